This design comes from an exercise in tuning for small area, a short achievable clock period and few clock cycles per item on the open sky130 flow, not from production work.
RTL that was checked went through simulation tests only; none was proved equivalent to the original.
Runs are listed by start time; runs that overlapped did not see each other's results, and the first one shown may already differ from the original design.
Some runs may be left out. An edit can pass the tests and still lose a function that they never use.
Function not checked in runs 1 to 4, 8 and 9: the RTL went through the layout flow alone.

--- design/flow/run.sh ---
#!/bin/bash
# synth_recipe.tcl (not shown) runs the flow's synth.tcl, then flattens the netlist and writes it again
# the make line also repeats each setting of config.mk as NAME=value (left out here)
make -C /OpenROAD-flow-scripts/flow DESIGN_CONFIG=/design/flow/config.mk WORK_HOME=/design/flow/orfs CLKGATE_MAP_FILE= SYNTH_SCRIPT=/design/flow/synth_recipe.tcl finish
--- design/flow/config.mk ---
export PLATFORM = sky130hd
export DESIGN_NAME = btc_sha256d
export DESIGN_NICKNAME = btc_sha256d
export VERILOG_FILES = /design/flow/design.v
export SDC_FILE = /design/flow/constraint.sdc
export NUM_CORES = 8
export LEC_CHECK = 0
export CAP_MARGIN = 20
export CORE_MARGIN = 2
export CORE_UTILIZATION = 40
export SLEW_MARGIN = 20
--- design/flow/constraint.sdc ---
create_clock -name core_clock -period 12.0 [get_ports {clk}]
set_input_delay 2.4000 -clock core_clock [delete_from_list [all_inputs] [get_ports {clk}]]
set_output_delay 2.4000 -clock core_clock [all_outputs]
set_load 0.01 [all_outputs]
--- design/flow/design.v ---
`timescale 1ns / 1ps
module btc_sha256d(
    input clk,
    input rst_n,
    input start,
    input [639:0] header,
    output done,
    output [255:0] hash
    );
    localparam [31:0] IV0 = 32'h6a09e667, IV1 = 32'hbb67ae85,
                      IV2 = 32'h3c6ef372, IV3 = 32'ha54ff53a,
                      IV4 = 32'h510e527f, IV5 = 32'h9b05688c,
                      IV6 = 32'h1f83d9ab, IV7 = 32'h5be0cd19;
    function [31:0] kc;
        input [5:0] i;
        begin
            case (i)
                6'd0: kc = 32'h428a2f98; 6'd1: kc = 32'h71374491; 6'd2: kc = 32'hb5c0fbcf; 6'd3: kc = 32'he9b5dba5;
                6'd4: kc = 32'h3956c25b; 6'd5: kc = 32'h59f111f1; 6'd6: kc = 32'h923f82a4; 6'd7: kc = 32'hab1c5ed5;
                6'd8: kc = 32'hd807aa98; 6'd9: kc = 32'h12835b01; 6'd10: kc = 32'h243185be; 6'd11: kc = 32'h550c7dc3;
                6'd12: kc = 32'h72be5d74; 6'd13: kc = 32'h80deb1fe; 6'd14: kc = 32'h9bdc06a7; 6'd15: kc = 32'hc19bf174;
                6'd16: kc = 32'he49b69c1; 6'd17: kc = 32'hefbe4786; 6'd18: kc = 32'h0fc19dc6; 6'd19: kc = 32'h240ca1cc;
                6'd20: kc = 32'h2de92c6f; 6'd21: kc = 32'h4a7484aa; 6'd22: kc = 32'h5cb0a9dc; 6'd23: kc = 32'h76f988da;
                6'd24: kc = 32'h983e5152; 6'd25: kc = 32'ha831c66d; 6'd26: kc = 32'hb00327c8; 6'd27: kc = 32'hbf597fc7;
                6'd28: kc = 32'hc6e00bf3; 6'd29: kc = 32'hd5a79147; 6'd30: kc = 32'h06ca6351; 6'd31: kc = 32'h14292967;
                6'd32: kc = 32'h27b70a85; 6'd33: kc = 32'h2e1b2138; 6'd34: kc = 32'h4d2c6dfc; 6'd35: kc = 32'h53380d13;
                6'd36: kc = 32'h650a7354; 6'd37: kc = 32'h766a0abb; 6'd38: kc = 32'h81c2c92e; 6'd39: kc = 32'h92722c85;
                6'd40: kc = 32'ha2bfe8a1; 6'd41: kc = 32'ha81a664b; 6'd42: kc = 32'hc24b8b70; 6'd43: kc = 32'hc76c51a3;
                6'd44: kc = 32'hd192e819; 6'd45: kc = 32'hd6990624; 6'd46: kc = 32'hf40e3585; 6'd47: kc = 32'h106aa070;
                6'd48: kc = 32'h19a4c116; 6'd49: kc = 32'h1e376c08; 6'd50: kc = 32'h2748774c; 6'd51: kc = 32'h34b0bcb5;
                6'd52: kc = 32'h391c0cb3; 6'd53: kc = 32'h4ed8aa4a; 6'd54: kc = 32'h5b9cca4f; 6'd55: kc = 32'h682e6ff3;
                6'd56: kc = 32'h748f82ee; 6'd57: kc = 32'h78a5636f; 6'd58: kc = 32'h84c87814; 6'd59: kc = 32'h8cc70208;
                6'd60: kc = 32'h90befffa; 6'd61: kc = 32'ha4506ceb; 6'd62: kc = 32'hbef9a3f7; default: kc = 32'hc67178f2;
            endcase
        end
    endfunction
    reg run, done_r;
    reg [1:0] blk;           
    reg [6:0] t;             
    wire acc   = start & ~run;
    wire b1 = blk == 2'd1, b2 = blk == 2'd2, b3 = blk == 2'd3;
    wire rnd   = run & ~t[6];                          
    wire ff    = run & (t[6:2] == 5'b10000);           
    wire t63 = t == 7'd63, t64 = t == 7'd64, t65 = t == 7'd65, t66 = t == 7'd66,
         t67 = t == 7'd67, t68 = t == 7'd68, t127 = t == 7'd127;
    wire shift_e = rnd | ff | t68 | t127;              
    wire shift_a = rnd | ff;                           
    always @(posedge clk) begin
        if (!rst_n) begin
            run <= 1'b0;
            done_r <= 1'b0;
        end else if (acc) begin
            run <= 1'b1;
            done_r <= 1'b0;
            blk <= 2'd1;
            t <= 7'd127;
        end else if (run) begin
            if ((b1 & t67) | (b2 & t68)) begin
                t <= 7'd0;
                blk <= blk + 2'd1;
            end else if (b3 & t67) begin
                run <= 1'b0;
                done_r <= 1'b1;
            end else
                t <= t + 7'd1;
        end
    end
    assign done = done_r;
    reg [31:0] a, b, c, d, e, f, g, p;
    reg [511:0] wv;                          
    reg [31:0] xr0, xr1, xr2, xr3, yr0, yr1, yr2, yr3;
    wire [31:0] w0 = wv[31:0], w1 = wv[63:32], w9 = wv[319:288],
                w14 = wv[479:448], w15 = wv[511:480];
    wire [31:0] S0 = {a[1:0], a[31:2]} ^ {a[12:0], a[31:13]} ^ {a[21:0], a[31:22]};
    wire [31:0] S1 = {e[5:0], e[31:6]} ^ {e[10:0], e[31:11]} ^ {e[24:0], e[31:25]};
    wire [31:0] ch = (e & f) ^ (~e & g);
    wire [31:0] mj = (a & b) ^ (a & c) ^ (b & c);
    wire [31:0] T1 = p + S1 + ch;
    wire [31:0] a_new = T1 + S0 + mj;
    wire [31:0] e_new = T1 + d;
    wire [31:0] s0 = {w1[6:0], w1[31:7]} ^ {w1[17:0], w1[31:18]} ^ {3'b0, w1[31:3]};
    wire [31:0] s1 = {w14[16:0], w14[31:17]} ^ {w14[18:0], w14[31:19]} ^ {10'b0, w14[31:10]};
    wire [31:0] sched = s1 + w9 + s0 + w0;
    reg [31:0] ky;
    always @* begin
        if (t127 | t68 | (t67 & b1)) ky = kc(6'd0);
        else if (~t[6] & ~t63) ky = kc(t[5:0] + 6'd1);
        else if (b2 | t67) ky = 32'd0;
        else if (t63) ky = IV7;
        else if (t64) ky = IV6;
        else if (t65) ky = IV5;
        else ky = IV4;
    end
    wire use_w = t127 | t68 | (t67 & b1) | (~t[6] & ~t63);
    wire use_y = b2 & (t63 | t64 | t65 | t66);
    wire [31:0] wy = ({32{use_w}} & w15) | ({32{use_y}} & yr3);
    wire [31:0] pre = g + ky + wy;
    reg [31:0] ivx;
    always @* begin
        case (t[1:0])
            2'd0: ivx = IV3;
            2'd1: ivx = IV2;
            2'd2: ivx = IV1;
            default: ivx = IV0;
        endcase
    end
    wire [31:0] ffa = d + (b2 ? xr3 : ivx);
    reg [31:0] ive;
    always @* begin
        if (t65) ive = IV7;
        else if (t66) ive = IV6;
        else if (t67) ive = IV5;
        else ive = IV4;
    end
    wire [31:0] hw [0:19];
    genvar gi;
    generate
        for (gi = 0; gi < 20; gi = gi + 1) begin : hwords
            assign hw[gi] = header[639 - 32*gi -: 32];
        end
    endgenerate
    wire [19:0] hsel;
    assign hsel[0] = ~run;
    assign hsel[1] = run & t127;
    generate
        for (gi = 2; gi < 16; gi = gi + 1) begin : hs
            assign hsel[gi] = run & b1 & (t == gi - 2);
        end
    endgenerate
    assign hsel[16] = run & b1 & t66;
    assign hsel[17] = run & b1 & t67;
    assign hsel[18] = run & b2 & (t == 7'd0);
    assign hsel[19] = run & b2 & (t == 7'd1);
    wire sel_sched = run & ~t[6] & (t[5:4] != 2'b00 | t[3:1] == 3'b111);   
    wire sel_80  = run & ((b2 & t == 7'd2) | (b3 & t == 7'd6));
    wire sel_280 = run & b2 & t == 7'd13;
    wire sel_100 = run & b3 & t == 7'd13;
    wire sel_ffa = run & b2 & t67;
    wire sel_x1  = run & ((b2 & t68) | (b3 & t == 7'd1));
    wire sel_x3  = run & b3 & t == 7'd0;
    wire sel_y0  = run & b3 & (t == 7'd2 | t == 7'd4);
    wire sel_y2  = run & b3 & (t == 7'd3 | t == 7'd5);
    reg [31:0] wnext;
    integer k;
    always @* begin
        wnext = ({32{sel_sched}} & sched) | ({32{sel_ffa}} & ffa) |
                ({32{sel_x1}} & xr1) | ({32{sel_x3}} & xr3) |
                ({32{sel_y0}} & yr0) | ({32{sel_y2}} & yr2);
        wnext[31] = wnext[31] | sel_80;
        wnext[9] = wnext[9] | sel_280;
        wnext[7] = wnext[7] | sel_280;
        wnext[8] = wnext[8] | sel_100;
        for (k = 0; k < 20; k = k + 1)
            wnext = wnext | ({32{hsel[k]}} & hw[k]);
    end
    always @(posedge clk) begin
        wv <= {wnext, wv[511:32]};
        xr0 <= (run & ff) ? ffa : xr3;
        xr1 <= xr0; xr2 <= xr1; xr3 <= xr2;
        yr0 <= (run & (t63 | t64 | t65 | t66)) ? pre : yr3;
        yr1 <= yr0; yr2 <= yr1; yr3 <= yr2;
        if (acc) begin
            a <= IV0; b <= IV1; c <= IV2; d <= IV3;
        end else if (shift_a) begin
            a <= rnd ? a_new : (b2 ? ivx : ffa);
            b <= a; c <= b; d <= c;
        end
        if (acc) begin
            e <= IV5; f <= IV6; g <= IV7;
        end else if (shift_e) begin
            e <= rnd ? e_new : ((ff & ~b2) ? p : ive);
            f <= e; g <= f;
        end
        if (run) p <= pre;
    end
    assign hash = {p[7:0], p[15:8], p[23:16], p[31:24], g[7:0], g[15:8], g[23:16], g[31:24],
                   f[7:0], f[15:8], f[23:16], f[31:24], e[7:0], e[15:8], e[23:16], e[31:24],
                   d[7:0], d[15:8], d[23:16], d[31:24], c[7:0], c[15:8], c[23:16], c[31:24],
                   b[7:0], b[15:8], b[23:16], b[31:24], a[7:0], a[15:8], a[23:16], a[31:24]};
endmodule
==> results of run 1 <==
==> cell type report <==
cell class,instances,area (um^2)
inverter,389,1460
multi-input combinational,3714,27000
clock buffer,141,2940
sequential,1035,21100
tap,1650,2060
antenna,27,67.6
fill,11600,60400
clock inverter,49,707
timing repair buffer,1005,9810
==> worst paths after layout <==
check / start / end / slack (ns) / depth (start not counted)
min reg2reg: wv[415]$_DFF_P_ / wv[383]$_DFF_P_ / 0.27 / 0
max: t[1]$_SDFFCE_PP1P_ / yr0[15]$_DFF_P_ / 4.33 / 24
min: wv[415]$_DFF_P_ / wv[383]$_DFF_P_ / 0.27 / 0
max reg2reg: t[1]$_SDFFCE_PP1P_ / yr0[15]$_DFF_P_ / 4.33 / 24
==> logic make-up after synthesis <==
logic type               count (synthesis)  synth area share
multiplexers                            74            0.0162
XOR/XNOR                               420            0.0729
AND/OR/NAND/NOR                       1341             0.116
buffers and inverters                  729            0.0545
AO/OA/AOI/OAI                         1512             0.208
adder cells (fa/ha/maj)                367             0.115
flip-flops                            1035             0.418
==> stage by stage <==
stage | instance area [um^2] | std cells | setup slack [ns]
2_1_floorplan | 50600 | 5478 | 5.50
3_3_place_gp | 61400 | 7790 | 4.71
3_5_place_dp | 61400 | 7791 | 4.73
4_1_cts | 65100 | 7981 | 4.68
5_1_grt | 65200 | 8000 | 4.10
6_report | 65200 | 8010 | 4.33
==> placed cells by master, fill, tap and decap left out, types with 102 or more instances in the layout <==
cell type	count
a21o_1	122
a21oi_1	326
a22oi_1	151
buf_4	102
clkbuf_16	106
clkdlybuf4s50_1	899
dfxtp_1	993
fa_1	161
ha_1	202
inv_1	384
nand2_1	641
nand3_1	182
nor2_1	243
o21ai_0	243
xnor2_1	239
xor2_1	175
==> per-layer routing <==
metal  vias up  wire, um
met5         -       134
met4        24     27800
met3       866     39500
met2      3990    127000
met1     25000    124000
li1      20900         -
==> impl_results.md, run 1 <==
- Status: complete, no violations
- Minimum clock period after layout: 7.67 ns
- Layout Area Growth over Synthesis: 28.9%
- Syn Nets: about 6,500
- Number of DRC markers in iteration 0: 8,413
- Layout cells sized above 1: 0.0610
- Gr ovfl total: 0
- Hold WS: around 0.27 ns
- Routability Congestion: between 1 and 1.5
- Critical path, cell by cell: buf_4 > inv_1 > ha_1 > buf_4 > inv_1 > nand2_1 > nor2_1 > nor2_1 > a211oi_1 > a311o_1 > a31oi_1 > fa_1 > ha_1 > inv_1 > fa_1 > nor2b_1 > o31a_1 > o41ai_4 > a211oi_1 > o21a_1 > o21a_1 > o21a_1 > nor3_1 > o31ai_1
- Final setup viols: 0
- Gate Count Post-Synth: around 5,500
- Largest net degree at the start of global routing: between 100 and 150
- CTS tree: yes
- Slew margin rel.: 0.0600
- First-pass iteration count of the detailed router: 7
- CTS Buffer Depth: 3
- Port bufs: 899
- Vias per cell: ~6.3
- Starting Density: 0.403
- Post-synth EDFFs: a little over 40
- Top reg by flops: wv
- Met1 global-route usage: 0.630
- Die area: roughly 130,000 um^2
- Most Crowded Layer GR: met2
- Slowest stage delay, CP: approximately 0.87 ns
- Setup TNS Final: 0 ns
- Num rows: 130
- Syn Std Cell Area: around 51,000 um^2
- Core footprint: 126,000 um^2
- Critical Path Start Type: flip-flop
- Antenna Nets Post-Route: 0
- Util after Layout: 0.519
- M3 GR Usage: 0.138
- Width of the die: roughly 360 um
- Buffers and inverters on the worst path: 5
- Top area cells in the synthesized netlist: dfxtp_1 39%, fa_1 6.4%, ha_1 5.0%
- Worst clock skew: 0.0645 ns
- Main synth FF type: dfxtp_1
- Worst-Margin Slew: around 1.4 ns
- Max-Cap Viols: 0
- CP top delay family: compound AO/OA/AOI/OAI gates
- Final Max Tran Viols: 0
- Critical Path End Type: flip-flop
- Hpwl dp: 256,000 um
- Asr flop ratio synth: 0
- Setup repair after global routing missed its margin: false
- FMAX: between 0.1 and 0.15 GHz
- Worst EP required: between 10 and 15 ns
- Die H: about 360 um
- Post-synth top area cell: dfxtp_1
- Hold Crit Class: flip-flop to flip-flop
- Initial antenna violation count: 54
- Wire per inst: about 40 um
- Final hold vios: 0
- H-tree depth: 3
- CP Max Fanout: 23
- Clock sink total: 1,035
- Cell variety after synth: 86
- Most common cell in the synthesized netlist: dfxtp_1
- Met2 Use GR: 0.659
- Vias: 50,700
- Synthesis Warnings: 1
- Hold_buf cts: 0
- CTS buffer count: roughly 100
- Crit Path Class: flip-flop to flip-flop
- Sequential area share after synthesis: 0.418
- Clock tree root buffer cell: clkbuf_16
- Crit path DAT: 8.19 ns
- Drt drc: 0
- Synth top area share: 0.393
- Synth Area per Inst: between 9 and 10 um^2
- Top cells by count, synth: 994 x dfxtp_1, 645 x nand2_1, 384 x inv_1
- Setup Buffers After CTS: 0
- I/O pin count: 900
- Total GRT Usage: 0.475
- Nets: a little over 7,000
- First-pass GRT wire length: approximately 420,000 um
- Tcrit/Tclk final: 0.639
- Cts repair resizes: 0
- Latest clock arrival within the worst-skew pair: about 0.77 ns
- Vias in the first global route: between 40,000 and 50,000
- Crit-path slowest cell: o31ai_1
- WL final: approximately 320,000 um
- Reg clk slew, reported paths: 0.07 ns
- Max reg flops: roughly 510
- Seq cells post-synth: slightly above 1,000
Power of run 1 is not shown: default switching activity piles up to over one toggle a cycle in this logic, so the estimate is an artifact.
==> inputs of run 2 (changes only) <==
==> design/flow/design.v (replaced) <==
`timescale 1ns / 1ps
module btc_sha256d(
    input clk,
    input rst_n,
    input start,
    input [639:0] header,
    output done,
    output [255:0] hash
    );
    localparam [31:0] IV0 = 32'h6a09e667, IV1 = 32'hbb67ae85,
                      IV2 = 32'h3c6ef372, IV3 = 32'ha54ff53a,
                      IV4 = 32'h510e527f, IV5 = 32'h9b05688c,
                      IV6 = 32'h1f83d9ab, IV7 = 32'h5be0cd19;
    function [31:0] kn;
        input [5:0] i;
        begin
            case (i)
                6'd0: kn = 32'h71374491; 6'd1: kn = 32'hb5c0fbcf; 6'd2: kn = 32'he9b5dba5; 6'd3: kn = 32'h3956c25b;
                6'd4: kn = 32'h59f111f1; 6'd5: kn = 32'h923f82a4; 6'd6: kn = 32'hab1c5ed5; 6'd7: kn = 32'hd807aa98;
                6'd8: kn = 32'h12835b01; 6'd9: kn = 32'h243185be; 6'd10: kn = 32'h550c7dc3; 6'd11: kn = 32'h72be5d74;
                6'd12: kn = 32'h80deb1fe; 6'd13: kn = 32'h9bdc06a7; 6'd14: kn = 32'hc19bf174; 6'd15: kn = 32'he49b69c1;
                6'd16: kn = 32'hefbe4786; 6'd17: kn = 32'h0fc19dc6; 6'd18: kn = 32'h240ca1cc; 6'd19: kn = 32'h2de92c6f;
                6'd20: kn = 32'h4a7484aa; 6'd21: kn = 32'h5cb0a9dc; 6'd22: kn = 32'h76f988da; 6'd23: kn = 32'h983e5152;
                6'd24: kn = 32'ha831c66d; 6'd25: kn = 32'hb00327c8; 6'd26: kn = 32'hbf597fc7; 6'd27: kn = 32'hc6e00bf3;
                6'd28: kn = 32'hd5a79147; 6'd29: kn = 32'h06ca6351; 6'd30: kn = 32'h14292967; 6'd31: kn = 32'h27b70a85;
                6'd32: kn = 32'h2e1b2138; 6'd33: kn = 32'h4d2c6dfc; 6'd34: kn = 32'h53380d13; 6'd35: kn = 32'h650a7354;
                6'd36: kn = 32'h766a0abb; 6'd37: kn = 32'h81c2c92e; 6'd38: kn = 32'h92722c85; 6'd39: kn = 32'ha2bfe8a1;
                6'd40: kn = 32'ha81a664b; 6'd41: kn = 32'hc24b8b70; 6'd42: kn = 32'hc76c51a3; 6'd43: kn = 32'hd192e819;
                6'd44: kn = 32'hd6990624; 6'd45: kn = 32'hf40e3585; 6'd46: kn = 32'h106aa070; 6'd47: kn = 32'h19a4c116;
                6'd48: kn = 32'h1e376c08; 6'd49: kn = 32'h2748774c; 6'd50: kn = 32'h34b0bcb5; 6'd51: kn = 32'h391c0cb3;
                6'd52: kn = 32'h4ed8aa4a; 6'd53: kn = 32'h5b9cca4f; 6'd54: kn = 32'h682e6ff3; 6'd55: kn = 32'h748f82ee;
                6'd56: kn = 32'h78a5636f; 6'd57: kn = 32'h84c87814; 6'd58: kn = 32'h8cc70208; 6'd59: kn = 32'h90befffa;
                6'd60: kn = 32'ha4506ceb; 6'd61: kn = 32'hbef9a3f7; 6'd62: kn = 32'hc67178f2; default: kn = 32'h428a2f98;
            endcase
        end
    endfunction
    reg run, done_r;
    reg [1:0] blk;           
    reg [6:0] t;             
    wire acc = start & ~run;
    wire b1 = blk == 2'd1, b2 = blk == 2'd2, b3 = blk == 2'd3;
    wire t63 = t == 7'd63, t64 = t == 7'd64, t65 = t == 7'd65, t66 = t == 7'd66,
         t67 = t == 7'd67, t68 = t == 7'd68, t127 = t == 7'd127;
    reg n_run, n_done;
    reg [1:0] n_blk;
    reg [6:0] n_t;
    always @* begin
        n_run = run; n_done = done_r; n_blk = blk; n_t = t;
        if (acc) begin
            n_run = 1'b1; n_done = 1'b0; n_blk = 2'd1; n_t = 7'd127;
        end else if (run) begin
            if ((b1 & t67) | (b2 & t68)) begin
                n_t = 7'd0; n_blk = blk + 2'd1;
            end else if (b3 & t67) begin
                n_run = 1'b0; n_done = 1'b1;
            end else
                n_t = t + 7'd1;
        end
        if (!rst_n) begin
            n_run = 1'b0; n_done = 1'b0;
        end
    end
    wire nb1 = n_blk == 2'd1, nb2 = n_blk == 2'd2;
    wire nrnd = n_run & ~n_t[6];
    wire nff = n_run & (n_t[6:2] == 5'b10000);
    wire nt63 = n_t == 7'd63, nt67 = n_t == 7'd67, nt68 = n_t == 7'd68, nt127 = n_t == 7'd127;
    reg f_rnd, f_shift_a, f_shift_e, f_ff, f_ffiv, f_e_p, f_use_w, f_use_y;
    reg [31:0] kyr;
    always @(posedge clk) begin
        run <= n_run; done_r <= n_done; blk <= n_blk; t <= n_t;
        f_rnd <= nrnd;
        f_ff <= nff;
        f_shift_a <= nrnd | nff;
        f_shift_e <= nrnd | nff | (n_run & (nt68 | nt127));
        f_ffiv <= nff & nb2;                       
        f_e_p <= nff & ~nb2;                       
        f_use_w <= n_run & (nt127 | nt68 | (nt67 & nb1) | (~n_t[6] & ~nt63));
        f_use_y <= n_run & nb2 & (nt63 | (n_t[6:2] == 5'b10000 & ~nt67));
        if (nt127 | nt68 | (nt67 & nb1)) kyr <= kn(6'd63);
        else if (~n_t[6] & ~nt63) kyr <= kn(n_t[5:0]);
        else if (nb2 | nt67) kyr <= 32'd0;
        else if (nt63) kyr <= IV7;
        else if (n_t == 7'd64) kyr <= IV6;
        else if (n_t == 7'd65) kyr <= IV5;
        else kyr <= IV4;
    end
    assign done = done_r;
    reg [31:0] a, b, c, d, e, f, g, p;
    reg [511:0] wv;                          
    reg [31:0] xr0, xr1, xr2, xr3, yr0, yr1, yr2, yr3;
    wire [31:0] w0 = wv[31:0], w1 = wv[63:32], w9 = wv[319:288],
                w14 = wv[479:448], w15 = wv[511:480];
    reg [31:0] ivx;
    always @* begin
        case (t[1:0])
            2'd0: ivx = IV3;
            2'd1: ivx = IV2;
            2'd2: ivx = IV1;
            default: ivx = IV0;
        endcase
    end
    wire [31:0] xop = b2 ? xr3 : ivx;
    wire [31:0] S0 = {a[1:0], a[31:2]} ^ {a[12:0], a[31:13]} ^ {a[21:0], a[31:22]};
    wire [31:0] S1 = {e[5:0], e[31:6]} ^ {e[10:0], e[31:11]} ^ {e[24:0], e[31:25]};
    wire [31:0] ch = (e & f) ^ (~e & g);
    wire [31:0] mj = (a & b) ^ (a & c) ^ (b & c);
    wire [31:0] x1s = p ^ S1 ^ ch;
    wire [31:0] x1c = {(p[30:0] & S1[30:0]) | (p[30:0] & ch[30:0]) | (S1[30:0] & ch[30:0]), 1'b0};
    wire [31:0] ys = f_ff ? xop : x1s;
    wire [31:0] yc = f_ff ? 32'd0 : x1c;
    wire [31:0] xes = ys ^ yc ^ d;
    wire [31:0] xec = {(ys[30:0] & yc[30:0]) | (ys[30:0] & d[30:0]) | (yc[30:0] & d[30:0]), 1'b0};
    wire [31:0] x2s = x1s ^ x1c ^ S0;
    wire [31:0] x2c = {(x1s[30:0] & x1c[30:0]) | (x1s[30:0] & S0[30:0]) | (x1c[30:0] & S0[30:0]), 1'b0};
    wire [31:0] x3s = x2s ^ x2c ^ mj;
    wire [31:0] x3c = {(x2s[30:0] & x2c[30:0]) | (x2s[30:0] & mj[30:0]) | (x2c[30:0] & mj[30:0]), 1'b0};
    wire [31:0] a_new = x3s + x3c;
    wire [31:0] e_new = xes + xec;
    wire [31:0] s0 = {w1[6:0], w1[31:7]} ^ {w1[17:0], w1[31:18]} ^ {3'b0, w1[31:3]};
    wire [31:0] s1 = {w14[16:0], w14[31:17]} ^ {w14[18:0], w14[31:19]} ^ {10'b0, w14[31:10]};
    wire [31:0] sched = s1 + w9 + s0 + w0;
    wire [31:0] wy = ({32{f_use_w}} & w15) | ({32{f_use_y}} & yr3);
    wire [31:0] pre = g + kyr + wy;
    reg [31:0] ive;
    always @* begin
        if (t65) ive = IV7;
        else if (t66) ive = IV6;
        else if (t67) ive = IV5;
        else ive = IV4;
    end
    wire [31:0] hw [0:19];
    genvar gi;
    generate
        for (gi = 0; gi < 20; gi = gi + 1) begin : hwords
            assign hw[gi] = header[639 - 32*gi -: 32];
        end
    endgenerate
    wire [19:0] hsel;
    assign hsel[0] = ~run;
    assign hsel[1] = run & t127;
    generate
        for (gi = 2; gi < 16; gi = gi + 1) begin : hs
            assign hsel[gi] = run & b1 & (t == gi - 2);
        end
    endgenerate
    assign hsel[16] = run & b1 & t66;
    assign hsel[17] = run & b1 & t67;
    assign hsel[18] = run & b2 & (t == 7'd0);
    assign hsel[19] = run & b2 & (t == 7'd1);
    wire sel_sched = run & ~t[6] & (t[5:4] != 2'b00 | t[3:1] == 3'b111);   
    wire sel_80  = run & ((b2 & t == 7'd2) | (b3 & t == 7'd6));
    wire sel_280 = run & b2 & t == 7'd13;
    wire sel_100 = run & b3 & t == 7'd13;
    wire sel_ffa = run & b2 & t67;
    wire sel_x1  = run & ((b2 & t68) | (b3 & t == 7'd1));
    wire sel_x3  = run & b3 & t == 7'd0;
    wire sel_y0  = run & b3 & (t == 7'd2 | t == 7'd4);
    wire sel_y2  = run & b3 & (t == 7'd3 | t == 7'd5);
    reg [31:0] wnext;
    integer k;
    always @* begin
        wnext = ({32{sel_sched}} & sched) | ({32{sel_ffa}} & e_new) |
                ({32{sel_x1}} & xr1) | ({32{sel_x3}} & xr3) |
                ({32{sel_y0}} & yr0) | ({32{sel_y2}} & yr2);
        wnext[31] = wnext[31] | sel_80;
        wnext[9] = wnext[9] | sel_280;
        wnext[7] = wnext[7] | sel_280;
        wnext[8] = wnext[8] | sel_100;
        for (k = 0; k < 20; k = k + 1)
            wnext = wnext | ({32{hsel[k]}} & hw[k]);
    end
    always @(posedge clk) begin
        wv <= {wnext, wv[511:32]};
        xr0 <= f_ff ? e_new : xr3;
        xr1 <= xr0; xr2 <= xr1; xr3 <= xr2;
        yr0 <= (run & (t63 | t64 | t65 | t66)) ? pre : yr3;
        yr1 <= yr0; yr2 <= yr1; yr3 <= yr2;
        if (acc) begin
            a <= IV0; b <= IV1; c <= IV2; d <= IV3;
        end else if (f_shift_a) begin
            a <= f_rnd ? a_new : (f_ffiv ? ivx : e_new);
            b <= a; c <= b; d <= c;
        end
        if (acc) begin
            e <= IV5; f <= IV6; g <= IV7;
        end else if (f_shift_e) begin
            e <= f_rnd ? e_new : (f_e_p ? p : ive);
            f <= e; g <= f;
        end
        if (run) p <= pre;
    end
    assign hash = {p[7:0], p[15:8], p[23:16], p[31:24], g[7:0], g[15:8], g[23:16], g[31:24],
                   f[7:0], f[15:8], f[23:16], f[31:24], e[7:0], e[15:8], e[23:16], e[31:24],
                   d[7:0], d[15:8], d[23:16], d[31:24], c[7:0], c[15:8], c[23:16], c[31:24],
                   b[7:0], b[15:8], b[23:16], b[31:24], a[7:0], a[15:8], a[23:16], a[31:24]};
endmodule
--- a/design/flow/config.mk
+++ b/design/flow/config.mk
@@ -10,2 +10,3 @@
 export CORE_UTILIZATION = 40
+export SETUP_SLACK_MARGIN = 5
 export SLEW_MARGIN = 20
==> run 2 against run 1 <==
  * Critical path depth shrank 3
  * Synthesized cell count shrank 5.5%
  * Sequential share of layout area grew 0.75 points
  * Wire length grew 6.0%
  * Clock skew grew 0.0031 ns
  * Flip-flop and latch count grew 40
  * Largest cell class unchanged
  * Via count shrank 1.4%
  * Final cell count shrank 2.9%
==> impl_results.md, run 2 <==
- Top area cells in the synthesized netlist: dfxtp_1 41%, fa_1 8.5%, xnor2_1 4.5%
- Clock sink total: 1,075
- Nets: 6,982
- Hold_buf cts: 0
- Post-synth EDFFs: 32
- Syn Nets: between 6,000 and 7,000
- Latest clock arrival within the worst-skew pair: about 0.8 ns
- Mux cell area share after synthesis: 0.0511
- Top reg by flops: wv
- Drt drc: 0
- Setup repair after global routing missed its margin: false
- Critical Path Start Type: flip-flop
- Final setup viols: 0
- Starting Density: 0.402
- Most frequent cells in the layout: 1,038 x dfxtp_1, 899 x clkdlybuf4s50_1, 396 x inv_1
- Most common cell in the synthesized netlist: dfxtp_1
- Critical Path End Type: flip-flop
- Width of the die: ~360 um
- Worst clock skew: 0.0676 ns
- I/O pin count: 900
- Synthesis Warnings: 1
- Crit Path Class: flip-flop to flip-flop
- Port bufs: ~900
- Main combinational cell family by area after synthesis: compound AO/OA/AOI/OAI gates
- Seq cells post-synth: approximately 1,100
- Most common cell after layout, fill and taps aside: dfxtp_1
- Adder-cell share of the synthesized area: 0.129
- Slew margin rel.: 0.126
- Hold Crit Class: flip-flop to flip-flop
- Antenna Nets Post-Route: 0
- CTS Buffer Depth: 3
- First-pass GRT wire length: approximately 440,000 um
- FF-to-FF End: wv[503]$_DFF_P_
- Post-synth top area cell: dfxtp_1
- R2R cell count: 21
- Sequential area share after synthesis: 0.428
- Minimum clock period after layout: between 6 and 7 ns
- CTS buffer count: 112
- Worst EP required: around 13 ns
- Worst-Margin Slew: approximately 1.3 ns
- Main synth FF type: dfxtp_1
- Setup slack, reg-to-reg: 5.49 ns
- Setup TNS Final: 0 ns
- Hpwl dp: between 200,000 and 300,000 um
- Core footprint: ~130,000 um^2
- Max-Cap Viols: 0
- Vias in the first global route: ~46,000
- Final hold vios: 0
- Footprint of the multi-input gates: 26,600 um^2
- Simple-gate share of the synthesized area: 0.0944
- Number of DRC markers in iteration 0: about 8,700
- Routability Congestion: between 1 and 1.5
- Cts repair resizes: 0
- Die H: between 300 and 400 um
- Reg clk slew, reported paths: approximately 0.070 ns
- Clock tree root buffer cell: clkbuf_16
- Num rows: around 130
- Cell variety after synth: about 100
- Vias: 50,000
- Wire per inst: ~43 um
- Layout Area Growth over Synthesis: 29.1%
- Fillers: between 10,000 and 15,000
- CP Max Fanout: 11
- Syn Std Cell Area: just over 50,000 um^2
- Gate Count Post-Synth: between 5,000 and 6,000
- WL final: ~340,000 um
- Asr flop ratio synth: 0
- Total GRT Usage: 0.504
- Gr ovfl total: 0
- Max reg flops: approximately 510
- First-pass iteration count of the detailed router: 10
- Synth top area share: 0.409
- Post-Synth XOR/XNOR Area: 0.0613
- Worst Setup SP: t[0]$_DFF_P_
- Synth Area per Inst: 9.85 um^2
- CTS tree: yes
- Crit path DAT: between 7 and 8 ns
- Vias per cell: 6.43
- Post-synthesis compound-gate area fraction: 0.179
- Status: complete, no violations
- Setup Buffers After CTS: 0
- CP endpoint: wv[503]$_DFF_P_
- Final Max Tran Viols: 0
- Largest net degree at the start of global routing: 93
- Initial antenna violation count: 86
- Layout cells sized above 1: 0.0741
- Tcrit/Tclk final: 0.543
- Register area: about 22,000 um^2
- FF-to-FF Start: t[0]$_DFF_P_
- Die area: ~130,000 um^2
- H-tree depth: 3
- FMAX: ~0.15 GHz
- Top cells by count, synth: 1,043 x dfxtp_1, 398 x inv_1, 341 x nand2_1
==> run 2: layout make-up <==
type,count,share of cell area
tap,1662,0.0316
inverter,404,0.0232
antenna,53,0.00201
timing repair buffer,1014,0.150
clock inverter,44,0.00872
multi-input combinational,3363,0.404
clock buffer,159,0.0497
sequential,1075,0.332
==> run 2: per-stage QoR <==
step	worst slack, ns	cell area, um^2	utilization	hold WS, ns	cells
floorplan	7.22	51000	-	0.310	5179
global placement	5.31	61800	0.487	0.310	7510
detailed placement	5.26	61800	0.487	0.312	7514
CTS	5.83	65700	0.517	0.287	7717
global route	5.27	65800	0.518	0.294	7733
finish	5.49	65900	0.519	0.289	7774
==> run 2: how the worst min path moves through the flow <==
stage	startpoint	to	depth (start not counted)	slack (ns)
2_1_floorplan	wv[132]$_DFF_P_	wv[100]$_DFF_P_	0	0.31
3_3_place_gp	wv[227]$_DFF_P_	wv[195]$_DFF_P_	0	0.31
3_5_place_dp	wv[142]$_DFF_P_	wv[110]$_DFF_P_	0	0.31
4_1_cts	yr1[15]$_DFF_P_	yr2[15]$_DFF_P_	0	0.29
5_1_grt	yr1[15]$_DFF_P_	yr2[15]$_DFF_P_	0	0.29
6_report	xr2[18]$_DFF_P_	xr3[18]$_DFF_P_	0	0.29
==> run 2: critical path, stage by stage, from the launching register on <==
cell	delay [ns]
dfxtp_1	0.51
inv_1	0.20
ha_1	0.24
buf_4	0.20
nor2_1	0.50
inv_1	0.19
nor2_1	0.26
a21oi_1	0.08
nand2_1	0.10
o21ai_0	0.11
fa_1	0.56
inv_1	0.06
fa_1	0.41
nand2b_1	0.19
a21oi_1	0.32
o21bai_1	0.17
nand2_1	0.15
a311oi_1	0.15
o21ai_0	0.58
nor3_1	0.13
a311oi_2	0.92
o221ai_1	0.25
==> run 2: cells by family after synthesis <==
group                    after synthesis
multiplexers                         254
AND/OR/NAND/NOR                     1038
flip-flops                          1075
AO/OA/AOI/OAI                       1313
XOR/XNOR                             357
adder cells (fa/ha/maj)              401
buffers and inverters                741
==> run 2: per-layer routing <==
metal	track usage	vias to the layer above	routed length, um
met5	0.00666	-	262
met1	0.602	24700	122000
met4	0.364	38	29700
met2	0.700	4317	136000
met3	0.243	1052	49300
li1	-	19900	-
Power of run 2 is left out for the same reason.
==> inputs of run 3 (changes only) <==
--- a/design/flow/config.mk
+++ b/design/flow/config.mk
@@ -9,3 +9,3 @@
 export CORE_MARGIN = 2
-export CORE_UTILIZATION = 40
+export CORE_UTILIZATION = 65
 export SETUP_SLACK_MARGIN = 5
==> run 3 against run 2 <==
  * The run now fails in global routing
  * Synthesized area unchanged
  * Synthesized cell count unchanged
==> impl_results.md, run 3 <==
- H-tree depth: 3
- Cell variety after synth: 99
- Syn Std Cell Area: roughly 50,000 um^2
- Die H: 284 um
- Placed cell area: 60,700 um^2
- Hpwl dp: between 200,000 and 250,000 um
- Hold_buf cts: 0
- CTS buffer count: around 100
- Gate Count Post-Synth: approximately 5,200
- Sequential area share after synthesis: 0.428
- Status: did not finish
- First-pass GRT wire length: approximately 530,000 um
- Largest net degree at the start of global routing: 93
- Vias in the first global route: just over 60,000
- Main synth FF type: dfxtp_1
- Top cells by count, synth: 1,043 x dfxtp_1, 398 x inv_1, 341 x nand2_1
- Cts repair resizes: 0
- Total GRT Usage: 0.909
- Exit stage: global routing
- Setup Buffers After CTS: 0
- CTS Buffer Depth: 3
- Clock sink total: around 1,100
- Asr flop ratio synth: 0
- Starting Density: 0.658
- Syn Nets: slightly above 6,000
- Most common cell in the synthesized netlist: dfxtp_1
- Num rows: ~100
- Clock tree root buffer cell: clkbuf_16
- Seq cells post-synth: approximately 1,100
- Synth top area share: 0.409
- Top area cells in the synthesized netlist: dfxtp_1 41%, fa_1 8.5%, xnor2_1 4.5%
- Gr ovfl total: about 560
- I/O pin count: 900
- Halt Reason: [ERROR GRT-0116] Global routing finished with congestion. Check the congestion regions in the DRC Viewer.
- Width of the die: 284 um
- Post-synth top area cell: dfxtp_1
- Synthesis Warnings: 1
- Routability Congestion: about 1.3
- Placed Cells incl. Taps: roughly 6,900
- Synth Area per Inst: a little under 10 um^2
- Post-synth EDFFs: 32
- Port bufs: between 800 and 900
## run 3: cell counts after synthesis
No cell type changed its count.
## run 3: cells by family after synthesis
| logic type | Yosys count | synth area share |
|---|---|---|
| buf+inv | 741 | 0.0573 |
| mux | 254 | 0.0511 |
| flops | 1075 | 0.428 |
| xor+xnor | 357 | 0.0613 |
| compound gates | 1313 | 0.179 |
| simple gates | 1038 | 0.0944 |
| fa+ha+maj | 401 | 0.129 |
## run 3: worst max-delay path by stage
stage,to,slack [ns],depth (start not counted),from
floorplan,kyr[4]$_SDFF_PP1_,7.22,11,start
global placement,kyr[20]$_SDFF_PP0_,4.94,12,start
detailed placement,kyr[20]$_SDFF_PP0_,4.91,12,start
CTS,kyr[20]$_SDFF_PP0_,5.62,12,start
## run 3: metal layers
metal  overflow  track usage
met5          4        0.718
met4        190        0.880
met3         31        0.861
met2        287        0.985
met1         49        0.904
## run 3: metrics by stage
step	util	worst slack (ns)
after floorplan	-	7.22
after global placement	0.782	4.94
after detailed placement	0.782	4.91
after CTS	0.830	5.62
==> inputs of run 4 (changes only) <==
==> design/flow/flow/run.sh (new file) <==
#!/bin/bash
set -euo pipefail
MARGIN=${MARGIN:-7}
bash standard.sh \
  SETUP_SLACK_MARGIN=$MARGIN \
  "BUFFER_PORTS_ARGS=-buffer_cell sky130_fd_sc_hd__buf_1" \
  finish > flow_make.log 2>&1
==> design/flow/standard.sh (new file) <==
#!/bin/bash
# synth_recipe.tcl (not shown) runs the flow's synth.tcl, then flattens the netlist and writes it again
# the make line also repeats each setting of config.mk as NAME=value (left out here)
make -C /OpenROAD-flow-scripts/flow DESIGN_CONFIG=/design/flow/config.mk WORK_HOME=/design/flow/orfs CLKGATE_MAP_FILE= SYNTH_SCRIPT=/design/flow/synth_recipe.tcl "${@:-finish}"
--- a/design/flow/config.mk
+++ b/design/flow/config.mk
@@ -9,4 +9,3 @@
 export CORE_MARGIN = 2
-export CORE_UTILIZATION = 65
-export SETUP_SLACK_MARGIN = 5
+export CORE_UTILIZATION = 45
 export SLEW_MARGIN = 20
removed: design/flow/run.sh
==> run 4 against run 3 <==
  * The run now finishes clean
  * Synthesized cell count stayed put
  * Synthesized area is the same
==> impl_results.md, run 4 <==
- Post-Synth XOR/XNOR Area: 0.0613
- Most common cell in the synthesized netlist: dfxtp_1
- Synth Area per Inst: just under 10 um^2
- H-tree depth: 3
- I/O pin count: 900
- Die H: around 340 um
- Most frequent cells in the layout: 994 x dfxtp_1, 896 x buf_1, 394 x inv_1
- Minimum clock period after layout: 5.09 ns
- Main combinational cell family by area after synthesis: compound AO/OA/AOI/OAI gates
- Most common cell after layout, fill and taps aside: dfxtp_1
- Gate Count Post-Synth: about 5,200
- Post-synth EDFFs: 32
- Vias in the first global route: 45,800
- Hpwl dp: 260,000 um
- Top area cells in the synthesized netlist: dfxtp_1 41%, fa_1 8.5%, xnor2_1 4.5%
- Wire per inst: ~43 um
- Synth top area share: 0.409
- Num rows: 123
- Width of the die: 341 um
- Initial antenna violation count: approximately 100
- Max reg flops: just over 500
- Asr flop ratio synth: 0
- Setup repair after global routing missed its margin: true
- Post-synth top area cell: dfxtp_1
- Synthesis Warnings: 1
- Crit-path slowest cell: nor3_1
- CTS tree: yes
- Crit Path Class: input port to flip-flop
- Syn Nets: around 6,200
- Routability Congestion: 1.12
- Port bufs: 899
- Max-Cap Viols: 0
- First-pass GRT wire length: roughly 430,000 um
- Vias per cell: approximately 6.7
- Final Max Tran Viols: 0
- Status: complete, no violations
- Reg clk slew, reported paths: 0.07 ns
- Top reg by flops: wv
- Antenna Nets Post-Route: 0
- Worst-Margin Slew: 1.44 ns
- Hold_buf cts: 0
- CP top delay family: simple AND/OR/NAND/NOR gates
- Syn Std Cell Area: around 51,000 um^2
- Seq cells post-synth: ~1,100
- Slowest stage delay, CP: a little over 0.4 ns
- Drt drc: 0
- FMAX: a little under 0.2 GHz
- Crit path DAT: ~5.7 ns
- Met1 global-route usage: 0.646
- Vias: a little over 50,000
- Adder-cell share of the synthesized area: 0.129
- Simple-gate share of the synthesized area: 0.0944
- Slew margin rel.: 0.0410
- Top cells by count, synth: 1,043 x dfxtp_1, 398 x inv_1, 341 x nand2_1
- Critical Path End Type: flip-flop
- Most Crowded Layer GR: met2
- Gr ovfl total: 0
- Worst EP required: approximately 13 ns
- Number of DRC markers in iteration 0: 8,945
- Starting Density: 0.454
- Clock sink total: about 1,100
- Critical Path Start Type: input port
- Total GRT Usage: 0.557
- Final hold vios: 0
- Largest net degree at the start of global routing: between 90 and 100
- Core footprint: about 110,000 um^2
- Latest clock arrival within the worst-skew pair: 0.76 ns
- Nets: approximately 7,000
- Worst clock skew: around 0.043 ns
- Sequential area share after synthesis: 0.428
- Mux cell area share after synthesis: 0.0511
- Met2 Use GR: 0.726
- Hold Crit Class: flip-flop to flip-flop
- First-pass iteration count of the detailed router: 12
- Cell variety after synth: 99
- Post-synthesis compound-gate area fraction: 0.179
- Buffers and inverters on the worst path: 3
- Final setup viols: 0
- CTS Buffer Depth: 3
- Setup TNS Final: 0 ns
- M3 GR Usage: 0.319
- Util after Layout: 0.549
- Clock tree root buffer cell: clkbuf_16
- WL final: between 300,000 and 400,000 um
- CP Max Fanout: between 50 and 60
- Die area: approximately 120,000 um^2
- Tcrit/Tclk final: 0.424
- Layout Area Growth over Synthesis: 21.1%
- Main synth FF type: dfxtp_1
- CTS buffer count: 109
- Layout cells sized above 1: 0.114
- Critical path, cell by cell: buf_2 > nor2b_4 > a311o_1 > nand2_4 > inv_2 > buf_12 > nand2_2 > o32ai_1 > nor4_1 > nor3_1 > o221ai_1
## run 4: final timing paths
check / to / cells after the start / slack (ns) / from
setup / recovery: kyr[17]$_SDFF_PP1_ / 11 / 6.91 / start
hold / removal: wv[291]$_DFF_P_ / 0 / 0.31 / wv[323]$_DFF_P_
setup reg to reg: a[30]$_SDFFE_PP1P_ / 17 / 6.92 / e[24]$_SDFFE_PP1P_
hold reg to reg: wv[291]$_DFF_P_ / 0 / 0.31 / wv[323]$_DFF_P_
## run 4: metal layers
layer	wire, um	vias to the layer above
met3	55900	1250
met5	1370	-
met4	33900	42
met1	115000	24900
li1	-	20000
met2	127000	4798
## run 4: worst reg2reg max path, cell delays in order (launching register included)
cell	delay, ns
dfxtp_1	0.30
buf_4	0.19
xnor2_1	0.24
xnor2_1	0.14
fa_2	0.67
inv_1	0.12
fa_1	0.40
fa_1	0.53
ha_4	0.32
and2_1	0.16
nand3_1	0.09
or4_1	0.54
a211oi_2	0.30
nor3_2	0.09
o31ai_1	0.25
a21oi_1	0.14
xor2_2	0.31
o21ai_0	0.16
## run 4: layout make-up
type                       instances  area, um^2
multi-input combinational       3365       27700
antenna                           66         165
inverter                         404        1540
timing repair buffer            1049        4710
tap                             1500        1880
clock buffer                     143        3060
clock inverter                    61         821
sequential                      1075       22000
fill                           10400       50700
## run 4: stage by stage
stage,cells,hold slack [ns],instance area [um^2],setup WS [ns]
floorplan,5179,0.310,51000,7.22
global placement,7331,0.309,55900,5.74
detailed placement,7333,0.312,55900,5.73
CTS,7558,0.312,60500,6.95
global route,7628,0.318,61700,6.88
finish,7663,0.312,61800,6.91
## run 4: timing repair
item,4_1_cts,5_1_grt
pin swaps,18,41
resized for setup,154,147
gates cloned,2,0
endpoints found under the setup margin,120,75
setup buffers,19,30
## run 4: kinds of logic (layout without fill, tap and decap cells)
logic type / count (synthesis) / in the layout
compound gates: 1313 / 1313
flops: 1075 / 1075
xor+xnor: 357 / 357
buf+inv: 741 / 1657
simple gates: 1038 / 1040
other cells: 0 / 66
mux: 254 / 254
fa+ha+maj: 401 / 401
Power of run 4 is left out for the same reason.
==> inputs of run 5 (changes only) <==
--- a/design/flow/design.v
+++ b/design/flow/design.v
@@ -36,53 +36,111 @@
     endfunction
+    localparam NF = 39;
+    localparam F_RND = 0, F_FF = 1, F_SHA = 2, F_SHE = 3, F_LD = 4, F_FFIV = 5, F_EP = 6,
+               F_USEW = 7, F_USEY = 8, F_WRY = 9, F_SCHED = 10, F_80 = 11, F_280 = 12,
+               F_100 = 13, F_FFA = 14, F_X1 = 15, F_X3 = 16, F_Y0 = 17, F_Y2 = 18, F_H = 19;
+    function [NF-1:0] cflags;
+        input r;
+        input [1:0] bk;
+        input [6:0] tt;
+        reg q1, q2, q3, rnd, ff, t63_66;
+        integer i;
+        begin
+            q1 = bk == 2'd1; q2 = bk == 2'd2; q3 = bk == 2'd3;
+            rnd = r & ~tt[6];
+            ff = r & (tt[6:2] == 5'b10000);
+            t63_66 = tt == 7'd63 | tt == 7'd64 | tt == 7'd65 | tt == 7'd66;
+            cflags = {NF{1'b0}};
+            cflags[F_RND] = rnd;
+            cflags[F_FF] = ff;
+            cflags[F_SHA] = rnd | ff;
+            cflags[F_SHE] = rnd | ff | (r & tt == 7'd68);
+            cflags[F_LD] = r & tt == 7'd127;
+            cflags[F_FFIV] = ff & q2;
+            cflags[F_EP] = ff & ~q2;
+            cflags[F_USEW] = r & (tt == 7'd127 | tt == 7'd68 | (tt == 7'd67 & q1) | tt < 7'd63);
+            cflags[F_USEY] = r & q2 & t63_66;
+            cflags[F_WRY] = r & t63_66;
+            cflags[F_SCHED] = rnd & tt >= 7'd14;
+            cflags[F_80] = r & ((q2 & tt == 7'd2) | (q3 & tt == 7'd6));
+            cflags[F_280] = r & q2 & tt == 7'd13;
+            cflags[F_100] = r & q3 & tt == 7'd13;
+            cflags[F_FFA] = r & q2 & tt == 7'd67;
+            cflags[F_X1] = r & ((q2 & tt == 7'd68) | (q3 & tt == 7'd1));
+            cflags[F_X3] = r & q3 & tt == 7'd0;
+            cflags[F_Y0] = r & q3 & (tt == 7'd2 | tt == 7'd4);
+            cflags[F_Y2] = r & q3 & (tt == 7'd3 | tt == 7'd5);
+            cflags[F_H + 0] = ~r;
+            cflags[F_H + 1] = r & tt == 7'd127;
+            for (i = 2; i < 16; i = i + 1)
+                cflags[F_H + i] = r & q1 & (tt == i - 2);
+            cflags[F_H + 16] = r & q1 & tt == 7'd66;
+            cflags[F_H + 17] = r & q1 & tt == 7'd67;
+            cflags[F_H + 18] = r & q2 & tt == 7'd0;
+            cflags[F_H + 19] = r & q2 & tt == 7'd1;
+        end
+    endfunction
+    function [31:0] kyf;
+        input [1:0] bk;
+        input [6:0] tt;
+        begin
+            if (tt == 7'd127) kyf = 32'h9e6afcb1;                  
+            else if (tt < 7'd63) kyf = kn(tt[5:0]);
+            else if (tt == 7'd68 | (tt == 7'd67 & bk == 2'd1)) kyf = kn(6'd63);
+            else if (bk == 2'd2 | tt == 7'd67) kyf = 32'd0;
+            else if (tt == 7'd63) kyf = IV7;
+            else if (tt == 7'd64) kyf = IV6;
+            else if (tt == 7'd65) kyf = IV5;
+            else kyf = IV4;
+        end
+    endfunction
     reg run, done_r;
-    reg [1:0] blk;           
-    reg [6:0] t;             
+    reg [1:0] blk;
+    reg [6:0] t;
+    reg [NF-1:0] fl;
+    reg [31:0] kyr;
     wire acc = start & ~run;
-    wire b1 = blk == 2'd1, b2 = blk == 2'd2, b3 = blk == 2'd3;
-    wire t63 = t == 7'd63, t64 = t == 7'd64, t65 = t == 7'd65, t66 = t == 7'd66,
-         t67 = t == 7'd67, t68 = t == 7'd68, t127 = t == 7'd127;
-    reg n_run, n_done;
-    reg [1:0] n_blk;
-    reg [6:0] n_t;
-    always @* begin
-        n_run = run; n_done = done_r; n_blk = blk; n_t = t;
-        if (acc) begin
-            n_run = 1'b1; n_done = 1'b0; n_blk = 2'd1; n_t = 7'd127;
-        end else if (run) begin
-            if ((b1 & t67) | (b2 & t68)) begin
-                n_t = 7'd0; n_blk = blk + 2'd1;
-            end else if (b3 & t67) begin
-                n_run = 1'b0; n_done = 1'b1;
+    wire b2 = blk == 2'd2;
+    wire t67 = t == 7'd67;
+    reg r_run, r_done;
+    reg [1:0] r_blk;
+    reg [6:0] r_t;
+    always @* begin
+        r_run = run; r_done = done_r; r_blk = blk; r_t = t;
+        if (run) begin
+            if ((blk == 2'd1 & t67) | (b2 & t == 7'd68)) begin
+                r_t = 7'd0; r_blk = blk + 2'd1;
+            end else if (blk == 2'd3 & t67) begin
+                r_run = 1'b0; r_done = 1'b1;
             end else
-                n_t = t + 7'd1;
-        end
+                r_t = t + 7'd1;
+        end
+    end
+    always @(posedge clk) begin
         if (!rst_n) begin
-            n_run = 1'b0; n_done = 1'b0;
-        end
-    end
-    wire nb1 = n_blk == 2'd1, nb2 = n_blk == 2'd2;
-    wire nrnd = n_run & ~n_t[6];
-    wire nff = n_run & (n_t[6:2] == 5'b10000);
-    wire nt63 = n_t == 7'd63, nt67 = n_t == 7'd67, nt68 = n_t == 7'd68, nt127 = n_t == 7'd127;
-    reg f_rnd, f_shift_a, f_shift_e, f_ff, f_ffiv, f_e_p, f_use_w, f_use_y;
-    reg [31:0] kyr;
-    always @(posedge clk) begin
-        run <= n_run; done_r <= n_done; blk <= n_blk; t <= n_t;
-        f_rnd <= nrnd;
-        f_ff <= nff;
-        f_shift_a <= nrnd | nff;
-        f_shift_e <= nrnd | nff | (n_run & (nt68 | nt127));
-        f_ffiv <= nff & nb2;                       
-        f_e_p <= nff & ~nb2;                       
-        f_use_w <= n_run & (nt127 | nt68 | (nt67 & nb1) | (~n_t[6] & ~nt63));
-        f_use_y <= n_run & nb2 & (nt63 | (n_t[6:2] == 5'b10000 & ~nt67));
-        if (nt127 | nt68 | (nt67 & nb1)) kyr <= kn(6'd63);
-        else if (~n_t[6] & ~nt63) kyr <= kn(n_t[5:0]);
-        else if (nb2 | nt67) kyr <= 32'd0;
-        else if (nt63) kyr <= IV7;
-        else if (n_t == 7'd64) kyr <= IV6;
-        else if (n_t == 7'd65) kyr <= IV5;
-        else kyr <= IV4;
+            run <= 1'b0;
+            done_r <= 1'b0;
+            fl <= cflags(1'b0, 2'd0, 7'd0);
+        end else if (acc) begin
+            run <= 1'b1;
+            done_r <= 1'b0;
+            blk <= 2'd1;
+            t <= 7'd127;
+            fl <= cflags(1'b1, 2'd1, 7'd127);
+            kyr <= kyf(2'd1, 7'd127);
+        end else begin
+            run <= r_run;
+            done_r <= r_done;
+            blk <= r_blk;
+            t <= r_t;
+            fl <= cflags(r_run, r_blk, r_t);
+            kyr <= kyf(r_blk, r_t);
+        end
     end
     assign done = done_r;
+    wire f_rnd = fl[F_RND], f_ff = fl[F_FF], f_shift_a = fl[F_SHA], f_shift_e = fl[F_SHE],
+         f_ld = fl[F_LD], f_ffiv = fl[F_FFIV], f_e_p = fl[F_EP], f_use_w = fl[F_USEW],
+         f_use_y = fl[F_USEY], wr_y = fl[F_WRY], sel_sched = fl[F_SCHED], sel_80 = fl[F_80],
+         sel_280 = fl[F_280], sel_100 = fl[F_100], sel_ffa = fl[F_FFA], sel_x1 = fl[F_X1],
+         sel_x3 = fl[F_X3], sel_y0 = fl[F_Y0], sel_y2 = fl[F_Y2];
+    wire [19:0] hsel = fl[F_H +: 20];
     reg [31:0] a, b, c, d, e, f, g, p;
@@ -122,9 +180,11 @@
     wire [31:0] wy = ({32{f_use_w}} & w15) | ({32{f_use_y}} & yr3);
-    wire [31:0] pre = g + kyr + wy;
+    wire [31:0] pre = (g & {32{~f_ld}}) + kyr + wy;
     reg [31:0] ive;
     always @* begin
-        if (t65) ive = IV7;
-        else if (t66) ive = IV6;
-        else if (t67) ive = IV5;
-        else ive = IV4;
+        case (t[1:0])                        
+            2'd1: ive = IV7;
+            2'd2: ive = IV6;
+            2'd3: ive = IV5;
+            default: ive = IV4;
+        endcase
     end
@@ -137,23 +197,2 @@
     endgenerate
-    wire [19:0] hsel;
-    assign hsel[0] = ~run;
-    assign hsel[1] = run & t127;
-    generate
-        for (gi = 2; gi < 16; gi = gi + 1) begin : hs
-            assign hsel[gi] = run & b1 & (t == gi - 2);
-        end
-    endgenerate
-    assign hsel[16] = run & b1 & t66;
-    assign hsel[17] = run & b1 & t67;
-    assign hsel[18] = run & b2 & (t == 7'd0);
-    assign hsel[19] = run & b2 & (t == 7'd1);
-    wire sel_sched = run & ~t[6] & (t[5:4] != 2'b00 | t[3:1] == 3'b111);   
-    wire sel_80  = run & ((b2 & t == 7'd2) | (b3 & t == 7'd6));
-    wire sel_280 = run & b2 & t == 7'd13;
-    wire sel_100 = run & b3 & t == 7'd13;
-    wire sel_ffa = run & b2 & t67;
-    wire sel_x1  = run & ((b2 & t68) | (b3 & t == 7'd1));
-    wire sel_x3  = run & b3 & t == 7'd0;
-    wire sel_y0  = run & b3 & (t == 7'd2 | t == 7'd4);
-    wire sel_y2  = run & b3 & (t == 7'd3 | t == 7'd5);
     reg [31:0] wnext;
@@ -175,5 +214,5 @@
         xr1 <= xr0; xr2 <= xr1; xr3 <= xr2;
-        yr0 <= (run & (t63 | t64 | t65 | t66)) ? pre : yr3;
+        yr0 <= wr_y ? pre : yr3;
         yr1 <= yr0; yr2 <= yr1; yr3 <= yr2;
-        if (acc) begin
+        if (f_ld) begin
             a <= IV0; b <= IV1; c <= IV2; d <= IV3;
@@ -183,4 +222,4 @@
         end
-        if (acc) begin
-            e <= IV5; f <= IV6; g <= IV7;
+        if (f_ld) begin
+            e <= IV4; f <= IV5; g <= IV6;
         end else if (f_shift_e) begin
==> design/flow/run.sh (new file) <==
#!/bin/bash
# synth_recipe.tcl (not shown) runs the flow's synth.tcl, then flattens the netlist and writes it again
# the make line also repeats each setting of config.mk as NAME=value (left out here)
make -C /OpenROAD-flow-scripts/flow DESIGN_CONFIG=/design/flow/config.mk WORK_HOME=/design/flow/orfs CLKGATE_MAP_FILE= SYNTH_SCRIPT=/design/flow/synth_recipe.tcl finish
--- a/design/flow/config.mk
+++ b/design/flow/config.mk
@@ -9,3 +9,4 @@
 export CORE_MARGIN = 2
-export CORE_UTILIZATION = 45
+export CORE_UTILIZATION = 40
+export SETUP_SLACK_MARGIN = 5
 export SLEW_MARGIN = 20
removed: design/flow/flow/run.sh
removed: design/flow/standard.sh
==> run 5 against run 4 <==
  * Highest routed layer unchanged
  * Synthesized area is 3.1% higher
  * Maximum frequency is 17% lower
  * Sequential share of layout area is 1.5 points lower
  * Die area is 16% higher
  * Design area is 8.8% higher
  * Non-clock buffer count is 57 lower
  * Count of clock-buffer cells in the layout is 13 higher
  * Register-to-register slack worse by 1.0 ns
  * Clock skew is 0.0076 ns higher
  * Synthesized cell count is 2.8% higher
  * Flip-flop and latch count is 30 higher
==> impl_results.md, run 5 <==
- Status: complete, no violations
- CP Max Fanout: 44
- Nets: between 7,000 and 8,000
- Largest net degree at the start of global routing: 79
- CTS Buffer Depth: 3
- Wire per inst: approximately 38 um
- FMAX: ~0.16 GHz
- Hpwl dp: 241,000 um
- H-tree depth: 3
- Top reg by flops: wv
- Routability Congestion: between 1 and 1.5
- Number of DRC markers in iteration 0: 6,671
- Layout Area Growth over Synthesis: 27.8%
- Critical Path Start Type: flip-flop
- Final hold vios: 0
- Port bufs: 899
- Synth top area share: 0.393
- Antenna Nets Post-Route: 0
- Max reg flops: roughly 500
- Worst clock skew: between 0.05 and 0.06 ns
- Layout cells sized above 1: 0.0646
- Setup TNS Final: 0 ns
- Minimum clock period after layout: 6.12 ns
- Vias per cell: about 6
- Syn Std Cell Area: roughly 53,000 um^2
- Die area: between 100,000 and 150,000 um^2
- Top area cells in the synthesized netlist: dfxtp_1 39%, fa_1 8.3%, edfxtp_1 4.2%
- Starting Density: 0.402
- Crit-path slowest cell: a2111oi_1
- I/O pin count: 900
- Gate Count Post-Synth: approximately 5,300
- Most frequent cells in the layout: 1,002 x dfxtp_1, 898 x clkdlybuf4s50_1, 373 x inv_1
- Core footprint: between 100,000 and 150,000 um^2
- Final Max Tran Viols: 0
- Crit path DAT: roughly 6.7 ns
- CP top delay family: compound AO/OA/AOI/OAI gates
- Drt drc: 0
- Clock tree root buffer cell: clkbuf_16
- Critical Path End Type: flip-flop
- Buffers and inverters on the worst path: 2
- Sequential area share after synthesis: 0.434
- Worst EP required: 12.61 ns
- First-pass iteration count of the detailed router: 7
- Hold_buf cts: 0
- First-pass GRT wire length: approximately 400,000 um
- Asr flop ratio synth: 0
- Vias in the first global route: 46,000
- Top cells by count, synth: 1,032 x dfxtp_1, 374 x inv_1, 342 x nor2_1
- Slew margin rel.: 0.175
- Seq cells post-synth: 1,105
- Crit Path Class: flip-flop to flip-flop
- Most common cell in the synthesized netlist: dfxtp_1
- Gr ovfl total: 0
- Slowest stage delay, CP: slightly above 1 ns
- Top Registers: wv: 512 flops, fl: 38 flops
- WL final: roughly 300,000 um
- Clock sink total: between 1,000 and 1,500
- Synthesis Warnings: 1
- Cts repair resizes: 0
- Vias: just under 50,000
- Main synth FF type: dfxtp_1
- Post-synth EDFFs: between 70 and 80
- Setup Buffers After CTS: 0
- Die H: approximately 370 um
- Reg clk slew, reported paths: approximately 0.070 ns
- Syn Nets: between 6,000 and 7,000
- Cell variety after synth: 95
- Total GRT Usage: 0.432
- Synth Area per Inst: 9.88 um^2
- Tcrit/Tclk final: 0.510
- CTS buffer count: approximately 110
- Setup repair after global routing missed its margin: false
- Critical path, cell by cell: inv_1 > ha_2 > buf_4 > nor3_1 > a21oi_1 > nand2_1 > o21ai_0 > fa_1 > ha_1 > a21o_1 > a21oi_1 > o211ai_1 > nand4_1 > a211o_1 > a31oi_1 > xor2_1 > a2111oi_1 > o21ai_0
- Num rows: approximately 130
- Post-synth top area cell: dfxtp_1
- Width of the die: 367 um
- CTS tree: yes
- Most common cell after layout, fill and taps aside: dfxtp_1
- Initial antenna violation count: 34
- Max-Cap Viols: 0
- Latest clock arrival within the worst-skew pair: roughly 0.78 ns
- Hold Crit Class: flip-flop to flip-flop
- Final setup viols: 0
- Worst-Margin Slew: about 1.2 ns
## run 5: changes by cell type in the layout (fill, tap and decap cells not counted), moves of 45 or more
cell | previous run | this run
a211o_1 | 7 | 100
and2_1 | 10 | 79
diode_2 | 66 | 11
mux2i_1 | 187 | 142
clkdlybuf4s50_1 | 0 | 898
a22oi_1 | 206 | 291
nor2_1 | 276 | 342
buf_1 | 896 | 0
## run 5: layout make-up
type | instances | area, um^2
Tap cell | 1755 | 2200
Sequential cell | 1105 | 22900
Fill cell | 12000 | 63800
Clock inverter | 50 | 634
Clock buffer | 156 | 3230
Timing Repair Buffer | 992 | 9700
Inverter | 382 | 1440
Antenna cell | 11 | 27.5
Multi-Input combinational cell | 3494 | 27100
## run 5: cell families (layout without fill, tap and decap cells)
kind of cell	after synthesis	after routing	share of synthesized area
AOI/OAI and AO/OA	1444	1444	0.193
xor gates and xnor gates	342	342	0.0571
adders and majority gates	404	404	0.126
buffers and inverters	723	1580	0.0529
DFF	1105	1105	0.434
muxes	184	184	0.0360
other	0	11	0
and+or+nand+nor	1120	1120	0.101
## run 5: metal layers
metal / routed length (um) / part of all wire / vias to the layer above / GRT usage
met5: 202 / 0.00067 / - / 0
met4: 17000 / 0.057 / 28 / 0.205
met3: 34400 / 0.11 / 667 / 0.153
met2: 127000 / 0.42 / 3021 / 0.632
met1: 123000 / 0.41 / 24100 / 0.565
li1: - / - / 20400 / -
## run 5: final timing paths
kind / slack, ns / depth (start not counted) / from / end
max: 5.88 / 18 / blk[0]$_SDFFCE_PP1P_ / wv[504]$_DFF_P_
min: 0.29 / 0 / yr1[18]$_DFF_P_ / yr2[18]$_DFF_P_
max reg2reg: 5.88 / 18 / blk[0]$_SDFFCE_PP1P_ / wv[504]$_DFF_P_
min reg2reg: 0.29 / 0 / yr1[18]$_DFF_P_ / yr2[18]$_DFF_P_
## run 5: per-stage QoR
stage / hold WS [ns] / instance area, um^2 / setup slack [ns] / instances / util
2_1_floorplan: 0.310 / 52600 / 7.14 / 5322 / -
5_1_grt: 0.292 / 67200 / 5.72 / 7938 / 0.513
6_report: 0.286 / 67200 / 5.88 / 7945 / 0.513
3_3_place_gp: 0.310 / 63200 / 5.80 / 7723 / 0.483
3_5_place_dp: 0.312 / 63300 / 6.07 / 7725 / 0.483
4_1_cts: 0.285 / 67100 / 6.06 / 7931 / 0.513
Testbench counts for the RTL of run 5, summed over its fixed seeds: cycles 9,936, hashes 48.
Power of run 5 is left out for the same reason.
==> inputs of run 6 (changes only) <==
==> design/flow/flow/run.sh (new file) <==
#!/bin/bash
set -euo pipefail
MARGIN=${MARGIN:-8}
bash standard.sh \
  SETUP_SLACK_MARGIN=$MARGIN \
  "BUFFER_PORTS_ARGS=-buffer_cell sky130_fd_sc_hd__buf_1" \
  finish > flow_make.log 2>&1
==> design/flow/standard.sh (new file) <==
#!/bin/bash
# synth_recipe.tcl (not shown) runs the flow's synth.tcl, then flattens the netlist and writes it again
# the make line also repeats each setting of config.mk as NAME=value (left out here)
make -C /OpenROAD-flow-scripts/flow DESIGN_CONFIG=/design/flow/config.mk WORK_HOME=/design/flow/orfs CLKGATE_MAP_FILE= SYNTH_SCRIPT=/design/flow/synth_recipe.tcl "${@:-finish}"
--- a/design/flow/config.mk
+++ b/design/flow/config.mk
@@ -9,4 +9,3 @@
 export CORE_MARGIN = 2
-export CORE_UTILIZATION = 40
-export SETUP_SLACK_MARGIN = 5
+export CORE_UTILIZATION = 45
 export SLEW_MARGIN = 20
removed: design/flow/run.sh
==> run 6 against run 5 <==
  * Still clean
  * Die area is 11% lower
  * Synthesized cell count stayed put
  * Wire length is 1.5% higher
  * Sequential share of layout area is 0.63 points higher
  * Worst hold slack worse by 0.0021 ns
  * Global-route usage is 5.5 points higher
  * Setup slack better by 1.1 ns
  * Count of clock-buffer cells in the layout is 16 lower
  * Maximum frequency is 22% higher
  * First-iteration DRC count is 18% higher
  * Design area is 1.2% lower
  * Via count is 6.4% higher
==> impl_results.md, run 6 <==
- Status: complete, no violations
- Initial antenna violation count: 47
- Hold Crit Class: flip-flop to flip-flop
- WL final: about 300,000 um
- Clock tree root buffer cell: clkbuf_16
- Starting Density: 0.453
- Asr flop ratio synth: 0
- Worst-Margin Slew: ~1.2 ns
- Latest clock arrival within the worst-skew pair: 0.76 ns
- Most common cell after layout, fill and taps aside: dfxtp_1
- Top reg by flops: wv
- Drt drc: 0
- Main synth FF type: dfxtp_1
- Antenna Nets Post-Route: 0
- Max reg flops: between 500 and 600
- First-pass GRT wire length: between 400,000 and 500,000 um
- Most frequent cells in the layout: 934 x dfxtp_1, 893 x buf_1, 359 x inv_1
- CTS tree: yes
- Total GRT Usage: 0.487
- Layout cells sized above 1: 0.167
- FMAX: about 0.20 GHz
- Final setup viols: 0
- Number of DRC markers in iteration 0: just under 8,000
- Final hold vios: 0
- Crit-path most repeated cell: fa_1
- Crit-path slowest cell: fa_2
- Reg clk slew, reported paths: roughly 0.070 ns
- Vias: ~50,000
- Largest net degree at the start of global routing: 79
- Placed Cells incl. Taps: 7,483
- Num rows: around 130
- Hpwl dp: ~230,000 um
- Worst clock skew: around 0.062 ns
- Vias in the first global route: approximately 48,000
- Syn Std Cell Area: 52,600 um^2
- Non-Filler Instances: between 7,000 and 8,000
- CP Max Fanout: 5
- Port bufs: roughly 900
- Slew margin rel.: 0.188
- Post-synth top area cell: dfxtp_1
- Syn Nets: ~6,300
- Most common cell in the synthesized netlist: dfxtp_1
- Final Max Tran Viols: 0
- Critical Path Start Type: flip-flop
- CP top delay family: adder cells
- CTS Buffer Depth: 3
- Wire per inst: approximately 39 um
- Die H: 346 um
- Hold_buf cts: 0
- Clock sink total: between 1,000 and 1,500
- Worst EP required: ~13 ns
- Crit Path Class: flip-flop to flip-flop
- Die area: about 120,000 um^2
- Crit path DAT: around 5.6 ns
- Util after Layout: 0.572
- Gate Count Post-Synth: roughly 5,300
- Synth Area per Inst: just under 10 um^2
- Cell variety after synth: 95
- Layout Area Growth over Synthesis: 26.2%
- Synth top area share: 0.393
- Critical path, cell by cell: buf_6 > mux2i_4 > fa_2 > inv_2 > fa_1 > fa_1 > ha_4 > buf_4 > a21oi_2 > o21ai_2 > a21o_1 > o211a_1 > o41a_1 > and3b_1 > nor4b_2 > a211oi_1
- First-pass iteration count of the detailed router: 7
- Seq cells post-synth: about 1,100
- Top area cells in the synthesized netlist: dfxtp_1 39%, fa_1 8.3%, edfxtp_1 4.2%
- I/O pin count: 900
- Top cells by count, synth: 1,032 x dfxtp_1, 374 x inv_1, 342 x nor2_1
- Max-Cap Viols: 0
- Top Registers: wv: 512 flops, fl: 38 flops
- Critical Path End Type: flip-flop
- Sequential area share after synthesis: 0.434
- Nets: between 7,000 and 8,000
- Post-synth EDFFs: 73
- Slowest stage delay, CP: ~0.8 ns
- Vias per cell: around 6.5
- Gr ovfl total: 0
- Setup TNS Final: 0 ns
- H-tree depth: 3
- Synthesis Warnings: 1
- Routability Congestion: about 1.1
- Minimum clock period after layout: around 5.0 ns
- Width of the die: 346 um
- CTS buffer count: ~110
- Setup repair after global routing missed its margin: true
- Buffers and inverters on the worst path: 3
- Tcrit/Tclk final: 0.418
- Core footprint: roughly 120,000 um^2
-- run 6: cell counts after synthesis --
Identical to the previous run, type by type.
-- run 6: kinds of logic after synthesis --
logic type,after synthesis,synth area share
compound gates,1444,0.193
mux,184,0.0360
fa+ha+maj,404,0.126
simple gates,1120,0.101
flops,1105,0.434
xor+xnor,342,0.0571
buf+inv,723,0.0529
-- run 6: cell type report --
cell class	instances	area, um^2
Antenna cell	16	40.0
Inverter	382	1470
Clock buffer	140	3040
Fill cell	10000	49700
Multi-Input combinational cell	3495	30100
Sequential cell	1105	23000
Clock inverter	61	763
Tap cell	1524	1910
Timing Repair Buffer	1174	6070
-- run 6: worst reg2reg max path: cells and delay by family, from the launching register on --
family,cells,cell delay [ns]
fa+ha+maj,4,2.07
compound gates,6,1.34
simple gates,2,0.49
flops,1,0.38
buf+inv,3,0.37
mux,1,0.20
-- run 6: timing repair --
action	CTS	global route
resized for setup	493	299
gates cloned	1	1
buffers inserted	117	78
endpoints found under the setup margin	225	174
pin swaps	129	143
-- run 6: through the flow --
stage                     hold slack, ns  area [um^2]  worst slack (ns)
after global routing               0.288        66400              6.89
after floorplan                    0.310        53000              7.60
after CTS                          0.284        64400              7.05
after global placement             0.310        57500              5.09
final                              0.284        66400              6.98
after detailed placement           0.312        57600              6.58
-- run 6: worst paths after layout --
check                           cells past startpoint  slack [ns]                from            endpoint
worst max-delay path                               16        6.98  e[12]$_SDFFE_PP1P_  a[29]$_SDFFE_PP1P_
worst min-delay path                                0        0.28     yr1[28]$_DFF_P_     yr2[28]$_DFF_P_
worst max register to register                     16        6.98  e[12]$_SDFFE_PP1P_  a[29]$_SDFFE_PP1P_
worst min register to register                      0        0.28     yr1[28]$_DFF_P_     yr2[28]$_DFF_P_
-- run 6: per-layer routing --
| layer | vias to the layer above | GRT usage | part of all wire |
|---|---|---|---|
| li1 | 20700 | - | - |
| met1 | 25400 | 0.644 | 0.39 |
| met2 | 4158 | 0.672 | 0.40 |
| met3 | 954 | 0.183 | 0.14 |
| met4 | 38 | 0.287 | 0.073 |
| met5 | - | 0 | 0.0013 |
Power of run 6 is left out for the same reason.
==> inputs of run 7 (changes only) <==
--- a/design/flow/flow/run.sh
+++ b/design/flow/flow/run.sh
@@ -2,3 +2,3 @@
 set -euo pipefail
-MARGIN=${MARGIN:-8}
+MARGIN=${MARGIN:-7}
 bash standard.sh \
==> run 7 against run 6 <==
  * Setup slack lost 0.093 ns
  * Clock skew shrank 0.0095 ns
  * Maximum frequency shrank 1.8%
  * First-iteration DRC count shrank 10%
  * Synthesized area is the same
  * Highest routed layer unchanged
  * Largest cell class unchanged
  * Non-clock buffer count shrank 148
  * Wire length shrank 5.8%
  * Via count shrank 3.8%
  * Synthesized cell count is the same
==> impl_results.md, run 7 <==
- Vias per cell: roughly 6.4
- Critical Path Start Type: flip-flop
- Synth top area share: 0.393
- First-pass iteration count of the detailed router: 6
- Clock sink total: between 1,000 and 1,500
- Gr ovfl total: 0
- Latest clock arrival within the worst-skew pair: between 0.7 and 0.8 ns
- Hold_sp: xr0[10]$_DFF_P_
- CTS buffer count: 110
- Setup repair after global routing missed its margin: true
- Die H: 346 um
- Seq cells post-synth: 1,105
- Status: complete, no violations
- CP Max Fanout: 6
- Starting Density: 0.453
- CTS tree: yes
- Antenna Nets Post-Route: 0
- Port bufs: around 900
- Vias: slightly below 50,000
- Most frequent cells in the layout: 966 x dfxtp_1, 898 x buf_1, 369 x inv_1
- Nets: roughly 7,100
- Syn Std Cell Area: 52,600 um^2
- Wire per inst: ~37 um
- Met2 Use GR: 0.654
- Most common cell in the synthesized netlist: dfxtp_1
- Most common cell after layout, fill and taps aside: dfxtp_1
- Asr flop ratio synth: 0
- Setup TNS Final: 0 ns
- Critical Path End Type: flip-flop
- Crit path DAT: between 5 and 6 ns
- Slew margin rel.: 0.177
- Vias in the first global route: roughly 46,000
- M3 GR Usage: 0.185
- Post-synth EDFFs: 73
- Total GRT Usage: 0.461
- Syn Nets: roughly 6,300
- Top Registers: wv: 512 flops, fl: 38 flops
- Max-Cap Viols: 0
- Final Max Tran Viols: 0
- Width of the die: 346 um
- Drt drc: 0
- Worst clock skew: between 0.05 and 0.06 ns
- Reg clk slew, reported paths: roughly 0.07 ns
- Hold Crit Class: flip-flop to flip-flop
- Worst EP required: 12.63 ns
- Hold Path End: xr1[10]$_DFF_P_
- Synthesis Warnings: 1
- Setup slack, reg-to-reg: 6.89 ns
- Top reg by flops: wv
- Most Crowded Layer GR: met2
- Post-synth top area cell: dfxtp_1
- R2R cell count: 17
- Minimum clock period after layout: between 5 and 6 ns
- Core footprint: ~120,000 um^2
- Cell variety after synth: 95
- I/O pin count: 900
- First-pass GRT wire length: around 380,000 um
- Sequential area share after synthesis: 0.434
- Crit Path Class: flip-flop to flip-flop
- Tcrit/Tclk final: 0.426
- Final setup viols: 0
- Hold Path Cell Cnt: 0
- Clock tree root buffer cell: clkbuf_16
- Synth Area per Inst: 9.88 um^2
- Main synth FF type: dfxtp_1
- Slowest stage delay, CP: between 0.7 and 0.8 ns
- Initial antenna violation count: 37
- FF-to-FF Start: e[9]$_SDFFE_PP1P_
- H-tree depth: 3
- Top area cells in the synthesized netlist: dfxtp_1 39%, fa_1 8.3%, edfxtp_1 4.2%
- Layout cells sized above 1: 0.0977
- WL final: 288,000 um
- Top cells by count, synth: 1,032 x dfxtp_1, 374 x inv_1, 342 x nor2_1
- Worst-Margin Slew: ~1.2 ns
- Finished Cell Area: ~63,000 um^2
- Met1 global-route usage: 0.597
- Hpwl dp: 227,000 um
- Max reg flops: just over 500
- Num rows: about 130
- Routability Congestion: around 1.1
- Die area: approximately 120,000 um^2
- Placed cell area: about 57,000 um^2
- Crit-path slowest cell: fa_2
- Final hold vios: 0
- CTS Buffer Depth: 3
- Critical path, cell by cell: xor2_4 > xnor2_2 > fa_2 > inv_2 > fa_1 > fa_1 > ha_4 > nor2b_4 > o21a_1 > o21ai_4 > a211oi_2 > buf_4 > o211a_4 > o41a_1 > nor4b_2 > nor4b_2 > a211oi_1
- Largest net degree at the start of global routing: 84
- FF-to-FF End: a[29]$_SDFFE_PP1P_
- Gate Count Post-Synth: roughly 5,300
- Layout Area Growth over Synthesis: 19.2%
- FMAX: just under 0.2 GHz
- Number of DRC markers in iteration 0: 7,051
[run 7: metal layers]
metal / routed length [um] / part of all wire
met2: 118000 / 0.41
met1: 112000 / 0.39
met4: 19400 / 0.067
met5: 259 / 0.00090
met3: 38100 / 0.13
[run 7: layout make-up]
class	instances	area [um^2]
antenna	19	47.5
clock buffer	150	3120
clock inverter	59	852
fill	10600	53400
inverter	382	1440
multi-input combinational	3494	27900
sequential	1105	23000
tap	1524	1910
timing repair buffer	1026	4390
[run 7: worst max-delay path by stage]
stage                                     to            startpoint  slack (ns)
final                     a[29]$_SDFFE_PP1P_     e[9]$_SDFFE_PP1P_        6.89
after global routing      a[29]$_SDFFE_PP1P_     e[9]$_SDFFE_PP1P_        6.81
after CTS                    wv[499]$_DFF_P_     e[1]$_SDFFE_PP1P_        7.00
after detailed placement  e[25]$_SDFFE_PP0P_  blk[0]$_SDFFCE_PP1P_        6.09
after global placement       wv[495]$_DFF_P_  blk[0]$_SDFFCE_PP1P_        5.05
after floorplan              wv[505]$_DFF_P_  blk[0]$_SDFFCE_PP1P_        7.14
[run 7: timing repair]
item,CTS,global route
pin swaps,13,33
buffers inserted,13,30
setup endpoints to repair,111,81
endpoints found under the hold margin,0,0
gates resized for setup,117,127
hold buffers,0,0
[run 7: cell families (layout without fill, tap and decap cells)]
group | Yosys count | count (layout) | synth area share
compound gates | 1444 | 1444 | 0.193
simple gates | 1120 | 1120 | 0.101
flops | 1105 | 1105 | 0.434
buf+inv | 723 | 1617 | 0.0529
fa+ha+maj | 404 | 404 | 0.126
xor+xnor | 342 | 342 | 0.0571
mux | 184 | 184 | 0.0360
other cells | 0 | 19 | 0
[run 7: worst max-delay path: cells and delay by family (launching register included)]
| family | cells | cell delay [ns] |
|---|---|---|
| flip-flops | 1 | 0.39 |
| AND/OR/NAND/NOR | 3 | 0.50 |
| adder cells (fa/ha/maj) | 4 | 2.08 |
| AO/OA/AOI/OAI | 6 | 1.38 |
| XOR/XNOR | 2 | 0.37 |
| buffers and inverters | 2 | 0.26 |
[run 7: stage by stage]
stage	util	worst slack, ns	std cells	hold slack (ns)
global placement	0.494	5.05	7484	0.310
CTS	0.533	7.00	7708	0.294
finish	0.540	6.89	7759	0.300
global route	0.540	6.81	7743	0.297
floorplan	-	7.14	5322	0.310
detailed placement	0.494	6.09	7486	0.312
Power of run 7 is left out for the same reason.
==> inputs of run 8 (changes only) <==
--- a/design/flow/design.v
+++ b/design/flow/design.v
@@ -121,3 +121,6 @@
             done_r <= 1'b0;
+            blk <= r_blk;
+            t <= r_t;
             fl <= cflags(1'b0, 2'd0, 7'd0);
+            kyr <= kyf(r_blk, r_t);
         end else if (acc) begin
--- a/design/flow/config.mk
+++ b/design/flow/config.mk
@@ -10,2 +10,4 @@
 export CORE_UTILIZATION = 45
+export CTS_CLUSTER_DIAMETER = 120
+export CTS_CLUSTER_SIZE = 24
 export SLEW_MARGIN = 20
==> run 8 against run 7 <==
  * Critical path depth stayed put
  * Non-clock buffer count is 22 higher
  * Register-to-register slack worse by 0.18 ns
  * Setup slack worse by 0.18 ns
  * Count of clock-buffer cells in the layout is 86 lower
  * Wire length is 8.7% higher
  * Flip-flop and latch count stayed put
  * Worst hold slack better by 0.0069 ns
  * Global-route usage is 5.3 points higher
==> impl_results.md, run 8 <==
- Status: complete, no violations
- CTS Buffer Depth: 3
- Most frequent cells in the layout: 1,004 x dfxtp_1, 899 x buf_1, 358 x inv_1
- Worst clock skew: approximately 0.050 ns
- Clock tree root buffer cell: clkbuf_16
- Layout Area Growth over Synthesis: 16.4%
- Synthesis Warnings: 1
- Register area: between 20,000 and 25,000 um^2
- Syn Std Cell Area: a little over 50,000 um^2
- Syn Nets: 6,193
- Critical Path End Type: flip-flop
- Tcrit/Tclk final: 0.440
- First-pass GRT wire length: around 400,000 um
- Minimum clock period after layout: between 5 and 6 ns
- Sequential area share after synthesis: 0.438
- Initial antenna violation count: 70
- Core footprint: between 100,000 and 150,000 um^2
- First-pass iteration count of the detailed router: 8
- Layout cells sized above 1: 0.0905
- Vias: 49,600
- Worst EP required: around 13 ns
- Fillers: between 10,000 and 15,000
- Final hold vios: 0
- Reg clk slew, reported paths: ~0.11 ns
- Wire per inst: approximately 42 um
- Setup TNS Final: 0 ns
- Gate Count Post-Synth: 5,167
- Final Max Tran Viols: 0
- Synth top area share: 0.419
- WL final: roughly 310,000 um
- Top reg by flops: wv
- Post-synth top area cell: dfxtp_1
- Critical Path Start Type: flip-flop
- Seq cells post-synth: around 1,100
- Nets: around 7,000
- CTS buffer count: between 50 and 60
- Final setup viols: 0
- Most common cell in the synthesized netlist: dfxtp_1
- Largest net degree at the start of global routing: 121
- Max-Cap Viols: 0
- Vias in the first global route: around 46,000
- Latest clock arrival within the worst-skew pair: 0.73 ns
- Gr ovfl total: 0
- CTS tree: yes
- Slew margin rel.: 0.154
- Top area cells in the synthesized netlist: dfxtp_1 42%, fa_1 8.5%, mux2i_1 4.5%
- Drt drc: 0
- Footprint of the multi-input gates: 27,500 um^2
- Max reg flops: about 510
- Top cells by count, synth: 1,073 x dfxtp_1, 362 x inv_1, 348 x nor2_1
- Crit Path Class: flip-flop to flip-flop
- Hold WS: just over 0.3 ns
- FMAX: between 0.15 and 0.2 GHz
- Asr flop ratio synth: 0
- Hpwl dp: ~250,000 um
- Die area: 117,000 um^2
- Antenna Nets Post-Route: 0
- Width of the die: 342 um
- I/O pin count: 900
- Routability Congestion: 1.14
- Total GRT Usage: 0.514
- Synth Area per Inst: slightly below 10 um^2
- Num rows: between 100 and 150
- Top Registers: wv: 512 flops, fl: 38 flops
- Hold Crit Class: flip-flop to flip-flop
- Clock sink total: between 1,000 and 1,500
- Post-synth EDFFs: 32
- CP Max Fanout: 7
- Setup repair after global routing missed its margin: true
- Cell variety after synth: approximately 80
- Number of DRC markers in iteration 0: between 8,000 and 9,000
- Worst-Margin Slew: between 1 and 1.5 ns
- Starting Density: 0.455
- Hold_buf cts: 0
- Die H: 342 um
- Port bufs: about 900
- H-tree depth: 2
- Vias per cell: 6.60
- Most common cell after layout, fill and taps aside: dfxtp_1
- Crit path DAT: around 5.9 ns
- Main synth FF type: dfxtp_1
==> run 8: what timing repair did <==
| action | 4_1_cts | 5_1_grt |
|---|---|---|
| cloned | 0 | 0 |
| endpoints found under the setup margin | 125 | 101 |
| pin swaps | 22 | 59 |
| setup buffers | 19 | 34 |
| gates resized for setup | 156 | 160 |
==> run 8: kinds of logic after synthesis <==
logic type	share of synthesized area
AOI/OAI and AO/OA	0.170
xor gates and xnor gates	0.0615
adders and majority gates	0.132
buffers and inverters	0.0503
DFF	0.438
muxes	0.0571
and+or+nand+nor	0.0913
==> run 8: final timing paths <==
kind	slack, ns	cells past startpoint	to	start
max reg2reg	6.71	17	e[25]$_SDFFE_PP0P_	e[30]$_SDFFE_PP1P_
min	0.31	0	wv[149]$_DFF_P_	wv[181]$_DFF_P_
max	6.71	17	e[25]$_SDFFE_PP0P_	e[30]$_SDFFE_PP1P_
min reg2reg	0.31	0	wv[149]$_DFF_P_	wv[181]$_DFF_P_
==> run 8: cell type report <==
cell class | count | area share
Multi-Input combinational cell | 3377 | 0.461
Sequential cell | 1105 | 0.379
Timing Repair Buffer | 1048 | 0.0777
Tap cell | 1500 | 0.0315
Inverter | 365 | 0.0232
Clock buffer | 64 | 0.0231
Clock inverter | 8 | 0.00266
Antenna cell | 44 | 0.00185
==> run 8: per-layer routing <==
metal	track usage	part of all wire	wire length, um
met5	0.0392	0.0031	973
met4	0.313	0.075	23500
met3	0.241	0.16	48900
met2	0.692	0.39	122000
met1	0.657	0.37	117000
==> run 8: metrics by stage <==
stage	cells	setup slack [ns]	util	area, um^2
2_1_floorplan	5167	7.03	-	51300
3_3_place_gp	7339	5.07	0.498	56200
3_5_place_dp	7341	5.87	0.498	56200
4_1_cts	7432	6.77	0.519	58500
5_1_grt	7485	6.75	0.528	59600
6_report	7511	6.71	0.529	59700
==> run 8: critical path, stage by stage (launching register included) <==
cell,delay (ns)
dfxtp_4,0.41
xor2_2,0.17
xnor2_2,0.34
fa_1,0.50
mux2i_1,0.20
fa_2,0.52
ha_4,0.29
nand4_1,0.14
buf_4,0.16
a2111oi_2,0.05
a2111o_1,0.40
a211oi_4,0.18
buf_6,0.16
a21boi_2,0.08
xnor2_1,0.92
a211oi_1,0.38
a21oi_1,0.23
nor2_1,0.05
Power of run 8 is left out for the same reason.
==> inputs of run 9 (changes only) <==
--- a/design/flow/design.v
+++ b/design/flow/design.v
@@ -36,6 +36,6 @@
     endfunction
-    localparam NF = 39;
+    localparam NF = 40;
     localparam F_RND = 0, F_FF = 1, F_SHA = 2, F_SHE = 3, F_LD = 4, F_FFIV = 5, F_EP = 6,
                F_USEW = 7, F_USEY = 8, F_WRY = 9, F_SCHED = 10, F_80 = 11, F_280 = 12,
-               F_100 = 13, F_FFA = 14, F_X1 = 15, F_X3 = 16, F_Y0 = 17, F_Y2 = 18, F_H = 19;
+               F_100 = 13, F_FFA = 14, F_X1 = 15, F_X3 = 16, F_Y0 = 17, F_Y2 = 18, F_H = 19, F_XR = 39;
     function [NF-1:0] cflags;
@@ -67,2 +67,3 @@
             cflags[F_FFA] = r & q2 & tt == 7'd67;
+            cflags[F_XR] = q2;
             cflags[F_X1] = r & ((q2 & tt == 7'd68) | (q3 & tt == 7'd1));
@@ -162,3 +163,3 @@
     end
-    wire [31:0] xop = b2 ? xr3 : ivx;
+    wire [31:0] xop = fl[F_XR] ? xr3 : ivx;
     wire [31:0] S0 = {a[1:0], a[31:2]} ^ {a[12:0], a[31:13]} ^ {a[21:0], a[31:22]};
@@ -167,12 +168,16 @@
     wire [31:0] mj = (a & b) ^ (a & c) ^ (b & c);
-    wire [31:0] x1s = p ^ S1 ^ ch;
-    wire [31:0] x1c = {(p[30:0] & S1[30:0]) | (p[30:0] & ch[30:0]) | (S1[30:0] & ch[30:0]), 1'b0};
-    wire [31:0] ys = f_ff ? xop : x1s;
-    wire [31:0] yc = f_ff ? 32'd0 : x1c;
-    wire [31:0] xes = ys ^ yc ^ d;
-    wire [31:0] xec = {(ys[30:0] & yc[30:0]) | (ys[30:0] & d[30:0]) | (yc[30:0] & d[30:0]), 1'b0};
-    wire [31:0] x2s = x1s ^ x1c ^ S0;
-    wire [31:0] x2c = {(x1s[30:0] & x1c[30:0]) | (x1s[30:0] & S0[30:0]) | (x1c[30:0] & S0[30:0]), 1'b0};
-    wire [31:0] x3s = x2s ^ x2c ^ mj;
-    wire [31:0] x3c = {(x2s[30:0] & x2c[30:0]) | (x2s[30:0] & mj[30:0]) | (x2c[30:0] & mj[30:0]), 1'b0};
+    wire [31:0] q  = p ^ S1;
+    wire [31:0] co = (q & ch) | (~q & p);
+    wire [31:0] ci = {co[30:0], 1'b0};
+    wire [31:0] xa = q ^ (ch ^ S0);
+    wire [31:0] cs_a = xa ^ ci;
+    wire [31:0] cc_a = (xa & ci) | (~xa & S0);
+    wire [31:0] ca = {cc_a[30:0], 1'b0};
+    wire [31:0] x3s = cs_a ^ ca ^ mj;
+    wire [31:0] x3c = {(cs_a[30:0] & ca[30:0]) | (cs_a[30:0] & mj[30:0]) | (ca[30:0] & mj[30:0]), 1'b0};
+    wire [31:0] xe = f_ff ? (xop ^ d) : (q ^ (ch ^ d));
+    wire [31:0] cie = f_ff ? 32'd0 : ci;
+    wire [31:0] xes = xe ^ cie;
+    wire [31:0] cc_e = (xe & cie) | (~xe & d);
+    wire [31:0] xec = {cc_e[30:0], 1'b0};
     wire [31:0] a_new = x3s + x3c;
==> run 9 against run 8 <==
  * Count of clock-buffer cells in the layout rose by 1
  * Synthesized area is 1.8% higher
  * Sequential share of layout area is 0.41 points lower
  * Setup slack lost 0.053 ns
  * Register-to-register slack got worse by 0.05 ns
  * Final cell count grew 3.5%
  * Worst hold slack gained 0.016 ns
  * Utilization is 0.29 points lower
  * Synthesized cell count increased by 5.2%
  * Wire length is 4.4% lower
  * Critical path type unchanged
  * Critical endpoint is now kyr[13]$_DFF_P_
==> impl_results.md, run 9 <==
- Nets: slightly above 7,000
- Post-synthesis compound-gate area fraction: 0.187
- Post-Synth XOR/XNOR Area: 0.0849
- Die H: approximately 340 um
- Reg clk slew, reported paths: 0.11 ns
- Top area cells in the synthesized netlist: dfxtp_1 41%, xnor2_1 5.9%, fa_1 4.9%
- Top cells by count, synth: 1,074 x dfxtp_1, 359 x inv_1, 352 x xnor2_1
- Starting Density: 0.455
- Num rows: ~120
- Cell variety after synth: slightly below 90
- Placed cell area: ~57,000 um^2
- Synth Area per Inst: 9.61 um^2
- Largest net degree at the start of global routing: 93
- CP endpoint: kyr[13]$_DFF_P_
- First-pass GRT wire length: 388,000 um
- Most common cell in the synthesized netlist: dfxtp_1
- Worst-Margin Slew: roughly 1.3 ns
- Main synth FF type: dfxtp_1
- Max-Cap Viols: 0
- Max reg flops: just over 500
- Vias in the first global route: 44,600
- Setup ws final: roughly 6.7 ns
- Worst Setup SP: t[0]$_DFF_P_
- Vias per cell: roughly 6.5
- Tcrit/Tclk final: 0.445
- Layout cells sized above 1: 0.0793
- Buffers and inverters on the worst path: 5
- Crit-path slowest cell: o41ai_4
- Crit Path Class: flip-flop to flip-flop
- CTS tree: yes
- Worst EP required: ~13 ns
- Gate Count Post-Synth: about 5,400
- Total GRT Usage: 0.483
- Synth top area share: 0.412
- WL final: approximately 300,000 um
- Clock sink total: 1,106
- Hold Crit Class: flip-flop to flip-flop
- Setup TNS Final: 0 ns
- Most common cell after layout, fill and taps aside: dfxtp_1
- Width of the die: 345 um
- Crit path DAT: 5.93 ns
- CP top delay family: simple AND/OR/NAND/NOR gates
- Critical path, cell by cell: inv_1 > ha_1 > nand3_1 > a21oi_1 > o21ai_1 > nand2_1 > and2_1 > buf_4 > inv_2 > ha_1 > buf_4 > inv_1 > nor2_1 > nor3_2 > nor3_1 > o41ai_4 > nand3_1
- Hold WS: about 0.32 ns
- Synthesis Warnings: 1
- Die area: 119,000 um^2
- Critical Path Start Type: flip-flop
- Minimum clock period after layout: between 5 and 6 ns
- CTS buffer count: 54
- Critical Path End Type: flip-flop
- FMAX: 0.187 GHz
- Syn Nets: 6,369
- Hold_buf cts: 0
- Seq cells post-synth: 1,106
- First-pass iteration count of the detailed router: 8
- Post-synth top area cell: dfxtp_1
- Most frequent cells in the layout: 1,005 x dfxtp_1, 899 x buf_1, 358 x inv_1
- Finished Cell Area: 60,300 um^2
- Worst slack, placed: between 6 and 7 ns
- Final hold vios: 0
- Setup repair after global routing missed its margin: true
- Layout Area Growth over Synthesis: 15.5%
- Final Max Tran Viols: 0
- Post-synth EDFFs: 32
- Worst path depth: 17
- Setup slack, reg-to-reg: ~6.7 ns
- Worst clock skew: around 0.044 ns
- CP Max Fanout: 15
- FF-to-FF Start: t[0]$_DFF_P_
- Initial antenna violation count: 73
- Gr ovfl total: 0
- Slowest stage delay, CP: 0.68 ns
- Antenna Nets Post-Route: 0
- Syn Std Cell Area: roughly 52,000 um^2
- Drt drc: 0
- Core footprint: approximately 110,000 um^2
- Fillers: 10,700
- R2R cell count: 17
- Vias: 50,200
- H-tree depth: 2
- FF-to-FF End: kyr[13]$_DFF_P_
- Final setup viols: 0
- Port bufs: between 800 and 900
- Sequential area share after synthesis: 0.430
- Number of DRC markers in iteration 0: slightly above 8,000
- Top Registers: wv: 512 flops, fl: 39 flops
- Adder-cell share of the synthesized area: 0.0984
- Clock tree root buffer cell: clkbuf_16
- CTS Buffer Depth: 3
- Hpwl dp: ~240,000 um
- Latest clock arrival within the worst-skew pair: 0.74 ns
- Asr flop ratio synth: 0
- Main combinational cell family by area after synthesis: compound AO/OA/AOI/OAI gates
- I/O pin count: 900
- Top reg by flops: wv
- Status: complete, no violations
- Slew margin rel.: 0.143
- Simple-gate share of the synthesized area: 0.0971
- Wire per inst: 38.5 um
- Mux cell area share after synthesis: 0.0520
- Routability Congestion: around 1.1
[run 9: changes by cell type in the layout (fill, tap and decap cells not counted), sizes merged, moves of 11 or more]
cell    change
nor3       +27
o21ai      +31
mux2i      -25
fa         -91
or3        +11
maj3       +20
a21o       +39
nand2b     +12
xnor2      +88
o31ai      +12
xor2       +48
nand3      +15
nor2       -24
[run 9: kinds of logic (layout without fill, tap and decap cells)]
group                      count (synthesis)  count (layout)
AOI/OAI and AO/OA                       1417            1417
xor gates and xnor gates                 500             500
adders and majority gates                344             344
buffers and inverters                    693            1476
DFF                                     1106            1106
muxes                                    263             263
other                                      0              43
and+or+nand+nor                         1111            1111
[run 9: cell type report]
cell class | count | area, um^2 | area share
Multi-Input combinational cell | 3635 | 28200 | 0.468
Timing Repair Buffer | 1041 | 4560 | 0.0757
Antenna cell | 43 | 108 | 0.00178
Clock buffer | 65 | 1400 | 0.0233
Inverter | 362 | 1370 | 0.0227
Sequential cell | 1106 | 22600 | 0.375
Tap cell | 1512 | 1890 | 0.0314
Clock inverter | 8 | 163 | 0.00270
[run 9: worst min path at each step]
stage,startpoint,cells after the start,endpoint,slack (ns)
final,yr1[15]$_DFF_P_,0,yr2[15]$_DFF_P_,0.32
after global placement,xr2[20]$_DFF_P_,0,xr3[20]$_DFF_P_,0.31
after global routing,wv[335]$_DFF_P_,0,wv[303]$_DFF_P_,0.33
after floorplan,wv[132]$_DFF_P_,0,wv[100]$_DFF_P_,0.31
after detailed placement,wv[136]$_DFF_P_,0,wv[104]$_DFF_P_,0.31
after CTS,yr1[27]$_DFF_P_,0,yr2[27]$_DFF_P_,0.32
[run 9: through the flow]
step                 util  cells
CTS                 0.518   7705
detailed placement  0.499   7621
global placement    0.498   7615
finish              0.526   7772
floorplan               -   5434
global route        0.525   7748
[run 9: repair_timing]
item	CTS	global route
setup endpoints to repair	115	97
pin swaps	12	30
setup buffers	11	22
resized for setup	113	130
cloned	0	0
[run 9: routing by layer]
metal	vias up	wire [um]	GRT usage	part of all wire
met5	-	1110	0.0637	0.0037
li1	20700	-	-	-
met3	842	46000	0.237	0.15
met1	24700	115000	0.619	0.38
met2	3897	120000	0.667	0.40
met4	60	17900	0.229	0.060
Power of run 9 is left out for the same reason.
==> inputs of run 10 (changes only) <==
--- a/design/flow/design.v
+++ b/design/flow/design.v
@@ -98,3 +98,3 @@
     reg [1:0] blk;
-    reg [6:0] t;
+    reg [6:0] t, tn;         
     reg [NF-1:0] fl;
@@ -115,3 +115,3 @@
             end else
-                r_t = t + 7'd1;
+                r_t = tn;
         end
@@ -124,2 +124,3 @@
             t <= r_t;
+            tn <= r_t + 7'd1;
             fl <= cflags(1'b0, 2'd0, 7'd0);
@@ -131,2 +132,3 @@
             t <= 7'd127;
+            tn <= 7'd0;
             fl <= cflags(1'b1, 2'd1, 7'd127);
@@ -138,2 +140,3 @@
             t <= r_t;
+            tn <= r_t + 7'd1;
             fl <= cflags(r_run, r_blk, r_t);
==> run 10 against run 9 <==
  * Still clean
  * Largest cell class unchanged
  * First-iteration DRC count rose by 7.2%
  * Via count grew 2.8%
  * Count of clock-buffer cells in the layout grew 2
  * Utilization fell by 0.31 points
  * Worst hold slack worse by 0.0023 ns
  * Critical path type unchanged
  * Setup slack improved by 0.30 ns
==> impl_results.md, run 10 <==
- R2R cell count: 16
- Core footprint: 118,000 um^2
- Top Registers: wv: 512 flops, fl: 39 flops
- Adder-cell share of the synthesized area: 0.0964
- Syn Std Cell Area: around 53,000 um^2
- Worst clock skew: ~0.057 ns
- Post-synth EDFFs: 32
- Buffers and inverters on the worst path: 2
- Number of DRC markers in iteration 0: about 8,600
- Clock tree root buffer cell: clkbuf_16
- Vias in the first global route: 46,100
- Width of the die: around 350 um
- Total GRT Usage: 0.482
- Drt drc: 0
- Port bufs: between 800 and 900
- Top cells by count, synth: 1,081 x dfxtp_1, 372 x inv_1, 366 x nand2_1
- Critical path, cell by cell: inv_1 > maj3_1 > nand2_1 > inv_1 > nor2_1 > o21ai_0 > xnor2_1 > ha_1 > a21o_1 > a21oi_1 > o211ai_1 > a221o_1 > a211oi_1 > and2_2 > a22oi_1 > a211oi_1
- Tcrit/Tclk final: 0.420
- Gate Count Post-Synth: between 5,000 and 6,000
- Hold Path Cell Cnt: 0
- First-pass GRT wire length: ~400,000 um
- Slew margin rel.: 0.127
- Mux cell area share after synthesis: 0.0506
- Util after Layout: 0.523
- Crit-path slowest cell: edfxtp_1
- Setup slack, reg-to-reg: 6.96 ns
- Top reg by flops: wv
- Simple-gate share of the synthesized area: 0.100
- Critical Path End Type: flip-flop
- FF-to-FF Start: p[18]$_DFFE_PP_
- Non-Filler Instances: roughly 8,000
- Top area cells in the synthesized netlist: dfxtp_1 41%, xnor2_1 5.7%, fa_1 4.8%
- Routability Congestion: between 1 and 1.5
- Final setup viols: 0
- Asr flop ratio synth: 0
- CP top delay family: compound AO/OA/AOI/OAI gates
- Antenna Nets Post-Route: 0
- Synth top area share: 0.407
- Largest net degree at the start of global routing: 100
- Hold WS: around 0.32 ns
- Setup repair after global routing missed its margin: true
- Die H: between 300 and 400 um
- CTS buffer count: 54
- Crit Path Class: flip-flop to flip-flop
- Max reg flops: between 500 and 600
- Layout Area Growth over Synthesis: 15.7%
- Initial antenna violation count: 66
- WL final: approximately 310,000 um
- Synth Area per Inst: 9.58 um^2
- Hold_buf cts: 0
- Setup TNS Final: 0 ns
- Placed Cells incl. Taps: ~7,700
- Synthesis Warnings: 1
- Num rows: roughly 130
- Max-Cap Viols: 0
- Main combinational cell family by area after synthesis: compound AO/OA/AOI/OAI gates
- Status: complete, no violations
- Layout cells sized above 1: 0.0888
- Wire per inst: 38.6 um
- Vias: a little over 50,000
- Crit path DAT: 5.67 ns
- Starting Density: 0.452
- Syn Nets: between 6,000 and 7,000
- Hpwl dp: ~240,000 um
- Fillers: ~11,000
- Most frequent cells in the layout: 1,008 x dfxtp_1, 899 x buf_1, 369 x inv_1
- Most common cell in the synthesized netlist: dfxtp_1
- Hold_sp: wv[332]$_DFF_P_
- Worst EP required: approximately 13 ns
- Critical Path Start Type: flip-flop
- CTS Buffer Depth: 3
- Most common cell after layout, fill and taps aside: dfxtp_1
- Final hold vios: 0
- Worst-Margin Slew: around 1.3 ns
- Post-Synth XOR/XNOR Area: 0.0832
- Reg clk slew, reported paths: around 0.12 ns
- FF-to-FF End: a[26]$_SDFFE_PP0P_
- Sequential area share after synthesis: 0.425
- Final Max Tran Viols: 0
- CTS tree: yes
- Main synth FF type: dfxtp_1
- First-pass iteration count of the detailed router: 7
- Die area: roughly 120,000 um^2
- FMAX: about 0.20 GHz
- Post-synthesis compound-gate area fraction: 0.192
- Hold Crit Class: flip-flop to flip-flop
- CP Max Fanout: 8
- Gr ovfl total: 0
- Minimum clock period after layout: approximately 5.0 ns
- Clock sink total: ~1,100
- Nets: around 7,300
- Slowest stage delay, CP: roughly 0.66 ns
- I/O pin count: 900
- Latest clock arrival within the worst-skew pair: 0.75 ns
- Hold Path End: wv[300]$_DFF_P_
- H-tree depth: 2
- Cell variety after synth: approximately 110
- Post-synth top area cell: dfxtp_1
- Vias per cell: 6.52
- Seq cells post-synth: approximately 1,100
-- run 10: changes by cell type after synthesis, sizes merged, moves of 15 or more --
cell	change
o211ai	+18
buf	+33
inv	+15
nand2	+23
clkbuf	-22
nor2	+32
-- run 10: area by class of cell --
cell class                      instances  area, um^2  area share
Inverter                              379        1450      0.0235
Tap cell                             1536        1920      0.0312
Multi-Input combinational cell       3718       29000       0.472
Sequential cell                      1113       22700       0.370
Antenna cell                           44         110     0.00179
Clock inverter                          7         161     0.00262
Timing Repair Buffer                 1054        4690      0.0762
Clock buffer                           67        1400      0.0228
-- run 10: stage by stage --
step	area, um^2	worst slack, ns
6_report	61500	6.96
5_1_grt	61400	6.94
4_1_cts	60400	6.87
3_5_place_dp	58000	5.91
3_3_place_gp	58000	5.75
2_1_floorplan	53200	7.27
-- run 10: cells by family after synthesis --
kind of cell	after synthesis
buffers and inverters	721
DFF	1113
adders and majority gates	343
and+or+nand+nor	1159
xor gates and xnor gates	497
AOI/OAI and AO/OA	1455
muxes	263
-- run 10: worst max-delay path by stage --
stage	startpoint	endpoint	slack [ns]	cells after the start
floorplan	e[11]$_SDFFE_PP0P_	a[23]$_SDFFE_PP0P_	7.27	21
global placement	e[15]$_SDFFE_PP0P_	wv[498]$_DFF_P_	5.75	17
detailed placement	e[15]$_SDFFE_PP0P_	wv[498]$_DFF_P_	5.91	17
CTS	t[0]$_DFF_P_	kyr[13]$_DFF_P_	6.87	15
global route	e[29]$_SDFFE_PP0P_	a[26]$_SDFFE_PP0P_	6.94	20
finish	p[18]$_DFFE_PP_	a[26]$_SDFFE_PP0P_	6.96	16
-- run 10: repair_timing --
item,4_1_cts,5_1_grt
cloned,0,1
setup endpoints to repair,146,100
pin swaps,13,35
resized for setup,137,146
setup buffers,14,35
-- run 10: routing by layer --
layer / up-vias / track usage / routed length, um
li1: 21100 / - / -
met1: 25400 / 0.620 / 117000
met2: 4048 / 0.660 / 121000
met3: 965 / 0.220 / 46500
met4: 46 / 0.270 / 21100
met5: - / 0.0176 / 482
Testbench counts for the RTL of run 10, summed over its fixed seeds: cycles 9,936, hashes 48.
Power of run 10 is left out for the same reason.
==> inputs of run 11 (changes only) <==
--- a/design/flow/flow/run.sh
+++ b/design/flow/flow/run.sh
@@ -2,3 +2,3 @@
 set -euo pipefail
-MARGIN=${MARGIN:-7}
+MARGIN=${MARGIN:-8}
 bash standard.sh \
==> run 11 against run 10 <==
  * Via count is 3.2% higher
  * Synthesized cell count stayed put
  * Clock skew is 0.015 ns lower
  * Flip-flop and latch count stayed put
  * Count of clock-buffer cells in the layout stayed put
  * Die area stayed put
  * Synthesized area stayed put
  * Still clean on timing, DRC and antenna
  * Wire length is 4.4% higher
  * Maximum frequency is 5.0% higher
  * Non-clock buffer count is 198 higher
  * Setup slack better by 0.24 ns
==> impl_results.md, run 11 <==
- Critical Path Start Type: flip-flop
- Worst-Margin Slew: 1.26 ns
- Largest net degree at the start of global routing: 110
- Number of DRC markers in iteration 0: 8,447
- Sequential area share after synthesis: 0.425
- Status: complete, no violations
- Syn Nets: ~6,500
- I/O pin count: 900
- Vias in the first global route: between 40,000 and 50,000
- CTS tree: yes
- Most common cell after layout, fill and taps aside: dfxtp_1
- Reg clk slew, reported paths: between 0.1 and 0.15 ns
- Clock sink total: roughly 1,100
- Max-Cap Viols: 0
- Die H: approximately 350 um
- Starting Density: 0.452
- Total GRT Usage: 0.503
- Asr flop ratio synth: 0
- Setup TNS Final: 0 ns
- Worst EP required: around 13 ns
- Drt drc: 0
- Final setup viols: 0
- Wl on met1: around 120,000 um
- Gr ovfl total: 0
- Top reg by flops: wv
- CP Max Fanout: 5
- Highest Signal Layer: met5
- Vias per cell: between 6 and 7
- Tcrit/Tclk final: 0.400
- Hpwl dp: around 250,000 um
- Main synth FF type: dfxtp_1
- Met3 wire len: 49,800 um
- Antenna Nets Post-Route: 0
- Port bufs: between 800 and 900
- Layout Area Growth over Synthesis: 23.9%
- Top Registers: wv: 512 flops, fl: 39 flops
- Slew margin rel.: 0.156
- Syn Std Cell Area: 53,200 um^2
- Final hold vios: 0
- First-pass GRT wire length: slightly above 400,000 um
- Setup repair after global routing missed its margin: true
- Crit path DAT: between 5 and 6 ns
- WL final: about 320,000 um
- Hold Crit Class: flip-flop to flip-flop
- Post-synth top area cell: dfxtp_1
- Finished Cell Area: ~66,000 um^2
- Crit Path Class: flip-flop to flip-flop
- CTS buffer count: between 50 and 60
- Placed Cells incl. Taps: approximately 7,800
- Vias: 53,300
- Initial antenna violation count: 65
- Post-synth EDFFs: 32
- Clock tree root buffer cell: clkbuf_16
- Minimum clock period after layout: 4.80 ns
- Num rows: about 130
- Hold WS: approximately 0.32 ns
- Non-Filler Instances: 8,115
- CTS Buffer Depth: 3
- Most common cell in the synthesized netlist: dfxtp_1
- Core footprint: 118,000 um^2
- Synth top area share: 0.407
- Routability Congestion: 1.12
- FMAX: 0.208 GHz
- Top cells by count, synth: 1,081 x dfxtp_1, 372 x inv_1, 366 x nand2_1
- Gate Count Post-Synth: approximately 5,600
- Placed cell area: between 50,000 and 60,000 um^2
- Critical Path End Type: flip-flop
- Latest clock arrival within the worst-skew pair: 0.75 ns
- Die area: 121,000 um^2
- Nets: roughly 7,500
- Most frequent cells in the layout: 978 x dfxtp_1, 891 x buf_1, 363 x inv_1
- Wire per inst: between 30 and 40 um
- Synthesis Warnings: 1
- Top area cells in the synthesized netlist: dfxtp_1 41%, xnor2_1 5.7%, fa_1 4.8%
- Cell variety after synth: 113
- First-pass iteration count of the detailed router: 7
- Max reg flops: 512
- Width of the die: about 350 um
- Layout cells sized above 1: 0.165
- H-tree depth: 2
- Final Max Tran Viols: 0
- WL met2: approximately 120,000 um
- Synth Area per Inst: 9.58 um^2
- Seq cells post-synth: ~1,100
- Worst clock skew: between 0.04 and 0.05 ns
run 11: through the flow:
step            util  setup WS (ns)
3_5_place_dp   0.495           5.97
2_1_floorplan      -           7.72
6_report       0.560           7.20
5_1_grt        0.560           7.11
3_3_place_gp   0.495           5.26
4_1_cts        0.545           7.31
run 11: final timing paths:
check                     startpoint                  to  slack (ns)  depth (start not counted)
hold reg to reg       wv[99]$_DFF_P_      wv[67]$_DFF_P_        0.32                          0
setup reg to reg  e[11]$_SDFFE_PP0P_  e[24]$_SDFFE_PP1P_        7.20                         20
hold / removal        wv[99]$_DFF_P_      wv[67]$_DFF_P_        0.32                          0
setup / recovery  e[11]$_SDFFE_PP0P_  e[24]$_SDFFE_PP1P_        7.20                         20
run 11: kinds of logic (layout without fill, tap and decap cells):
kind of cell             count (synthesis)  after routing  synth area share
AO/OA/AOI/OAI                         1455           1455             0.192
AND/OR/NAND/NOR                       1159           1159             0.100
flip-flops                            1113           1113             0.425
buffers and inverters                  721           1709            0.0528
XOR/XNOR                               497            497            0.0832
adder cells (fa/ha/maj)                343            343            0.0964
multiplexers                           263            263            0.0506
other                                    0             40                 0
run 11: final cells by class:
cell class	count	area [um^2]
fill	10600	51700
clock buffer	67	1400
timing repair inverter	2	17.5
multi-input combinational	3717	31100
clock inverter	9	170
antenna	40	100
timing repair buffer	1252	6870
sequential	1113	22800
inverter	379	1470
tap	1536	1920
run 11: worst max-delay path, stage by stage, from the launching register on:
cell       delay, ns
dfxtp_4         0.41
xnor2_4         0.22
xnor2_4         0.10
ha_4            0.29
nor2b_4         0.16
nor2_4          0.07
buf_4           0.14
buf_6           0.10
maj3_2          0.33
o22ai_4         0.17
ha_1            0.25
a21o_1          0.19
a21oi_2         0.19
o21ai_2         0.12
a2111oi_4       0.31
buf_6           0.18
o21ai_4         0.12
a21o_1          0.22
a21oi_2         0.22
nand4_1         0.47
a221o_1         0.45
run 11: timing repair:
action | CTS | global route
setup buffers | 169 | 72
endpoints found under the setup margin | 244 | 171
resized for setup | 613 | 232
hold buffers | 0 | 0
pin swaps | 174 | 132
gates cloned | 4 | 0
run 11: routing by layer:
metal	vias to the layer above	track usage
met2	4310	0.680
met5	-	0.0492
met3	994	0.243
met4	62	0.283
met1	26400	0.642
li1	21500	-
Power of run 11 is left out for the same reason.
==> inputs of run 12 (changes only) <==
--- a/design/flow/flow/run.sh
+++ b/design/flow/flow/run.sh
@@ -2,3 +2,3 @@
 set -euo pipefail
-MARGIN=${MARGIN:-8}
+MARGIN=${MARGIN:-8.5}
 bash standard.sh \
==> run 12 against run 11 <==
  * Still clean on timing, DRC and antenna
  * Register-to-register slack worse by 0.10 ns
  * Synthesized cell count unchanged
  * Flip-flop and latch count unchanged
  * Final cell count grew 3.8%
  * Wire length grew 1.4%
  * Critical endpoint is now a[23]$_SDFFE_PP0P_
  * Largest cell class unchanged
==> impl_results.md, run 12 <==
- Reg clk slew, reported paths: 0.10 ns
- Synth Area per Inst: approximately 9.6 um^2
- WL final: approximately 320,000 um
- Main synth FF type: dfxtp_1
- Worst clock skew: around 0.047 ns
- Syn Std Cell Area: 53,200 um^2
- Starting Density: 0.452
- First-pass GRT wire length: around 420,000 um
- Tcrit/Tclk final: 0.409
- Clock sink total: approximately 1,100
- Final setup viols: 0
- Seq cells post-synth: approximately 1,100
- First-pass iteration count of the detailed router: 9
- Total GRT Usage: 0.502
- Number of DRC markers in iteration 0: 8,579
- Max-Cap Viols: 0
- Hold WS: about 0.31 ns
- Synth top area share: 0.407
- Sequential area share after synthesis: 0.425
- Num rows: ~130
- Clock tree root buffer cell: clkbuf_16
- Critical Path End Type: flip-flop
- FMAX: between 0.2 and 0.25 GHz
- Worst Setup SP: e[25]$_SDFFE_PP0P_
- CTS tree: yes
- Width of the die: roughly 350 um
- Vias per cell: roughly 6.6
- Top Registers: wv: 512 flops, fl: 39 flops
- CTS buffer count: 54
- CTS Buffer Depth: 3
- Slew margin rel.: 0.199
- Top reg by flops: wv
- Most common cell in the synthesized netlist: dfxtp_1
- Placed cell area: roughly 60,000 um^2
- Routability Congestion: around 1.1
- Synthesis Warnings: 1
- Antenna Nets Post-Route: 0
- Status: complete, no violations
- Hpwl dp: ~240,000 um
- Post-synth top area cell: dfxtp_1
- Largest net degree at the start of global routing: 110
- Top cells by count, synth: 1,081 x dfxtp_1, 372 x inv_1, 366 x nand2_1
- Die H: about 350 um
- Crit Path Class: flip-flop to flip-flop
- Vias: ~56,000
- Util after Layout: 0.621
- Asr flop ratio synth: 0
- Cell variety after synth: around 110
- CP Max Fanout: 5
- Nets: 7,769
- Setup TNS Final: 0 ns
- Wire per inst: 38.4 um
- Crit path DAT: between 5 and 6 ns
- Drt drc: 0
- Final hold vios: 0
- Latest clock arrival within the worst-skew pair: between 0.7 and 0.8 ns
- Top area cells in the synthesized netlist: dfxtp_1 41%, xnor2_1 5.7%, fa_1 4.8%
- Core footprint: between 100,000 and 150,000 um^2
- Vias in the first global route: 49,600
- Final Max Tran Viols: 0
- Most common cell after layout, fill and taps aside: dfxtp_1
- Finished Cell Area: between 70,000 and 80,000 um^2
- Port bufs: approximately 900
- Worst EP required: approximately 13 ns
- Max reg flops: 512
- Most frequent cells in the layout: 807 x dfxtp_1, 680 x buf_1, 435 x buf_4
- Critical Path Start Type: flip-flop
- Gr ovfl total: 0
- Post-synth EDFFs: 32
- Hold Crit Class: flip-flop to flip-flop
- Layout cells sized above 1: 0.299
- Hold_sp: wv[372]$_DFF_P_
- FF-to-FF Start: e[25]$_SDFFE_PP0P_
- Gate Count Post-Synth: roughly 5,600
- Setup repair after global routing missed its margin: true
- I/O pin count: 900
- Hold_buf cts: 0
- Initial antenna violation count: 55
- Syn Nets: between 6,000 and 7,000
- Worst-Margin Slew: approximately 1.2 ns
- Minimum clock period after layout: roughly 5 ns
- Die area: 121,000 um^2
- Layout Area Growth over Synthesis: 37.4%
- H-tree depth: 2
## run 12: final timing paths
path | endpoint | slack, ns | cells past startpoint
setup / recovery | a[23]$_SDFFE_PP0P_ | 7.09 | 21
setup reg to reg | a[23]$_SDFFE_PP0P_ | 7.09 | 21
hold / removal | wv[340]$_DFF_P_ | 0.31 | 0
hold reg to reg | wv[340]$_DFF_P_ | 0.31 | 0
## run 12: area by class of cell
type | instances | area (um^2)
flip-flops and latches | 1113 | 23400
multi-input cells | 3720 | 33300
diodes | 36 | 90.1
clock inverters | 11 | 191
repair buffers | 1564 | 11200
well taps | 1536 | 1920
clock buffers | 61 | 1390
inverters | 379 | 1510
repair inverters | 2 | 25.0
fillers | 9718 | 44500
## run 12: cells by family after synthesis
| group | after synthesis | synth area share |
|---|---|---|
| AND/OR/NAND/NOR | 1159 | 0.100 |
| AO/OA/AOI/OAI | 1455 | 0.192 |
| multiplexers | 263 | 0.0506 |
| adder cells (fa/ha/maj) | 343 | 0.0964 |
| flip-flops | 1113 | 0.425 |
| XOR/XNOR | 497 | 0.0832 |
| buffers and inverters | 721 | 0.0528 |
## run 12: metrics by stage
step	cells	setup slack, ns
floorplan	5551	7.72
global placement	7748	6.06
detailed placement	7748	6.11
CTS	8184	7.43
global route	8392	7.07
finish	8422	7.09
## run 12: repair_timing
item	CTS	global route
cloned	8	12
resized for setup	1569	477
setup endpoints to repair	482	462
endpoints found under the hold margin	0	0
pin swaps	249	275
setup buffers	356	189
## run 12: routing by layer
layer / GRT usage / part of all wire / up-vias
met5: 0.0144 / 0.0020 / -
met4: 0.297 / 0.081 / 46
met3: 0.233 / 0.16 / 1307
met2: 0.693 / 0.39 / 4891
met1: 0.633 / 0.36 / 27200
li1: - / - / 22200
## run 12: critical path, cell delays in order, from the launching register on
cell and delay [ns]:
dfxtp_4 0.39, xnor2_2 0.14, xnor2_1 0.21, ha_1 0.29, nor2b_4 0.14, nor2_4 0.22
xor2_2 0.20, xnor2_1 0.11, fa_1 0.51, ha_2 0.20, inv_2 0.04, fa_2 0.38
nor2b_4 0.16, o31ai_4 0.13, a2111oi_4 0.46, buf_4 0.19, o2111ai_2 0.14, a21boi_1 0.17
o21a_1 0.17, o32ai_2 0.09, mux2_4 0.31, a211oi_2 0.17
Power of run 12 is left out for the same reason.
==> inputs of run 13 (changes only) <==
--- a/design/flow/flow/run.sh
+++ b/design/flow/flow/run.sh
@@ -2,3 +2,3 @@
 set -euo pipefail
-MARGIN=${MARGIN:-8.5}
+MARGIN=${MARGIN:-7.5}
 bash standard.sh \
==> run 13 against run 12 <==
  * Die area unchanged
  * Maximum frequency is 3.1% higher
  * Final cell count is 5.0% lower
  * Clock skew rose by 0.025 ns
  * Register-to-register slack gained 0.15 ns
  * Non-clock buffer count decreased by 413
  * Sequential share of layout area is 3.7 points higher
  * Design area fell by 13%
  * First-iteration DRC count is 5.0% lower
  * Critical endpoint unchanged
==> impl_results.md, run 13 <==
- Final setup viols: 0
- Total GRT Usage: 0.489
- Vias per cell: 6.49
- Layout cells sized above 1: 0.131
- Clock sink total: about 1,100
- Buffers and inverters on the worst path: 2
- Critical path, cell by cell: xor2_2 > xnor2_2 > buf_4 > xnor2_2 > xnor2_1 > xnor2_1 > fa_1 > inv_1 > ha_1 > a21oi_1 > o21ai_1 > a221o_1 > o2111ai_2 > a21boi_1 > o21a_1 > o32ai_2 > mux2_2 > a211oi_1
- Mux cell area share after synthesis: 0.0506
- Post-synthesis compound-gate area fraction: 0.192
- Largest net degree at the start of global routing: roughly 100
- Status: complete, no violations
- Crit-path slowest cell: fa_1
- Seq cells post-synth: between 1,000 and 1,500
- Adder-cell share of the synthesized area: 0.0964
- Setup repair after global routing missed its margin: true
- Max-Cap Viols: 0
- CP Max Fanout: 7
- Layout Area Growth over Synthesis: 19.7%
- Met1 global-route usage: 0.632
- Latest clock arrival within the worst-skew pair: around 0.76 ns
- Worst EP required: between 10 and 15 ns
- Worst clock skew: ~0.072 ns
- Reg clk slew, reported paths: about 0.10 ns
- Width of the die: approximately 350 um
- M3 GR Usage: 0.209
- Critical Path End Type: flip-flop
- First-pass iteration count of the detailed router: 10
- Top cells by count, synth: 1,081 x dfxtp_1, 372 x inv_1, 366 x nand2_1
- Post-synth EDFFs: 32
- Critical Path Start Type: flip-flop
- Most common cell in the synthesized netlist: dfxtp_1
- Top reg by flops: wv
- Wire per inst: approximately 39 um
- Crit path DAT: around 5.4 ns
- Num rows: between 100 and 150
- Clock tree root buffer cell: clkbuf_16
- Cell variety after synth: ~110
- Simple-gate share of the synthesized area: 0.100
- CP top delay family: compound AO/OA/AOI/OAI gates
- Drt drc: 0
- Synth top area share: 0.407
- Vias in the first global route: between 40,000 and 50,000
- Final hold vios: 0
- Main combinational cell family by area after synthesis: compound AO/OA/AOI/OAI gates
- Syn Std Cell Area: between 50,000 and 60,000 um^2
- Syn Nets: approximately 6,500
- Asr flop ratio synth: 0
- Sequential area share after synthesis: 0.425
- Crit Path Class: flip-flop to flip-flop
- Gate Count Post-Synth: between 5,000 and 6,000
- Starting Density: 0.452
- Core footprint: roughly 120,000 um^2
- Fillers: 10,800
- Die area: between 100,000 and 150,000 um^2
- Antenna Nets Post-Route: 0
- Hold Crit Class: flip-flop to flip-flop
- Number of DRC markers in iteration 0: between 8,000 and 9,000
- Top area cells in the synthesized netlist: dfxtp_1 41%, xnor2_1 5.7%, fa_1 4.8%
- I/O pin count: 900
- Most frequent cells in the layout: 1,004 x dfxtp_1, 899 x buf_1, 369 x inv_1
- Die H: about 350 um
- WL final: about 310,000 um
- CTS Buffer Depth: 3
- Synth Area per Inst: 9.58 um^2
- Tcrit/Tclk final: 0.397
- Worst-Margin Slew: approximately 1.4 ns
- Top Registers: wv: 512 flops, fl: 39 flops
- Routability Congestion: 1.11
- Initial antenna violation count: 52
- Most Crowded Layer GR: met2
- Most common cell after layout, fill and taps aside: dfxtp_1
- Setup TNS Final: 0 ns
- Gr ovfl total: 0
- FMAX: roughly 0.21 GHz
- Slew margin rel.: 0.0893
- Met2 Use GR: 0.670
- Vias: 52,000
- Slowest stage delay, CP: between 0.4 and 0.5 ns
- CTS tree: yes
- Nets: about 7,400
- Port bufs: approximately 900
- Post-Synth XOR/XNOR Area: 0.0832
- Setup slack, reg-to-reg: 7.24 ns
- Final Max Tran Viols: 0
- H-tree depth: 2
- CTS buffer count: between 50 and 60
- Hpwl dp: between 200,000 and 250,000 um
- Minimum clock period after layout: 4.76 ns
- Main synth FF type: dfxtp_1
- First-pass GRT wire length: between 400,000 and 500,000 um
- Synthesis Warnings: 1
- Post-synth top area cell: dfxtp_1
- Max reg flops: about 500
[run 13: path summary, 6_finish.rpt]
path / from / to / cells past startpoint
min: xr2[10]$_DFF_P_ / xr3[10]$_DFF_P_ / 0
max: e[21]$_SDFFE_PP0P_ / a[23]$_SDFFE_PP0P_ / 18
max reg2reg: e[21]$_SDFFE_PP0P_ / a[23]$_SDFFE_PP0P_ / 18
min reg2reg: xr2[10]$_DFF_P_ / xr3[10]$_DFF_P_ / 0
[run 13: cells by family (layout without fill, tap and decap cells)]
kind of cell,Yosys count,count (layout)
xor gates and xnor gates,497,497
buffers and inverters,721,1602
other,0,36
adders and majority gates,343,343
AOI/OAI and AO/OA,1455,1456
muxes,263,263
DFF,1113,1113
and+or+nand+nor,1159,1159
[run 13: layer usage]
metal  share of wire  vias to the layer above  wire length [um]
met3            0.15                      985             45500
met4           0.072                       50             22500
met2            0.40                     4161            123000
met5          0.0026                        -               823
li1                -                    21300                 -
met1            0.38                    25500            119000
[run 13: final cells by class]
cell class | instances | area [um^2] | share of cell area
Antenna cell | 36 | 90.1 | 0.00141
Clock buffer | 65 | 1370 | 0.0215
Timing Repair Buffer | 1151 | 5660 | 0.0889
Sequential cell | 1113 | 22800 | 0.358
Inverter | 379 | 1460 | 0.0229
Clock inverter | 7 | 126 | 0.00198
Tap cell | 1536 | 1920 | 0.0302
Multi-Input combinational cell | 3718 | 30300 | 0.475
[run 13: stage by stage]
stage | worst slack (ns) | utilization | instances | hold WS (ns) | area [um^2]
3_5_place_dp | 6.05 | 0.494 | 7752 | 0.312 | 58000
5_1_grt | 7.14 | 0.541 | 7986 | 0.300 | 63600
2_1_floorplan | 7.52 | - | 5551 | 0.310 | 53200
4_1_cts | 7.38 | 0.528 | 7917 | 0.293 | 62100
6_report | 7.24 | 0.541 | 8005 | 0.302 | 63700
3_3_place_gp | 6.04 | 0.493 | 7752 | 0.310 | 58000
[run 13: worst register-to-register path, cell delays in order (launching register included)]
cell       delay (ns)
dfxtp_4          0.44
xor2_2           0.22
xnor2_2          0.10
buf_4            0.17
xnor2_2          0.38
xnor2_1          0.16
xnor2_1          0.33
fa_1             0.47
inv_1            0.07
ha_1             0.30
a21oi_1          0.24
o21ai_1          0.13
a221o_1          0.39
o2111ai_2        0.24
a21boi_1         0.10
o21a_1           0.19
o32ai_2          0.23
mux2_2           0.37
a211oi_1         0.19
[run 13: timing repair]
action / CTS / global route
setup endpoints to repair: 186 / 111
buffers inserted: 92 / 50
gates cloned: 1 / 1
resized for setup: 368 / 211
hold buffers: 0 / 0
pin swaps: 93 / 92
Power of run 13 is left out for the same reason.
==> inputs of run 14 (changes only) <==
--- a/design/flow/config.mk
+++ b/design/flow/config.mk
@@ -12,2 +12,3 @@
 export CTS_CLUSTER_SIZE = 24
+export PLACE_DENSITY = 0.75
 export SLEW_MARGIN = 20
==> run 14 against run 13 <==
  * Via count up 1.2%
  * Non-clock buffer count up 31
  * Synthesized cell count unchanged
  * Critical endpoint is now e[24]$_SDFFE_PP1P_
==> impl_results.md, run 14 <==
- Slowest stage delay, CP: ~0.53 ns
- Setup slack, reg-to-reg: between 7 and 8 ns
- Critical path, cell by cell: xor2_4 > xnor2_4 > buf_6 > nor2_4 > a21oi_4 > buf_6 > nor2_2 > maj3_1 > ha_2 > nand4_1 > nor2_2 > nand2_1 > o21ai_4 > buf_4 > a211oi_1 > a21oi_2 > nand4_1 > a221o_1
- Most common cell in the synthesized netlist: dfxtp_1
- Worst EP required: around 13 ns
- Initial antenna violation count: 103
- Buffers and inverters on the worst path: 3
- CP Max Fanout: 7
- Hold Path End: wv[254]$_DFF_P_
- Crit path DAT: about 5.5 ns
- Post-synth EDFFs: 32
- Footprint of the multi-input gates: between 30,000 and 40,000 um^2
- CTS Buffer Depth: 3
- WL final: ~320,000 um
- CTS tree: yes
- Minimum clock period after layout: 4.85 ns
- Layout Area Growth over Synthesis: 21.6%
- Setup TNS Final: 0 ns
- Latest clock arrival within the worst-skew pair: between 0.7 and 0.8 ns
- Hpwl dp: 251,000 um
- Width of the die: 348 um
- FMAX: ~0.21 GHz
- Setup repair after global routing missed its margin: true
- Worst path depth: 18
- FF-to-FF End: e[24]$_SDFFE_PP1P_
- Wire per inst: between 30 and 40 um
- Antenna Nets Post-Route: 0
- Synth Area per Inst: between 9 and 10 um^2
- I/O pin count: 900
- First-pass iteration count of the detailed router: 11
- Port bufs: 899
- Cell variety after synth: about 110
- Num rows: around 130
- Reg clk slew, reported paths: roughly 0.11 ns
- Tcrit/Tclk final: 0.404
- Worst slack, placed: between 5 and 6 ns
- R2R cell count: 18
- Layout cells sized above 1: 0.146
- Clock sink total: about 1,100
- Gr ovfl total: 0
- Hold_buf cts: 0
- Top area cells in the synthesized netlist: dfxtp_1 41%, xnor2_1 5.7%, fa_1 4.8%
- Largest net degree at the start of global routing: about 70
- Setup ws final: about 7 ns
- Final Max Tran Viols: 0
- Drt drc: 0
- First-pass GRT wire length: 410,000 um
- Max reg flops: approximately 510
- Seq cells post-synth: approximately 1,100
- Asr flop ratio synth: 0
- Die area: ~120,000 um^2
- Top reg by flops: wv
- Top Registers: wv: 512 flops, fl: 39 flops
- Wl on met1: between 100,000 and 150,000 um
- Total GRT Usage: 0.501
- CP top delay family: compound AO/OA/AOI/OAI gates
- Critical Path End Type: flip-flop
- Vias in the first global route: between 40,000 and 50,000
- Final setup viols: 0
- Gate Count Post-Synth: between 5,000 and 6,000
- Routability Congestion: roughly 1.1
- Crit Path Class: flip-flop to flip-flop
- Syn Std Cell Area: 53,200 um^2
- Synth top area share: 0.407
- Number of DRC markers in iteration 0: just under 9,000
- WL met2: around 130,000 um
- Highest Signal Layer: met5
- Max-Cap Viols: 0
- Hold Path Cell Cnt: 0
- Post-synth top area cell: dfxtp_1
- Clock tree root buffer cell: clkbuf_16
- Hold WS: roughly 0.29 ns
- H-tree depth: 2
- Nets: approximately 7,400
- Core footprint: 118,000 um^2
- Most common cell after layout, fill and taps aside: dfxtp_1
- Crit-path slowest cell: nand4_1
- Critical Path Start Type: flip-flop
- Hold Crit Class: flip-flop to flip-flop
- FF-to-FF Start: e[20]$_SDFFE_PP0P_
- Worst-Margin Slew: 1.44 ns
- Syn Nets: 6,486
- Final hold vios: 0
- Worst clock skew: 0.0650 ns
- Most frequent cells in the layout: 994 x dfxtp_1, 899 x buf_1, 368 x inv_1
- Sequential area share after synthesis: 0.425
- Status: complete, no violations
- Met3 wire len: roughly 48,000 um
- Synthesis Warnings: 1
- CTS buffer count: 56
- Slew margin rel.: 0.0433
- Die H: between 300 and 400 um
- Register area: between 20,000 and 25,000 um^2
- Main synth FF type: dfxtp_1
- Hold_sp: wv[286]$_DFF_P_
- Top cells by count, synth: 1,081 x dfxtp_1, 372 x inv_1, 366 x nand2_1
- Fillers: ~11,000
- Vias: 52,600
- Vias per cell: ~6.5
- Starting Density: 0.452
## run 14: metrics by stage
stage / utilization / cell area (um^2) / instances
6_report: 0.550 / 64700 / 8055
5_1_grt: 0.549 / 64600 / 8024
4_1_cts: 0.532 / 62500 / 7923
3_5_place_dp: 0.494 / 58100 / 7749
3_3_place_gp: 0.494 / 58100 / 7749
2_1_floorplan: - / 53200 / 5551
## run 14: layout make-up
class | count | area share
clock inverter | 12 | 0.00387
clock buffer | 64 | 0.0221
antenna | 52 | 0.00201
timing repair buffer | 1182 | 0.0924
inverter | 379 | 0.0225
multi-input combinational | 3717 | 0.475
sequential | 1113 | 0.353
tap | 1536 | 0.0297
## run 14: cells by family (layout without fill, tap and decap cells)
family | Yosys count | after routing | share of synthesized area
buf+inv | 721 | 1637 | 0.0528
simple gates | 1159 | 1159 | 0.100
other cells | 0 | 52 | 0
compound gates | 1455 | 1455 | 0.192
xor+xnor | 497 | 497 | 0.0832
mux | 263 | 263 | 0.0506
flops | 1113 | 1113 | 0.425
fa+ha+maj | 343 | 343 | 0.0964
## run 14: routing by layer
metal | up-vias | global-route usage
li1 | 21400 | -
met1 | 25800 | 0.640
met2 | 4346 | 0.693
met3 | 1039 | 0.222
met4 | 82 | 0.290
met5 | - | 0.00600
## run 14: worst max-delay path by stage
| stage | startpoint | to | slack, ns |
|---|---|---|---|
| global placement | e[14]$_SDFFE_PP1P_ | wv[500]$_DFF_P_ | 5.42 |
| finish | e[20]$_SDFFE_PP0P_ | e[24]$_SDFFE_PP1P_ | 7.15 |
| CTS | e[25]$_SDFFE_PP0P_ | a[31]$_SDFFE_PP0P_ | 7.35 |
| floorplan | e[12]$_SDFFE_PP1P_ | a[23]$_SDFFE_PP0P_ | 7.52 |
| global route | e[11]$_SDFFE_PP0P_ | a[17]$_SDFFE_PP0P_ | 7.09 |
| detailed placement | e[9]$_SDFFE_PP1P_ | wv[500]$_DFF_P_ | 5.69 |
## run 14: repair_timing
| item | in CTS | in global routing |
|---|---|---|
| buffers inserted | 95 | 78 |
| pin swaps | 97 | 143 |
| endpoints found under the setup margin | 182 | 98 |
| resized for setup | 412 | 257 |
| cloned | 3 | 0 |
Power of run 14 is left out for the same reason.
==> inputs of run 15 (changes only) <==
--- a/design/flow/config.mk
+++ b/design/flow/config.mk
@@ -9,6 +9,5 @@
 export CORE_MARGIN = 2
-export CORE_UTILIZATION = 45
+export CORE_UTILIZATION = 38
 export CTS_CLUSTER_DIAMETER = 120
 export CTS_CLUSTER_SIZE = 24
-export PLACE_DENSITY = 0.75
 export SLEW_MARGIN = 20
==> run 15 against run 14 <==
  * Design area shrank 0.12%
  * Final cell count up 3.8%
  * Die area increased by 18%
  * Via count shrank 1.3%
==> impl_results.md, run 15 <==
- Hpwl dp: between 200,000 and 300,000 um
- Post-Synth XOR/XNOR Area: 0.0832
- Worst-Margin Slew: 1.39 ns
- Critical path, cell by cell: xor2_2 > xnor2_2 > buf_4 > xnor2_2 > xor2_2 > xnor2_1 > fa_1 > ha_4 > inv_2 > fa_2 > nor2b_4 > o31ai_4 > a2111oi_4 > buf_4 > o2111ai_2 > a21boi_1 > o21a_1 > o32ai_2 > mux2_4 > a211oi_2
- Main combinational cell family by area after synthesis: compound AO/OA/AOI/OAI gates
- Top reg by flops: wv
- Worst Setup SP: e[12]$_SDFFE_PP1P_
- Gate Count Post-Synth: 5,551
- Sequential area share after synthesis: 0.425
- CP top delay family: compound AO/OA/AOI/OAI gates
- Vias: 51,900
- I/O pin count: 900
- Main synth FF type: dfxtp_1
- Tcrit/Tclk final: 0.391
- Slowest stage delay, CP: 0.48 ns
- First-pass iteration count of the detailed router: 6
- Reg clk slew, reported paths: 0.11 ns
- CTS buffer count: 55
- Most frequent cells in the layout: 1,009 x dfxtp_1, 899 x buf_1, 366 x inv_1
- Synthesis Warnings: 1
- Hold_buf cts: 0
- Cell variety after synth: 113
- Synth top area share: 0.407
- WL final: 328,000 um
- Setup slack, reg-to-reg: approximately 7.3 ns
- Placed Cells incl. Taps: 8,104
- Largest net degree at the start of global routing: around 120
- R2R cell count: 20
- Die H: between 300 and 400 um
- Mux cell area share after synthesis: 0.0506
- Post-synthesis compound-gate area fraction: 0.192
- Layout Area Growth over Synthesis: 21.5%
- Non-Filler Instances: approximately 8,400
- Width of the die: between 300 and 400 um
- Layout cells sized above 1: 0.141
- Top Registers: wv: 512 flops, fl: 39 flops
- Latest clock arrival within the worst-skew pair: approximately 0.75 ns
- Most common cell in the synthesized netlist: dfxtp_1
- Drt drc: 0
- Top cells by count, synth: 1,081 x dfxtp_1, 372 x inv_1, 366 x nand2_1
- Setup TNS Final: 0 ns
- Setup repair after global routing missed its margin: true
- CP Max Fanout: 7
- Status: complete, no violations
- Clock sink total: roughly 1,100
- Seq cells post-synth: approximately 1,100
- Critical Path Start Type: flip-flop
- Synth Area per Inst: between 9 and 10 um^2
- Crit-path slowest cell: fa_1
- Max reg flops: roughly 510
- Gr ovfl total: 0
- Vias per cell: 6.21
- Initial antenna violation count: 58
- Total GRT Usage: 0.439
- Hold Crit Class: flip-flop to flip-flop
- Top area cells in the synthesized netlist: dfxtp_1 41%, xnor2_1 5.7%, fa_1 4.8%
- CTS Buffer Depth: 3
- H-tree depth: 2
- Syn Nets: approximately 6,500
- Worst clock skew: roughly 0.061 ns
- Asr flop ratio synth: 0
- Slew margin rel.: 0.0764
- Port bufs: ~900
- Syn Std Cell Area: between 50,000 and 60,000 um^2
- Minimum clock period after layout: 4.69 ns
- Fillers: around 14,000
- FMAX: between 0.2 and 0.25 GHz
- Die area: ~140,000 um^2
- Critical Path End Type: flip-flop
- Routability Congestion: 1.07
- Antenna Nets Post-Route: 0
- Crit Path Class: flip-flop to flip-flop
- Post-synth top area cell: dfxtp_1
- Num rows: 137
- FF-to-FF Start: e[12]$_SDFFE_PP1P_
- Crit path DAT: between 5 and 6 ns
- Starting Density: 0.382
- Number of DRC markers in iteration 0: 7,601
- CP endpoint: a[23]$_SDFFE_PP0P_
- Post-synth EDFFs: 32
- Final setup viols: 0
- Vias in the first global route: 46,800
- First-pass GRT wire length: roughly 420,000 um
- Buffers and inverters on the worst path: 3
- Final Max Tran Viols: 0
- CTS tree: yes
- Final hold vios: 0
- FF-to-FF End: a[23]$_SDFFE_PP0P_
- Core footprint: between 100,000 and 150,000 um^2
- Nets: approximately 7,400
- Clock tree root buffer cell: clkbuf_16
- Max-Cap Viols: 0
- Adder-cell share of the synthesized area: 0.0964
- Wire per inst: between 30 and 40 um
- Most common cell after layout, fill and taps aside: dfxtp_1
- Worst path depth: 20
- Simple-gate share of the synthesized area: 0.100
- Worst EP required: 12.64 ns
run 15: cell counts after synthesis:
No cell type changed its count.
run 15: cell type report:
| class | count | area [um^2] | share of cell area |
|---|---|---|---|
| Sequential cell | 1113 | 22800 | 0.353 |
| Clock buffer | 63 | 1420 | 0.0219 |
| Antenna cell | 20 | 50.0 | 0.000775 |
| Tap cell | 1876 | 2350 | 0.0363 |
| Timing Repair Buffer | 1182 | 5850 | 0.0906 |
| Inverter | 379 | 1470 | 0.0227 |
| Clock inverter | 11 | 214 | 0.00331 |
| Multi-Input combinational cell | 3717 | 30500 | 0.472 |
run 15: kinds of logic after synthesis:
kind of cell | Yosys count
muxes | 263
buffers and inverters | 721
and+or+nand+nor | 1159
adders and majority gates | 343
AOI/OAI and AO/OA | 1455
DFF | 1113
xor gates and xnor gates | 497
run 15: worst reg2reg max path: cells and delay by family (launching register included):
family                   cells  cell delay, ns
AO/OA/AOI/OAI                7            1.38
XOR/XNOR                     5            1.12
adder cells (fa/ha/maj)      3            0.90
flip-flops                   1            0.42
buffers and inverters        3            0.39
multiplexers                 1            0.34
AND/OR/NAND/NOR              1            0.06
run 15: layer usage:
layer / track usage / vias up / part of all wire
li1: - / 21300 / -
met1: 0.575 / 25800 / 0.39
met2: 0.636 / 3849 / 0.41
met3: 0.145 / 891 / 0.13
met4: 0.236 / 56 / 0.068
met5: 0 / - / 0.0011
run 15: per-stage QoR:
step / worst slack [ns] / hold slack [ns] / instance area, um^2 / util
final: 7.31 / 0.300 / 64600 / 0.464
after global routing: 7.22 / 0.309 / 64600 / 0.464
after CTS: 7.38 / 0.289 / 63200 / 0.454
after detailed placement: 5.39 / 0.312 / 58600 / 0.421
after global placement: 4.57 / 0.310 / 58500 / 0.420
after floorplan: 7.52 / 0.310 / 53200 / -
run 15: how the worst min path moves through the flow:
stage / startpoint / end / slack, ns / cells past startpoint
floorplan: wv[132]$_DFF_P_ / wv[100]$_DFF_P_ / 0.31 / 0
global placement: wv[379]$_DFF_P_ / wv[347]$_DFF_P_ / 0.31 / 0
detailed placement: wv[140]$_DFF_P_ / wv[108]$_DFF_P_ / 0.31 / 0
CTS: yr1[19]$_DFF_P_ / yr2[19]$_DFF_P_ / 0.29 / 0
global route: yr1[19]$_DFF_P_ / yr2[19]$_DFF_P_ / 0.31 / 0
finish: yr1[19]$_DFF_P_ / yr2[19]$_DFF_P_ / 0.30 / 0
run 15: timing repair:
item                                    4_1_cts  5_1_grt
cloned                                        1        1
endpoints found under the setup margin      195      117
pin swaps                                   106       81
resized for setup                           415      181
setup buffers                               109       51
Power of run 15 is left out for the same reason.
==> inputs of run 16 (changes only) <==
--- a/design/flow/config.mk
+++ b/design/flow/config.mk
@@ -9,3 +9,3 @@
 export CORE_MARGIN = 2
-export CORE_UTILIZATION = 38
+export CORE_UTILIZATION = 55
 export CTS_CLUSTER_DIAMETER = 120
==> run 16 against run 15 <==
  * Via count grew 3.7%
  * Wire length down 10%
  * First-iteration DRC count rose by 31%
  * Synthesized area stayed put
  * Final cell count is 7.0% lower
  * Global-route usage rose by 13 points
  * Worst hold slack improved by 0.018 ns
  * Synthesized cell count is the same
  * Critical endpoint is now a[31]$_SDFFE_PP0P_
  * Design area is 1.1% lower
  * Largest cell class unchanged
==> impl_results.md, run 16 <==
- Crit-path slowest cell: fa_1
- Hold_buf cts: 0
- Sequential area share after synthesis: 0.425
- Layout Area Growth over Synthesis: 20.2%
- Drt drc: 0
- Syn Nets: around 6,500
- Number of DRC markers in iteration 0: approximately 10,000
- Crit path DAT: around 5.4 ns
- Hold Crit Class: flip-flop to flip-flop
- Slew margin rel.: 0.142
- Critical Path End Type: flip-flop
- Port bufs: around 900
- Max-Cap Viols: 0
- Routability Congestion: between 1 and 1.5
- Die area: ~99,000 um^2
- Clock sink total: about 1,100
- WL final: 295,000 um
- CP Max Fanout: 3
- Syn Std Cell Area: between 50,000 and 60,000 um^2
- Reg clk slew, reported paths: 0.11 ns
- Vias: roughly 54,000
- Worst EP required: around 13 ns
- H-tree depth: 2
- Hpwl dp: between 200,000 and 250,000 um
- Finished Cell Area: around 64,000 um^2
- Top cells by count, synth: 1,081 x dfxtp_1, 372 x inv_1, 366 x nand2_1
- Setup TNS Final: 0 ns
- Gate Count Post-Synth: ~5,600
- Seq cells post-synth: ~1,100
- Minimum clock period after layout: approximately 4.8 ns
- Main synth FF type: dfxtp_1
- Placed Cells incl. Taps: 7,466
- Die H: 315 um
- Critical path, cell by cell: xnor2_2 > xnor2_2 > ha_4 > nor2b_4 > nor2_4 > buf_4 > buf_6 > maj3_2 > inv_2 > fa_1 > inv_1 > fa_2 > nor2b_4 > o31ai_4 > a2111oi_4 > o211ai_1 > a21oi_2 > nor2_2 > o2111a_1 > a211oi_2 > a211oi_1
- Synth top area share: 0.407
- Largest net degree at the start of global routing: just over 80
- Most frequent cells in the layout: 996 x dfxtp_1, 899 x buf_1, 366 x inv_1
- Gr ovfl total: 0
- Top Registers: wv: 512 flops, fl: 39 flops
- Slowest stage delay, CP: 0.53 ns
- CTS Buffer Depth: 3
- Post-synth top area cell: dfxtp_1
- Crit Path Class: flip-flop to flip-flop
- Core footprint: about 96,000 um^2
- CTS tree: yes
- Most common cell after layout, fill and taps aside: dfxtp_1
- Total GRT Usage: 0.567
- Num rows: 114
- Most common cell in the synthesized netlist: dfxtp_1
- Synthesis Warnings: 1
- Top reg by flops: wv
- Setup repair after global routing missed its margin: true
- Top area cells in the synthesized netlist: dfxtp_1 41%, xnor2_1 5.7%, fa_1 4.8%
- First-pass iteration count of the detailed router: 10
- Util after Layout: 0.664
- First-pass GRT wire length: around 390,000 um
- Vias in the first global route: 48,600
- I/O pin count: 900
- Starting Density: 0.552
- CTS buffer count: 54
- Final setup viols: 0
- Final Max Tran Viols: 0
- Worst clock skew: roughly 0.055 ns
- Critical Path Start Type: flip-flop
- Vias per cell: around 6.9
- Nets: approximately 7,400
- Buffers and inverters on the worst path: 4
- Post-synth EDFFs: 32
- Tcrit/Tclk final: 0.397
- Worst-Margin Slew: around 1.3 ns
- FMAX: between 0.2 and 0.25 GHz
- Antenna Nets Post-Route: 0
- Status: complete, no violations
- Final hold vios: 0
- Non-Filler Instances: 7,778
- Placed cell area: roughly 57,000 um^2
- CP top delay family: compound AO/OA/AOI/OAI gates
- Latest clock arrival within the worst-skew pair: 0.74 ns
- Wire per inst: between 30 and 40 um
- Max reg flops: slightly above 500
- Asr flop ratio synth: 0
- Width of the die: roughly 310 um
- Initial antenna violation count: between 70 and 80
- Layout cells sized above 1: 0.142
- Cell variety after synth: 113
- Clock tree root buffer cell: clkbuf_16
- Synth Area per Inst: 9.58 um^2
run 16: cell types whose count changed in the layout (fill, tap and decap cells not counted), moves of 7 or more:
cell / change
diode_2: +26
xnor2_1: -14
dfxtp_1: -13
xnor2_2: +13
a21oi_1: +10
a21oi_2: -10
ha_2: -9
nor2_4: +9
o21ai_0: -9
dfxtp_4: +8
nor2_1: -8
o21ai_1: +8
nand2_1: -7
nand2_2: +7
run 16: logic make-up (layout without fill, tap and decap cells):
group,count (synthesis),in the layout,synth area share
xor gates and xnor gates,497,497,0.0832
AOI/OAI and AO/OA,1455,1456,0.192
other,0,46,0
and+or+nand+nor,1159,1159,0.100
DFF,1113,1113,0.425
adders and majority gates,343,343,0.0964
buffers and inverters,721,1625,0.0528
muxes,263,263,0.0506
run 16: layout make-up:
cell class	count	area [um^2]
well taps	1276	1600
inverters	379	1450
fillers	7606	32400
diodes	46	115
clock inverters	8	168
multi-input cells	3718	30600
repair buffers	1174	5730
flip-flops and latches	1113	22800
clock buffers	64	1410
run 16: per-stage QoR:
step           setup WS (ns)  hold WS, ns
2_1_floorplan           7.52        0.310
3_3_place_gp            5.91        0.309
3_5_place_dp            5.89        0.312
4_1_cts                 7.40        0.324
5_1_grt                 7.14        0.329
6_report                7.24        0.317
run 16: final timing paths:
kind | startpoint | end | slack [ns] | depth (start not counted)
worst max-delay path | e[25]$_SDFFE_PP0P_ | a[31]$_SDFFE_PP0P_ | 7.24 | 21
worst min-delay path | wv[83]$_DFF_P_ | wv[51]$_DFF_P_ | 0.32 | 0
worst max register to register | e[25]$_SDFFE_PP0P_ | a[31]$_SDFFE_PP0P_ | 7.24 | 21
worst min register to register | wv[83]$_DFF_P_ | wv[51]$_DFF_P_ | 0.32 | 0
run 16: what timing repair did:
item                                    CTS  global route
pin swaps                                89           131
buffers inserted                         87           104
gates cloned                              1             1
resized for setup                       383           271
endpoints found under the setup margin  181           118
run 16: worst reg2reg max path, cell delays in order, from the launching register on:
cell       delay, ns
dfxtp_4         0.39
xnor2_2         0.15
xnor2_2         0.25
ha_4            0.25
nor2b_4         0.13
nor2_4          0.16
buf_4           0.15
buf_6           0.08
maj3_2          0.18
inv_2           0.05
fa_1            0.53
inv_1           0.07
fa_2            0.39
nor2b_4         0.16
o31ai_4         0.10
a2111oi_4       0.43
o211ai_1        0.21
a21oi_2         0.24
nor2_2          0.08
o2111a_1        0.25
a211oi_2        0.27
a211oi_1        0.14
run 16: layer usage:
layer	vias up	routed length [um]	share of wire	global-route usage
li1	21300	-	-	-
met1	25500	99000	0.34	0.670
met2	5345	111000	0.38	0.751
met3	1619	53400	0.18	0.318
met4	58	30100	0.10	0.427
met5	-	1090	0.0037	0.0484
Power of run 16 is left out for the same reason.
==> inputs of run 17 (changes only) <==
--- a/design/flow/design.v
+++ b/design/flow/design.v
@@ -171,16 +171,18 @@
     wire [31:0] mj = (a & b) ^ (a & c) ^ (b & c);
-    wire [31:0] q  = p ^ S1;
-    wire [31:0] co = (q & ch) | (~q & p);
+    wire [31:0] f1s = p ^ ch ^ mj;
+    wire [31:0] f1c = {(p[30:0] & ch[30:0]) | (p[30:0] & mj[30:0]) | (ch[30:0] & mj[30:0]), 1'b0};
+    wire [31:0] q  = S1 ^ S0;
+    wire [31:0] co = (q & f1s) | (~q & S1);             
     wire [31:0] ci = {co[30:0], 1'b0};
-    wire [31:0] xa = q ^ (ch ^ S0);
-    wire [31:0] cs_a = xa ^ ci;
-    wire [31:0] cc_a = (xa & ci) | (~xa & S0);
-    wire [31:0] ca = {cc_a[30:0], 1'b0};
-    wire [31:0] x3s = cs_a ^ ca ^ mj;
-    wire [31:0] x3c = {(cs_a[30:0] & ca[30:0]) | (cs_a[30:0] & mj[30:0]) | (ca[30:0] & mj[30:0]), 1'b0};
-    wire [31:0] xe = f_ff ? (xop ^ d) : (q ^ (ch ^ d));
-    wire [31:0] cie = f_ff ? 32'd0 : ci;
-    wire [31:0] xes = xe ^ cie;
-    wire [31:0] cc_e = (xe & cie) | (~xe & d);
-    wire [31:0] xec = {cc_e[30:0], 1'b0};
+    wire [31:0] xa = q ^ (f1s ^ f1c);
+    wire [31:0] x3s = xa ^ ci;
+    wire [31:0] cc_a = (xa & ci) | (~xa & f1c);
+    wire [31:0] x3c = {cc_a[30:0], 1'b0};
+    wire [31:0] pe = f_ff ? xop : p;
+    wire [31:0] che = ch & {32{~f_ff}};
+    wire [31:0] s1e = S1 & {32{~f_ff}};
+    wire [31:0] g1s = pe ^ che ^ d;
+    wire [31:0] g1c = {(pe[30:0] & che[30:0]) | (pe[30:0] & d[30:0]) | (che[30:0] & d[30:0]), 1'b0};
+    wire [31:0] xes = g1s ^ g1c ^ s1e;
+    wire [31:0] xec = {(g1s[30:0] & g1c[30:0]) | (g1s[30:0] & s1e[30:0]) | (g1c[30:0] & s1e[30:0]), 1'b0};
     wire [31:0] a_new = x3s + x3c;
--- a/design/flow/config.mk
+++ b/design/flow/config.mk
@@ -9,3 +9,3 @@
 export CORE_MARGIN = 2
-export CORE_UTILIZATION = 55
+export CORE_UTILIZATION = 45
 export CTS_CLUSTER_DIAMETER = 120
==> run 17 against run 16 <==
  * Still clean on timing, DRC and antenna
  * Highest routed layer unchanged
  * Clock skew up 0.019 ns
  * Sequential share of layout area down 0.45 points
  * Non-clock buffer count down 17
  * Critical path depth down 1
  * Largest cell class unchanged
  * Die area up 23%
==> impl_results.md, run 17 <==
- Top cells by count, synth: 1,081 x dfxtp_1, 411 x inv_1, 382 x nor2_1
- Post-synth top area cell: dfxtp_1
- Latest clock arrival within the worst-skew pair: around 0.75 ns
- CTS Buffer Depth: 3
- Layout Area Growth over Synthesis: 20.1%
- Nets: roughly 7,500
- Most common cell after layout, fill and taps aside: dfxtp_1
- Most common cell in the synthesized netlist: dfxtp_1
- Final Max Tran Viols: 0
- Clock sink total: roughly 1,100
- CTS buffer count: between 50 and 60
- Main synth FF type: dfxtp_1
- Worst-Margin Slew: 1.28 ns
- I/O pin count: 900
- Die area: about 120,000 um^2
- Final setup viols: 0
- Slew margin rel.: 0.149
- Worst clock skew: about 0.073 ns
- H-tree depth: 2
- Vias per cell: between 6 and 7
- Max reg flops: between 500 and 600
- Most frequent cells in the layout: 988 x dfxtp_1, 899 x buf_1, 399 x inv_1
- Crit-path slowest cell: fa_1
- Minimum clock period after layout: a little under 5 ns
- Clock tree root buffer cell: clkbuf_16
- Asr flop ratio synth: 0
- FMAX: ~0.21 GHz
- Slowest stage delay, CP: around 0.46 ns
- Setup slack, reg-to-reg: between 7 and 8 ns
- Sequential area share after synthesis: 0.420
- Worst EP required: about 13 ns
- Largest net degree at the start of global routing: 112
- Num rows: approximately 130
- Routability Congestion: approximately 1.1
- WL final: approximately 310,000 um
- Antenna Nets Post-Route: 0
- Number of DRC markers in iteration 0: 8,209
- CTS tree: yes
- Port bufs: 899
- Final hold vios: 0
- Critical path, cell by cell: buf_12 > ha_4 > or3_1 > o21ai_2 > nor2_1 > a21oi_2 > fa_1 > inv_2 > fa_1 > ha_4 > buf_4 > o211ai_1 > nand2_1 > a41oi_4 > o31a_1 > a21o_4 > o31ai_4 > a311oi_4 > o221ai_1 > or3b_1
- Critical Path End Type: flip-flop
- Seq cells post-synth: 1,113
- Syn Std Cell Area: between 50,000 and 60,000 um^2
- Critical Path Start Type: flip-flop
- Top area cells in the synthesized netlist: dfxtp_1 40%, fa_1 7.1%, xnor2_1 5.4%
- Vias: approximately 52,000
- Width of the die: roughly 350 um
- Initial antenna violation count: 54
- Vias in the first global route: approximately 47,000
- Status: complete, no violations
- Top Registers: wv: 512 flops, fl: 39 flops
- Syn Nets: ~6,600
- Layout cells sized above 1: 0.138
- Core footprint: 118,000 um^2
- Total GRT Usage: 0.478
- Synth Area per Inst: 9.61 um^2
- Crit path DAT: 5.47 ns
- Crit Path Class: flip-flop to flip-flop
- Die H: between 300 and 400 um
- Wire per inst: about 38 um
- Tcrit/Tclk final: 0.403
- Gate Count Post-Synth: approximately 5,600
- Reg clk slew, reported paths: 0.11 ns
- Hold Crit Class: flip-flop to flip-flop
- Drt drc: 0
- Setup repair after global routing missed its margin: true
- Cell variety after synth: between 100 and 150
- First-pass iteration count of the detailed router: 12
- Post-synth EDFFs: 32
- First-pass GRT wire length: 398,000 um
- Synth top area share: 0.402
- CP Max Fanout: 5
- Starting Density: 0.455
- Top reg by flops: wv
- Hpwl dp: approximately 240,000 um
- Setup TNS Final: 0 ns
- Max-Cap Viols: 0
- Synthesis Warnings: 1
- Gr ovfl total: 0
[run 17: final timing paths]
kind,endpoint,cells past startpoint,startpoint
worst min register to register,yr2[0]$_DFF_P_,0,yr1[0]$_DFF_P_
worst max register to register,wv[511]$_DFF_P_,20,t[0]$_DFF_P_
worst min-delay path,yr2[0]$_DFF_P_,0,yr1[0]$_DFF_P_
worst max-delay path,wv[511]$_DFF_P_,20,t[0]$_DFF_P_
[run 17: final cells by class]
class,count,area [um^2]
diodes,31,77.6
clock buffers,65,1420
clock inverters,10,191
fillers,10900,53700
inverters,418,1590
multi-input cells,3738,30900
flip-flops and latches,1113,22800
well taps,1600,2000
repair buffers,1157,5740
[run 17: what timing repair did]
action                                  in CTS  in global routing
hold buffers                                 0                  0
gates resized for setup                    391                230
buffers inserted                            78                 56
pin swaps                                  120                112
endpoints found under the setup margin     173                115
cloned                                       1                  1
[run 17: metal layers]
metal | vias to the layer above | global-route usage | wire length (um)
met5 | - | 0.0326 | 498
li1 | 21400 | - | -
met2 | 3995 | 0.661 | 123000
met4 | 46 | 0.251 | 20500
met1 | 25700 | 0.621 | 118000
met3 | 899 | 0.210 | 45800
[run 17: critical path: cells and delay by family (launching register included)]
kind | cells | cell delay [ns]
compound gates | 9 | 1.70
fa+ha+maj | 4 | 1.29
simple gates | 4 | 1.01
flops | 1 | 0.41
buf+inv | 3 | 0.36
[run 17: logic make-up after synthesis]
family / share of synthesized area
XOR/XNOR: 0.0767
AND/OR/NAND/NOR: 0.103
buffers and inverters: 0.0531
flip-flops: 0.420
adder cells (fa/ha/maj): 0.114
multiplexers: 0.0493
AO/OA/AOI/OAI: 0.184
[run 17: stage by stage]
stage                     instances  utilization  worst slack, ns  hold WS (ns)  instance area (um^2)
after detailed placement       7887        0.499             5.73         0.312                 59000
final                          8132        0.546             7.16         0.293                 64700
after global placement         7884        0.498             5.37         0.310                 59000
after CTS                      8041        0.533             7.19         0.290                 63100
after global routing           8112        0.546             7.12         0.282                 64600
after floorplan                5602            -             7.42         0.310                 54000
Testbench counts for the RTL of run 17, summed over its fixed seeds: cycles 9,936, hashes 48.
Power of run 17 is left out for the same reason.
==> inputs of run 18 (changes only) <==
--- a/design/flow/design.v
+++ b/design/flow/design.v
@@ -171,18 +171,16 @@
     wire [31:0] mj = (a & b) ^ (a & c) ^ (b & c);
-    wire [31:0] f1s = p ^ ch ^ mj;
-    wire [31:0] f1c = {(p[30:0] & ch[30:0]) | (p[30:0] & mj[30:0]) | (ch[30:0] & mj[30:0]), 1'b0};
-    wire [31:0] q  = S1 ^ S0;
-    wire [31:0] co = (q & f1s) | (~q & S1);             
+    wire [31:0] q  = p ^ S1;
+    wire [31:0] co = (q & ch) | (~q & p);
     wire [31:0] ci = {co[30:0], 1'b0};
-    wire [31:0] xa = q ^ (f1s ^ f1c);
-    wire [31:0] x3s = xa ^ ci;
-    wire [31:0] cc_a = (xa & ci) | (~xa & f1c);
-    wire [31:0] x3c = {cc_a[30:0], 1'b0};
-    wire [31:0] pe = f_ff ? xop : p;
-    wire [31:0] che = ch & {32{~f_ff}};
-    wire [31:0] s1e = S1 & {32{~f_ff}};
-    wire [31:0] g1s = pe ^ che ^ d;
-    wire [31:0] g1c = {(pe[30:0] & che[30:0]) | (pe[30:0] & d[30:0]) | (che[30:0] & d[30:0]), 1'b0};
-    wire [31:0] xes = g1s ^ g1c ^ s1e;
-    wire [31:0] xec = {(g1s[30:0] & g1c[30:0]) | (g1s[30:0] & s1e[30:0]) | (g1c[30:0] & s1e[30:0]), 1'b0};
+    wire [31:0] xa = q ^ (ch ^ S0);
+    wire [31:0] cs_a = xa ^ ci;
+    wire [31:0] cc_a = (xa & ci) | (~xa & S0);
+    wire [31:0] ca = {cc_a[30:0], 1'b0};
+    wire [31:0] x3s = cs_a ^ ca ^ mj;
+    wire [31:0] x3c = {(cs_a[30:0] & ca[30:0]) | (cs_a[30:0] & mj[30:0]) | (ca[30:0] & mj[30:0]), 1'b0};
+    wire [31:0] xe = f_ff ? (xop ^ d) : (q ^ (ch ^ d));
+    wire [31:0] cie = f_ff ? 32'd0 : ci;
+    wire [31:0] xes = xe ^ cie;
+    wire [31:0] cc_e = (xe & cie) | (~xe & d);
+    wire [31:0] xec = {cc_e[30:0], 1'b0};
     wire [31:0] a_new = x3s + x3c;
--- a/design/flow/flow/run.sh
+++ b/design/flow/flow/run.sh
@@ -2,3 +2,3 @@
 set -euo pipefail
-MARGIN=${MARGIN:-7.5}
+MARGIN=${MARGIN:-8}
 bash standard.sh \
--- a/design/flow/config.mk
+++ b/design/flow/config.mk
@@ -7,2 +7,3 @@
 export LEC_CHECK = 0
+export ABC_AREA = 1
 export CAP_MARGIN = 20
==> run 18 against run 17 <==
  * Still clean
  * Final cell count grew 21%
  * Die area grew 2.7%
  * Setup slack gained 0.35 ns
  * Design area grew 9.4%
  * Clock skew shrank 0.0049 ns
  * Utilization grew 3.4 points
  * Global-route usage grew 2.6 points
  * Critical endpoint is now wv[505]$_DFF_P_
  * Largest cell class unchanged
  * Highest routed layer unchanged
==> impl_results.md, run 18 <==
- Max reg flops: around 500
- Setup TNS Final: 0 ns
- CP Max Fanout: 2
- Worst path depth: 8
- H-tree depth: 2
- Worst slack, placed: 5.55 ns
- Max-Cap Viols: 0
- CTS Buffer Depth: 3
- Most common cell in the synthesized netlist: nand2_1
- Gr ovfl total: 0
- WL final: between 300,000 and 400,000 um
- Total GRT Usage: 0.504
- Sequential area share after synthesis: 0.409
- Hold Crit Class: flip-flop to flip-flop
- First-pass GRT wire length: ~440,000 um
- Layout cells sized above 1: 0.176
- Setup ws final: about 7.5 ns
- Initial antenna violation count: 40
- Top cells by count, synth: 1,819 x nand2_1, 1,081 x dfxtp_1, 825 x inv_1
- Most common cell after layout, fill and taps aside: nand2_1
- Final Max Tran Viols: 0
- Syn Std Cell Area: 55,300 um^2
- Placed Cells incl. Taps: between 9,000 and 10,000
- Worst EP required: 12.57 ns
- Cell variety after synth: 64
- Slew margin rel.: 0.222
- Num rows: about 130
- Gate Count Post-Synth: ~7,200
- Layout Area Growth over Synthesis: 27.9%
- Width of the die: between 300 and 400 um
- Vias per cell: ~6
- Worst clock skew: roughly 0.07 ns
- Port bufs: about 900
- Die area: about 130,000 um^2
- Top Registers: wv: 512 flops, fl: 39 flops
- Top area cells in the synthesized netlist: dfxtp_1 39%, nand2_1 12%, inv_1 5.6%
- Vias in the first global route: ~55,000
- Starting Density: 0.454
- CTS tree: yes
- Antenna Nets Post-Route: 0
- Crit-path slowest cell: nor4_4
- Most frequent cells in the layout: 1,677 x nand2_1, 970 x dfxtp_1, 893 x buf_1
- Non-Filler Instances: 9,855
- Drt drc: 0
- Post-synth EDFFs: 32
- Crit-path most repeated cell: nand4_1
- Asr flop ratio synth: 0
- Post-synth top area cell: dfxtp_1
- Die H: between 300 and 400 um
- Wire per inst: roughly 34 um
- Slowest stage delay, CP: a little under 0.9 ns
- CP top delay family: simple AND/OR/NAND/NOR gates
- Vias: 60,700
- I/O pin count: 900
- Worst-Margin Slew: 1.16 ns
- Latest clock arrival within the worst-skew pair: 0.76 ns
- Reg clk slew, reported paths: 0.09 ns
- Largest net degree at the start of global routing: between 90 and 100
- Routability Congestion: about 1.1
- Critical path, cell by cell: buf_1 > a22o_1 > nor2_4 > nand4_1 > nor4_4 > nand4_1 > nor2_1 > nand3_1
- Hold Path Cell Cnt: 0
- Tcrit/Tclk final: 0.374
- R2R cell count: 25
- Critical Path End Type: flip-flop
- Final setup viols: 0
- Syn Nets: approximately 8,100
- Final hold vios: 0
- Top reg by flops: wv
- Synthesis Warnings: 1
- Nets: 9,130
- Main synth FF type: dfxtp_1
- Hpwl dp: 266,000 um
- First-pass iteration count of the detailed router: 13
- Fillers: around 11,000
- Crit Path Class: input port to flip-flop
- Clock tree root buffer cell: clkbuf_16
- Buffers and inverters on the worst path: 1
- Critical Path Start Type: input port
- Synth top area share: 0.391
- Minimum clock period after layout: roughly 4.5 ns
- Crit path DAT: 5.06 ns
- CTS buffer count: 55
- Hold_buf cts: 0
- Setup repair after global routing missed its margin: true
- Synth Area per Inst: between 7 and 8 um^2
- FMAX: around 0.22 GHz
- Core footprint: approximately 120,000 um^2
- Number of DRC markers in iteration 0: 10,700
- Status: complete, no violations
- Clock sink total: around 1,100
- Seq cells post-synth: approximately 1,100
==> run 18: per-stage QoR <==
stage / hold slack [ns] / instance area [um^2] / util
floorplan: 0.310 / 55300 / -
global placement: 0.310 / 60200 / 0.494
detailed placement: 0.312 / 60200 / 0.494
CTS: 0.289 / 67300 / 0.552
global route: 0.302 / 70700 / 0.580
finish: 0.296 / 70700 / 0.580
==> run 18: timing repair <==
action                                  in CTS  in global routing
endpoints found under the setup margin     241                169
cloned                                       4                  4
setup buffers                              168                110
gates resized for setup                    952                567
pin swaps                                  170                217
==> run 18: final cells by class <==
cell class	count	area, um^2	area share
Tap cell	1625	2030	0.0287
Timing Repair inverter	1	7.51	0.000106
Timing Repair Buffer	1255	6770	0.0957
Clock buffer	61	1410	0.0199
Sequential cell	1113	22900	0.324
Inverter	840	3210	0.0453
Antenna cell	21	52.6	0.000743
Multi-Input combinational cell	4929	34200	0.483
Clock inverter	10	191	0.00271
==> run 18: kinds of logic (layout without fill, tap and decap cells) <==
family | after synthesis | after routing | share of synthesized area
AO/OA/AOI/OAI | 1263 | 1264 | 0.134
XOR/XNOR | 445 | 445 | 0.0715
adder cells (fa/ha/maj) | 298 | 298 | 0.0845
buffers and inverters | 1131 | 2167 | 0.0784
flip-flops | 1113 | 1113 | 0.409
multiplexers | 13 | 13 | 0.00253
other | 0 | 21 | 0
AND/OR/NAND/NOR | 2908 | 2909 | 0.221
==> run 18: layer usage <==
layer  part of all wire  track usage
met1               0.39        0.691
met2               0.39        0.683
met3               0.17        0.227
met4              0.053        0.203
met5             0.0016            0
==> run 18: final timing paths <==
| check | startpoint | slack (ns) | to |
|---|---|---|---|
| max | header[441] | 7.51 | wv[505]$_DFF_P_ |
| min | wv[406]$_DFF_P_ | 0.30 | wv[374]$_DFF_P_ |
| max reg2reg | e[25]$_SDFFE_PP0P_ | 7.52 | e[19]$_SDFFE_PP1P_ |
| min reg2reg | wv[406]$_DFF_P_ | 0.30 | wv[374]$_DFF_P_ |
Testbench counts for the RTL of run 18, summed over its fixed seeds: cycles 9,936, hashes 48.
Power of run 18 is left out for the same reason.
==> inputs of run 19 (changes only) <==
--- a/design/flow/flow/run.sh
+++ b/design/flow/flow/run.sh
@@ -2,3 +2,3 @@
 set -euo pipefail
-MARGIN=${MARGIN:-8}
+MARGIN=${MARGIN:-7}
 bash standard.sh \
--- a/design/flow/config.mk
+++ b/design/flow/config.mk
@@ -12,3 +12,3 @@
 export CTS_CLUSTER_DIAMETER = 120
-export CTS_CLUSTER_SIZE = 24
+export CTS_CLUSTER_SIZE = 20
 export SLEW_MARGIN = 20
==> run 19 against run 18 <==
  * Synthesized cell count did not move
  * Still clean on timing, DRC and antenna
  * Via count fell by 4.0%
  * Clock skew fell by 0.021 ns
  * Design area fell by 11%
  * Non-clock buffer count fell by 274
==> impl_results.md, run 19 <==
- CP endpoint: wv[493]$_DFF_P_
- Most common cell in the synthesized netlist: nand2_1
- Num rows: between 100 and 150
- Max-Cap Viols: 0
- FMAX: about 0.19 GHz
- CTS Buffer Depth: 3
- Post-synth EDFFs: 32
- Most frequent cells in the layout: 1,811 x nand2_1, 1,023 x dfxtp_1, 899 x buf_1
- Top Registers: wv: 512 flops, fl: 39 flops
- Syn Nets: approximately 8,000
- Top reg by flops: wv
- First-pass GRT wire length: 426,000 um
- Final setup viols: 0
- Util after Layout: 0.516
- Minimum clock period after layout: approximately 5.3 ns
- Seq cells post-synth: ~1,100
- Clock sink total: roughly 1,100
- Crit-path slowest cell: nor4_2
- Layout cells sized above 1: 0.0497
- Critical path, cell by cell: buf_1 > nand2_1 > nand2_1 > a21oi_1 > nand4_1 > nor4_2 > nand4_1 > nor3_1 > o221ai_1
- Drt drc: 0
- Post-synth top area cell: dfxtp_1
- Max reg flops: between 500 and 600
- R2R cell count: 20
- Core footprint: between 100,000 and 150,000 um^2
- Most common cell after layout, fill and taps aside: nand2_1
- Critical Path Start Type: input port
- Synth top area share: 0.391
- FF-to-FF Start: e[30]$_SDFFE_PP1P_
- Port bufs: 899
- H-tree depth: 3
- Wire per inst: 33.5 um
- Number of DRC markers in iteration 0: about 11,000
- Setup slack, reg-to-reg: 6.98 ns
- Setup repair after global routing missed its margin: true
- CTS tree: yes
- Hpwl dp: ~260,000 um
- CTS buffer count: 67
- Clock tree root buffer cell: clkbuf_16
- Cell variety after synth: 64
- CP Max Fanout: 1
- Starting Density: 0.454
- Placed cell area: 60,100 um^2
- Finished Cell Area: 62,900 um^2
- Slowest stage delay, CP: ~0.8 ns
- Crit path DAT: between 5 and 6 ns
- Status: complete, no violations
- Total GRT Usage: 0.490
- Gate Count Post-Synth: 7,171
- WL final: about 320,000 um
- Worst EP required: around 13 ns
- Gr ovfl total: 0
- Die area: roughly 130,000 um^2
- Die H: 355 um
- CP top delay family: simple AND/OR/NAND/NOR gates
- Tcrit/Tclk final: 0.439
- Worst Setup SP: header[397]
- Top cells by count, synth: 1,819 x nand2_1, 1,081 x dfxtp_1, 825 x inv_1
- Vias: around 58,000
- Reg clk slew, reported paths: around 0.12 ns
- Initial antenna violation count: 39
- Synth Area per Inst: about 7.7 um^2
- Worst path depth: 9
- Hold_buf cts: 0
- Hold Crit Class: flip-flop to flip-flop
- Width of the die: 355 um
- Antenna Nets Post-Route: 0
- Final Max Tran Viols: 0
- Syn Std Cell Area: 55,300 um^2
- Setup TNS Final: 0 ns
- Setup ws final: slightly below 7 ns
- Worst slack, placed: around 6 ns
- Crit Path Class: input port to flip-flop
- Buffers and inverters on the worst path: 1
- Asr flop ratio synth: 0
- Top area cells in the synthesized netlist: dfxtp_1 39%, nand2_1 12%, inv_1 5.6%
- Layout Area Growth over Synthesis: 13.8%
- Vias in the first global route: 52,700
- FF-to-FF End: a[30]$_SDFFE_PP1P_
- Main synth FF type: dfxtp_1
- Sequential area share after synthesis: 0.409
- Slew margin rel.: 0.130
- Synthesis Warnings: 1
- Nets: 8,866
- First-pass iteration count of the detailed router: 8
- Worst clock skew: approximately 0.048 ns
- Fillers: roughly 12,000
- Critical Path End Type: flip-flop
- Worst-Margin Slew: roughly 1.3 ns
- I/O pin count: 900
- Largest net degree at the start of global routing: 92
- Latest clock arrival within the worst-skew pair: slightly above 0.7 ns
- Routability Congestion: 1.11
- Vias per cell: about 6.1
- Final hold vios: 0
[run 19: worst min path at each step]
stage | from | endpoint | cells after the start
final | xr2[30]$_DFF_P_ | xr3[30]$_DFF_P_ | 0
after global routing | yr1[3]$_DFF_P_ | yr2[3]$_DFF_P_ | 0
after CTS | xr0[25]$_DFF_P_ | xr1[25]$_DFF_P_ | 0
after detailed placement | xr2[26]$_DFF_P_ | xr3[26]$_DFF_P_ | 0
after global placement | wv[255]$_DFF_P_ | wv[223]$_DFF_P_ | 0
after floorplan | wv[132]$_DFF_P_ | wv[100]$_DFF_P_ | 0
[run 19: stage by stage]
stage,std cells,hold slack (ns)
3_5_place_dp,9468,0.312
5_1_grt,9573,0.310
3_3_place_gp,9468,0.310
6_report,9590,0.287
2_1_floorplan,7171,0.310
4_1_cts,9558,0.297
[run 19: per-layer routing]
| metal | wire (um) | up-vias | GRT usage |
|---|---|---|---|
| li1 | - | 24700 | - |
| met1 | 128000 | 28100 | 0.670 |
| met2 | 124000 | 4654 | 0.661 |
| met3 | 53200 | 792 | 0.225 |
| met4 | 16300 | 34 | 0.194 |
| met5 | 360 | - | 0.00491 |
[run 19: repair_timing]
item                                    4_1_cts  5_1_grt
cloned                                        0        1
endpoints found under the setup margin      134       92
buffers inserted                              4       14
gates resized for setup                      64      130
pin swaps                                     2        7
[run 19: cell type report]
class	count	area (um^2)	area share
Clock inverter	12	173	0.00274
Inverter	840	3170	0.0504
Multi-Input combinational cell	4927	29000	0.461
Tap cell	1625	2030	0.0323
Antenna cell	17	42.5	0.000676
Sequential cell	1113	22700	0.361
Timing Repair Buffer	981	4080	0.0648
Timing Repair inverter	1	5.00	0.0000795
Clock buffer	74	1700	0.0271
[run 19: cell families (layout without fill, tap and decap cells)]
family / after synthesis / after routing / synth area share
AOI/OAI and AO/OA: 1263 / 1263 / 0.134
and+or+nand+nor: 2908 / 2908 / 0.221
DFF: 1113 / 1113 / 0.409
muxes: 13 / 13 / 0.00253
other: 0 / 17 / 0
xor gates and xnor gates: 445 / 445 / 0.0715
adders and majority gates: 298 / 298 / 0.0845
buffers and inverters: 1131 / 1908 / 0.0784
[run 19: worst register-to-register path, delay by kind of cell (launching register included)]
family	cells	cell delay, ns
XOR/XNOR	4	0.99
AO/OA/AOI/OAI	5	1.35
flip-flops	1	0.52
adder cells (fa/ha/maj)	2	0.89
buffers and inverters	3	0.43
AND/OR/NAND/NOR	6	0.80
Power of run 19 is left out for the same reason.
==> inputs of run 20 (changes only) <==
--- a/design/flow/design.v
+++ b/design/flow/design.v
@@ -171,16 +171,18 @@
     wire [31:0] mj = (a & b) ^ (a & c) ^ (b & c);
-    wire [31:0] q  = p ^ S1;
-    wire [31:0] co = (q & ch) | (~q & p);
+    wire [31:0] f1s = p ^ ch ^ mj;
+    wire [31:0] f1c = {(p[30:0] & ch[30:0]) | (p[30:0] & mj[30:0]) | (ch[30:0] & mj[30:0]), 1'b0};
+    wire [31:0] q  = S1 ^ S0;
+    wire [31:0] co = (q & f1s) | (~q & S1);             
     wire [31:0] ci = {co[30:0], 1'b0};
-    wire [31:0] xa = q ^ (ch ^ S0);
-    wire [31:0] cs_a = xa ^ ci;
-    wire [31:0] cc_a = (xa & ci) | (~xa & S0);
-    wire [31:0] ca = {cc_a[30:0], 1'b0};
-    wire [31:0] x3s = cs_a ^ ca ^ mj;
-    wire [31:0] x3c = {(cs_a[30:0] & ca[30:0]) | (cs_a[30:0] & mj[30:0]) | (ca[30:0] & mj[30:0]), 1'b0};
-    wire [31:0] xe = f_ff ? (xop ^ d) : (q ^ (ch ^ d));
-    wire [31:0] cie = f_ff ? 32'd0 : ci;
-    wire [31:0] xes = xe ^ cie;
-    wire [31:0] cc_e = (xe & cie) | (~xe & d);
-    wire [31:0] xec = {cc_e[30:0], 1'b0};
+    wire [31:0] xa = q ^ (f1s ^ f1c);
+    wire [31:0] x3s = xa ^ ci;
+    wire [31:0] cc_a = (xa & ci) | (~xa & f1c);
+    wire [31:0] x3c = {cc_a[30:0], 1'b0};
+    wire [31:0] pe = f_ff ? xop : p;
+    wire [31:0] che = ch & {32{~f_ff}};
+    wire [31:0] s1e = S1 & {32{~f_ff}};
+    wire [31:0] g1s = pe ^ che ^ d;
+    wire [31:0] g1c = {(pe[30:0] & che[30:0]) | (pe[30:0] & d[30:0]) | (che[30:0] & d[30:0]), 1'b0};
+    wire [31:0] xes = g1s ^ g1c ^ s1e;
+    wire [31:0] xec = {(g1s[30:0] & g1c[30:0]) | (g1s[30:0] & s1e[30:0]) | (g1c[30:0] & s1e[30:0]), 1'b0};
     wire [31:0] a_new = x3s + x3c;
--- a/design/flow/flow/run.sh
+++ b/design/flow/flow/run.sh
@@ -2,3 +2,3 @@
 set -euo pipefail
-MARGIN=${MARGIN:-7}
+MARGIN=${MARGIN:-7.5}
 bash standard.sh \
==> run 20 against run 19 <==
  * Global-route usage up 1.7 points
  * Wire length up 4.1%
  * Critical endpoint is now a[31]$_SDFFE_PP0P_
  * Final cell count up 0.75%
  * Flip-flop and latch count unchanged
  * Count of clock-buffer cells in the layout up 1
  * Clock skew up 0.0061 ns
  * Worst hold slack better by 0.016 ns
==> impl_results.md, run 20 <==
- Status: complete, no violations
- Most common cell in the synthesized netlist: nand2_1
- Reg clk slew, reported paths: 0.10 ns
- Num rows: about 130
- Clock tree root buffer cell: clkbuf_16
- Post-synth EDFFs: 32
- Buffers and inverters on the worst path: 0
- CP Max Fanout: 8
- Number of DRC markers in iteration 0: ~9,200
- Most common cell after layout, fill and taps aside: nand2_1
- Crit-path slowest cell: dfxtp_2
- Hold_sp: wv[419]$_DFF_P_
- Wire per inst: 34.7 um
- Worst Setup SP: e[14]$_SDFFE_PP1P_
- Max-Cap Viols: 0
- Footprint of the multi-input gates: roughly 30,000 um^2
- CP top delay family: XOR/XNOR gates
- Synthesis Warnings: 1
- Slowest stage delay, CP: roughly 0.63 ns
- Asr flop ratio synth: 0
- Die H: 357 um
- Max reg flops: 512
- Synth Area per Inst: 7.82 um^2
- First-pass GRT wire length: about 440,000 um
- Setup repair after global routing missed its margin: true
- FF-to-FF Start: e[14]$_SDFFE_PP1P_
- CTS buffer count: 66
- CTS Buffer Depth: 3
- Register area: between 20,000 and 25,000 um^2
- Slew margin rel.: 0.202
- Seq cells post-synth: 1,113
- WL final: between 300,000 and 400,000 um
- Gr ovfl total: 0
- Mux cell area share after synthesis: 0.00235
- Worst EP required: approximately 13 ns
- Fillers: 12,200
- Clock sink total: 1,113
- Final setup viols: 0
- Critical Path End Type: flip-flop
- Vias per cell: slightly above 6
- Cell variety after synth: 64
- Port bufs: ~900
- Layout cells sized above 1: 0.0814
- Top area cells in the synthesized netlist: dfxtp_1 39%, nand2_1 12%, fa_1 6.8%
- Routability Congestion: roughly 1.1
- Starting Density: 0.453
- Top cells by count, synth: 1,790 x nand2_1, 1,081 x dfxtp_1, 899 x inv_1
- CTS tree: yes
- Crit Path Class: flip-flop to flip-flop
- Final Max Tran Viols: 0
- Initial antenna violation count: 43
- Hpwl dp: 273,000 um
- Top Registers: wv: 512 flops, fl: 39 flops
- Sequential area share after synthesis: 0.404
- Layout Area Growth over Synthesis: 16.3%
- Top reg by flops: wv
- Worst clock skew: 0.0542 ns
- Post-synthesis compound-gate area fraction: 0.125
- Final hold vios: 0
- Drt drc: 0
- Post-Synth XOR/XNOR Area: 0.0596
- I/O pin count: 900
- Setup TNS Final: 0 ns
- Minimum clock period after layout: about 4.6 ns
- Adder-cell share of the synthesized area: 0.105
- Antenna Nets Post-Route: 0
- FMAX: 0.218 GHz
- Latest clock arrival within the worst-skew pair: just over 0.7 ns
- Tcrit/Tclk final: 0.381
- Simple-gate share of the synthesized area: 0.222
- Syn Std Cell Area: ~56,000 um^2
- Width of the die: roughly 360 um
- Gate Count Post-Synth: roughly 7,200
- Die area: around 130,000 um^2
- Syn Nets: 8,147
- Synth top area share: 0.387
- Core footprint: 124,000 um^2
- Crit path DAT: 5.20 ns
- Vias in the first global route: around 54,000
- Worst-Margin Slew: 1.19 ns
- Hold Crit Class: flip-flop to flip-flop
- Largest net degree at the start of global routing: 108
- Main synth FF type: dfxtp_1
- Post-synth top area cell: dfxtp_1
- Critical path, cell by cell: xnor2_1 > xor2_1 > xnor2_1 > xor2_2 > xor2_1 > xor2_1 > ha_2 > a21oi_1 > o21bai_1 > a21oi_1 > nand2_1 > nand2_1 > nand2_4 > nand3_1 > nand3_1 > a21oi_1
- H-tree depth: 3
- Most frequent cells in the layout: 1,767 x nand2_1, 1,012 x dfxtp_1, 899 x buf_1
- Nets: about 9,000
- Main combinational cell family by area after synthesis: simple AND/OR/NAND/NOR gates
- Total GRT Usage: 0.506
- First-pass iteration count of the detailed router: 8
- Vias: 58,800
- Critical Path Start Type: flip-flop
run 20: cell types whose count changed in the layout (fill, tap and decap cells not counted), moves of 35 or more:
cell     before   now
o21ai_0     428   357
a21oi_1     424   366
xor2_1      239   181
nand3_1     430   395
nand2_1    1811  1767
fa_1        128   186
inv_1       820   879
buf_4        76   134
run 20: area by class of cell:
type | instances | share of cell area
diodes | 19 | 0.000730
clock buffers | 75 | 0.0265
clock inverters | 9 | 0.00265
inverters | 913 | 0.0533
multi-input cells | 4842 | 0.462
flip-flops and latches | 1113 | 0.349
well taps | 1637 | 0.0315
repair buffers | 1053 | 0.0735
repair inverters | 1 | 0.000115
run 20: layer usage:
layer | GRT usage | wire (um) | vias to the layer above
met2 | 0.682 | 129000 | 4646
met4 | 0.240 | 19600 | 32
met1 | 0.668 | 129000 | 28500
li1 | - | - | 24700
met3 | 0.250 | 56100 | 883
met5 | 0.0148 | 598 | -
run 20: timing repair:
action / 4_1_cts / 5_1_grt
buffers inserted: 17 / 40
cloned: 4 / 0
hold endpoints to repair: 0 / 0
pin swaps: 4 / 27
hold buffers: 0 / 0
gates resized for setup: 181 / 232
setup endpoints to repair: 185 / 111
run 20: cells by family (layout without fill, tap and decap cells):
family,after synthesis,in the layout
AND/OR/NAND/NOR,2917,2917
other,0,19
multiplexers,13,13
AO/OA/AOI/OAI,1175,1175
flip-flops,1113,1113
buffers and inverters,1198,2051
XOR/XNOR,381,381
adder cells (fa/ha/maj),356,356
run 20: metrics by stage:
step	hold WS [ns]	instance area [um^2]	util	setup WS [ns]	instances
final	0.303	65100	0.526	7.42	9662
after global routing	0.308	65000	0.526	7.38	9646
after CTS	0.307	63800	0.516	7.37	9602
after detailed placement	0.312	61000	0.493	5.74	9497
after global placement	0.310	60900	0.493	5.23	9495
after floorplan	0.310	56000	-	7.99	7153
run 20: worst paths after layout:
check | slack [ns] | to | cells after the start
setup / recovery | 7.42 | a[31]$_SDFFE_PP0P_ | 16
setup reg to reg | 7.42 | a[31]$_SDFFE_PP0P_ | 16
hold reg to reg | 0.30 | wv[387]$_DFF_P_ | 0
hold / removal | 0.30 | wv[387]$_DFF_P_ | 0
Testbench counts for the RTL of run 20, summed over its fixed seeds: cycles 9,936, hashes 48.
Power of run 20 is left out for the same reason.
==> inputs of run 21 (changes only) <==
--- a/design/flow/flow/run.sh
+++ b/design/flow/flow/run.sh
@@ -2,3 +2,3 @@
 set -euo pipefail
-MARGIN=${MARGIN:-7.5}
+MARGIN=${MARGIN:-8}
 bash standard.sh \
==> run 21 against run 20 <==
  * Utilization increased by 4.4 points
  * Worst hold slack got worse by 0.016 ns
  * Synthesized cell count unchanged
  * Wire length increased by 4.1%
  * Largest cell class unchanged
==> impl_results.md, run 21 <==
- Status: complete, no violations
- Nets: between 9,000 and 10,000
- Most common cell in the synthesized netlist: nand2_1
- CTS buffer count: 68
- Worst-Margin Slew: between 1 and 1.5 ns
- CP Max Fanout: 4
- FMAX: between 0.2 and 0.25 GHz
- Worst EP required: about 12 ns
- Synth Area per Inst: 7.82 um^2
- First-pass iteration count of the detailed router: 9
- Most frequent cells in the layout: 1,675 x nand2_1, 984 x dfxtp_1, 893 x buf_1
- Syn Nets: 8,147
- WL final: around 350,000 um
- CTS tree: yes
- Post-synthesis compound-gate area fraction: 0.125
- Final hold vios: 0
- FF-to-FF End: wv[482]$_DFF_P_
- Vias: roughly 60,000
- Mux cell area share after synthesis: 0.00235
- Crit-path most repeated cell: buf_4
- Slowest stage delay, CP: approximately 0.46 ns
- Gr ovfl total: 0
- Final Max Tran Viols: 0
- Layout Area Growth over Synthesis: 26.0%
- Util after Layout: 0.570
- Critical Path Start Type: flip-flop
- Final setup viols: 0
- Cell variety after synth: 64
- Hold Path End: yr2[25]$_DFF_P_
- Post-synth EDFFs: 32
- Layout cells sized above 1: 0.163
- Crit path DAT: around 4.8 ns
- Top Registers: wv: 512 flops, fl: 39 flops
- Port bufs: roughly 900
- Setup TNS Final: 0 ns
- Drt drc: 0
- Critical Path End Type: flip-flop
- Most common cell after layout, fill and taps aside: nand2_1
- Vias in the first global route: 55,100
- Hpwl dp: between 200,000 and 300,000 um
- Critical path, cell by cell: ha_4 > buf_4 > buf_6 > nor2_4 > inv_2 > nor2_4 > buf_4 > a221oi_4 > fa_2 > inv_1 > fa_1 > inv_2 > ha_4 > fa_2 > clkinvlp_4 > o2111ai_4 > a2111oi_4 > buf_4 > nand4_1
- Largest net degree at the start of global routing: 90
- Max-Cap Viols: 0
- Register area: 22,800 um^2
- Syn Std Cell Area: roughly 56,000 um^2
- Main synth FF type: dfxtp_1
- Tcrit/Tclk final: 0.366
- Buffers and inverters on the worst path: 8
- Fillers: between 10,000 and 15,000
- Clock sink total: 1,113
- Synth top area share: 0.387
- Antenna Nets Post-Route: 0
- Initial antenna violation count: 43
- Minimum clock period after layout: ~4.4 ns
- Post-Synth XOR/XNOR Area: 0.0596
- Synthesis Warnings: 1
- Reg clk slew, reported paths: approximately 0.08 ns
- Crit Path Class: flip-flop to flip-flop
- Die area: 127,000 um^2
- Top cells by count, synth: 1,790 x nand2_1, 1,081 x dfxtp_1, 899 x inv_1
- Clock tree root buffer cell: clkbuf_16
- Core footprint: about 120,000 um^2
- Hold_buf cts: 0
- Hold_sp: yr1[25]$_DFF_P_
- Top area cells in the synthesized netlist: dfxtp_1 39%, nand2_1 12%, fa_1 6.8%
- Hold Path Cell Cnt: 0
- Setup slack, reg-to-reg: around 7.6 ns
- FF-to-FF Start: t[0]$_DFF_P_
- Starting Density: 0.453
- Setup ws final: 7.61 ns
- Wire per inst: around 35 um
- Finished Cell Area: ~70,000 um^2
- CP top delay family: adder cells
- Width of the die: about 360 um
- Asr flop ratio synth: 0
- Num rows: roughly 130
- H-tree depth: 3
- Total GRT Usage: 0.525
- Hold Crit Class: flip-flop to flip-flop
- Simple-gate share of the synthesized area: 0.222
- Footprint of the multi-input gates: around 33,000 um^2
- CTS Buffer Depth: 3
- Sequential area share after synthesis: 0.404
- Vias per cell: slightly above 6
- Setup repair after global routing missed its margin: true
- Main combinational cell family by area after synthesis: simple AND/OR/NAND/NOR gates
- Worst slack, placed: around 6.4 ns
- Worst clock skew: roughly 0.080 ns
- Routability Congestion: roughly 1.2
- R2R cell count: 19
- Placed cell area: about 60,000 um^2
- Top reg by flops: wv
- Number of DRC markers in iteration 0: roughly 11,000
- Worst path depth: 19
- Adder-cell share of the synthesized area: 0.105
- Max reg flops: 512
- Gate Count Post-Synth: 7,153
- Post-synth top area cell: dfxtp_1
- I/O pin count: 900
- Slew margin rel.: 0.159
- Crit-path slowest cell: fa_2
- First-pass GRT wire length: between 400,000 and 500,000 um
- Seq cells post-synth: between 1,000 and 1,500
- Die H: around 360 um
- Latest clock arrival within the worst-skew pair: around 0.77 ns
==> run 21: logic make-up after synthesis <==
family                   count (synthesis)
adder cells (fa/ha/maj)                356
multiplexers                            13
flip-flops                            1113
AO/OA/AOI/OAI                         1175
AND/OR/NAND/NOR                       2917
XOR/XNOR                               381
buffers and inverters                 1198
==> run 21: worst max-delay path by stage <==
stage,start,endpoint,slack [ns]
floorplan,t[0]$_DFF_P_,wv[501]$_DFF_P_,8.06
global route,t[0]$_DFF_P_,a[31]$_SDFFE_PP0P_,7.59
finish,t[0]$_DFF_P_,wv[482]$_DFF_P_,7.61
global placement,fl[1]$_SDFF_PP0_,wv[482]$_DFF_P_,5.22
CTS,wv[40]$_DFF_P_,wv[482]$_DFF_P_,7.74
detailed placement,fl[1]$_SDFF_PP0_,wv[482]$_DFF_P_,6.40
==> run 21: layer usage <==
layer / routed length (um) / up-vias / global-route usage / share of wire
met5: 327 / - / 0 / 0.00094
met4: 23000 / 39 / 0.272 / 0.066
met1: 130000 / 29100 / 0.679 / 0.37
met3: 63300 / 1092 / 0.289 / 0.18
met2: 132000 / 5097 / 0.693 / 0.38
li1: - / 25100 / - / -
==> run 21: repair_timing <==
item | 4_1_cts | 5_1_grt
pin swaps | 134 | 198
setup endpoints to repair | 243 | 170
resized for setup | 777 | 493
endpoints found under the hold margin | 0 | 0
setup buffers | 138 | 111
cloned | 5 | 2
==> run 21: through the flow <==
stage               hold slack (ns)  std cells
detailed placement            0.312       9513
CTS                           0.288       9744
floorplan                     0.310       7153
global placement              0.310       9511
finish                        0.287       9877
global route                  0.300       9859
==> run 21: area by class of cell <==
class / instances / area share
multi-input combinational: 4844 / 0.471
sequential: 1113 / 0.323
timing repair buffer: 1261 / 0.0975
inverter: 913 / 0.0503
tap: 1637 / 0.0290
clock buffer: 75 / 0.0249
clock inverter: 13 / 0.00326
antenna: 20 / 0.000710
timing repair inverter: 1 / 0.000106
Power of run 21 is left out for the same reason.
==> inputs of run 22 (changes only) <==
--- a/design/flow/flow/run.sh
+++ b/design/flow/flow/run.sh
@@ -2,3 +2,3 @@
 set -euo pipefail
-MARGIN=${MARGIN:-8}
+MARGIN=${MARGIN:-7.25}
 bash standard.sh \
==> run 22 against run 21 <==
  * Critical path depth stayed put
  * Design area is 9.3% lower
  * Worst hold slack better by 0.015 ns
  * Register-to-register slack worse by 0.43 ns
  * Synthesized area stayed put
  * Via count is 3.0% lower
  * Die area stayed put
  * Largest cell class unchanged
==> impl_results.md, run 22 <==
- Status: complete, no violations
- Hpwl dp: between 200,000 and 300,000 um
- CTS buffer count: 66
- Seq cells post-synth: around 1,100
- Most common cell in the synthesized netlist: nand2_1
- Layout cells sized above 1: 0.0614
- Top Registers: wv: 512 flops, fl: 39 flops
- FF-to-FF Start: fl[1]$_SDFF_PP0_
- I/O pin count: 900
- Setup TNS Final: 0 ns
- Syn Nets: roughly 8,000
- Setup repair after global routing missed its margin: true
- Latest clock arrival within the worst-skew pair: 0.71 ns
- Critical Path Start Type: flip-flop
- Synthesis Warnings: 1
- Initial antenna violation count: 47
- R2R cell count: 19
- Number of DRC markers in iteration 0: around 9,000
- Setup slack, reg-to-reg: between 7 and 8 ns
- Final setup viols: 0
- Setup ws final: 7.17 ns
- Clock tree root buffer cell: clkbuf_16
- Critical Path End Type: flip-flop
- First-pass GRT wire length: between 400,000 and 500,000 um
- Top cells by count, synth: 1,790 x nand2_1, 1,081 x dfxtp_1, 899 x inv_1
- Worst clock skew: around 0.056 ns
- Worst slack, placed: about 5.7 ns
- Crit Path Class: flip-flop to flip-flop
- Num rows: between 100 and 150
- Drt drc: 0
- Tcrit/Tclk final: 0.402
- Hold_buf cts: 0
- Core footprint: 124,000 um^2
- Hold WS: 0.302 ns
- Vias: just under 60,000
- Worst-Margin Slew: between 1 and 1.5 ns
- FMAX: 0.207 GHz
- Hold Path End: wv[387]$_DFF_P_
- Gate Count Post-Synth: roughly 7,200
- Minimum clock period after layout: about 4.8 ns
- Clock sink total: about 1,100
- Reg clk slew, reported paths: about 0.10 ns
- FF-to-FF End: a[30]$_SDFFE_PP1P_
- CTS tree: yes
- Max-Cap Viols: 0
- Wire per inst: 34.7 um
- Hold_sp: wv[419]$_DFF_P_
- Worst Setup SP: fl[1]$_SDFF_PP0_
- Port bufs: 899
- First-pass iteration count of the detailed router: 7
- Main synth FF type: dfxtp_1
- Final hold vios: 0
- Gr ovfl total: 0
- Asr flop ratio synth: 0
- Hold Crit Class: flip-flop to flip-flop
- Most frequent cells in the layout: 1,782 x nand2_1, 1,022 x dfxtp_1, 899 x buf_1
- Syn Std Cell Area: between 50,000 and 60,000 um^2
- Starting Density: 0.453
- Synth Area per Inst: 7.82 um^2
- Post-synth top area cell: dfxtp_1
- Die H: roughly 360 um
- Routability Congestion: around 1.1
- Die area: between 100,000 and 150,000 um^2
- Synth top area share: 0.387
- CTS Buffer Depth: 3
- Width of the die: about 360 um
- Worst EP required: roughly 13 ns
- Total GRT Usage: 0.505
- WL final: roughly 330,000 um
- Largest net degree at the start of global routing: 108
- Layout Area Growth over Synthesis: 14.3%
- Vias in the first global route: between 50,000 and 60,000
- Sequential area share after synthesis: 0.404
- Post-synth EDFFs: 32
- Util after Layout: 0.518
- Antenna Nets Post-Route: 0
- Hold Path Cell Cnt: 0
- H-tree depth: 3
- Max reg flops: slightly above 500
- Vias per cell: just over 6
- Crit path DAT: 5.44 ns
- Top reg by flops: wv
- Cell variety after synth: between 60 and 70
- Top area cells in the synthesized netlist: dfxtp_1 39%, nand2_1 12%, fa_1 6.8%
- Nets: approximately 8,900
- Slew margin rel.: 0.258
- CP Max Fanout: 20
- Final Max Tran Viols: 0
- Most common cell after layout, fill and taps aside: nand2_1
==> run 22: cell counts after synthesis <==
Identical to the previous run, type by type.
==> run 22: cell families (layout without fill, tap and decap cells) <==
group / Yosys count / count (layout) / share of synthesized area
buffers and inverters: 1198 / 2015 / 0.0827
flip-flops: 1113 / 1113 / 0.404
multiplexers: 13 / 13 / 0.00235
AO/OA/AOI/OAI: 1175 / 1175 / 0.125
XOR/XNOR: 381 / 381 / 0.0596
AND/OR/NAND/NOR: 2917 / 2917 / 0.222
other: 0 / 21 / 0
adder cells (fa/ha/maj): 356 / 356 / 0.105
==> run 22: worst max-delay path by stage <==
| stage | to | cells after the start |
|---|---|---|
| after floorplan | wv[501]$_DFF_P_ | 21 |
| after global placement | wv[481]$_DFF_P_ | 14 |
| after detailed placement | a[11]$_SDFFE_PP0P_ | 21 |
| after CTS | a[23]$_SDFFE_PP0P_ | 26 |
| after global routing | a[30]$_SDFFE_PP1P_ | 19 |
| final | a[30]$_SDFFE_PP1P_ | 19 |
==> run 22: what timing repair did <==
action / in CTS / in global routing
pin swaps: 1 / 4
endpoints found under the setup margin: 154 / 108
cloned: 2 / 2
buffers inserted: 7 / 15
resized for setup: 99 / 118
==> run 22: layer usage <==
| metal | part of all wire | GRT usage |
|---|---|---|
| met2 | 0.38 | 0.679 |
| met4 | 0.061 | 0.241 |
| met5 | 0.0022 | 0.0148 |
| met1 | 0.39 | 0.667 |
| met3 | 0.16 | 0.247 |
==> run 22: layout make-up <==
| class | count | area [um^2] |
|---|---|---|
| Clock buffer | 75 | 1730 |
| Multi-Input combinational cell | 4842 | 29400 |
| Fill cell | 12300 | 59600 |
| Clock inverter | 9 | 173 |
| Antenna cell | 21 | 52.6 |
| Timing Repair inverter | 1 | 7.51 |
| Timing Repair Buffer | 1017 | 4450 |
| Inverter | 913 | 3450 |
| Sequential cell | 1113 | 22700 |
| Tap cell | 1637 | 2050 |
==> run 22: worst max-delay path, cell delays in order (launching register included) <==
cell and delay (ns):
dfxtp_4 0.40, buf_12 0.15, nand2_4 0.24, clkinvlp_4 0.33, a22oi_1 0.32, fa_1 0.51, fa_1 0.50, inv_1 0.05
ha_1 0.51, inv_1 0.14, o21ai_1 0.36, a31oi_1 0.23, o21ai_0 0.25, nor2_1 0.10, nand2_1 0.09, nand2_1 0.09
nand3_1 0.20, o211ai_1 0.14, nand2_1 0.08, nand2_1 0.06
==> run 22: stage by stage <==
stage / std cells / cell area (um^2)
6_report: 9628 / 64000
5_1_grt: 9611 / 64000
4_1_cts: 9590 / 63300
3_5_place_dp: 9497 / 61000
3_3_place_gp: 9495 / 60900
2_1_floorplan: 7153 / 56000
Power of run 22 is left out for the same reason.
==> inputs of run 23 (changes only) <==
--- a/design/flow/flow/run.sh
+++ b/design/flow/flow/run.sh
@@ -2,3 +2,3 @@
 set -euo pipefail
-MARGIN=${MARGIN:-7.25}
+MARGIN=${MARGIN:-7.75}
 bash standard.sh \
==> run 23 against run 22 <==
  * Worst hold slack better by 0.0049 ns
  * Design area up 5.0%
  * Register-to-register slack better by 0.45 ns
  * First-iteration DRC count up 7.7%
  * Sequential share of layout area down 1.6 points
  * Largest cell class unchanged
  * Via count up 1.1%
  * Highest routed layer unchanged
  * Still clean on timing, DRC and antenna
  * Final cell count up 1.0%
==> impl_results.md, run 23 <==
- Worst EP required: roughly 13 ns
- Crit-path slowest cell: fa_1
- Asr flop ratio synth: 0
- Routability Congestion: around 1.1
- Post-synth EDFFs: 32
- Layout Area Growth over Synthesis: 20.1%
- Synthesis Warnings: 1
- Worst clock skew: between 0.05 and 0.06 ns
- Minimum clock period after layout: 4.37 ns
- I/O pin count: 900
- Clock tree root buffer cell: clkbuf_16
- Hold Path End: wv[387]$_DFF_P_
- First-pass iteration count of the detailed router: 8
- Final setup viols: 0
- Final hold vios: 0
- Post-synth top area cell: dfxtp_1
- FMAX: ~0.23 GHz
- Die H: 357 um
- Width of the die: 357 um
- Top reg by flops: wv
- CP top delay family: simple AND/OR/NAND/NOR gates
- Status: complete, no violations
- Worst-Margin Slew: between 1 and 1.5 ns
- Sequential area share after synthesis: 0.404
- Critical Path Start Type: flip-flop
- Max-Cap Viols: 0
- Clock sink total: approximately 1,100
- Setup repair after global routing missed its margin: true
- Latest clock arrival within the worst-skew pair: 0.71 ns
- Most common cell in the synthesized netlist: nand2_1
- FF-to-FF Start: a[12]$_SDFFE_PP0P_
- Hold_sp: wv[419]$_DFF_P_
- Vias per cell: slightly above 6
- Gate Count Post-Synth: around 7,000
- Num rows: about 130
- Wire per inst: about 35 um
- Slew margin rel.: 0.190
- Top Registers: wv: 512 flops, fl: 39 flops
- Final Max Tran Viols: 0
- Nets: a little over 9,000
- Hpwl dp: 273,000 um
- Main synth FF type: dfxtp_1
- Top area cells in the synthesized netlist: dfxtp_1 39%, nand2_1 12%, fa_1 6.8%
- Crit-path most repeated cell: nand3_1
- Synth Area per Inst: between 7 and 8 um^2
- Vias in the first global route: around 54,000
- Crit path DAT: approximately 5.0 ns
- Number of DRC markers in iteration 0: 9,933
- First-pass GRT wire length: about 440,000 um
- Starting Density: 0.453
- Synth top area share: 0.387
- Largest net degree at the start of global routing: ~110
- Drt drc: 0
- Gr ovfl total: 0
- R2R cell count: 18
- Setup TNS Final: 0 ns
- Syn Std Cell Area: approximately 56,000 um^2
- Most common cell after layout, fill and taps aside: nand2_1
- FF-to-FF End: a[31]$_SDFFE_PP0P_
- Syn Nets: 8,147
- CTS buffer count: 66
- Cell variety after synth: 64
- H-tree depth: 3
- Initial antenna violation count: between 40 and 50
- Vias: just under 60,000
- Total GRT Usage: 0.508
- Port bufs: 899
- Die area: ~130,000 um^2
- Core footprint: 124,000 um^2
- Most frequent cells in the layout: 1,741 x nand2_1, 994 x dfxtp_1, 899 x buf_1
- CP Max Fanout: 6
- Seq cells post-synth: between 1,000 and 1,500
- Hold Crit Class: flip-flop to flip-flop
- WL final: roughly 340,000 um
- Max reg flops: between 500 and 600
- Tcrit/Tclk final: 0.364
- Layout cells sized above 1: 0.114
- Hold Path Cell Cnt: 0
- Reg clk slew, reported paths: 0.10 ns
- Top cells by count, synth: 1,790 x nand2_1, 1,081 x dfxtp_1, 899 x inv_1
- Setup slack, reg-to-reg: approximately 7.6 ns
- Critical path, cell by cell: clkinvlp_4 > nand2_1 > o21ai_1 > fa_1 > xor2_2 > xor2_1 > xor2_1 > ha_1 > a21o_1 > nand3_1 > nand3_1 > a21oi_1 > nand2_1 > nand2_1 > nand2_4 > nand3_1 > nand3_1 > a21oi_1
- Crit Path Class: flip-flop to flip-flop
- Antenna Nets Post-Route: 0
- Critical Path End Type: flip-flop
- CTS tree: yes
- Slowest stage delay, CP: between 0.6 and 0.7 ns
- Buffers and inverters on the worst path: 1
- CTS Buffer Depth: 3
run 23: final cells by class:
type / instances / area, um^2
timing repair buffer: 1116 / 5430
timing repair inverter: 1 / 7.51
sequential: 1113 / 22800
tap: 1637 / 2050
antenna: 16 / 40.0
fill: 12000 / 56400
clock buffer: 75 / 1730
inverter: 913 / 3500
clock inverter: 9 / 173
multi-input combinational: 4844 / 31500
run 23: metrics by stage:
step	setup slack, ns	std cells	utilization	hold slack (ns)	instance area (um^2)
2_1_floorplan	7.99	7153	-	0.310	56000
3_3_place_gp	5.23	9495	0.493	0.310	60900
3_5_place_dp	5.74	9497	0.493	0.312	61000
4_1_cts	7.68	9622	0.522	0.307	64500
5_1_grt	7.59	9712	0.543	0.309	67200
6_report	7.63	9724	0.544	0.306	67200
run 23: worst max path at each step:
stage	from	endpoint	slack (ns)	depth (start not counted)
floorplan	t[0]$_DFF_P_	wv[501]$_DFF_P_	7.99	21
detailed placement	fl[1]$_SDFF_PP0_	a[11]$_SDFFE_PP0P_	5.74	21
global placement	fl[1]$_SDFF_PP0_	wv[481]$_DFF_P_	5.23	14
finish	a[12]$_SDFFE_PP0P_	a[31]$_SDFFE_PP0P_	7.63	18
CTS	fl[1]$_SDFF_PP0_	a[31]$_SDFFE_PP0P_	7.68	19
global route	a[1]$_SDFFE_PP1P_	a[30]$_SDFFE_PP1P_	7.59	24
run 23: layer usage:
metal | part of all wire | vias to the layer above | GRT usage
met4 | 0.059 | 28 | 0.245
li1 | - | 24800 | -
met2 | 0.39 | 4862 | 0.684
met1 | 0.38 | 28700 | 0.674
met3 | 0.17 | 911 | 0.245
met5 | 0.0010 | - | 0
run 23: kinds of logic after synthesis:
logic type	Yosys count	synth area share
multiplexers	13	0.00235
adder cells (fa/ha/maj)	356	0.105
XOR/XNOR	381	0.0596
AO/OA/AOI/OAI	1175	0.125
AND/OR/NAND/NOR	2917	0.222
flip-flops	1113	0.404
buffers and inverters	1198	0.0827
run 23: what timing repair did:
item,in CTS,in global routing
endpoints found under the hold margin,0,0
endpoints found under the setup margin,207,153
resized for setup,334,427
pin swaps,14,103
gates cloned,5,2
setup buffers,36,83
hold buffers,0,0
Power of run 23 is left out for the same reason.
==> inputs of run 24 (changes only) <==
--- a/design/flow/config.mk
+++ b/design/flow/config.mk
@@ -10,3 +10,3 @@
 export CORE_MARGIN = 2
-export CORE_UTILIZATION = 45
+export CORE_UTILIZATION = 40
 export CTS_CLUSTER_DIAMETER = 120
==> run 24 against run 23 <==
  * Flip-flop and latch count unchanged
  * Die area increased by 12%
  * Count of clock-buffer cells in the layout increased by 1
  * Setup slack improved by 0.053 ns
  * Via count decreased by 1.7%
  * Non-clock buffer count increased by 8
  * Synthesized area unchanged
  * Worst hold slack got worse by 0.017 ns
==> impl_results.md, run 24 <==
- Status: complete, no violations
- Worst clock skew: roughly 0.056 ns
- Sequential area share after synthesis: 0.404
- Drt drc: 0
- Gr ovfl total: 0
- Num rows: 137
- Top cells by count, synth: 1,790 x nand2_1, 1,081 x dfxtp_1, 899 x inv_1
- Slew margin rel.: 0.0848
- Synthesis Warnings: 1
- Seq cells post-synth: around 1,100
- Die area: approximately 140,000 um^2
- Clock tree root buffer cell: clkbuf_16
- Hpwl dp: about 280,000 um
- First-pass GRT wire length: between 400,000 and 500,000 um
- R2R cell count: 21
- Clock sink total: ~1,100
- Routability Congestion: 1.09
- Number of DRC markers in iteration 0: 7,905
- Main synth FF type: dfxtp_1
- Max-Cap Viols: 0
- CTS buffer count: approximately 70
- Initial antenna violation count: 47
- WL final: 342,000 um
- Core footprint: 139,000 um^2
- Hold Path End: wv[63]$_DFF_P_
- Vias: 58,300
- Hold_sp: wv[95]$_DFF_P_
- Crit Path Class: flip-flop to flip-flop
- Setup repair after global routing missed its margin: true
- Final Max Tran Viols: 0
- Critical Path Start Type: flip-flop
- I/O pin count: 900
- Worst-Margin Slew: 1.36 ns
- Nets: ~9,000
- Worst EP required: 12.63 ns
- Antenna Nets Post-Route: 0
- Syn Std Cell Area: around 56,000 um^2
- FF-to-FF Start: e[20]$_SDFFE_PP0P_
- Hold WS: around 0.29 ns
- Port bufs: 899
- Synth Area per Inst: roughly 8 um^2
- Most frequent cells in the layout: 1,734 x nand2_1, 982 x dfxtp_1, 899 x buf_1
- Final setup viols: 0
- CTS tree: yes
- Hold_buf cts: 0
- Layout Area Growth over Synthesis: 20.8%
- Final hold vios: 0
- Hold Crit Class: flip-flop to flip-flop
- Top reg by flops: wv
- Reg clk slew, reported paths: 0.10 ns
- Setup slack, reg-to-reg: about 7.7 ns
- Latest clock arrival within the worst-skew pair: roughly 0.73 ns
- Gate Count Post-Synth: around 7,200
- FMAX: roughly 0.23 GHz
- H-tree depth: 3
- Crit path DAT: about 5 ns
- Post-synth top area cell: dfxtp_1
- First-pass iteration count of the detailed router: 9
- Starting Density: 0.402
- FF-to-FF End: a[31]$_SDFFE_PP0P_
- Syn Nets: roughly 8,000
- Largest net degree at the start of global routing: around 100
- Synth top area share: 0.387
- CP Max Fanout: 5
- Tcrit/Tclk final: 0.360
- Hold Path Cell Cnt: 0
- Vias per cell: roughly 5.8
- Post-synth EDFFs: 32
- Total GRT Usage: 0.461
- CTS Buffer Depth: 3
- Most common cell after layout, fill and taps aside: nand2_1
- Asr flop ratio synth: 0
- Minimum clock period after layout: between 4 and 5 ns
- Setup TNS Final: 0 ns
- Wire per inst: 34.3 um
- Max reg flops: slightly above 500
- Vias in the first global route: 53,000
- Die H: about 380 um
- Layout cells sized above 1: 0.118
- Most common cell in the synthesized netlist: nand2_1
- Top area cells in the synthesized netlist: dfxtp_1 39%, nand2_1 12%, fa_1 6.8%
- Width of the die: 378 um
- Cell variety after synth: 64
- Top Registers: wv: 512 flops, fl: 39 flops
- Critical Path End Type: flip-flop
run 24: changes by cell type in the layout (fill, tap and decap cells not counted), moves of 7 or more:
cell     before   now
buf_6        17    10
buf_4       173   189
dfxtp_2      56    63
dfxtp_1     994   982
nand2_1    1741  1734
diode_2      16    24
xor2_1      159   149
run 24: stage by stage:
| step | worst slack (ns) | std cells | instance area, um^2 | utilization |
|---|---|---|---|---|
| after floorplan | 7.99 | 7153 | 56000 | - |
| after global placement | 4.91 | 9737 | 61300 | 0.440 |
| after detailed placement | 5.22 | 9739 | 61300 | 0.440 |
| after CTS | 7.68 | 9876 | 65400 | 0.470 |
| after global routing | 7.55 | 9963 | 67600 | 0.485 |
| final | 7.68 | 9983 | 67600 | 0.486 |
run 24: critical path, cell delays in order, from the launching register on:
cell,delay [ns]
dfxtp_4,0.43
buf_4,0.18
xnor2_1,0.25
xor2_1,0.23
inv_1,0.09
nand2_1,0.08
nand2_1,0.09
xor2_2,0.28
xor2_2,0.30
xor2_4,0.30
inv_1,0.09
ha_2,0.41
nand2_2,0.14
nor4_4,0.32
nand2_1,0.10
nand2_2,0.14
nand2_1,0.11
nand2_4,0.21
inv_1,0.06
nand2_1,0.08
nand3_2,0.13
a21oi_1,0.16
run 24: cell families (layout without fill, tap and decap cells):
logic type,after synthesis,after routing,synth area share
flip-flops,1113,1113,0.404
XOR/XNOR,381,381,0.0596
buffers and inverters,1198,2127,0.0827
multiplexers,13,13,0.00235
adder cells (fa/ha/maj),356,356,0.105
AND/OR/NAND/NOR,2917,2918,0.222
other,0,24,0
AO/OA/AOI/OAI,1175,1175,0.125
run 24: worst max-delay path by stage:
stage	startpoint	to	slack, ns	cells past startpoint
floorplan	t[0]$_DFF_P_	wv[501]$_DFF_P_	7.99	21
global placement	fl[1]$_SDFF_PP0_	wv[483]$_DFF_P_	4.91	15
detailed placement	fl[1]$_SDFF_PP0_	wv[483]$_DFF_P_	5.22	15
CTS	wv[40]$_DFF_P_	wv[483]$_DFF_P_	7.68	12
global route	t[1]$_DFF_P_	a[31]$_SDFFE_PP0P_	7.55	23
finish	e[20]$_SDFFE_PP0P_	a[31]$_SDFFE_PP0P_	7.68	21
run 24: cell type report:
| class | count | area [um^2] |
|---|---|---|
| repair inverters | 2 | 16.3 |
| clock buffers | 76 | 1770 |
| multi-input cells | 4843 | 31500 |
| repair buffers | 1124 | 5450 |
| fillers | 14200 | 71600 |
| inverters | 913 | 3510 |
| well taps | 1876 | 2350 |
| flip-flops and latches | 1113 | 22800 |
| diodes | 24 | 60.1 |
| clock inverters | 12 | 166 |
run 24: what timing repair did:
action / CTS / global route
pin swaps: 30 / 73
setup buffers: 44 / 82
gates cloned: 5 / 1
gates resized for setup: 410 / 350
endpoints found under the setup margin: 221 / 137
run 24: routing by layer:
metal | wire length, um | part of all wire | track usage
met1 | 139000 | 0.41 | 0.623
met2 | 138000 | 0.40 | 0.653
met3 | 49000 | 0.14 | 0.193
met4 | 15500 | 0.045 | 0.164
met5 | 587 | 0.0017 | 0
Power of run 24 is left out for the same reason.
==> inputs of run 25 (changes only) <==
--- a/design/flow/config.mk
+++ b/design/flow/config.mk
@@ -10,5 +10,6 @@
 export CORE_MARGIN = 2
-export CORE_UTILIZATION = 40
+export CORE_UTILIZATION = 45
 export CTS_CLUSTER_DIAMETER = 120
 export CTS_CLUSTER_SIZE = 20
+export PLACE_DENSITY = 0.65
 export SLEW_MARGIN = 20
==> run 25 against run 24 <==
  * Setup slack lost 0.041 ns
  * First-iteration DRC count grew 14%
  * Non-clock buffer count shrank 29
  * Highest routed layer unchanged
  * Flip-flop and latch count is the same
  * Largest cell class unchanged
  * Synthesized cell count is the same
  * Maximum frequency shrank 0.93%
  * Utilization grew 5.3 points
  * Design area shrank 1.4%
  * Still clean
==> impl_results.md, run 25 <==
- First-pass iteration count of the detailed router: 8
- R2R cell count: 16
- Setup ws final: 7.64 ns
- Initial antenna violation count: 51
- Wire per inst: 34.3 um
- Main synth FF type: dfxtp_1
- Crit path DAT: roughly 4.8 ns
- Vias: between 50,000 and 60,000
- Most common cell after layout, fill and taps aside: nand2_1
- FF-to-FF End: wv[483]$_DFF_P_
- Final Max Tran Viols: 0
- Seq cells post-synth: approximately 1,100
- CTS tree: yes
- Asr flop ratio synth: 0
- Routability Congestion: 1.13
- Setup repair after global routing missed its margin: true
- Clock sink total: between 1,000 and 1,500
- CTS Buffer Depth: 3
- Crit Path Class: flip-flop to flip-flop
- Synth top area share: 0.387
- Num rows: 129
- Width of the die: about 360 um
- Worst-Margin Slew: between 1 and 1.5 ns
- Number of DRC markers in iteration 0: approximately 9,000
- I/O pin count: 900
- Worst clock skew: about 0.074 ns
- Worst EP required: roughly 12 ns
- Syn Std Cell Area: between 50,000 and 60,000 um^2
- Gate Count Post-Synth: approximately 7,000
- Latest clock arrival within the worst-skew pair: 0.76 ns
- Setup TNS Final: 0 ns
- CP endpoint: wv[483]$_DFF_P_
- Clock tree root buffer cell: clkbuf_16
- Cell variety after synth: 64
- Minimum clock period after layout: between 4 and 5 ns
- Gr ovfl total: 0
- Nets: around 9,000
- Critical Path End Type: flip-flop
- Max-Cap Viols: 0
- FMAX: about 0.23 GHz
- Total GRT Usage: 0.503
- Max reg flops: just over 500
- Top cells by count, synth: 1,790 x nand2_1, 1,081 x dfxtp_1, 899 x inv_1
- Worst Setup SP: t[0]$_DFF_P_
- Status: complete, no violations
- Layout Area Growth over Synthesis: 19.1%
- CP Max Fanout: 5
- Die area: between 100,000 and 150,000 um^2
- Most frequent cells in the layout: 1,739 x nand2_1, 992 x dfxtp_1, 899 x buf_1
- Hold Crit Class: flip-flop to flip-flop
- Layout cells sized above 1: 0.106
- Setup slack, reg-to-reg: around 7.6 ns
- Hold_buf cts: 0
- WL final: about 330,000 um
- Top Registers: wv: 512 flops, fl: 39 flops
- Fillers: around 12,000
- Reg clk slew, reported paths: about 0.10 ns
- Syn Nets: ~8,100
- Core footprint: 124,000 um^2
- Post-synth top area cell: dfxtp_1
- Drt drc: 0
- Final hold vios: 0
- Critical Path Start Type: flip-flop
- H-tree depth: 3
- First-pass GRT wire length: between 400,000 and 500,000 um
- Largest net degree at the start of global routing: 89
- Vias per cell: a little over 6
- Synthesis Warnings: 1
- Port bufs: roughly 900
- Antenna Nets Post-Route: 0
- Top area cells in the synthesized netlist: dfxtp_1 39%, nand2_1 12%, fa_1 6.8%
- Worst slack, placed: between 5 and 6 ns
- Final setup viols: 0
- Starting Density: 0.453
- Die H: 357 um
- Synth Area per Inst: between 7 and 8 um^2
- Post-synth EDFFs: 32
- CTS buffer count: 67
- Slew margin rel.: 0.0917
- Hpwl dp: ~270,000 um
- Sequential area share after synthesis: 0.404
- Vias in the first global route: about 53,000
- Tcrit/Tclk final: 0.363
- Most common cell in the synthesized netlist: nand2_1
- Top reg by flops: wv
- FF-to-FF Start: t[0]$_DFF_P_
-- run 25: layout make-up --
type | instances | area, um^2 | share of cell area
Multi-Input combinational cell | 4843 | 31100 | 0.467
Sequential cell | 1113 | 22800 | 0.342
Timing Repair Buffer | 1095 | 5180 | 0.0777
Inverter | 913 | 3490 | 0.0524
Tap cell | 1637 | 2050 | 0.0307
Clock buffer | 77 | 1730 | 0.0260
Clock inverter | 10 | 203 | 0.00304
Antenna cell | 19 | 47.5 | 0.000713
Timing Repair inverter | 1 | 7.51 | 0.000113
-- run 25: kinds of logic after synthesis --
group           count (synthesis)  share of synthesized area
simple gates                 2917                      0.222
fa+ha+maj                     356                      0.105
flops                        1113                      0.404
buf+inv                      1198                     0.0827
xor+xnor                      381                     0.0596
mux                            13                    0.00235
compound gates               1175                      0.125
-- run 25: layer usage --
metal / GRT usage / part of all wire / vias up / wire length, um
met5: 0.00889 / 0.0020 / - / 656
met2: 0.683 / 0.39 / 4684 / 129000
met1: 0.657 / 0.38 / 28500 / 127000
met4: 0.229 / 0.058 / 50 / 19500
li1: - / - / 24800 / -
met3: 0.257 / 0.17 / 884 / 57500
-- run 25: worst max-delay path, cell delays in order (launching register included) --
cell and delay (ns):
dfxtp_4 0.40, inv_4 0.10, ha_4 0.21, clkinvlp_4 0.16
a21oi_4 0.21, o21ai_2 0.09, o21ai_2 0.07, fa_1 0.46
fa_1 0.51, inv_2 0.05, ha_4 0.16, fa_2 0.41
xor2_1 0.21, inv_2 0.17, o22ai_4 0.13, a2111oi_4 0.37
nand4_1 0.40
-- run 25: how the worst min path moves through the flow --
| stage | start | to | slack (ns) | depth (start not counted) |
|---|---|---|---|---|
| floorplan | wv[132]$_DFF_P_ | wv[100]$_DFF_P_ | 0.31 | 0 |
| CTS | xr0[16]$_DFF_P_ | xr1[16]$_DFF_P_ | 0.29 | 0 |
| finish | wv[283]$_DFF_P_ | wv[251]$_DFF_P_ | 0.29 | 0 |
| detailed placement | wv[195]$_DFF_P_ | wv[163]$_DFF_P_ | 0.31 | 0 |
| global placement | wv[321]$_DFF_P_ | wv[289]$_DFF_P_ | 0.31 | 0 |
| global route | wv[283]$_DFF_P_ | wv[251]$_DFF_P_ | 0.30 | 0 |
-- run 25: metrics by stage --
step,util,area [um^2],std cells,hold WS [ns]
after floorplan,-,56000,7153,0.310
after global placement,0.493,61000,9495,0.310
after detailed placement,0.493,61000,9495,0.312
after CTS,0.521,64500,9614,0.294
after global routing,0.539,66600,9693,0.298
final,0.539,66600,9708,0.289
-- run 25: what timing repair did --
item	in CTS	in global routing
resized for setup	334	353
pin swaps	20	71
gates cloned	3	3
setup buffers	29	71
setup endpoints to repair	201	145
Power of run 25 is left out for the same reason.
==> inputs of run 26 (changes only) <==
--- a/design/flow/design.v
+++ b/design/flow/design.v
@@ -87,2 +87,3 @@
             if (tt == 7'd127) kyf = 32'h9e6afcb1;                  
+            else if (tt == 7'd62 & bk == 2'd3) kyf = 32'h307b5f59;    
             else if (tt < 7'd63) kyf = kn(tt[5:0]);
@@ -93,2 +94,3 @@
             else if (tt == 7'd65) kyf = IV5;
+            else if (bk == 2'd3) kyf = 32'he7046c18;               
             else kyf = IV4;
@@ -112,3 +114,3 @@
                 r_t = 7'd0; r_blk = blk + 2'd1;
-            end else if (blk == 2'd3 & t67) begin
+            end else if (blk == 2'd3 & t == 7'd66) begin
                 r_run = 1'b0; r_done = 1'b1;
@@ -243,6 +245,7 @@
     end
-    assign hash = {p[7:0], p[15:8], p[23:16], p[31:24], g[7:0], g[15:8], g[23:16], g[31:24],
-                   f[7:0], f[15:8], f[23:16], f[31:24], e[7:0], e[15:8], e[23:16], e[31:24],
-                   d[7:0], d[15:8], d[23:16], d[31:24], c[7:0], c[15:8], c[23:16], c[31:24],
-                   b[7:0], b[15:8], b[23:16], b[31:24], a[7:0], a[15:8], a[23:16], a[31:24]};
+    function [31:0] rb;
+        input [31:0] x;
+        rb = {x[7:0], x[15:8], x[23:16], x[31:24]};
+    endfunction
+    assign hash = {rb(g), rb(f), rb(e), rb(p), rb(c), rb(b), rb(a), rb(d)};
 endmodule
--- a/design/flow/config.mk
+++ b/design/flow/config.mk
@@ -13,3 +13,2 @@
 export CTS_CLUSTER_SIZE = 20
-export PLACE_DENSITY = 0.65
 export SLEW_MARGIN = 20
==> run 26 against run 25 <==
  * Clock skew up 0.0040 ns
  * Critical path depth down 9
  * Synthesized cell count down 2.4%
  * First-iteration DRC count up 3.1%
  * Via count down 1.8%
  * Final cell count down 1.5%
  * Die area down 1.0%
  * Register-to-register slack better by 0.04 ns
  * Utilization up 0.77 points
  * Global-route usage down 1.7 points
  * Wire length down 3.9%
  * Worst hold slack better by 0.012 ns
==> impl_results.md, run 26 <==
- Mux cell area share after synthesis: 0.00181
- Die area: roughly 130,000 um^2
- Finished Cell Area: roughly 67,000 um^2
- Antenna Nets Post-Route: 0
- CTS Buffer Depth: 3
- Synth top area share: 0.391
- Worst Setup SP: header[52]
- Layout cells sized above 1: 0.123
- Setup repair after global routing missed its margin: true
- Main combinational cell family by area after synthesis: simple AND/OR/NAND/NOR gates
- Total GRT Usage: 0.486
- FF-to-FF End: kyr[6]$_DFF_P_
- Hpwl dp: about 260,000 um
- Core footprint: 122,000 um^2
- Worst EP required: roughly 13 ns
- Final setup viols: 0
- Vias: between 50,000 and 60,000
- Status: complete, no violations
- CP Max Fanout: 1
- Most Crowded Layer GR: met2
- Slew margin rel.: 0.116
- FF-to-FF Start: t[0]$_DFF_P_
- First-pass iteration count of the detailed router: 9
- Port bufs: between 800 and 900
- Top cells by count, synth: 1,668 x nand2_1, 1,081 x dfxtp_1, 821 x inv_1
- Crit Path Class: input port to flip-flop
- Max-Cap Viols: 0
- Met2 Use GR: 0.661
- CP endpoint: wv[500]$_DFF_P_
- Die H: between 300 and 400 um
- Reg clk slew, reported paths: 0.09 ns
- Hold_sp: xr2[19]$_DFF_P_
- Met1 global-route usage: 0.640
- CTS buffer count: 66
- Vias per cell: between 6 and 7
- Layout Area Growth over Synthesis: 20.4%
- Post-synthesis compound-gate area fraction: 0.129
- Hold Crit Class: flip-flop to flip-flop
- Gr ovfl total: 0
- Post-synth top area cell: dfxtp_1
- Wire per inst: 33.5 um
- FMAX: approximately 0.23 GHz
- Clock sink total: between 1,000 and 1,500
- Starting Density: 0.454
- Num rows: 128
- M3 GR Usage: 0.253
- Placed cell area: between 60,000 and 70,000 um^2
- Syn Nets: ~8,000
- CTS tree: yes
- Util after Layout: 0.547
- Simple-gate share of the synthesized area: 0.214
- Final hold vios: 0
- Number of DRC markers in iteration 0: 9,277
- Seq cells post-synth: 1,113
- Minimum clock period after layout: approximately 4.3 ns
- Top area cells in the synthesized netlist: dfxtp_1 39%, nand2_1 11%, fa_1 6.8%
- Worst clock skew: around 0.078 ns
- Top reg by flops: wv
- Setup TNS Final: 0 ns
- Latest clock arrival within the worst-skew pair: approximately 0.76 ns
- Width of the die: around 350 um
- I/O pin count: 900
- WL final: between 300,000 and 400,000 um
- Syn Std Cell Area: roughly 55,000 um^2
- Post-synth EDFFs: 32
- Top Registers: wv: 512 flops, fl: 39 flops
- Max reg flops: about 510
- Hold_buf cts: 0
- Final Max Tran Viols: 0
- R2R cell count: 20
- Initial antenna violation count: a little over 40
- Most common cell in the synthesized netlist: nand2_1
- Gate Count Post-Synth: 6,980
- Critical Path End Type: flip-flop
- Vias in the first global route: 52,900
- Nets: between 8,000 and 9,000
- Synthesis Warnings: 1
- H-tree depth: 3
- Placed Cells incl. Taps: between 9,000 and 10,000
- Drt drc: 0
- Critical Path Start Type: input port
- Most frequent cells in the layout: 1,612 x nand2_1, 987 x dfxtp_1, 898 x buf_1
- Post-Synth XOR/XNOR Area: 0.0634
- Fillers: 11,800
- Adder-cell share of the synthesized area: 0.105
- Largest net degree at the start of global routing: 82
- Main synth FF type: dfxtp_1
- Crit path DAT: 4.93 ns
- First-pass GRT wire length: 423,000 um
- Routability Congestion: approximately 1.1
- Most common cell after layout, fill and taps aside: nand2_1
- Non-Filler Instances: approximately 9,600
- Asr flop ratio synth: 0
- Synth Area per Inst: 7.94 um^2
- Worst-Margin Slew: between 1 and 1.5 ns
- Tcrit/Tclk final: 0.360
- Cell variety after synth: 64
- Setup slack, reg-to-reg: 7.68 ns
- Sequential area share after synthesis: 0.408
- Clock tree root buffer cell: clkbuf_16
==> run 26: timing repair <==
item | CTS | global route
pin swaps | 24 | 120
endpoints found under the setup margin | 206 | 152
resized for setup | 342 | 441
gates cloned | 1 | 2
setup buffers | 38 | 103
==> run 26: logic make-up (layout without fill, tap and decap cells) <==
logic type	count (synthesis)	in the layout
AOI/OAI and AO/OA	1215	1215
buffers and inverters	1127	2062
other	0	20
xor gates and xnor gates	401	401
DFF	1113	1113
and+or+nand+nor	2758	2758
muxes	10	10
adders and majority gates	356	356
==> run 26: through the flow <==
step                      setup WS [ns]  hold WS (ns)
after floorplan                    7.77         0.310
after global placement             6.03         0.310
after detailed placement           5.99         0.312
after CTS                          7.60         0.305
after global routing               7.65         0.317
final                              7.68         0.301
==> run 26: how the worst min path moves through the flow <==
stage                            to  slack [ns]  depth (start not counted)
finish              xr3[19]$_DFF_P_        0.30                          0
global route        wv[386]$_DFF_P_        0.32                          0
CTS                 xr3[19]$_DFF_P_        0.31                          0
detailed placement  wv[112]$_DFF_P_        0.31                          0
global placement    wv[254]$_DFF_P_        0.31                          0
floorplan           wv[100]$_DFF_P_        0.31                          0
==> run 26: worst max-delay path, stage by stage <==
cell	delay, ns
buf_1	0.08
nand2_1	0.37
nand3_1	0.21
nor4_2	0.86
nand4_1	0.16
nor3_1	0.69
nand3_1	0.15
==> run 26: final cells by class <==
cell class | instances | area, um^2 | share of cell area
Timing Repair Buffer | 1137 | 5450 | 0.0817
Clock inverter | 12 | 198 | 0.00296
Inverter | 840 | 3210 | 0.0481
Clock buffer | 72 | 1670 | 0.0251
Timing Repair inverter | 1 | 7.51 | 0.000113
Sequential cell | 1113 | 22800 | 0.342
Tap cell | 1625 | 2030 | 0.0305
Antenna cell | 20 | 50.0 | 0.000750
Multi-Input combinational cell | 4740 | 31300 | 0.469
==> run 26: routing by layer <==
| metal | share of wire | up-vias |
|---|---|---|
| li1 | - | 24400 |
| met1 | 0.39 | 28000 |
| met2 | 0.39 | 4551 |
| met3 | 0.17 | 961 |
| met4 | 0.054 | 36 |
| met5 | 0.0010 | - |
Testbench counts for the RTL of run 26, summed over its fixed seeds: cycles 9,888, hashes 48.
Power of run 26 is left out for the same reason.
==> inputs of run 27 (changes only) <==
--- a/design/flow/flow/run.sh
+++ b/design/flow/flow/run.sh
@@ -2,3 +2,3 @@
 set -euo pipefail
-MARGIN=${MARGIN:-7.75}
+MARGIN=${MARGIN:-7.6}
 bash standard.sh \
==> run 27 against run 26 <==
  * Sequential share of layout area increased by 0.93 points
  * Register-to-register slack got worse by 0.39 ns
  * First-iteration DRC count decreased by 1.3%
  * Die area unchanged
  * Global-route usage decreased by 0.13 points
  * Maximum frequency decreased by 8.2%
==> impl_results.md, run 27 <==
- Status: complete, no violations
- Gr ovfl total: 0
- FF-to-FF End: a[21]$_SDFFE_PP0P_
- Starting Density: 0.454
- CTS tree: yes
- Worst EP required: roughly 13 ns
- CP Max Fanout: 7
- Footprint of the multi-input gates: approximately 30,000 um^2
- Top reg by flops: wv
- Routability Congestion: 1.12
- R2R cell count: 18
- FF-to-FF Start: e[8]$_SDFFE_PP0P_
- Simple-gate share of the synthesized area: 0.214
- Initial antenna violation count: 36
- Synth top area share: 0.391
- Crit Path Class: flip-flop to flip-flop
- Syn Std Cell Area: between 50,000 and 60,000 um^2
- Worst Setup SP: e[8]$_SDFFE_PP0P_
- Layout Area Growth over Synthesis: 17.0%
- CTS buffer count: 66
- Die H: 355 um
- Clock tree root buffer cell: clkbuf_16
- Seq cells post-synth: ~1,100
- I/O pin count: 900
- Post-synth top area cell: dfxtp_1
- Final setup viols: 0
- Most common cell in the synthesized netlist: nand2_1
- First-pass GRT wire length: ~420,000 um
- Vias: about 57,000
- Crit path DAT: 5.35 ns
- Final Max Tran Viols: 0
- Vias in the first global route: 52,700
- Most frequent cells in the layout: 1,645 x nand2_1, 999 x dfxtp_1, 899 x buf_1
- Sequential area share after synthesis: 0.408
- Port bufs: 899
- Width of the die: approximately 350 um
- Largest net degree at the start of global routing: 82
- H-tree depth: 3
- Worst clock skew: around 0.076 ns
- Mux cell area share after synthesis: 0.00181
- WL final: 317,000 um
- CTS Buffer Depth: 3
- Minimum clock period after layout: between 4 and 5 ns
- Syn Nets: 7,970
- Clock sink total: around 1,100
- Post-synthesis compound-gate area fraction: 0.129
- Synth Area per Inst: between 7 and 8 um^2
- Hold Crit Class: flip-flop to flip-flop
- Core footprint: 122,000 um^2
- Nets: between 8,000 and 9,000
- Vias per cell: just over 6
- Final hold vios: 0
- Register area: about 23,000 um^2
- Post-synth EDFFs: 32
- Top cells by count, synth: 1,668 x nand2_1, 1,081 x dfxtp_1, 821 x inv_1
- Critical Path End Type: flip-flop
- Latest clock arrival within the worst-skew pair: around 0.76 ns
- Synthesis Warnings: 1
- Util after Layout: 0.531
- Most common cell after layout, fill and taps aside: nand2_1
- Layout cells sized above 1: 0.0921
- Antenna Nets Post-Route: 0
- Main synth FF type: dfxtp_1
- Critical Path Start Type: flip-flop
- FMAX: ~0.21 GHz
- Max reg flops: between 500 and 600
- Top Registers: wv: 512 flops, fl: 39 flops
- Die area: ~130,000 um^2
- Setup TNS Final: 0 ns
- Main combinational cell family by area after synthesis: simple AND/OR/NAND/NOR gates
- Post-Synth XOR/XNOR Area: 0.0634
- Slew margin rel.: 0.149
- Hpwl dp: ~260,000 um
- Gate Count Post-Synth: between 6,000 and 7,000
- Num rows: roughly 130
- Reg clk slew, reported paths: ~0.1 ns
- Max-Cap Viols: 0
- Fillers: about 12,000
- Number of DRC markers in iteration 0: 9,155
- CP endpoint: a[21]$_SDFFE_PP0P_
- Wire per inst: between 30 and 40 um
- Top area cells in the synthesized netlist: dfxtp_1 39%, nand2_1 11%, fa_1 6.8%
- Asr flop ratio synth: 0
- Worst-Margin Slew: ~1.3 ns
- Tcrit/Tclk final: 0.393
- Setup slack, reg-to-reg: 7.29 ns
- Total GRT Usage: 0.485
- Setup repair after global routing missed its margin: true
- Drt drc: 0
- Cell variety after synth: 64
- First-pass iteration count of the detailed router: 7
- Adder-cell share of the synthesized area: 0.105
[run 27: cell count changes in the layout (fill, tap and decap cells not counted), moves of 21 or more]
cell / change
buf_4: -60
nand2_1: +33
o21ai_0: +24
ha_4: -24
a21oi_1: +21
nand2_2: -31
[run 27: cell type report]
type | instances | area share
antenna | 13 | 0.000502
clock buffer | 72 | 0.0258
clock inverter | 12 | 0.00305
inverter | 840 | 0.0494
multi-input combinational | 4740 | 0.465
sequential | 1113 | 0.351
tap | 1625 | 0.0314
timing repair buffer | 1062 | 0.0731
timing repair inverter | 1 | 0.000116
[run 27: worst min path at each step]
| stage | start | to | depth (start not counted) |
|---|---|---|---|
| 6_report | wv[152]$_DFF_P_ | wv[120]$_DFF_P_ | 0 |
| 5_1_grt | wv[418]$_DFF_P_ | wv[386]$_DFF_P_ | 0 |
| 4_1_cts | xr2[19]$_DFF_P_ | xr3[19]$_DFF_P_ | 0 |
| 3_5_place_dp | wv[144]$_DFF_P_ | wv[112]$_DFF_P_ | 0 |
| 3_3_place_gp | wv[286]$_DFF_P_ | wv[254]$_DFF_P_ | 0 |
| 2_1_floorplan | wv[132]$_DFF_P_ | wv[100]$_DFF_P_ | 0 |
[run 27: per-stage QoR]
stage / instance area [um^2] / worst slack (ns) / hold slack [ns] / instances
2_1_floorplan: 55400 / 7.77 / 0.310 / 6980
3_3_place_gp: 60400 / 6.03 / 0.310 / 9310
3_5_place_dp: 60400 / 5.99 / 0.312 / 9312
4_1_cts: 63300 / 7.45 / 0.305 / 9418
5_1_grt: 64800 / 7.43 / 0.317 / 9468
6_report: 64800 / 7.29 / 0.301 / 9478
[run 27: worst max-delay path: stages, from the launching register on]
cell	delay, ns
dfxtp_2	0.59
mux2i_2	0.54
fa_1	0.55
xor2_1	0.24
xor2_1	0.26
nor2_1	0.10
a21oi_2	0.38
ha_1	0.33
nand2_1	0.12
nor2_1	0.15
inv_1	0.22
nor3_1	0.23
nand3_2	0.22
nand3b_1	0.18
a21oi_1	0.07
o21ai_0	0.17
nand3_1	0.12
o211ai_1	0.11
inv_1	0.05
[run 27: what timing repair did]
action	4_1_cts	5_1_grt
hold endpoints to repair	0	0
hold buffers	0	0
cloned	1	0
pin swaps	8	35
buffers inserted	21	47
endpoints found under the setup margin	191	142
resized for setup	231	257
[run 27: cell families after synthesis]
family | after synthesis
xor gates and xnor gates | 401
muxes | 10
buffers and inverters | 1127
adders and majority gates | 356
AOI/OAI and AO/OA | 1215
and+or+nand+nor | 2758
DFF | 1113
[run 27: routing by layer]
layer	vias to the layer above	global-route usage	routed length [um]
li1	24200	-	-
met1	27800	0.645	124000
met2	4461	0.661	123000
met3	785	0.243	53400
met4	26	0.196	16300
met5	-	0	228
Power of run 27 is left out for the same reason.
==> inputs of run 28 (changes only) <==
--- a/design/flow/flow/run.sh
+++ b/design/flow/flow/run.sh
@@ -2,3 +2,3 @@
 set -euo pipefail
-MARGIN=${MARGIN:-7.6}
+MARGIN=${MARGIN:-7.9}
 bash standard.sh \
==> run 28 against run 27 <==
  * Still clean on timing, DRC and antenna
  * Critical path depth decreased by 10
  * Flip-flop and latch count did not move
  * Synthesized area is the same
  * Global-route usage increased by 1.7 points
  * Utilization is 3.5 points higher
  * Setup slack improved by 0.42 ns
  * Synthesized cell count unchanged
  * Critical path type is now input port to flip-flop
==> impl_results.md, run 28 <==
- WL final: about 330,000 um
- Tcrit/Tclk final: 0.358
- Top cells by count, synth: 1,668 x nand2_1, 1,081 x dfxtp_1, 821 x inv_1
- Hold Crit Class: flip-flop to flip-flop
- Syn Nets: between 7,000 and 8,000
- Max reg flops: 512
- Placed Cells incl. Taps: about 9,300
- Crit Path Class: input port to flip-flop
- Routability Congestion: between 1 and 1.5
- Main synth FF type: dfxtp_1
- Width of the die: approximately 350 um
- Wire per inst: 34.4 um
- Core footprint: 122,000 um^2
- Antenna Nets Post-Route: 0
- H-tree depth: 3
- Placed cell area: roughly 60,000 um^2
- Reg clk slew, reported paths: ~0.090 ns
- Top area cells in the synthesized netlist: dfxtp_1 39%, nand2_1 11%, fa_1 6.8%
- Crit-path most repeated cell: nand4_1
- Worst-Margin Slew: 1.29 ns
- Setup repair after global routing missed its margin: true
- Crit-path slowest cell: nor4_1
- Fillers: approximately 11,000
- Largest net degree at the start of global routing: approximately 90
- Footprint of the multi-input gates: between 30,000 and 40,000 um^2
- Critical Path Start Type: input port
- Post-synth EDFFs: 32
- Seq cells post-synth: between 1,000 and 1,500
- Final Max Tran Viols: 0
- Critical path, cell by cell: buf_1 > a21oi_1 > nand4_1 > nor4_1 > buf_4 > nand4_1 > nor3_1 > nand3_2
- Worst EP required: between 10 and 15 ns
- CTS Buffer Depth: 3
- Hpwl dp: around 270,000 um
- Top reg by flops: wv
- I/O pin count: 900
- Vias: 58,900
- Slowest stage delay, CP: around 0.71 ns
- Util after Layout: 0.566
- FF-to-FF Start: t[0]$_DFF_P_
- Setup slack, reg-to-reg: a little under 8 ns
- Slew margin rel.: 0.133
- Starting Density: 0.454
- Status: complete, no violations
- Synth top area share: 0.391
- Layout cells sized above 1: 0.164
- First-pass GRT wire length: between 400,000 and 500,000 um
- CTS tree: yes
- Critical Path End Type: flip-flop
- First-pass iteration count of the detailed router: 10
- CP Max Fanout: 1
- Port bufs: around 900
- Latest clock arrival within the worst-skew pair: around 0.71 ns
- Synth Area per Inst: around 8 um^2
- Initial antenna violation count: 52
- Final setup viols: 0
- Max-Cap Viols: 0
- Most common cell in the synthesized netlist: nand2_1
- Nets: between 8,000 and 9,000
- Die area: 126,000 um^2
- Top Registers: wv: 512 flops, fl: 39 flops
- Register area: roughly 23,000 um^2
- Drt drc: 0
- Vias in the first global route: 54,500
- Num rows: roughly 130
- Worst clock skew: 0.0561 ns
- Number of DRC markers in iteration 0: slightly above 9,000
- Clock sink total: 1,113
- Hold_sp: xr2[9]$_DFF_P_
- Setup TNS Final: 0 ns
- Minimum clock period after layout: around 4.3 ns
- FMAX: 0.233 GHz
- Final hold vios: 0
- Most frequent cells in the layout: 1,567 x nand2_1, 976 x dfxtp_1, 899 x buf_1
- Gr ovfl total: 0
- Die H: ~350 um
- Total GRT Usage: 0.502
- Hold_buf cts: 0
- Clock tree root buffer cell: clkbuf_16
- Gate Count Post-Synth: ~7,000
- Post-synth top area cell: dfxtp_1
- Layout Area Growth over Synthesis: 24.7%
- Finished Cell Area: 69,100 um^2
- CTS buffer count: 67
- Synthesis Warnings: 1
- Asr flop ratio synth: 0
- Cell variety after synth: 64
- Non-Filler Instances: 9,639
- Most common cell after layout, fill and taps aside: nand2_1
- Syn Std Cell Area: about 55,000 um^2
- Vias per cell: just over 6
- Sequential area share after synthesis: 0.408
- Crit path DAT: approximately 4.9 ns
- Worst Setup SP: header[596]
run 28: cell counts after synthesis:
Identical to the previous run, type by type.
run 28: metal layers:
layer / track usage / part of all wire / wire (um)
met5: 0 / 0.0014 / 474
met4: 0.246 / 0.066 / 21800
met3: 0.230 / 0.16 / 54500
met2: 0.688 / 0.39 / 129000
met1: 0.662 / 0.38 / 126000
run 28: what timing repair did:
action,4_1_cts,5_1_grt
setup buffers,90,131
pin swaps,62,212
resized for setup,563,622
cloned,3,3
endpoints found under the setup margin,218,163
run 28: worst paths after layout:
path | cells past startpoint | endpoint
hold reg to reg | 0 | xr3[9]$_DFF_P_
hold / removal | 0 | xr3[9]$_DFF_P_
setup reg to reg | 25 | a[23]$_SDFFE_PP0P_
setup / recovery | 8 | wv[500]$_DFF_P_
run 28: cell type report:
cell class,count,share of cell area
antenna,14,0.000507
timing repair buffer,1219,0.0927
timing repair inverter,1,0.000109
sequential,1113,0.331
clock buffer,75,0.0247
multi-input combinational,4741,0.473
clock inverter,11,0.00252
tap,1625,0.0294
inverter,840,0.0466
run 28: per-stage QoR:
step	hold WS [ns]	setup WS, ns
4_1_cts	0.308	7.70
5_1_grt	0.318	7.64
3_3_place_gp	0.310	5.71
6_report	0.311	7.71
3_5_place_dp	0.312	5.70
2_1_floorplan	0.310	7.93
run 28: logic make-up (layout without fill, tap and decap cells):
family / Yosys count / in the layout / synth area share
simple gates: 2758 / 2759 / 0.214
compound gates: 1215 / 1215 / 0.129
buf+inv: 1127 / 2146 / 0.0788
flops: 1113 / 1113 / 0.408
xor+xnor: 401 / 401 / 0.0634
fa+ha+maj: 356 / 356 / 0.105
mux: 10 / 10 / 0.00181
other cells: 0 / 14 / 0
run 28: critical path: cells and delay by family:
kind | cells | cell delay, ns
AND/OR/NAND/NOR | 5 | 1.98
buffers and inverters | 2 | 0.34
AO/OA/AOI/OAI | 1 | 0.13
Power of run 28 is left out for the same reason.

==> port drivers added, routing unchanged <==
The results above use ideal ports. As a check the final layouts listed here were re-extracted and re-timed, cells and wires unchanged.
Step 1 assumes that a clkbuf_16 drives the clock port and a buf_2 every other input.
Step 2 also shifts input and output timing later by t, the mid clock arrival at the registers, as if the neighbouring blocks saw the same clock.
a / b / c = ideal ports / drivers / drivers and shift; a / b = the first two.
| run | t (ns) | slack for setup (ns) | worst register clock-pin slew, ns | worst slew at a driven data input, ns | cell pins on the clock port's net |
|---|---|---|---|---|---|
| run 1 | 0.820 | 4.335 / 4.335 / 4.335 | 0.08 / 0.08 | 0.36 | 1 |
| run 2 | 0.837 | 5.486 / 5.486 / 5.144 | 0.07 / 0.07 | 0.45 | 1 |
| run 4 | 0.816 | 6.915 / 6.921 / 6.115 | 0.08 / 0.08 | 0.34 | 1 |
| run 5 | 0.845 | 5.879 / 5.879 / 5.879 | 0.07 / 0.07 | 0.48 | 1 |
| run 6 | 0.804 | 6.984 / 6.984 / 6.661 | 0.07 / 0.07 | 0.30 | 1 |
| run 7 | 0.799 | 6.891 / 6.891 / 6.811 | 0.07 / 0.07 | 0.36 | 1 |
| run 8 | 0.800 | 6.715 / 6.715 / 6.417 | 0.12 / 0.12 | 0.34 | 1 |
| run 9 | 0.800 | 6.662 / 6.662 / 6.662 | 0.12 / 0.12 | 0.41 | 1 |
| run 10 | 0.805 | 6.958 / 6.958 / 6.863 | 0.12 / 0.12 | 0.42 | 1 |
| run 11 | 0.811 | 7.198 / 7.198 / 6.872 | 0.12 / 0.12 | 0.36 | 1 |
| run 12 | 0.819 | 7.093 / 7.093 / 6.709 | 0.11 / 0.11 | 0.44 | 1 |
| run 13 | 0.811 | 7.241 / 7.241 / 6.859 | 0.12 / 0.12 | 0.29 | 1 |
| run 14 | 0.815 | 7.147 / 7.147 / 6.632 | 0.12 / 0.12 | 0.30 | 1 |
| run 15 | 0.814 | 7.307 / 7.307 / 6.678 | 0.12 / 0.12 | 0.38 | 1 |
| run 16 | 0.791 | 7.238 / 7.238 / 6.529 | 0.11 / 0.11 | 0.38 | 1 |
| run 17 | 0.798 | 7.161 / 7.161 / 6.721 | 0.11 / 0.11 | 0.35 | 1 |
| run 18 | 0.809 | 7.510 / 7.520 / 6.752 | 0.12 / 0.12 | 0.23 | 1 |
| run 19 | 0.766 | 6.737 / 6.773 / 6.006 | 0.12 / 0.12 | 0.17 | 1 |
| run 20 | 0.768 | 7.423 / 7.423 / 6.847 | 0.10 / 0.10 | 0.30 | 1 |
| run 21 | 0.820 | 7.607 / 7.607 / 6.971 | 0.11 / 0.11 | 0.23 | 1 |
| run 22 | 0.772 | 7.173 / 7.173 / 6.808 | 0.10 / 0.10 | 0.30 | 1 |
| run 23 | 0.774 | 7.627 / 7.624 / 6.996 | 0.10 / 0.10 | 0.32 | 1 |
| run 24 | 0.791 | 7.680 / 7.680 / 7.006 | 0.11 / 0.11 | 0.28 | 1 |
| run 25 | 0.811 | 7.639 / 7.639 / 6.959 | 0.11 / 0.11 | 0.18 | 1 |
| run 26 | 0.801 | 7.677 / 7.683 / 6.929 | 0.11 / 0.11 | 0.24 | 1 |
| run 27 | 0.800 | 7.289 / 7.289 / 6.597 | 0.11 / 0.11 | 0.26 | 1 |
| run 28 | 0.772 | 7.709 / 7.724 / 7.003 | 0.10 / 0.10 | 0.24 | 1 |
After both steps setup and hold are still met in every run listed. The setup slack of run 4, which loses most, moves by +0.006 ns with the drivers and by -0.800 ns with both steps.
